This design comes from an exercise in tuning for a short achievable clock period and few clock cycles on the open sky130 flow, not from production work.
Where RTL was checked, it was by simulation tests only, not by an equivalence proof against the original.
The runs stand in the order in which they began. Some may have run side by side, so a run need not build on the results above it, and the first need not be the original design.
The series may have gaps, and a smaller design here may also do less where the tests do not look.
For runs 2 to 4, 6 to 8 and 10, only the layout was checked, not whether the RTL still works.
Power figures rest on the tool's default switching activity, not on a simulated workload.

===== flow/design.v =====
`timescale 1ns / 1ps
module ARM(
    input CLK,
    input RESET,
    input [31:0] InstrF,
    input [31:0] ReadData,
    output reg MemWriteM,
    output [31:0] PCF,
    output reg [31:0] ALUResultM,
    output [31:0] WriteData
    );
    reg [31:0] InstrD;
	reg[31:0] RD1E;
	wire [31:0] ResultW;
	wire [31:0] PC_Prev;
    wire WE3 ;
    wire [31:0] WD3 ;
    wire [31:0] R15 ;
    wire [31:0] RD1D ;
    wire [31:0] RD2D ;
    wire [1:0] ImmSrc ;
    wire [23:0] InstrImm ;
    wire [31:0] ExtImmD ;
    wire [3:0] Rd ;
    wire [1:0] Op ;
    wire [5:0] Funct ;
    wire MemtoRegD ;
    wire ALUSrcD ;
    wire [1:0] RegSrcD ;
    wire PCSD ;
    wire RegWD ;
    wire NoWriteD ;
    wire MemWD ;
    wire [1:0] FlagWD ;
    wire [3:0] CondD ;
    wire C_Flag ;
    wire [1:0] ShD ;
    reg [1:0] ShE;
    wire [4:0] Shamt5D ;
    wire [31:0] ShIn ;
    wire [31:0] ShOut ;
    wire [3:0] ALUControlD ;
    wire [3:0] ALUFlags ;
    wire WE_PC ;    
    wire [31:0] PC_IN ;
    reg PCSE;
    reg RegWE;
    reg MemWE;
    reg [1:0] FlagWE;
    reg NoWriteE;
    reg [3:0] ALUControlE;
    reg MemtoRegE;
    reg ALUSrcE;
    reg [3:0] CondE;
    reg [31:0] RD2E;
    reg [3:0] WA3E;
    reg [31:0] ExtImmE;
    reg [4:0] Shamt5E;
    wire RegWriteE;
    wire MemWriteE;
    wire FlushE;
    wire [31:0] SrcAE;
    wire [31:0] SrcBE;
    wire [1:0] ForwardAE;
    wire [1:0] ForwardBE;
    wire [31:0] WriteDataE;
    wire [31:0] ALUResultE;    
    wire PCSrcE;
    reg PCSrcM;
    reg RegWriteM;
    reg MemtoRegM;
    reg [3:0] WA3M;
    reg [31:0] WriteDataM;
    wire ForwardM;
    reg PCSrcW;
    reg RegWriteW;
    reg MemtoRegW;
    reg [31:0] ReadDataW;
    reg [31:0] ALUResultW;
    reg [3:0] WA3W;
    wire StallF;
    wire FlushD;
    wire StallD;
    reg [31:0] PCD;
    reg [31:0] PCE;
    wire [31:0] PCPlus4F;
    reg [31:0] PCPlus4D;
    reg [31:0] PCPlus4E;
    wire WE_PrALUResult;
    wire WE_PrPCSrc;
    wire BranchAcceptD = 1'b0;
    wire [3:0] RA1D;
    wire [3:0] RA2D;
    reg [3:0] RA1E;
    reg [3:0] RA2E;
    reg [3:0] RA2M;
    wire FlushD_H;
    wire FlushE_H;
    always @ (posedge CLK) begin
        if (RESET || FlushD) begin
            InstrD <= 1'b0;
            PCD <= 1'b0;
            PCPlus4D <= 1'b0;
        end
        else if (!StallD) begin
            InstrD <= InstrF;
            PCD <= PCF;
            PCPlus4D <= PCPlus4F;
        end
    end 
    always @ (posedge CLK) begin
        if (RESET || FlushE) begin
            PCSE <= 1'b0;
            RegWE <= 1'b0;
            MemWE <= 1'b0;
            FlagWE <= 1'b0;
            NoWriteE <= 1'b0;
            ALUControlE <= 1'b0;
            MemtoRegE <= 1'b0;
            ALUSrcE <= 1'b0;
            CondE <= 1'b0;
            ShE <= 1'b0;
            RD1E <= 1'b0;
            RD2E <= 1'b0;
            WA3E <= 1'b0;
            ExtImmE <= 1'b0;
            RA1E <= 1'b0;
            RA2E <= 1'b0;
            Shamt5E <= 1'b0;
            PCE <= 1'b0;
            PCPlus4E <= 1'b0;
        end
        else begin    
            ShE <= ShD;
            PCSE <= PCSD;
            RegWE <= RegWD;
            MemWE <= MemWD;
            FlagWE <= FlagWD;
            NoWriteE <= NoWriteD;
            ALUControlE <= ALUControlD;
            MemtoRegE <= MemtoRegD;
            ALUSrcE <= ALUSrcD;
            CondE <= CondD;
            RD1E <= RD1D;
            RD2E <= RD2D;
            WA3E <= InstrD[15:12];
            ExtImmE <= ExtImmD;
            RA1E <= RA1D;
            RA2E <= RA2D;
            Shamt5E <= Shamt5D;
            PCE <= PCD;
            PCPlus4E <= PCPlus4D;
        end
    end
    assign SrcAE = 
        ForwardAE == 2'b00 ? RD1E:
        ForwardAE == 2'b01 ? ResultW:
        ForwardAE == 2'b10 ? ALUResultM:
        1'b0;
    assign ShIn = 
        ForwardBE == 2'b00 ? RD2E:
        ForwardBE == 2'b01 ? ResultW:
        ForwardBE == 2'b10 ? ALUResultM:
        1'b0;
    assign WriteDataE = ShIn;    
    assign SrcBE = 
        ALUSrcE == 1'b0 ? ShOut: 
        ExtImmE;
    assign InstrImm = InstrD[23:0];
    assign Shamt5D = InstrD[11:7]; 
    assign ShD = InstrD[6:5];
    always @ (posedge CLK) begin
        if (RESET) begin
            RegWriteM <= 1'b0;
            MemWriteM <= 1'b0;
            MemtoRegM <= 1'b0;
        end
        else begin
            RegWriteM <= RegWriteE;
            MemWriteM <= MemWriteE;
            MemtoRegM <= MemtoRegE;
        end
        ALUResultM <= ALUResultE;
        WriteDataM <= WriteDataE;
        WA3M <= WA3E;
        RA2M <= RA2E;
    end
    always @ (posedge CLK) begin
        if (RESET) begin
            RegWriteW <= 1'b0;
            MemtoRegW <= 1'b0;
        end
        else begin
            RegWriteW <= RegWriteM;
            MemtoRegW <= MemtoRegM;
        end
        ReadDataW <= ReadData;
        ALUResultW <= ALUResultM;
        WA3W <= WA3M;
    end
    assign ResultW = (MemtoRegW == 1'b1) ? ReadDataW : ALUResultW;
    assign WE_PC = !StallF ;  
    RegFile RegFile1( 
                    CLK,
                    WE3,
                    RA1D,
                    RA2D,
                    WA3W,
                    WD3,
                    R15,
                    RD1D,
                    RD2D     
                );
    Extend Extend1(
                    ImmSrc,
                    InstrImm,
                    ExtImmD
                );
    Decoder Decoder1(
                    Rd,
                    Op,
                    Funct,
                    PCSD,
                    RegWD,
                    MemWD,
                    MemtoRegD,
                    ALUSrcD,
                    ImmSrc,
                    RegSrcD,
                    NoWriteD,
                    ALUControlD,
                    FlagWD
                );
    CondLogic CondLogic1(
                    CLK,
                    PCSE,
                    RegWE,
                    NoWriteE,
                    MemWE,
                    FlagWE,
                    CondE,
                    ALUFlags,
                    C_Flag,
                    PCSrcE,
                    RegWriteE,
                    MemWriteE,
                    RESET
                );
    Shifter Shifter1(
                    ShE,
                    Shamt5E,
                    ShIn,
                    ShOut
                );
    ALU ALU1(
                    SrcAE,
                    SrcBE,
                    ALUControlE,
                    C_Flag,
                    ALUResultE,
                    ALUFlags
                );           
    hazard_logic hazard_logic1(
                    RA1E,
                    RA2E,
                    RA1D,
                    RA2D,
                    WA3E,
                    MemtoRegE,
                    RegWriteE,
                    RegWriteM,
                    RegWriteW,
                    WA3M,
                    WA3W,
                    RA2M,
                    MemWriteM,
                    MemtoRegW,
                    PCSrcE,
                    MemtoRegD,
                    FlushD_H,
                    StallF,
                    StallD,
                    FlushE_H,
                    ForwardAE,
                    ForwardBE,
                    ForwardM
    );
    assign PCPlus4F = PCF + 3'b100;
    ProgramCounter ProgramCounter1(
                    CLK,
                    RESET,
                    WE_PC,    
                    PC_IN,
                    PCF  
                );                      
    assign CondD = InstrD[31:28];
    assign Op = InstrD[27:26];
    assign Funct = InstrD[25:20];
    assign Rd = InstrD[15:12];
    assign RA1D = RegSrcD[0] == 1'b0 ? InstrD[19:16] : 4'b1111;
    assign RA2D = RegSrcD[1] == 1'b0 ? InstrD[3:0] : InstrD[15:12];
    assign WD3 = ResultW;
    assign WE3 = RegWriteW;
    assign R15 = (BranchAcceptD) ? PCPlus4D + 3'b100 : PCPlus4F;
    assign WriteData = 
        ForwardM == 1'b0 ? WriteDataM :
        ResultW;   
    assign FlushD = FlushD_H;
    assign FlushE = FlushE_H;
    assign PC_IN = (!PCSrcE == 1'b0) ? ALUResultE : PCPlus4F ;
    assign PC_Prev = PC_IN;
endmodule
`timescale 1ns / 1ps
module RegFile(
    input         CLK,
    input         WE3,
    input  [3:0]  A1,
    input  [3:0]  A2,
    input  [3:0]  A3,
    input  [31:0] WD3,
    input  [31:0] R15,
    output [31:0] RD1,
    output [31:0] RD2
    );
    reg [31:0] RegBank [0:14];
    always @(posedge CLK) begin
        if (WE3 && A3 != 4'b1111)
            RegBank[A3] <= WD3;
    end
    assign RD1 = (A1 == 4'b1111) ? R15 :
                 (WE3 && A1 == A3) ? WD3 : RegBank[A1];
    assign RD2 = (A2 == 4'b1111) ? R15 :
                 (WE3 && A2 == A3) ? WD3 : RegBank[A2];
endmodule
`timescale 1ns / 1ps
module Extend(
    input      [1:0]  ImmSrc,
    input      [23:0] InstrImm,
    output reg [31:0] ExtImm
    );
    always @(*) begin
        case (ImmSrc)
            2'b00:   ExtImm = {24'b0, InstrImm[7:0]};                        
            2'b01:   ExtImm = {20'b0, InstrImm[11:0]};                       
            2'b10:   ExtImm = {{6{InstrImm[23]}}, InstrImm[23:0], 2'b00};    
            default: ExtImm = 32'h00000000;
        endcase
    end
endmodule
`timescale 1ns / 1ps
module Decoder(
    input  [3:0] Rd,
    input  [1:0] Op,
    input  [5:0] Funct,
    output PCS,
    output RegW,
    output MemW,
    output MemtoReg,
    output ALUSrc,
    output [1:0] ImmSrc,
    output [1:0] RegSrc,
    output reg NoWrite,
    output reg [3:0] ALUControl,
    output reg [1:0] FlagW
    );
    wire [1:0] ALUOp;
    wire Branch;
    wire RegW_internal;
    assign Branch = (Op == 2'b10);
    assign MemtoReg = (Op == 2'b01);
    assign MemW = (Op == 2'b01 && Funct[0] == 1'b0);
    assign ALUSrc = (Op == 2'b00 && Funct[5] == 1'b0) ? 1'b0 : 1'b1;
    assign ImmSrc = (Op == 2'b00) ? 2'b00 :
                    (Op == 2'b01) ? 2'b01 : 2'b10;
    assign RegW_internal = ((Op == 2'b01 && Funct[0] == 1'b0) || (Op == 2'b10)) ? 1'b0 : 1'b1;
    assign RegW = RegW_internal;
    assign RegSrc[0] = (Op == 2'b10);
    assign RegSrc[1] = (Op == 2'b01 && Funct[0] == 1'b0);
    assign ALUOp = (Op == 2'b00) ? 2'b01 :
                   (Op == 2'b01 && Funct[3] == 1'b1) ? 2'b10 :
                   (Op == 2'b01 && Funct[3] == 1'b0) ? 2'b11 :
                   2'b00;
    assign PCS = ((Rd == 4'b1111 && RegW_internal) || Branch) ? 1'b1 : 1'b0;
    always @(*) begin
        NoWrite = 1'b0;
        ALUControl = 4'b0100;
        FlagW = 2'b00;
        if (ALUOp[1]) begin
            if (ALUOp[0]) ALUControl = 4'b0010;    
            else          ALUControl = 4'b0100;    
        end
        else if (ALUOp[0]) begin
            case (Funct[4:1])
                4'b0000: begin ALUControl = 4'b0000; FlagW = Funct[0] ? 2'b10 : 2'b00; end  
                4'b0001: begin ALUControl = 4'b0001; FlagW = Funct[0] ? 2'b10 : 2'b00; end  
                4'b0010: begin ALUControl = 4'b0010; FlagW = Funct[0] ? 2'b11 : 2'b00; end  
                4'b0011: begin ALUControl = 4'b0011; FlagW = Funct[0] ? 2'b11 : 2'b00; end  
                4'b0100: begin ALUControl = 4'b0100; FlagW = Funct[0] ? 2'b11 : 2'b00; end  
                4'b0101: begin ALUControl = 4'b0101; FlagW = Funct[0] ? 2'b11 : 2'b00; end  
                4'b0110: begin ALUControl = 4'b0110; FlagW = Funct[0] ? 2'b11 : 2'b00; end  
                4'b0111: begin ALUControl = 4'b0111; FlagW = Funct[0] ? 2'b11 : 2'b00; end  
                4'b1000: begin ALUControl = 4'b0000; FlagW = 2'b10; NoWrite = 1'b1; end     
                4'b1001: begin ALUControl = 4'b0001; FlagW = 2'b10; NoWrite = 1'b1; end     
                4'b1010: begin ALUControl = 4'b0010; FlagW = 2'b11; NoWrite = 1'b1; end     
                4'b1011: begin ALUControl = 4'b0100; FlagW = 2'b11; NoWrite = 1'b1; end     
                4'b1100: begin ALUControl = 4'b1100; FlagW = Funct[0] ? 2'b10 : 2'b00; end  
                4'b1101: begin ALUControl = 4'b1101; FlagW = 2'b10; end                     
                4'b1110: begin ALUControl = 4'b1110; FlagW = Funct[0] ? 2'b10 : 2'b00; end  
                default: begin ALUControl = 4'b1111; FlagW = Funct[0] ? 2'b10 : 2'b00; end  
            endcase
        end
    end
endmodule
`timescale 1ns / 1ps
module CondLogic(
    input        CLK,
    input        PCS,
    input        RegW,
    input        NoWrite,
    input        MemW,
    input  [1:0] FlagW,
    input  [3:0] Cond,
    input  [3:0] ALUFlags,
    output       C_Flag,
    output       PCSrc,
    output       RegWrite,
    output       MemWrite,
    input        RESET
    );
    reg CondEx;
    reg N, Z, C, V;
    wire [1:0] FlagWrite;
    always @(*) begin
        case (Cond)
            4'b0000: CondEx = Z;
            4'b0001: CondEx = ~Z;
            4'b0010: CondEx = C;
            4'b0011: CondEx = ~C;
            4'b0100: CondEx = N;
            4'b0101: CondEx = ~N;
            4'b0110: CondEx = V;
            4'b0111: CondEx = ~V;
            4'b1000: CondEx = ~Z & C;
            4'b1001: CondEx = Z | ~C;
            4'b1010: CondEx = ~(N ^ V);
            4'b1011: CondEx = N ^ V;
            4'b1100: CondEx = ~Z & ~(N ^ V);
            4'b1101: CondEx = Z | (N ^ V);
            4'b1110: CondEx = 1'b1;
            default: CondEx = 1'b0;    
        endcase
    end
    assign FlagWrite = FlagW & {2{CondEx}};
    assign PCSrc = PCS & CondEx;
    assign RegWrite = RegW & CondEx & ~NoWrite;
    assign MemWrite = MemW & CondEx;
    assign C_Flag = C;
    always @(posedge CLK) begin
        if (RESET) begin
            N <= 1'b0;
            Z <= 1'b0;
            C <= 1'b0;
            V <= 1'b0;
        end
        else begin
            if (FlagWrite[1]) begin
                N <= ALUFlags[3];
                Z <= ALUFlags[2];
            end
            if (FlagWrite[0]) begin
                C <= ALUFlags[1];
                V <= ALUFlags[0];
            end
        end
    end
endmodule
`timescale 1ns / 1ps
module Shifter(
    input      [1:0]  Sh,
    input      [4:0]  Shamt5,
    input      [31:0] ShIn,
    output reg [31:0] ShOut
    );
    always @(*) begin
        case (Sh)
            2'b00:   ShOut = ShIn << Shamt5;
            2'b01:   ShOut = ShIn >> Shamt5;
            2'b10:   ShOut = $signed(ShIn) >>> Shamt5;
            default: ShOut = (ShIn >> Shamt5) | (ShIn << (6'd32 - {1'b0, Shamt5}));
        endcase
    end
endmodule
`timescale 1ns / 1ps
module ALU(
    input  [31:0] Src_A,
    input  [31:0] Src_B,
    input  [3:0]  ALUControl,
    input         C_Flag,
    output [31:0] ALUResult,
    output [3:0]  ALUFlags
    );
    reg  [32:0] Src_A_comp;
    reg  [32:0] Src_B_comp;
    reg  [32:0] C_0;
    reg  [31:0] ALUResult_i;
    reg         V;
    wire [32:0] S_wider;
    wire N, Z, C;
    assign S_wider = Src_A_comp + Src_B_comp + C_0;
    always @(*) begin
        C_0 = 33'd0;
        Src_A_comp = {1'b0, Src_A};
        Src_B_comp = {1'b0, Src_B};
        ALUResult_i = Src_B;
        V = 1'b0;
        case (ALUControl)
            4'b0000: ALUResult_i = Src_A & Src_B;
            4'b0001: ALUResult_i = Src_A ^ Src_B;
            4'b0010: begin
                C_0[0] = 1'b1;
                Src_B_comp = {1'b0, ~Src_B};
                ALUResult_i = S_wider[31:0];
                V = (Src_A[31] ^ Src_B[31]) & ~(Src_B[31] ^ S_wider[31]);
            end
            4'b0011: begin
                C_0[0] = 1'b1;
                Src_A_comp = {1'b0, ~Src_A};
                ALUResult_i = S_wider[31:0];
            end
            4'b0100: begin
                ALUResult_i = S_wider[31:0];
                V = ~(Src_A[31] ^ Src_B[31]) & (Src_B[31] ^ S_wider[31]);
            end
            4'b0101: begin
                C_0[0] = 1'b1;
                ALUResult_i = S_wider[31:0];
                V = ~(Src_A[31] ^ Src_B[31]) & (Src_B[31] ^ S_wider[31]);
            end
            4'b0110: begin
                C_0 = C_Flag ? {33{1'b1}} : 33'd0;
                Src_B_comp = {1'b0, ~Src_B};
                ALUResult_i = S_wider[31:0];
                V = ~(Src_A[31] ^ Src_B[31]) & (Src_B[31] ^ S_wider[31]);
            end
            4'b0111: begin
                C_0 = C_Flag ? {33{1'b1}} : 33'd0;
                Src_A_comp = {1'b0, ~Src_A};
                ALUResult_i = S_wider[31:0];
                V = ~(Src_A[31] ^ Src_B[31]) & (Src_B[31] ^ S_wider[31]);
            end
            4'b1100: ALUResult_i = Src_A | Src_B;
            4'b1101: ALUResult_i = Src_B;
            4'b1110: ALUResult_i = Src_A & ~Src_B;
            4'b1111: ALUResult_i = ~Src_B;
            default: ALUResult_i = Src_B;    
        endcase
    end
    assign N = ALUResult_i[31];
    assign Z = (ALUResult_i == 32'h00000000);
    assign C = S_wider[32];
    assign ALUResult = ALUResult_i;
    assign ALUFlags = {N, Z, C, V};
endmodule
`timescale 1ns / 1ps
module hazard_logic(
    input  [3:0] RA1E,
    input  [3:0] RA2E,
    input  [3:0] RA1D,
    input  [3:0] RA2D,
    input  [3:0] WA3E,
    input        MemtoRegE,
    input        RegWriteE,
    input        RegWriteM,
    input        RegWriteW,
    input  [3:0] WA3M,
    input  [3:0] WA3W,
    input  [3:0] RA2M,
    input        MemWriteM,
    input        MemtoRegW,
    input        PCSrcE,
    input        MemtoRegD,
    output       FlushD,
    output       StallF,
    output       StallD,
    output       FlushE,
    output [1:0] ForwardAE,
    output [1:0] ForwardBE,
    output       ForwardM
    );
    wire Match_1E_M = (RA1E == WA3M);
    wire Match_2E_M = (RA2E == WA3M);
    wire Match_1E_W = (RA1E == WA3W);
    wire Match_2E_W = (RA2E == WA3W);
    wire Match_12_D_E;
    wire ldrstall;
    assign ForwardAE = (Match_1E_M && RegWriteM) ? 2'b10 :
                       (Match_1E_W && RegWriteW) ? 2'b01 : 2'b00;
    assign ForwardBE = (Match_2E_M && RegWriteM) ? 2'b10 :
                       (Match_2E_W && RegWriteW) ? 2'b01 : 2'b00;
    assign ForwardM = (RA2M == WA3W) && MemWriteM && MemtoRegW && RegWriteW;
    assign Match_12_D_E = (RA1D == WA3E) || ((RA2D == WA3E) && !MemtoRegD);
    assign ldrstall = Match_12_D_E && MemtoRegE && RegWriteE;
    assign StallF = ldrstall;
    assign StallD = ldrstall;
    assign FlushE = ldrstall || PCSrcE;
    assign FlushD = PCSrcE;
endmodule
`timescale 1ns / 1ps
module ProgramCounter(
    input             CLK,
    input             RESET,
    input             WE_PC,
    input      [31:0] PC_IN,
    output reg [31:0] PC
    );
    always @(posedge CLK) begin
        if (RESET)
            PC <= 32'h00000000;
        else if (WE_PC)
            PC <= PC_IN;
    end
endmodule

===== flow/run.sh =====
#!/bin/bash
# synth_recipe.tcl (not shown) runs the flow's synth.tcl, then flattens the netlist and writes it again
# the make line also repeats each setting of config.mk as NAME=value (left out here)
make -C /OpenROAD-flow-scripts/flow DESIGN_CONFIG=/design/flow/config.mk WORK_HOME=/design/flow/orfs CLKGATE_MAP_FILE= SYNTH_SCRIPT=/design/flow/synth_recipe.tcl finish

===== flow/config.mk =====
export PLATFORM = sky130hd
export DESIGN_NAME = ARM
export DESIGN_NICKNAME = ARM
export VERILOG_FILES = /design/flow/design.v
export SDC_FILE = /design/flow/constraint.sdc
export NUM_CORES = 4
export LEC_CHECK = 0
export CAP_MARGIN = 20
export CORE_MARGIN = 2
export CORE_UTILIZATION = 40
export SLEW_MARGIN = 20

===== flow/constraint.sdc =====
create_clock -name core_clock -period 9.0 [get_ports {CLK}]
set_input_delay 1.8000 -clock core_clock [delete_from_list [all_inputs] [get_ports {CLK}]]
set_output_delay 1.8000 -clock core_clock [all_outputs]
set_load 0.01 [all_outputs]

==> impl_metrics.toml, run 1 <==
[clock_tree]
clockRootBuffer = "clkbuf_16"
cts_tree = "built"
path_clk_slew_ns = 0.06
cts_buffer_depth = 3
clock-sinks = 818
clk_latency_ns = 0.71
cts_buffers = 89
htree_levels = 3

[logic_synthesis]
synth_area_leaders = "edfxtp_1 29%, dfxtp_1 14%, mux2i_1 5.5%, nand2_1 4.6%, mux4_2 4.4%"
yosysSeqAreaShare = 0.4254
synthArstFlopShare = 0
syn_area_per_cell_sq_um = 9.444
synthFlopType = "edfxtp_1"
syn-cell-area_sq_um = 49790
synth_top_cell_area_share = 0.2895
synth-seq-cells = 818
synth_edf_count = 480
synthCells = 5272
ys_types = 99
yosys_warnings = 8
yosys.area.top_type = "edfxtp_1"

[sta]
worst_pin_slew_ns = 1.231
hold_viol = 0
rsz0062_at_grt = "no"
max_freq_ghz = 0.1156
fin_tns_setup_ns = 0
slew_violations = 0
fin_skew_ns = 0.03433
finalCriticalPeriod_ns = 8.653
period_share = 0.9615
finalSetupViolCount = 0
slew_headroom = 0.1766

[global_routing]
grt_overflow = 0
grt_pass1_wl_um = 358900
grt_pass1_vias = 45133
antenna_found_initial = 26
grt_max_degree = 198
grt_use_total = 0.4000

[hold_path]
hp-class = "reg2reg"
min_path_cells = 0

[status]
status = "timing/DRC/antenna clean"

[worst_setup_path]
cp-end-kind = "flip-flop"
worstPathRequired_ns = 9.63
slowest_stage = "mux4_2"
reg2reg_depth = 30
cp-start-kind = "flip-flop"
rrSetupSlack_ns = 0.35
criticalPathCategory = "reg2reg"
arrival_ns = 9.29
crit_path_max_incr_delay_ns = 0.62
crit_fanout = 12
cp_common_cell = "a21oi_1"

[power_and_ir_drop]
powerDensity_nw_per_um2 = 207.6
vdd_ir_drop_max_mv = 0.1607
total_power_mw = 11.97
power_leakage_nw = 21.12

[placement]
dpl.hpwl_um = 186200
port_buffers = 162
dp_cells = 6965
place.gp.congestion = 1.157

[floorplan]
ios = 163
rows = 129
die-area_sq_um = 127300
core-area_sq_um = 123600
start_util = 0.4027
die_w_um = 356.8
die_h_um = 356.8

[finish]
drive_gt1_frac = 0.1331
final_common_cell = "nand2_1"
stdcell_count = 7152
syn_to_final_growth_pct = 15.83
nets = 5593
final_cell_mix = "611 x nand2_1, 480 x edfxtp_1, 432 x nor2_1"

[routing]
detail-route-antenna-nets = 0
first_pass_iters = 12
routedWlPerCell_um = 36.68
drt_iter0_markers = 7783
via_per_inst = 6.850
drt_wl_total_um = 262300
route.detailed.drc = 0
dr_total_vias = 48992

[flow_run]
maxCapViolCount = 0
path summary, 6_finish.rpt:
kind,startpoint,endpoint
hold / removal,WA3M[0],WA3W[0]
setup reg to reg,MemtoRegW,ProgramCounter1.PC[8]
setup / recovery,MemtoRegW,ProgramCounter1.PC[8]
hold reg to reg,WA3M[0],WA3W[0]
sequential cells by signal, indices dropped and copies added (netlist names), 2 cells and up:
name	count
InstrD	32
RegFile1.RegBank	480
CondE	4
ReadDataW	32
RD2E	32
ALUControlE	4
ALUResultW	32
FlagWE	2
ALUResultM	32
RA2M	4
RA2E	4
WriteDataM	32
Shamt5E	5
RA1E	4
ShE	2
ProgramCounter1.PC	32
RD1E	32
WA3W	4
WA3E	4
WA3M	4
ExtImmE	26
critical path: cells and delay by family (launching register included):
| family | cells | cell delay (ns) |
|---|---|---|
| AOI/OAI and AO/OA | 12 | 3.20 |
| buffers and inverters | 6 | 1.37 |
| and+or+nand+nor | 6 | 1.36 |
| muxes | 2 | 1.00 |
| adders and majority gates | 2 | 0.86 |
| DFF | 1 | 0.51 |
| xor gates and xnor gates | 2 | 0.22 |
cells by family (layout without fill, tap and decap cells):
logic type               after synthesis  in the layout  synth area share
XOR/XNOR                             155            155           0.02742
AND/OR/NAND/NOR                     1615           1617            0.1446
AO/OA/AOI/OAI                       1596           1596            0.2191
multiplexers                         407            407            0.1074
flip-flops                           818            818            0.4254
adder cells (fa/ha/maj)               98             98           0.02960
other                                  0             16                 0
buffers and inverters                583            808           0.04647
where the power goes:
| group | total [mW] | leakage [nW] | internal [mW] | switching (mW) |
|---|---|---|---|---|
| Sequential | 4.52 | 7.19 | 4.31 | 0.212 |
| Combinational | 3.84 | 12.6 | 1.22 | 2.62 |
| Clock | 3.61 | 1.36 | 2.00 | 1.61 |
cell type report:
class                      count  area [sq um]
multi-input combinational   3873         26680
sequential                   818         21200
antenna                       16         40.04
timing repair buffer         502          4323
clock buffer                 114          2382
inverter                     145         559.3
clock inverter                47         430.4
tap                         1637          2048
fill                       11721         65970
cell usage after synthesis, types with 12 or more instances:
library cell and count:
mux4_2 98, fa_1 33, o31a_1 24, xnor2_1 92, nor4_1 22, nand2b_1 28, nor2b_1 19, nand4_1 18
edfxtp_1 480, nor3_1 82, mux2i_1 273, inv_1 129, a21o_1 28, buf_1 51, dfxtp_1 338, o22ai_1 94
o211ai_1 111, and2_1 41, a2111oi_0 14, xor2_1 62, clkbuf_1 347, a221o_1 15, nor2_1 450, mux2_2 36
ha_1 65, a21oi_1 338, o221ai_1 128, nand3_1 187, and3_1 80, a311oi_1 41, a22oi_1 25, o2111ai_1 14
o21ai_0 324, a211oi_1 36, or3_1 17, o31ai_1 19, o21a_1 16, o311ai_0 60, or2_2 13, a221oi_1 94
buf_2 22, a31oi_1 67, nand2_1 612, a21boi_0 12
layer usage:
metal,part of all wire,up-vias,global-route usage
met1,0.37,24034,0.5059
met3,0.12,863,0.1172
met2,0.42,3719,0.5898
met4,0.087,22,0.2718
li1,-,20354,-
met5,0.0011,-,0
timing repair:
action,CTS,global route
buffers inserted,0,5
hold buffers,0,0
gates resized for setup,0,12
setup endpoints to repair,0,11
stage by stage:
step           worst slack, ns  hold WS (ns)    util  cell area [sq um]
5_1_grt                0.03002        0.3891  0.4661              57630
3_3_place_gp            0.2091        0.3760  0.4420              54650
6_report                0.3465        0.3794  0.4664              57670
3_5_place_dp            0.2496        0.3769  0.4422              54670
2_1_floorplan           0.7427        0.3632       -              49790
4_1_cts                 0.2342        0.3851  0.4649              57480
Testbench counts, summed over its fixed seeds: cycles 105,132.
==> run 2, diff against run 1 <==
==> flow/design.v (replaced) <==
`timescale 1ns / 1ps
module ARM(
    input CLK,
    input RESET,
    input [31:0] InstrF,
    input [31:0] ReadData,
    output reg MemWriteM,
    output [31:0] PCF,
    output reg [31:0] ALUResultM,
    output [31:0] WriteData
    );
    localparam NBTB = 8;
    reg  [31:2] pcF;
    reg         validD;
    reg  [31:0] InstrD;
    reg  [31:2] pcD;
    reg         btbHitD;
    reg         validE;
    reg  [3:0]  condE;
    reg         branchE, predE;
    reg         regWE, memWE, memtoRegE;
    reg  [1:0]  flagWE;
    reg  [3:0]  wa3E;
    reg  [31:0] srcAE, srcBE, stDataE;
    reg         fwdAE, fwdBE, fwdSE;
    reg         invAE, invBE, cinE, m1E;
    reg         selSumE, selAndE, selEorE, selOrrE, selBicE, selMovE, selMvnE;
    reg         vSubE, vAddE;
    reg  [31:2] tgtE, fallE;
    reg         regWriteM, memtoRegM;
    reg  [3:0]  wa3M;
    reg  [31:0] WriteDataM;
    reg  [1:0]  flagWM;
    reg         cM, vM;
    reg         flagN, flagZ, flagC, flagV;
    reg  [31:0] rf [0:14];
    reg         btbV   [0:NBTB-1];
    reg  [31:2] btbTag [0:NBTB-1];
    reg  [31:2] btbTgt [0:NBTB-1];
    reg  [2:0]  btbPtr;
    assign PCF = {pcF, 2'b00};
    assign WriteData = WriteDataM;
    wire [31:0] wdM = memtoRegM ? ReadData : ALUResultM;
    wire        zM  = (ALUResultM == 32'd0);
    wire fN = flagWM[1] ? ALUResultM[31] : flagN;
    wire fZ = flagWM[1] ? zM : flagZ;
    wire fC = flagWM[0] ? cM : flagC;
    wire fV = flagWM[0] ? vM : flagV;
    always @(posedge CLK) begin
        if (RESET) begin
            flagN <= 1'b0; flagZ <= 1'b0; flagC <= 1'b0; flagV <= 1'b0;
        end else begin
            flagN <= fN; flagZ <= fZ; flagC <= fC; flagV <= fV;
        end
        if (regWriteM && wa3M != 4'd15)
            rf[wa3M] <= wdM;
    end
    reg condEx;
    always @(*) begin
        case (condE)
            4'b0000: condEx = fZ;
            4'b0001: condEx = ~fZ;
            4'b0010: condEx = fC;
            4'b0011: condEx = ~fC;
            4'b0100: condEx = fN;
            4'b0101: condEx = ~fN;
            4'b0110: condEx = fV;
            4'b0111: condEx = ~fV;
            4'b1000: condEx = ~fZ & fC;
            4'b1001: condEx = fZ | ~fC;
            4'b1010: condEx = ~(fN ^ fV);
            4'b1011: condEx = fN ^ fV;
            4'b1100: condEx = ~fZ & ~(fN ^ fV);
            4'b1101: condEx = fZ | (fN ^ fV);
            4'b1110: condEx = 1'b1;
            default: condEx = 1'b0;
        endcase
    end
    wire fwdA = fwdAE & regWriteM;
    wire fwdB = fwdBE & regWriteM;
    wire [31:0] A = fwdA ? ALUResultM : srcAE;
    wire [31:0] B = fwdB ? ALUResultM : srcBE;
    wire [31:0] a1 = invAE ? ~A : A;
    wire [31:0] b1 = invBE ? ~B : B;
    wire        m1 = m1E & fC;      
    wire [32:0] X = m1 ? {1'b1, ~(a1 ^ b1)} : {1'b0, a1};
    wire [32:0] Y = m1 ? {a1 | b1, 1'b0}    : {1'b0, b1};
    wire [32:0] sum = X + Y + {32'd0, cinE};
    wire [31:0] resE = ({32{selSumE}} & sum[31:0])
                     | ({32{selAndE}} & (A & B))
                     | ({32{selEorE}} & (A ^ B))
                     | ({32{selOrrE}} & (A | B))
                     | ({32{selBicE}} & (A & ~B))
                     | ({32{selMovE}} & B)
                     | ({32{selMvnE}} & ~B);
    wire vE = (vSubE & (A[31] ^ B[31]) & ~(B[31] ^ sum[31]))
            | (vAddE & ~(A[31] ^ B[31]) & (B[31] ^ sum[31]));
    wire fwdS = fwdSE & regWriteM;
    wire [31:0] stE = fwdS ? wdM : stDataE;
    wire takenE = validE & branchE & condEx;
    wire redirE = validE & branchE & (condEx ^ predE);
    wire [31:2] redirPcE = predE ? fallE : tgtE;
    always @(posedge CLK) begin
        if (RESET) begin
            regWriteM <= 1'b0;
            MemWriteM <= 1'b0;
            flagWM    <= 2'b00;
        end else begin
            regWriteM <= validE & regWE & condEx;
            MemWriteM <= validE & memWE & condEx;
            flagWM    <= {2{validE & condEx}} & flagWE;
        end
        memtoRegM  <= memtoRegE;
        wa3M       <= wa3E;
        ALUResultM <= resE;
        WriteDataM <= stE;
        cM         <= sum[32];
        vM         <= vE;
    end
    wire [3:0] condD  = InstrD[31:28];
    wire [1:0] opD    = InstrD[27:26];
    wire       immD   = InstrD[25];
    wire [3:0] aluOpD = InstrD[24:21];
    wire       sD     = InstrD[20];
    wire       loadD  = InstrD[20];
    wire       upD    = InstrD[23];
    wire [3:0] rnD    = InstrD[19:16];
    wire [3:0] rdD    = InstrD[15:12];
    wire [3:0] rmD    = InstrD[3:0];
    wire [4:0] shamtD = InstrD[11:7];
    wire [1:0] shD    = InstrD[6:5];
    wire isDP    = (opD == 2'b00);
    wire isMem   = (opD == 2'b01);
    wire isBr    = (opD == 2'b10);
    wire isStore = isMem & ~loadD;
    wire isLoad  = isMem & loadD;
    wire isMovMvn = isDP & (aluOpD == 4'b1101 || aluOpD == 4'b1111);
    wire useA  = (isDP & ~isMovMvn) | isMem;
    wire useBr = isDP & ~immD;               
    wire [3:0] ra2D = isStore ? rdD : rmD;
    wire useB2 = useBr | isStore;
    wire regWD = isLoad | (isDP & ~(aluOpD[3:2] == 2'b10));   
    wire [31:2] pc8D = pcD + 30'd2;
    wire [31:0] rfA = rf[rnD];
    wire [31:0] rfB = rf[ra2D];
    wire byA = regWriteM & (wa3M == rnD);
    wire byB = regWriteM & (wa3M == ra2D);
    wire [31:0] rd1D = (rnD == 4'd15) ? {pc8D, 2'b00} : (byA ? wdM : rfA);
    wire [31:0] rd2D = byB ? wdM : rfB;
    reg [31:0] shOut;
    always @(*) begin
        case (shD)
            2'b00:   shOut = rd2D << shamtD;
            2'b01:   shOut = rd2D >> shamtD;
            2'b10:   shOut = $signed(rd2D) >>> shamtD;
            default: shOut = (rd2D >> shamtD) | (rd2D << (6'd32 - {1'b0, shamtD}));
        endcase
    end
    wire [31:0] opBD = isDP ? (immD ? {24'd0, InstrD[7:0]} : shOut) : {20'd0, InstrD[11:0]};
    wire eW = validE & regWE;
    wire depA  = eW & useA  & (wa3E == rnD);
    wire depB  = eW & useBr & (wa3E == rmD);
    wire depS  = eW & isStore & (wa3E == rdD);
    wire stallD = validD & ((memtoRegE & (depA | depB)) | (depB & (shamtD != 5'd0)));
    reg invA, invB, cin, m1D, selSum, selAnd, selEor, selOrr, selBic, selMov, selMvn, vSub, vAdd;
    reg [1:0] flagW;
    always @(*) begin
        invA = 0; invB = 0; cin = 0; m1D = 0; vSub = 0; vAdd = 0;
        selSum = 0; selAnd = 0; selEor = 0; selOrr = 0; selBic = 0; selMov = 0; selMvn = 0;
        flagW = 2'b00;
        if (isMem) begin
            selSum = 1;
            if (!upD) begin invB = 1; cin = 1; vSub = 1; end
        end else if (isDP) begin
            case (aluOpD)
                4'b0000: begin selAnd = 1; flagW = {sD, 1'b0}; end
                4'b0001: begin selEor = 1; flagW = {sD, 1'b0}; end
                4'b0010: begin selSum = 1; invB = 1; cin = 1; vSub = 1; flagW = {2{sD}}; end
                4'b0011: begin selSum = 1; invA = 1; cin = 1; flagW = {2{sD}}; end
                4'b0100: begin selSum = 1; vAdd = 1; flagW = {2{sD}}; end
                4'b0101: begin selSum = 1; cin = 1; vAdd = 1; flagW = {2{sD}}; end
                4'b0110: begin selSum = 1; invB = 1; m1D = 1; vAdd = 1; flagW = {2{sD}}; end
                4'b0111: begin selSum = 1; invA = 1; m1D = 1; vAdd = 1; flagW = {2{sD}}; end
                4'b1000: begin selAnd = 1; flagW = 2'b10; end
                4'b1001: begin selEor = 1; flagW = 2'b10; end
                4'b1010: begin selSum = 1; invB = 1; cin = 1; vSub = 1; flagW = 2'b11; end
                4'b1011: begin selSum = 1; vAdd = 1; flagW = 2'b11; end
                4'b1100: begin selOrr = 1; flagW = {sD, 1'b0}; end
                4'b1101: begin selMov = 1; flagW = 2'b10; end
                4'b1110: begin selBic = 1; flagW = {sD, 1'b0}; end
                default: begin selMvn = 1; flagW = {sD, 1'b0}; end
            endcase
        end
    end
    wire [31:2] tgtD  = pc8D + {{6{InstrD[23]}}, InstrD[23:0]};
    wire [31:2] fallD = pcD + 30'd1;
    wire predD  = isBr & ((condD == 4'b1110) | InstrD[23]);
    wire redirD = validD & predD & ~btbHitD;
    always @(posedge CLK) begin
        if (RESET || redirE || stallD || !validD) begin
            validE  <= 1'b0;
            regWE   <= 1'b0;
            memWE   <= 1'b0;
            branchE <= 1'b0;
            flagWE  <= 2'b00;
        end else begin
            validE  <= 1'b1;
            regWE   <= regWD;
            memWE   <= isStore;
            branchE <= isBr;
            flagWE  <= flagW;
        end
        condE     <= condD;
        predE     <= predD;
        memtoRegE <= isLoad;
        wa3E      <= rdD;
        srcAE     <= rd1D;
        srcBE     <= opBD;
        stDataE   <= rd2D;
        fwdAE     <= depA;
        fwdBE     <= depB;
        fwdSE     <= depS;
        invAE <= invA; invBE <= invB; cinE <= cin; m1E <= m1D;
        selSumE <= selSum; selAndE <= selAnd; selEorE <= selEor; selOrrE <= selOrr;
        selBicE <= selBic; selMovE <= selMov; selMvnE <= selMvn;
        vSubE <= vSub; vAddE <= vAdd;
        tgtE  <= tgtD;
        fallE <= fallD;
    end
    reg btbHitF;
    reg [31:2] btbTgtF;
    integer i;
    always @(*) begin
        btbHitF = 1'b0;
        btbTgtF = 30'd0;
        for (i = 0; i < NBTB; i = i + 1)
            if (btbV[i] && btbTag[i] == pcF) begin
                btbHitF = 1'b1;
                btbTgtF = btbTgtF | btbTgt[i];
            end
    end
    always @(posedge CLK) begin
        if (RESET)
            pcF <= 30'd0;
        else if (redirE)
            pcF <= redirPcE;
        else if (stallD)
            pcF <= pcF;
        else if (redirD)
            pcF <= tgtD;
        else if (btbHitF)
            pcF <= btbTgtF;
        else
            pcF <= pcF + 30'd1;
        if (RESET || redirE || redirD)
            validD <= 1'b0;
        else if (!stallD)
            validD <= 1'b1;
        if (!stallD) begin
            InstrD  <= InstrF;
            pcD     <= pcF;
            btbHitD <= btbHitF;
        end
    end
    always @(posedge CLK) begin
        if (RESET) begin
            for (i = 0; i < NBTB; i = i + 1) btbV[i] <= 1'b0;
            btbPtr <= 3'd0;
        end else if (redirD) begin
            btbV[btbPtr]   <= 1'b1;
            btbTag[btbPtr] <= pcD;
            btbTgt[btbPtr] <= tgtD;
            btbPtr <= btbPtr + 3'd1;
        end
    end
endmodule
--- a/flow/config.mk
+++ b/flow/config.mk
@@ -7,2 +7,3 @@
 export LEC_CHECK = 0
+export ABC_CLOCK_PERIOD_IN_PS = 3500
 export CAP_MARGIN = 20
@@ -10,2 +11,3 @@
 export CORE_UTILIZATION = 40
+export SETUP_SLACK_MARGIN = 5
 export SLEW_MARGIN = 20
==> impl_metrics.toml, run 2 <==
[status]
status = "timing/DRC/antenna clean"

[finish]
top_register = "rf"
syn_to_final_growth_pct = 28.22
drive_gt1_frac = 0.2805
reg_top3 = "rf x480, btbTag x240, btbTgt x240"
nets = 6672
largest_reg_flops = 480
fin_area_sq_um = 89430
final_cell_mix = "1023 x edfxtp_1, 536 x nand2_1, 414 x buf_4"
utilization = 0.5151
final_common_cell = "edfxtp_1"

[logic_synthesis]
yosys_warnings = 1
synthCells = 5828
yosysSeqAreaShare = 0.5303
synth_edf_count = 1023
synthTopCellsByCount = "1023 x edfxtp_1, 561 x nand2_1, 468 x mux2i_1, 313 x dfxtp_1, 295 x nor2_1"
synthFlopType = "edfxtp_1"
ys_types = 104
yosysMostFrequentCell = "edfxtp_1"
synth-seq-cells = 1336
syn_area_per_cell_sq_um = 11.97
synth_area_leaders = "edfxtp_1 44%, dfxtp_1 9.0%, mux2i_1 6.7%, mux4_2 5.2%, ha_1 3.5%"
synthArstFlopShare = 0
syn-cell-area_sq_um = 69750
yosys.area.top_type = "edfxtp_1"
synth_top_cell_area_share = 0.4404

[routing]
drt_wl_total_um = 290900
routedWlPerCell_um = 32.87
dr_total_vias = 56024
via_per_inst = 6.330
detail-route-antenna-nets = 0
first_pass_iters = 7
drt_iter0_markers = 6848
route.detailed.drc = 0

[floorplan]
core-area_sq_um = 173600
die_h_um = 421.6
ios = 163
start_util = 0.4017
die_w_um = 421.6
die-area_sq_um = 177700
rows = 153

[worst_setup_path]
cp-end-kind = "flip-flop"
cp-start-kind = "flip-flop"
criticalPathCategory = "reg2reg"
cp_common_cell = "buf_12"
worstPathRequired_ns = 9.73
crit_path_cell_trace = "buf_6, buf_6, or3b_4, buf_6, buf_12, a21oi_4, buf_12, buf_12, buf_12, buf_16, buf_4, nand2_1, nand3_2, a311oi_4, o31ai_4, mux2i_4, buf_12, mux4_2, a211oi_2, a21oi_4, a31oi_2"
crit_path_max_incr_delay_ns = 0.52
slowest_stage = "mux4_2"
crit_fanout = 5
arrival_ns = 5.43

[sta]
hold_viol = 0
slew_violations = 0
finalSetupViolCount = 0
worst_pin_slew_ns = 1.157
fin_tns_setup_ns = 0
slew_headroom = 0.2063
holdWs_ns = 0.3691
fin_skew_ns = 0.04852
period_share = 0.5219
finalCriticalPeriod_ns = 4.697
max_freq_ghz = 0.2129
rsz0062_at_grt = "yes"

[clock_tree]
cts_buffer_depth = 3
clk_latency_ns = 0.81
clockRootBuffer = "clkbuf_16"
htree_levels = 4
cts_buffers = 145
path_clk_slew_ns = 0.07
clock-sinks = 1336
postCtsHoldBufs = 0
cts_tree = "built"

[placement]
place.gp.congestion = 1.022
dpl.hpwl_um = 175900
post_dp_cell_area_sq_um = 74810
port_buffers = 160

[global_routing]
grt_use_total = 0.3129
grt_max_degree = 125
antenna_found_initial = 14
grt_pass1_vias = 53152
grt_overflow = 0
grt_pass1_wl_um = 401400

[flow_run]
maxCapViolCount = 0

[power_and_ir_drop]
vdd_ir_drop_max_mv = 0.2148
total_power_mw = 17.03
power_leakage_nw = 33.09
powerDensity_nw_per_um2 = 190.4

[hold_path]
hp-class = "reg2reg"
[run 2: cell types whose count changed in the layout (fill, tap and decap cells not counted), sizes merged, moves of 81 or more]
cell / previous run / this run
edfxtp: 480 / 1023
buf: 341 / 650
o21ai: 328 / 219
mux2i: 273 / 471
xnor2: 93 / 240
nor2: 450 / 303
o221ai: 130 / 22
xor2: 62 / 224
nand4: 18 / 99
a21oi: 338 / 216
ha: 65 / 194
clkbuf: 114 / 200
[run 2: final timing paths]
| check | startpoint | end | slack [ns] | cells past startpoint |
|---|---|---|---|---|
| worst max-delay path | InstrD[20] | srcBE[18] | 4.30 | 21 |
| worst min-delay path | InstrD[30] | condE[2] | 0.37 | 0 |
| worst max register to register | InstrD[20] | srcBE[18] | 4.30 | 21 |
| worst min register to register | InstrD[30] | condE[2] | 0.37 | 0 |
[run 2: cells by family after synthesis]
family | share of synthesized area
AOI/OAI and AO/OA | 0.1169
xor gates and xnor gates | 0.05827
adders and majority gates | 0.03566
buffers and inverters | 0.03281
DFF | 0.5303
muxes | 0.1343
other | 0.00005376
and+or+nand+nor | 0.09174
[run 2: worst max-delay path, delay by kind of cell, from the launching register on]
family          cells  cell delay [ns]
compound gates      6             1.36
buf+inv            10             1.39
flops               1             0.42
mux                 2             0.78
simple gates        3             0.63
[run 2: what timing repair did]
item / CTS / global route
gates cloned: 30 / 11
resized for setup: 721 / 373
pin swaps: 192 / 200
endpoints found under the setup margin: 395 / 205
buffers inserted: 301 / 141
[run 2: per-stage QoR]
stage,worst slack [ns],instances
detailed placement,2.739,8102
global placement,2.613,8101
CTS,4.311,8692
floorplan,4.535,5829
finish,4.303,8850
global route,4.229,8846
[run 2: report_power, final]
| group | switching [mW] | internal (mW) | total (mW) |
|---|---|---|---|
| Combinational | 2.27 | 1.54 | 3.81 |
| Sequential | 0.276 | 6.98 | 7.26 |
| Clock | 2.60 | 3.36 | 5.96 |
[run 2: cell type report]
class                      instances  area (sq um)
timing repair buffer             822          8701
clock buffer                     192          3909
multi-input combinational       3944         35510
sequential                      1336         37060
clock inverter                    67         694.4
inverter                         160         634.4
antenna                            4         10.01
fill                           14833         84200
tap                             2325          2909
[run 2: per-layer routing]
metal	wire length (um)	track usage
met3	29700	0.07492
met1	108500	0.3942
met4	21680	0.1980
met5	86	0
met2	130900	0.4838
==> run 3, diff against run 2 <==
==> flow/design.v (replaced) <==
`timescale 1ns / 1ps
module ARM(
    input CLK,
    input RESET,
    input [31:0] InstrF,
    input [31:0] ReadData,
    output reg MemWriteM,
    output [31:0] PCF,
    output reg [31:0] ALUResultM,
    output [31:0] WriteData
    );
    localparam NBTB = 8;
    localparam NBW  = 3;
    reg  [31:2] pcF;
    reg         validD;
    reg  [31:0] InstrD;
    reg  [31:2] pcD, pc4D, pc8D, tgtD;
    reg         seqD;
    reg         fbD, fbPredD;
    reg  [3:0]  fbCondD;
    reg  [31:2] fbAltD;
    reg  [NBW-1:0] fbIdxD;
    reg  [3:0]  raAD, raBD;
    reg         isDPD, isMemD, isBrD, isStoreD, isLoadD, useAD, useBrD, regWDD, pcAD;
    reg         validE;
    reg  [3:0]  condE;
    reg         branchE, predE;
    reg         regWE, memWE, memtoRegE;
    reg  [1:0]  flagWE;
    reg  [3:0]  wa3E;
    reg  [31:0] srcAE, srcBE, stDataE;
    reg         fwdAE, fwdBE, fwdSE;
    reg         invAE, invBE, cinE, m1E;
    reg         selSumE, selAndE, selEorE, selOrrE, selBicE, selMovE, selMvnE;
    reg         vSubE, vAddE;
    reg  [31:2] tgtE, fallE, pcE;
    reg         fbE, fbPredE;
    reg  [3:0]  fbCondE;
    reg  [31:2] fbAltE;
    reg  [NBW-1:0] fbIdxE;
    reg         regWriteM, memtoRegM;
    reg  [3:0]  wa3M;
    reg  [31:0] WriteDataM;
    reg  [1:0]  flagWM;
    reg         cM, vM;
    reg         fbM, fbPredM;
    reg  [3:0]  fbCondM;
    reg  [31:2] fbAltM;
    reg  [NBW-1:0] fbIdxM;
    reg         flagN, flagZ, flagC, flagV;
    reg  [31:0] rf [0:14];
    reg         btbV   [0:NBTB-1];
    reg  [31:2] btbTag [0:NBTB-1];
    reg  [31:2] btbTgt [0:NBTB-1];
    reg  [3:0]  btbCond[0:NBTB-1];
    reg  [1:0]  btbCtr [0:NBTB-1];
    reg  [NBW-1:0] btbPtr;
    assign PCF = {pcF, 2'b00};
    assign WriteData = WriteDataM;
    function condPass(input [3:0] c, input n, input z, input cf, input v);
        case (c)
            4'b0000: condPass = z;
            4'b0001: condPass = ~z;
            4'b0010: condPass = cf;
            4'b0011: condPass = ~cf;
            4'b0100: condPass = n;
            4'b0101: condPass = ~n;
            4'b0110: condPass = v;
            4'b0111: condPass = ~v;
            4'b1000: condPass = ~z & cf;
            4'b1001: condPass = z | ~cf;
            4'b1010: condPass = ~(n ^ v);
            4'b1011: condPass = n ^ v;
            4'b1100: condPass = ~z & ~(n ^ v);
            4'b1101: condPass = z | (n ^ v);
            4'b1110: condPass = 1'b1;
            default: condPass = 1'b0;
        endcase
    endfunction
    wire [31:0] wdM = memtoRegM ? ReadData : ALUResultM;
    wire        zM  = (ALUResultM == 32'd0);
    wire fN = flagWM[1] ? ALUResultM[31] : flagN;
    wire fZ = flagWM[1] ? zM : flagZ;
    wire fC = flagWM[0] ? cM : flagC;
    wire fV = flagWM[0] ? vM : flagV;
    always @(posedge CLK) begin
        if (RESET) begin
            flagN <= 1'b0; flagZ <= 1'b0; flagC <= 1'b0; flagV <= 1'b0;
        end else begin
            flagN <= fN; flagZ <= fZ; flagC <= fC; flagV <= fV;
        end
        if (regWriteM && wa3M != 4'd15)
            rf[wa3M] <= wdM;
    end
    wire fbPassM = condPass(fbCondM, fN, fZ, fC, fV);
    wire fbMissM = fbM & (fbPassM ^ fbPredM);
    wire condEx = condPass(condE, fN, fZ, fC, fV);
    wire killE  = fbMissM;
    wire [31:0] A = fwdAE ? ALUResultM : srcAE;
    wire [31:0] B = fwdBE ? ALUResultM : srcBE;
    wire [31:0] a1 = invAE ? ~A : A;
    wire [31:0] b1 = invBE ? ~B : B;
    wire        m1 = m1E & fC;
    wire [32:0] xm = {1'b1, ~(a1 ^ b1)};
    wire [32:0] ym = {a1 | b1, 1'b0};
    wire [32:0] pg = m1 ? (xm ^ ym) : {1'b0, a1 ^ b1};
    wire [32:0] gg = m1 ? (xm & ym) : {1'b0, a1 & b1};
    wire [33:0] kp [0:6];
    wire [33:0] kg [0:6];
    assign kp[0] = {pg, 1'b0};
    assign kg[0] = {gg, cinE & ~m1};
    genvar gl, gb;
    generate
        for (gl = 0; gl < 6; gl = gl + 1) begin : ks
            for (gb = 0; gb < 34; gb = gb + 1) begin : bit_
                if (gb >= (1 << gl)) begin : op
                    assign kg[gl+1][gb] = kg[gl][gb] | (kp[gl][gb] & kg[gl][gb - (1 << gl)]);
                    assign kp[gl+1][gb] = kp[gl][gb] & kp[gl][gb - (1 << gl)];
                end else begin : pass
                    assign kg[gl+1][gb] = kg[gl][gb];
                    assign kp[gl+1][gb] = kp[gl][gb];
                end
            end
        end
    endgenerate
    wire [32:0] sum = pg ^ kg[6][32:0];
    wire [31:0] resE = ({32{selSumE}} & sum[31:0])
                     | ({32{selAndE}} & (A & B))
                     | ({32{selEorE}} & (A ^ B))
                     | ({32{selOrrE}} & (A | B))
                     | ({32{selBicE}} & (A & ~B))
                     | ({32{selMovE}} & B)
                     | ({32{selMvnE}} & ~B);
    wire vE = (vSubE & (A[31] ^ B[31]) & ~(B[31] ^ sum[31]))
            | (vAddE & ~(A[31] ^ B[31]) & (B[31] ^ sum[31]));
    wire [31:0] stE = fwdSE ? wdM : stDataE;
    wire redirE = validE & branchE & (condEx ^ predE) & ~killE;
    wire [31:2] redirPcE = predE ? fallE : tgtE;
    always @(posedge CLK) begin
        if (RESET) begin
            regWriteM <= 1'b0;
            MemWriteM <= 1'b0;
            flagWM    <= 2'b00;
            fbM       <= 1'b0;
        end else begin
            regWriteM <= validE & ~killE & regWE & condEx;
            MemWriteM <= validE & ~killE & memWE & condEx;
            flagWM    <= {2{validE & ~killE & condEx}} & flagWE;
            fbM       <= validE & ~killE & fbE;
        end
        fbPredM    <= fbPredE;
        fbCondM    <= fbCondE;
        fbAltM     <= fbAltE;
        fbIdxM     <= fbIdxE;
        memtoRegM  <= memtoRegE;
        wa3M       <= wa3E;
        ALUResultM <= resE;
        WriteDataM <= stE;
        cM         <= sum[32];
        vM         <= vE;
    end
    wire [3:0] condD  = InstrD[31:28];
    wire       immD   = InstrD[25];
    wire [3:0] aluOpD = InstrD[24:21];
    wire       sD     = InstrD[20];
    wire       upD    = InstrD[23];
    wire [3:0] rdD    = InstrD[15:12];
    wire [4:0] shamtD = InstrD[11:7];
    wire [1:0] shD    = InstrD[6:5];
    wire [31:0] rfA = rf[raAD];
    wire [31:0] rfB = rf[raBD];
    wire byA = regWriteM & (wa3M == raAD);
    wire byB = regWriteM & (wa3M == raBD);
    wire byBL = byB & memtoRegM;
    wire [31:0] rd1D = pcAD ? {pc8D, 2'b00} : (byA ? wdM : rfA);
    wire [31:0] rd2D = byB ? wdM : rfB;
    wire [31:0] rd2S = (byB & ~memtoRegM) ? ALUResultM : rfB;
    reg [31:0] shOut;
    always @(*) begin
        case (shD)
            2'b00:   shOut = rd2S << shamtD;
            2'b01:   shOut = rd2S >> shamtD;
            2'b10:   shOut = $signed(rd2S) >>> shamtD;
            default: shOut = (rd2S >> shamtD) | (rd2S << (6'd32 - {1'b0, shamtD}));
        endcase
    end
    wire [31:0] opBD = isDPD ? (immD ? {24'd0, InstrD[7:0]} : (byBL ? ReadData : shOut))
                             : {20'd0, InstrD[11:0]};
    wire eW = validE & regWE;
    wire depA  = eW & useAD    & (wa3E == raAD);
    wire depB  = eW & useBrD   & (wa3E == raBD);
    wire depS  = eW & isStoreD & (wa3E == raBD);
    wire stallD = validD & ((memtoRegE & (depA | depB)) |
                            ((depB | (useBrD & byBL)) & (shamtD != 5'd0)));
    wire eWill = validE & ~killE & regWE & condEx;
    reg invA, invB, cin, m1D, selSum, selAnd, selEor, selOrr, selBic, selMov, selMvn, vSub, vAdd;
    reg [1:0] flagW;
    always @(*) begin
        invA = 0; invB = 0; cin = 0; m1D = 0; vSub = 0; vAdd = 0;
        selSum = 0; selAnd = 0; selEor = 0; selOrr = 0; selBic = 0; selMov = 0; selMvn = 0;
        flagW = 2'b00;
        if (isMemD) begin
            selSum = 1;
            if (!upD) begin invB = 1; cin = 1; vSub = 1; end
        end else if (isDPD) begin
            case (aluOpD)
                4'b0000: begin selAnd = 1; flagW = {sD, 1'b0}; end
                4'b0001: begin selEor = 1; flagW = {sD, 1'b0}; end
                4'b0010: begin selSum = 1; invB = 1; cin = 1; vSub = 1; flagW = {2{sD}}; end
                4'b0011: begin selSum = 1; invA = 1; cin = 1; flagW = {2{sD}}; end
                4'b0100: begin selSum = 1; vAdd = 1; flagW = {2{sD}}; end
                4'b0101: begin selSum = 1; cin = 1; vAdd = 1; flagW = {2{sD}}; end
                4'b0110: begin selSum = 1; invB = 1; m1D = 1; vAdd = 1; flagW = {2{sD}}; end
                4'b0111: begin selSum = 1; invA = 1; m1D = 1; vAdd = 1; flagW = {2{sD}}; end
                4'b1000: begin selAnd = 1; flagW = 2'b10; end
                4'b1001: begin selEor = 1; flagW = 2'b10; end
                4'b1010: begin selSum = 1; invB = 1; cin = 1; vSub = 1; flagW = 2'b11; end
                4'b1011: begin selSum = 1; vAdd = 1; flagW = 2'b11; end
                4'b1100: begin selOrr = 1; flagW = {sD, 1'b0}; end
                4'b1101: begin selMov = 1; flagW = 2'b10; end
                4'b1110: begin selBic = 1; flagW = {sD, 1'b0}; end
                default: begin selMvn = 1; flagW = {sD, 1'b0}; end
            endcase
        end
    end
    wire [31:2] fallD = pc4D;
    wire predD  = isBrD & ((condD == 4'b1110) | InstrD[23]);
    wire redirD = validD & predD;
    wire learnD = validD & isBrD & validE & ~branchE & ~fbE & seqD;
    always @(posedge CLK) begin
        if (RESET || killE || redirE || stallD || !validD) begin
            validE  <= 1'b0;
            regWE   <= 1'b0;
            memWE   <= 1'b0;
            branchE <= 1'b0;
            flagWE  <= 2'b00;
            fbE     <= 1'b0;
        end else begin
            validE  <= 1'b1;
            regWE   <= regWDD;
            memWE   <= isStoreD;
            branchE <= isBrD;
            flagWE  <= flagW;
            fbE     <= fbD;
        end
        fbPredE   <= fbPredD;
        fbCondE   <= fbCondD;
        fbAltE    <= fbAltD;
        fbIdxE    <= fbIdxD;
        condE     <= condD;
        predE     <= predD;
        memtoRegE <= isLoadD;
        wa3E      <= rdD;
        srcAE     <= rd1D;
        srcBE     <= opBD;
        stDataE   <= rd2D;
        fwdAE     <= depA & eWill;
        fwdBE     <= depB & eWill;
        fwdSE     <= depS & eWill;
        invAE <= invA; invBE <= invB; cinE <= cin; m1E <= m1D;
        selSumE <= selSum; selAndE <= selAnd; selEorE <= selEor; selOrrE <= selOrr;
        selBicE <= selBic; selMovE <= selMov; selMvnE <= selMvn;
        vSubE <= vSub; vAddE <= vAdd;
        tgtE  <= tgtD;
        fallE <= fallD;
        pcE   <= pcD;
    end
    reg btbHitF;
    reg [1:0] btbCtrF;
    reg [31:2] btbTgtF;
    reg [3:0] btbCondF;
    reg [NBW-1:0] btbIdxF;
    integer i;
    always @(*) begin
        btbHitF = 1'b0;
        btbCtrF = 2'd0;
        btbTgtF = 30'd0;
        btbCondF = 4'd0;
        btbIdxF = {NBW{1'b0}};
        for (i = 0; i < NBTB; i = i + 1)
            if (btbV[i] && btbTag[i] == pcF) begin
                btbHitF  = 1'b1;
                btbCtrF  = btbCtrF | btbCtr[i];
                btbTgtF  = btbTgtF | btbTgt[i];
                btbCondF = btbCondF | btbCond[i];
                btbIdxF  = btbIdxF | i[NBW-1:0];
            end
    end
    wire btbPredF = btbCtrF[1];
    wire [31:2] pcF1 = pcF + 30'd1;
    wire [31:2] pcF2 = pcF + 30'd2;
    wire [1:0] opF     = InstrF[27:26];
    wire       isDPF   = (opF == 2'b00);
    wire       isMemF  = (opF == 2'b01);
    wire       isStoreF = isMemF & ~InstrF[20];
    wire       isMovMvnF = isDPF & (InstrF[24:21] == 4'b1101 || InstrF[24:21] == 4'b1111);
    always @(posedge CLK) begin
        if (RESET)
            pcF <= 30'd0;
        else if (fbMissM)
            pcF <= fbAltM;
        else if (redirE)
            pcF <= redirPcE;
        else if (stallD)
            pcF <= pcF;
        else if (redirD)
            pcF <= tgtD;
        else if (btbHitF)
            pcF <= btbPredF ? btbTgtF : pcF2;
        else
            pcF <= pcF1;
        if (RESET || fbMissM || redirE || redirD)
            validD <= 1'b0;
        else if (!stallD)
            validD <= 1'b1;
        if (!stallD) begin
            InstrD  <= InstrF;
            pcD     <= pcF;
            pc4D    <= pcF1;
            pc8D    <= pcF2;
            tgtD    <= pcF2 + {{6{InstrF[23]}}, InstrF[23:0]};
            seqD    <= (pcF == pc4D);
            fbD     <= btbHitF;
            fbPredD <= btbPredF;
            fbCondD <= btbCondF;
            fbAltD  <= btbPredF ? pcF2 : btbTgtF;
            fbIdxD  <= btbIdxF;
            raAD     <= InstrF[19:16];
            raBD     <= isStoreF ? InstrF[15:12] : InstrF[3:0];
            pcAD     <= (InstrF[19:16] == 4'd15);
            isDPD    <= isDPF;
            isMemD   <= isMemF;
            isBrD    <= (opF == 2'b10);
            isStoreD <= isStoreF;
            isLoadD  <= isMemF & InstrF[20];
            useAD    <= (isDPF & ~isMovMvnF) | isMemF;
            useBrD   <= isDPF & ~InstrF[25];
            regWDD   <= (isMemF & InstrF[20]) | (isDPF & ~(InstrF[24:23] == 2'b10));
        end
    end
    always @(posedge CLK) begin
        if (RESET) begin
            for (i = 0; i < NBTB; i = i + 1) btbV[i] <= 1'b0;
            btbPtr <= {NBW{1'b0}};
        end else begin
            if (fbM) begin
                if (fbPassM && btbCtr[fbIdxM] != 2'b11)
                    btbCtr[fbIdxM] <= btbCtr[fbIdxM] + 2'd1;
                else if (!fbPassM && btbCtr[fbIdxM] != 2'b00)
                    btbCtr[fbIdxM] <= btbCtr[fbIdxM] - 2'd1;
            end
            if (learnD) begin
                btbV[btbPtr]    <= 1'b1;
                btbTag[btbPtr]  <= pcE;
                btbTgt[btbPtr]  <= tgtD;
                btbCond[btbPtr] <= condD;
                btbCtr[btbPtr]  <= predD ? 2'b11 : 2'b01;
                btbPtr <= btbPtr + 1'b1;
            end
        end
    end
endmodule
==> impl_metrics.toml, run 3 <==
[clock_tree]
clk_latency_ns = 0.87
path_clk_slew_ns = 0.06
cts_tree = "built"
clock-sinks = 1635
cts_buffers = 174
cts_buffer_depth = 3
clockRootBuffer = "clkbuf_16"
htree_levels = 4

[logic_synthesis]
synth-seq-cells = 1635
synthArstFlopShare = 0
synthCells = 6319
synth_edf_count = 1202
yosys_warnings = 1
yosysSeqAreaShare = 0.5576
synth_top_cell_area_share = 0.4496
synthFlopType = "edfxtp_1"
ys_types = 99
synth_area_leaders = "edfxtp_1 45%, dfxtp_1 11%, mux4_2 7.1%, mux2i_1 5.3%, xnor2_1 4.4%"
yosysMostFrequentCell = "edfxtp_1"
yosys.area.top_type = "edfxtp_1"
synthTopCellsByCount = "1202 x edfxtp_1, 433 x dfxtp_1, 428 x mux2i_1, 403 x xnor2_1, 385 x nand2_1"
syn_area_per_cell_sq_um = 12.70
syn-cell-area_sq_um = 80280

[power_and_ir_drop]
combPwrFrac = 0.168
power_switching_mw = 5.708
total_power_mw = 19.84
vdd_ir_drop_max_mv = 0.2002
powerDensity_nw_per_um2 = 204.1
clkPwrFrac = 0.382
swShare = 0.2877
power_leakage_nw = 34.82
p_seq_frac = 0.450
p_int_mw = 14.13

[worst_setup_path]
crit_fanout = 4
crit_family = "compound AO/OA/AOI/OAI gates"
cp_num_buf_inv = 4
criticalPathCategory = "reg2reg"
crit_path_cell_trace = "buf_12, buf_16, mux2i_4, xnor2_2, ha_1, inv_1, ha_4, a211o_1, a21oi_2, o211ai_1, o22ai_2, a211o_1, a2111o_1, a31oi_1, xor2_1, mux2i_1, buf_4, xnor2_2, mux2i_1"
crit_path_max_incr_delay_ns = 0.45
arrival_ns = 5.03
slowest_stage = "a2111o_1"
cp-start-kind = "flip-flop"
worstPathRequired_ns = 9.73
cp-end-kind = "flip-flop"

[finish]
reg_top3 = "rf x480, btbTag x240, btbTgt x240"
n_fill_cell = 17309
top_register = "rf"
syn_to_final_growth_pct = 21.10
final_cell_mix = "1202 x edfxtp_1, 372 x nand2_1, 363 x dfxtp_1"
largest_reg_flops = 480
fin_area_sq_um = 97220
drive_gt1_frac = 0.2220
final_common_cell = "edfxtp_1"
nets = 6951

[sta]
slew_violations = 0
holdWs_ns = 0.3166
fin_skew_ns = 0.08172
fin_tns_setup_ns = 0
slew_headroom = 0.1582
worst_pin_slew_ns = 1.254
max_freq_ghz = 0.2325
finalSetupViolCount = 0
finalCriticalPeriod_ns = 4.302
hold_viol = 0
fin_ws_ns = 4.698
period_share = 0.4780
rsz0062_at_grt = "yes"

[routing]
dr_total_vias = 58351
route.detailed.drc = 0
drt_iter0_markers = 8112
routedWlPerCell_um = 32.51
first_pass_iters = 7
drt_wl_total_um = 308100
via_per_inst = 6.158
detail-route-antenna-nets = 0

[flow_run]
maxCapViolCount = 0

[hold_path]
hp-class = "reg2reg"

[floorplan]
ios = 163
rows = 164
start_util = 0.4021
die_h_um = 452.0
die-area_sq_um = 204300
core-area_sq_um = 199700
die_w_um = 452.0

[global_routing]
antenna_found_initial = 21
grt_overflow = 0
grt_max_degree = 102
grt_pass1_wl_um = 424000
grt_use_total = 0.2910
grt_pass1_vias = 55092

[placement]
port_buffers = 160
place_ws_ns = 3.489
dpl.hpwl_um = 199700
place.gp.congestion = 1.002
post_dp_cell_area_sq_um = 85150

[status]
status = "timing/DRC/antenna clean"
run 3: layout make-up:
type                       count  area [sq um]  share of cell area
multi-input combinational   4005         35700              0.3672
sequential                  1635         44900              0.4618
tap                         2656          3323             0.03418
clock buffer                 227          4791             0.04928
inverter                     266          1050             0.01080
antenna                       10         25.02           0.0002574
timing repair buffer         572          6095             0.06269
timing repair inverter         4         35.03           0.0003604
clock inverter               101          1306             0.01344
run 3: worst paths after layout:
path / startpoint / endpoint / slack, ns / depth (start not counted)
worst max-delay path: fwdAE / vM / 4.70 / 19
worst min-delay path: fbAltE[22] / fbAltM[22] / 0.32 / 0
worst min register to register: fbAltE[22] / fbAltM[22] / 0.32 / 0
worst max register to register: fwdAE / vM / 4.70 / 19
run 3: cells by family after synthesis:
kind of cell | after synthesis | synth area share
fa+ha+maj | 228 | 0.03560
simple gates | 1389 | 0.08711
mux | 753 | 0.1366
xor+xnor | 481 | 0.05248
compound gates | 1151 | 0.09551
buf+inv | 681 | 0.03510
flops | 1635 | 0.5576
other cells | 1 | 0.00004671
run 3: routing by layer:
layer / global-route usage / part of all wire / vias to the layer above
met5: 0 / 0.00042 / -
met2: 0.4381 / 0.44 / 3357
met4: 0.1363 / 0.054 / 20
li1: - / - / 24708
met3: 0.06029 / 0.10 / 613
met1: 0.4023 / 0.40 / 29653
run 3: worst reg2reg max path, cell delays in order, from the launching register on:
cell      delay, ns
dfxtp_4        0.40
buf_12         0.12
buf_16         0.14
mux2i_4        0.30
xnor2_2        0.09
ha_1           0.31
inv_1          0.08
ha_4           0.29
a211o_1        0.16
a21oi_2        0.09
o211ai_1       0.26
o22ai_2        0.18
a211o_1        0.31
a2111o_1       0.45
a31oi_1        0.23
xor2_1         0.17
mux2i_1        0.09
buf_4          0.17
xnor2_2        0.14
mux2i_1        0.20
run 3: through the flow:
step | util | std cells
2_1_floorplan | - | 6320
3_3_place_gp | 0.4263 | 8892
3_5_place_dp | 0.4265 | 8893
4_1_cts | 0.4741 | 9347
5_1_grt | 0.4868 | 9469
6_report | 0.4869 | 9476
run 3: power by group through the flow:
stage                     logic [mW]  clock network (mW)  registers [mW]
final                           3.34                7.57            8.93
after global routing            3.51                7.93            8.93
after CTS                       3.03                7.64            8.91
after detailed placement        2.80                   0            9.04
after global placement          2.79                   0            9.04
after floorplan                 1.72                   0            8.79
run 3: what timing repair did:
action | in CTS | in global routing
hold endpoints to repair | 0 | 0
gates cloned | 17 | 8
pin swaps | 48 | 85
buffers inserted | 109 | 110
gates resized for setup | 443 | 280
setup endpoints to repair | 425 | 88
hold buffers | 0 | 0
==> run 4, diff against run 3 <==
--- a/flow/config.mk
+++ b/flow/config.mk
@@ -7,3 +7,3 @@
 export LEC_CHECK = 0
-export ABC_CLOCK_PERIOD_IN_PS = 3500
+export ABC_CLOCK_PERIOD_IN_PS = 2500
 export CAP_MARGIN = 20
==> impl_metrics.toml, run 4 <==
[worst_setup_path]
crit_end = "vM"
crit_fanout = 4
crit_path_start = "fwdAE"
cp_num_buf_inv = 4
reg2reg_from = "fwdAE"
worstPathRequired_ns = 9.73
reg2reg_depth = 19
crit_family = "compound AO/OA/AOI/OAI gates"
criticalPathCategory = "reg2reg"
cp.depth = 19
crit_path_max_incr_delay_ns = 0.45
cp-end-kind = "flip-flop"
arrival_ns = 5.03
crit_path_cell_trace = "buf_12, buf_16, mux2i_4, xnor2_2, ha_1, inv_1, ha_4, a211o_1, a21oi_2, o211ai_1, o22ai_2, a211o_1, a2111o_1, a31oi_1, xor2_1, mux2i_1, buf_4, xnor2_2, mux2i_1"
rrSetupSlack_ns = 4.70
cp-start-kind = "flip-flop"
r2r-end = "vM"
slowest_stage = "a2111o_1"

[power_and_ir_drop]
powerDensity_nw_per_um2 = 204.1
total_power_mw = 19.84
power_leakage_nw = 34.82
vdd_ir_drop_max_mv = 0.2002

[clock_tree]
clk_latency_ns = 0.87
clock-sinks = 1635
cts_buffer_depth = 3
cts_tree = "built"
cts_buffers = 174
path_clk_slew_ns = 0.06
clockRootBuffer = "clkbuf_16"
htree_levels = 4

[finish]
reg_top3 = "rf x480, btbTag x240, btbTgt x240"
final_common_cell = "edfxtp_1"
syn_to_final_growth_pct = 21.10
n_fill_cell = 17309
largest_reg_flops = 480
final_cell_mix = "1202 x edfxtp_1, 372 x nand2_1, 363 x dfxtp_1"
fin_area_sq_um = 97220
top_register = "rf"
drive_gt1_frac = 0.2220
nets = 6951

[routing]
routedWlPerCell_um = 32.51
drt_iter0_markers = 8112
route.detailed.drc = 0
first_pass_iters = 7
via_per_inst = 6.158
drt_wl_total_um = 308100
detail-route-antenna-nets = 0
dr_total_vias = 58351

[sta]
slew_headroom = 0.1582
holdWs_ns = 0.3166
hold_viol = 0
fin_skew_ns = 0.08172
worst_pin_slew_ns = 1.254
slew_violations = 0
finalSetupViolCount = 0
rsz0062_at_grt = "yes"
fin_tns_setup_ns = 0
max_freq_ghz = 0.2325
finalCriticalPeriod_ns = 4.302
fin_ws_ns = 4.698
period_share = 0.4780

[logic_synthesis]
synthTopCellsByCount = "1202 x edfxtp_1, 433 x dfxtp_1, 428 x mux2i_1, 403 x xnor2_1, 385 x nand2_1"
yosys_warnings = 1
yosys.area.top_type = "edfxtp_1"
syn_area_per_cell_sq_um = 12.70
ys_types = 99
yosysSeqAreaShare = 0.5576
syn-cell-area_sq_um = 80280
synth_top_cell_area_share = 0.4496
synth-seq-cells = 1635
yosysMostFrequentCell = "edfxtp_1"
synth_area_leaders = "edfxtp_1 45%, dfxtp_1 11%, mux4_2 7.1%, mux2i_1 5.3%, xnor2_1 4.4%"
synthCells = 6319
synth_edf_count = 1202
synthFlopType = "edfxtp_1"
synthArstFlopShare = 0

[placement]
place_ws_ns = 3.489
port_buffers = 160
dpl.hpwl_um = 199700
post_dp_cell_area_sq_um = 85150
place.gp.congestion = 1.002

[flow_run]
maxCapViolCount = 0

[floorplan]
die_h_um = 452.0
rows = 164
die-area_sq_um = 204300
start_util = 0.4021
ios = 163
die_w_um = 452.0
core-area_sq_um = 199700

[global_routing]
grt_max_degree = 102
grt_pass1_wl_um = 424000
grt_overflow = 0
antenna_found_initial = 21
grt_use_total = 0.2910
grt_pass1_vias = 55092

[status]
status = "timing/DRC/antenna clean"

[hold_path]
hp-class = "reg2reg"
==> run 4: worst min-delay path by stage <==
stage	from	endpoint	slack, ns	cells after the start
2_1_floorplan	fbAltE[10]	fbAltM[10]	0.31	0
3_5_place_dp	fbAltE[26]	fbAltM[26]	0.31	0
4_1_cts	fbAltE[26]	fbAltM[26]	0.32	0
3_3_place_gp	fbAltE[18]	fbAltM[18]	0.31	0
5_1_grt	fbCondE[1]	fbCondM[1]	0.33	0
6_report	fbAltE[22]	fbAltM[22]	0.32	0
==> run 4: layout make-up <==
type / count / area, sq um / share of cell area
multi-input cells: 4005 / 35700 / 0.3672
flip-flops and latches: 1635 / 44900 / 0.4618
repair inverters: 4 / 35.03 / 0.0003604
repair buffers: 572 / 6095 / 0.06269
clock buffers: 227 / 4791 / 0.04928
clock inverters: 101 / 1306 / 0.01344
well taps: 2656 / 3323 / 0.03418
diodes: 10 / 25.02 / 0.0002574
inverters: 266 / 1050 / 0.01080
==> run 4: metrics by stage <==
step / util / std cells
5_1_grt: 0.4868 / 9469
4_1_cts: 0.4741 / 9347
3_3_place_gp: 0.4263 / 8892
6_report: 0.4869 / 9476
2_1_floorplan: - / 6320
3_5_place_dp: 0.4265 / 8893
==> run 4: what timing repair did <==
item                                    in CTS  in global routing
buffers inserted                           109                110
endpoints found under the hold margin        0                  0
endpoints found under the setup margin     425                 88
pin swaps                                   48                 85
gates cloned                                17                  8
hold buffers                                 0                  0
resized for setup                          443                280
==> run 4: metal layers <==
| metal | vias to the layer above | track usage | share of wire |
|---|---|---|---|
| li1 | 24708 | - | - |
| met1 | 29653 | 0.4023 | 0.40 |
| met2 | 3357 | 0.4381 | 0.44 |
| met3 | 613 | 0.06029 | 0.10 |
| met4 | 20 | 0.1363 | 0.054 |
| met5 | - | 0 | 0.00042 |
==> run 4: kinds of logic after synthesis <==
group / Yosys count / share of synthesized area
compound gates: 1151 / 0.09551
xor+xnor: 481 / 0.05248
fa+ha+maj: 228 / 0.03560
buf+inv: 681 / 0.03510
flops: 1635 / 0.5576
mux: 753 / 0.1366
other cells: 1 / 0.00004671
simple gates: 1389 / 0.08711
==> run 4: power breakdown <==
group / internal (mW) / switching [mW] / total [mW]
logic: 1.31 / 2.02 / 3.34
clock network: 4.34 / 3.23 / 7.57
registers: 8.48 / 0.454 / 8.93
total: 14.1 / 5.71 / 19.8
==> run 4: worst reg2reg max path, stage by stage (launching register included) <==
cell	delay, ns
dfxtp_4	0.40
buf_12	0.12
buf_16	0.14
mux2i_4	0.30
xnor2_2	0.09
ha_1	0.31
inv_1	0.08
ha_4	0.29
a211o_1	0.16
a21oi_2	0.09
o211ai_1	0.26
o22ai_2	0.18
a211o_1	0.31
a2111o_1	0.45
a31oi_1	0.23
xor2_1	0.17
mux2i_1	0.09
buf_4	0.17
xnor2_2	0.14
mux2i_1	0.20
==> run 5, diff against run 4 <==
--- a/flow/design.v
+++ b/flow/design.v
@@ -16,4 +16,3 @@
     reg  [31:0] InstrD;
-    reg  [31:2] pcD, pc4D, pc8D, tgtD;
-    reg         seqD;
+    reg  [31:2] pcD, pc8D;
     reg         fbD, fbPredD;
@@ -98,30 +97,13 @@
     wire killE  = fbMissM;
-    wire [31:0] A = fwdAE ? ALUResultM : srcAE;
-    wire [31:0] B = fwdBE ? ALUResultM : srcBE;
+    wire fwdA = fwdAE & regWriteM;
+    wire fwdB = fwdBE & regWriteM;
+    wire [31:0] A = fwdA ? ALUResultM : srcAE;
+    wire [31:0] B = fwdB ? ALUResultM : srcBE;
     wire [31:0] a1 = invAE ? ~A : A;
     wire [31:0] b1 = invBE ? ~B : B;
-    wire        m1 = m1E & fC;
-    wire [32:0] xm = {1'b1, ~(a1 ^ b1)};
-    wire [32:0] ym = {a1 | b1, 1'b0};
-    wire [32:0] pg = m1 ? (xm ^ ym) : {1'b0, a1 ^ b1};
-    wire [32:0] gg = m1 ? (xm & ym) : {1'b0, a1 & b1};
-    wire [33:0] kp [0:6];
-    wire [33:0] kg [0:6];
-    assign kp[0] = {pg, 1'b0};
-    assign kg[0] = {gg, cinE & ~m1};
-    genvar gl, gb;
-    generate
-        for (gl = 0; gl < 6; gl = gl + 1) begin : ks
-            for (gb = 0; gb < 34; gb = gb + 1) begin : bit_
-                if (gb >= (1 << gl)) begin : op
-                    assign kg[gl+1][gb] = kg[gl][gb] | (kp[gl][gb] & kg[gl][gb - (1 << gl)]);
-                    assign kp[gl+1][gb] = kp[gl][gb] & kp[gl][gb - (1 << gl)];
-                end else begin : pass
-                    assign kg[gl+1][gb] = kg[gl][gb];
-                    assign kp[gl+1][gb] = kp[gl][gb];
-                end
-            end
-        end
-    endgenerate
-    wire [32:0] sum = pg ^ kg[6][32:0];
+    wire        m1 = m1E & fC;      
+    wire [32:0] X = m1 ? {1'b1, ~(a1 ^ b1)} : {1'b0, a1};
+    wire [32:0] Y = m1 ? {a1 | b1, 1'b0}    : {1'b0, b1};
+    wire [33:0] sum34 = {X, 1'b1} + {Y, cinE};
+    wire [32:0] sum = sum34[33:1];
     wire [31:0] resE = ({32{selSumE}} & sum[31:0])
@@ -135,3 +117,4 @@
             | (vAddE & ~(A[31] ^ B[31]) & (B[31] ^ sum[31]));
-    wire [31:0] stE = fwdSE ? wdM : stDataE;
+    wire fwdS = fwdSE & regWriteM;
+    wire [31:0] stE = fwdS ? wdM : stDataE;
     wire redirE = validE & branchE & (condEx ^ predE) & ~killE;
@@ -173,6 +156,4 @@
     wire byB = regWriteM & (wa3M == raBD);
-    wire byBL = byB & memtoRegM;
     wire [31:0] rd1D = pcAD ? {pc8D, 2'b00} : (byA ? wdM : rfA);
     wire [31:0] rd2D = byB ? wdM : rfB;
-    wire [31:0] rd2S = (byB & ~memtoRegM) ? ALUResultM : rfB;
     reg [31:0] shOut;
@@ -180,10 +161,9 @@
         case (shD)
-            2'b00:   shOut = rd2S << shamtD;
-            2'b01:   shOut = rd2S >> shamtD;
-            2'b10:   shOut = $signed(rd2S) >>> shamtD;
-            default: shOut = (rd2S >> shamtD) | (rd2S << (6'd32 - {1'b0, shamtD}));
+            2'b00:   shOut = rd2D << shamtD;
+            2'b01:   shOut = rd2D >> shamtD;
+            2'b10:   shOut = $signed(rd2D) >>> shamtD;
+            default: shOut = (rd2D >> shamtD) | (rd2D << (6'd32 - {1'b0, shamtD}));
         endcase
     end
-    wire [31:0] opBD = isDPD ? (immD ? {24'd0, InstrD[7:0]} : (byBL ? ReadData : shOut))
-                             : {20'd0, InstrD[11:0]};
+    wire [31:0] opBD = isDPD ? (immD ? {24'd0, InstrD[7:0]} : shOut) : {20'd0, InstrD[11:0]};
     wire eW = validE & regWE;
@@ -192,5 +172,3 @@
     wire depS  = eW & isStoreD & (wa3E == raBD);
-    wire stallD = validD & ((memtoRegE & (depA | depB)) |
-                            ((depB | (useBrD & byBL)) & (shamtD != 5'd0)));
-    wire eWill = validE & ~killE & regWE & condEx;
+    wire stallD = validD & ((memtoRegE & (depA | depB)) | (depB & (shamtD != 5'd0)));
     reg invA, invB, cin, m1D, selSum, selAnd, selEor, selOrr, selBic, selMov, selMvn, vSub, vAdd;
@@ -225,6 +203,7 @@
     end
-    wire [31:2] fallD = pc4D;
+    wire [31:2] tgtD  = pc8D + {{6{InstrD[23]}}, InstrD[23:0]};
+    wire [31:2] fallD = pcD + 30'd1;
     wire predD  = isBrD & ((condD == 4'b1110) | InstrD[23]);
     wire redirD = validD & predD;
-    wire learnD = validD & isBrD & validE & ~branchE & ~fbE & seqD;
+    wire learnD = validD & isBrD & validE & ~branchE & ~fbE & (fallE == pcD);
     always @(posedge CLK) begin
@@ -256,5 +235,5 @@
         stDataE   <= rd2D;
-        fwdAE     <= depA & eWill;
-        fwdBE     <= depB & eWill;
-        fwdSE     <= depS & eWill;
+        fwdAE     <= depA;
+        fwdBE     <= depB;
+        fwdSE     <= depS;
         invAE <= invA; invBE <= invB; cinE <= cin; m1E <= m1D;
@@ -318,6 +297,3 @@
             pcD     <= pcF;
-            pc4D    <= pcF1;
             pc8D    <= pcF2;
-            tgtD    <= pcF2 + {{6{InstrF[23]}}, InstrF[23:0]};
-            seqD    <= (pcF == pc4D);
             fbD     <= btbHitF;
--- a/flow/config.mk
+++ b/flow/config.mk
@@ -7,3 +7,3 @@
 export LEC_CHECK = 0
-export ABC_CLOCK_PERIOD_IN_PS = 2500
+export ABC_CLOCK_PERIOD_IN_PS = 3500
 export CAP_MARGIN = 20
==> impl_metrics.toml, run 5 <==
[routing]
via_per_inst = 6.244
dr_total_vias = 55695
first_pass_iters = 6
route.detailed.drc = 0
drt_wl_total_um = 292100
drt_iter0_markers = 7697
routedWlPerCell_um = 32.75
detail-route-antenna-nets = 0

[worst_setup_path]
cp-start-kind = "flip-flop"
cp_common_cell = "ha_1"
slowest_stage = "or4b_4"
crit_path_max_incr_delay_ns = 0.52
worstPathRequired_ns = 9.63
reg2reg_from = "regWriteM"
crit_fanout = 8
crit_path_cell_trace = "buf_12, nand2_8, mux2i_4, xor2_1, ha_1, mux2i_1, ha_1, and2_4, and4_1, a31oi_2, a21boi_1, or4b_4, a21oi_4, o31ai_4, o41ai_4, xnor2_1, nand2_1, nand4_1"
cp-end-kind = "flip-flop"
reg2reg_depth = 18
criticalPathCategory = "reg2reg"
rrSetupSlack_ns = 4.65
r2r-end = "ALUResultM[30]"
arrival_ns = 4.99

[logic_synthesis]
synth-seq-cells = 1574
synthTopCellsByCount = "1141 x edfxtp_1, 433 x dfxtp_1, 408 x mux2i_1, 406 x nand2_1, 289 x nor2_1"
synth_area_leaders = "edfxtp_1 45%, dfxtp_1 11%, mux4_2 7.5%, mux2i_1 5.3%, ha_1 3.2%"
yosysMostFrequentCell = "edfxtp_1"
synthFlopType = "edfxtp_1"
synthCells = 5926
ys_types = 103
syn-cell-area_sq_um = 76920
yosys_warnings = 1
synthArstFlopShare = 0
synth_top_cell_area_share = 0.4455
yosysSeqAreaShare = 0.5582
syn_area_per_cell_sq_um = 12.98
yosys.area.top_type = "edfxtp_1"
synth_edf_count = 1141

[global_routing]
grt_pass1_vias = 52612
grt_use_total = 0.2890
antenna_found_initial = 29
grt_pass1_wl_um = 404700
grt_overflow = 0
grt_max_degree = 101

[clock_tree]
clock-sinks = 1574
cts_buffer_depth = 3
cts_buffers = 166
postCtsHoldBufs = 0
clk_latency_ns = 0.86
clockRootBuffer = "clkbuf_16"
htree_levels = 4
cts_tree = "built"
path_clk_slew_ns = 0.06

[sta]
max_freq_ghz = 0.2298
finalCriticalPeriod_ns = 4.352
period_share = 0.4835
rsz0062_at_grt = "yes"
slew_headroom = 0.2076
finalSetupViolCount = 0
fin_skew_ns = 0.05737
fin_tns_setup_ns = 0
worst_pin_slew_ns = 1.182
slew_violations = 0
hold_viol = 0

[finish]
seq_area_sq_um = 42990
final_cell_mix = "1141 x edfxtp_1, 405 x dfxtp_1, 399 x nand2_1"
drive_gt1_frac = 0.2131
n_fill_cell = 16641
final_common_cell = "edfxtp_1"
reg_top3 = "rf x480, btbTag x240, btbTgt x240"
syn_to_final_growth_pct = 19.05
fin_area_sq_um = 91570
multi_input_area_sq_um = 34040
nets = 6521
largest_reg_flops = 480
top_register = "rf"

[floorplan]
ios = 163
rows = 160
die-area_sq_um = 195800
die_w_um = 442.5
start_util = 0.4036
core-area_sq_um = 190600
die_h_um = 442.5

[placement]
port_buffers = 160
post_dp_cell_area_sq_um = 81450
place.gp.congestion = 1.024
dpl.hpwl_um = 187800

[power_and_ir_drop]
power_switching_mw = 5.264
combPwrFrac = 0.167
p_int_mw = 13.28
powerDensity_nw_per_um2 = 202.5
clkPwrFrac = 0.381
swShare = 0.2839
vdd_ir_drop_max_mv = 0.1442
p_seq_frac = 0.452
power_leakage_nw = 33.74

[hold_path]
whs_endpoint = "fbAltE[26]"
min_path_cells = 0
hp-class = "reg2reg"
min-delay-start = "fbAltD[26]"

[flow_run]
maxCapViolCount = 0

[status]
status = "timing/DRC/antenna clean"
==> run 5: power groups by stage <==
stage / Combinational [mW] / Clock, mW / Sequential [mW]
2_1_floorplan: 1.57 / 0 / 8.40
3_3_place_gp: 2.65 / 0 / 8.49
3_5_place_dp: 2.66 / 0 / 8.50
4_1_cts: 2.91 / 7.12 / 8.36
5_1_grt: 3.22 / 7.41 / 8.38
6_report: 3.10 / 7.06 / 8.38
==> run 5: how the worst max path moves through the flow <==
stage / from / to / cells past startpoint
5_1_grt: regWriteM / vM / 19
3_5_place_dp: ReadData[3] / srcBE[1] / 11
3_3_place_gp: ReadData[3] / srcBE[1] / 11
2_1_floorplan: regWriteM / ALUResultM[21] / 19
4_1_cts: RESET / btbCtr[5][0] / 6
6_report: regWriteM / ALUResultM[30] / 18
==> run 5: layout make-up <==
type,instances,share of cell area
inverters,173,0.007597
repair buffers,520,0.05460
multi-input cells,3815,0.3717
well taps,2511,0.03431
flip-flops and latches,1574,0.4695
diodes,9,0.0002459
clock buffers,231,0.05050
clock inverters,79,0.01093
repair inverters,8,0.0005602
==> run 5: layer usage <==
layer	global-route usage	up-vias	wire (um)
li1	-	23267	-
met1	0.3934	28412	114900
met2	0.4362	3362	128900
met3	0.06138	644	31290
met4	0.1467	10	16920
met5	0	-	69
==> run 5: cell families (layout without fill, tap and decap cells) <==
family | count (synthesis) | count (layout) | share of synthesized area
multiplexers | 807 | 807 | 0.1515
other | 1 | 11 | 0.00004875
AO/OA/AOI/OAI | 1017 | 1017 | 0.09015
adder cells (fa/ha/maj) | 197 | 197 | 0.03224
flip-flops | 1574 | 1574 | 0.5582
AND/OR/NAND/NOR | 1305 | 1316 | 0.08203
buffers and inverters | 549 | 1011 | 0.03167
XOR/XNOR | 476 | 476 | 0.05420
==> run 5: through the flow <==
step / total power [mW] / std cells / setup WS (ns) / hold WS [ns] / utilization
3_3_place_gp: 11.15 / 8369 / 3.322 / 0.3103 / 0.4273
2_1_floorplan: 9.963 / 5927 / 5.006 / 0.3096 / -
5_1_grt: 19.02 / 8912 / 4.554 / 0.3284 / 0.4804
6_report: 18.54 / 8920 / 4.648 / 0.3228 / 0.4805
4_1_cts: 18.38 / 8840 / 4.738 / 0.3195 / 0.4737
3_5_place_dp: 11.16 / 8369 / 3.316 / 0.3121 / 0.4274
==> run 5: worst max-delay path: cells and delay by family, from the launching register on <==
family          cells  cell delay, ns
buf+inv             1            0.14
mux                 2            0.42
compound gates      5            0.96
simple gates        6            1.35
fa+ha+maj           2            0.55
xor+xnor            2            0.36
flops               1            0.37
==> run 5: repair_timing <==
action,4_1_cts,5_1_grt
hold endpoints to repair,0,0
buffers inserted,140,68
setup endpoints to repair,624,278
cloned,21,3
resized for setup,361,140
pin swaps,50,35
Testbench counts for the RTL of run 5, summed over its fixed seeds: cycles 79,922.
==> run 6, diff against run 5 <==
--- a/flow/design.v
+++ b/flow/design.v
@@ -13,6 +13,9 @@
     localparam NBW  = 3;
+    integer i, j;
     reg  [31:2] pcF;
+    reg  [NBTB-1:0] hitF;       
     reg         validD;
     reg  [31:0] InstrD;
-    reg  [31:2] pcD, pc8D;
+    reg  [31:2] pcD, pc4D, pc8D, tgtD;
+    reg         seqD;           
     reg         fbD, fbPredD;
@@ -23,2 +26,3 @@
     reg         isDPD, isMemD, isBrD, isStoreD, isLoadD, useAD, useBrD, regWDD, pcAD;
+    reg  [31:0] rfAD, rfBD;
     reg         validE;
@@ -29,7 +33,8 @@
     reg  [3:0]  wa3E;
-    reg  [31:0] srcAE, srcBE, stDataE;
-    reg         fwdAE, fwdBE, fwdSE;
-    reg         invAE, invBE, cinE, m1E;
-    reg         selSumE, selAndE, selEorE, selOrrE, selBicE, selMovE, selMvnE;
-    reg         vSubE, vAddE;
+    reg  [32:0] xE, yE;
+    reg         cinE;
+    reg  [31:0] logE;
+    reg         selSumE, vSubE, vAddE, vA31E, vB31E;
+    reg  [31:0] stDataE;
+    reg         fwdSE;
     reg  [31:2] tgtE, fallE, pcE;
@@ -50,3 +55,3 @@
     reg  [31:0] rf [0:14];
-    reg         btbV   [0:NBTB-1];
+    reg  [NBTB-1:0] btbV;
     reg  [31:2] btbTag [0:NBTB-1];
@@ -55,2 +60,3 @@
     reg  [1:0]  btbCtr [0:NBTB-1];
+    reg  [NBTB-1:0] btbTm [0:NBTB-1];    
     reg  [NBW-1:0] btbPtr;
@@ -78,2 +84,7 @@
     endfunction
+    function [NBTB-1:0] btbMatch(input [31:2] a);
+        integer k;
+        for (k = 0; k < NBTB; k = k + 1)
+            btbMatch[k] = btbV[k] & (btbTag[k] == a);
+    endfunction
     wire [31:0] wdM = memtoRegM ? ReadData : ALUResultM;
@@ -97,26 +108,29 @@
     wire killE  = fbMissM;
-    wire fwdA = fwdAE & regWriteM;
-    wire fwdB = fwdBE & regWriteM;
-    wire [31:0] A = fwdA ? ALUResultM : srcAE;
-    wire [31:0] B = fwdB ? ALUResultM : srcBE;
-    wire [31:0] a1 = invAE ? ~A : A;
-    wire [31:0] b1 = invBE ? ~B : B;
-    wire        m1 = m1E & fC;      
-    wire [32:0] X = m1 ? {1'b1, ~(a1 ^ b1)} : {1'b0, a1};
-    wire [32:0] Y = m1 ? {a1 | b1, 1'b0}    : {1'b0, b1};
-    wire [33:0] sum34 = {X, 1'b1} + {Y, cinE};
-    wire [32:0] sum = sum34[33:1];
-    wire [31:0] resE = ({32{selSumE}} & sum[31:0])
-                     | ({32{selAndE}} & (A & B))
-                     | ({32{selEorE}} & (A ^ B))
-                     | ({32{selOrrE}} & (A | B))
-                     | ({32{selBicE}} & (A & ~B))
-                     | ({32{selMovE}} & B)
-                     | ({32{selMvnE}} & ~B);
-    wire vE = (vSubE & (A[31] ^ B[31]) & ~(B[31] ^ sum[31]))
-            | (vAddE & ~(A[31] ^ B[31]) & (B[31] ^ sum[31]));
-    wire fwdS = fwdSE & regWriteM;
-    wire [31:0] stE = fwdS ? wdM : stDataE;
+    wire [32:0] pg = xE ^ yE;
+    wire [33:0] kp [0:6];
+    wire [33:0] kg [0:6];
+    assign kp[0] = {pg, 1'b0};
+    assign kg[0] = {xE & yE, cinE};
+    genvar gl, gb;
+    generate
+        for (gl = 0; gl < 6; gl = gl + 1) begin : ks
+            for (gb = 0; gb < 34; gb = gb + 1) begin : bit_
+                if (gb >= (1 << gl)) begin : op
+                    assign kg[gl+1][gb] = kg[gl][gb] | (kp[gl][gb] & kg[gl][gb - (1 << gl)]);
+                    assign kp[gl+1][gb] = kp[gl][gb] & kp[gl][gb - (1 << gl)];
+                end else begin : pass
+                    assign kg[gl+1][gb] = kg[gl][gb];
+                    assign kp[gl+1][gb] = kp[gl][gb];
+                end
+            end
+        end
+    endgenerate
+    wire [32:0] sum = pg ^ kg[6][32:0];
+    wire [31:0] resE = selSumE ? sum[31:0] : logE;
+    wire vE = (vSubE & (vA31E ^ vB31E) & ~(vB31E ^ sum[31]))
+            | (vAddE & ~(vA31E ^ vB31E) & (vB31E ^ sum[31]));
+    wire [31:0] stE = fwdSE ? wdM : stDataE;
     wire redirE = validE & branchE & (condEx ^ predE) & ~killE;
     wire [31:2] redirPcE = predE ? fallE : tgtE;
+    wire eWill = validE & regWE & condEx;
     always @(posedge CLK) begin
@@ -152,8 +166,8 @@
     wire [1:0] shD    = InstrD[6:5];
-    wire [31:0] rfA = rf[raAD];
-    wire [31:0] rfB = rf[raBD];
-    wire byA = regWriteM & (wa3M == raAD);
-    wire byB = regWriteM & (wa3M == raBD);
-    wire [31:0] rd1D = pcAD ? {pc8D, 2'b00} : (byA ? wdM : rfA);
-    wire [31:0] rd2D = byB ? wdM : rfB;
+    wire byA  = regWriteM & (wa3M == raAD);
+    wire byB  = regWriteM & (wa3M == raBD);
+    wire byBL = byB & memtoRegM;
+    wire [31:0] valA = pcAD ? {pc8D, 2'b00} : (byA ? wdM : rfAD);
+    wire [31:0] valB = byB ? wdM : rfBD;
+    wire [31:0] valBS = (byB & ~memtoRegM) ? ALUResultM : rfBD;
     reg [31:0] shOut;
@@ -161,19 +175,16 @@
         case (shD)
-            2'b00:   shOut = rd2D << shamtD;
-            2'b01:   shOut = rd2D >> shamtD;
-            2'b10:   shOut = $signed(rd2D) >>> shamtD;
-            default: shOut = (rd2D >> shamtD) | (rd2D << (6'd32 - {1'b0, shamtD}));
+            2'b00:   shOut = valBS << shamtD;
+            2'b01:   shOut = valBS >> shamtD;
+            2'b10:   shOut = $signed(valBS) >>> shamtD;
+            default: shOut = (valBS >> shamtD) | (valBS << (6'd32 - {1'b0, shamtD}));
         endcase
     end
-    wire [31:0] opBD = isDPD ? (immD ? {24'd0, InstrD[7:0]} : shOut) : {20'd0, InstrD[11:0]};
-    wire eW = validE & regWE;
-    wire depA  = eW & useAD    & (wa3E == raAD);
-    wire depB  = eW & useBrD   & (wa3E == raBD);
-    wire depS  = eW & isStoreD & (wa3E == raBD);
-    wire stallD = validD & ((memtoRegE & (depA | depB)) | (depB & (shamtD != 5'd0)));
-    reg invA, invB, cin, m1D, selSum, selAnd, selEor, selOrr, selBic, selMov, selMvn, vSub, vAdd;
+    wire [31:0] opB = isDPD ? (immD ? {24'd0, InstrD[7:0]} : (byBL ? ReadData : shOut))
+                            : {20'd0, InstrD[11:0]};
+    reg invA, invB, cin, m1D, selSum, vSub, vAdd;
+    reg [31:0] logic_;
     reg [1:0] flagW;
     always @(*) begin
-        invA = 0; invB = 0; cin = 0; m1D = 0; vSub = 0; vAdd = 0;
-        selSum = 0; selAnd = 0; selEor = 0; selOrr = 0; selBic = 0; selMov = 0; selMvn = 0;
+        invA = 0; invB = 0; cin = 0; m1D = 0; vSub = 0; vAdd = 0; selSum = 0;
+        logic_ = opB;
         flagW = 2'b00;
@@ -184,4 +195,4 @@
             case (aluOpD)
-                4'b0000: begin selAnd = 1; flagW = {sD, 1'b0}; end
-                4'b0001: begin selEor = 1; flagW = {sD, 1'b0}; end
+                4'b0000: begin logic_ = valA & opB; flagW = {sD, 1'b0}; end
+                4'b0001: begin logic_ = valA ^ opB; flagW = {sD, 1'b0}; end
                 4'b0010: begin selSum = 1; invB = 1; cin = 1; vSub = 1; flagW = {2{sD}}; end
@@ -192,10 +203,10 @@
                 4'b0111: begin selSum = 1; invA = 1; m1D = 1; vAdd = 1; flagW = {2{sD}}; end
-                4'b1000: begin selAnd = 1; flagW = 2'b10; end
-                4'b1001: begin selEor = 1; flagW = 2'b10; end
+                4'b1000: begin logic_ = valA & opB; flagW = 2'b10; end
+                4'b1001: begin logic_ = valA ^ opB; flagW = 2'b10; end
                 4'b1010: begin selSum = 1; invB = 1; cin = 1; vSub = 1; flagW = 2'b11; end
                 4'b1011: begin selSum = 1; vAdd = 1; flagW = 2'b11; end
-                4'b1100: begin selOrr = 1; flagW = {sD, 1'b0}; end
-                4'b1101: begin selMov = 1; flagW = 2'b10; end
-                4'b1110: begin selBic = 1; flagW = {sD, 1'b0}; end
-                default: begin selMvn = 1; flagW = {sD, 1'b0}; end
+                4'b1100: begin logic_ = valA | opB; flagW = {sD, 1'b0}; end
+                4'b1101: begin logic_ = opB; flagW = 2'b10; end
+                4'b1110: begin logic_ = valA & ~opB; flagW = {sD, 1'b0}; end
+                default: begin logic_ = ~opB; flagW = {sD, 1'b0}; end
             endcase
@@ -203,7 +214,15 @@
     end
-    wire [31:2] tgtD  = pc8D + {{6{InstrD[23]}}, InstrD[23:0]};
-    wire [31:2] fallD = pcD + 30'd1;
+    wire [31:0] a1 = invA ? ~valA : valA;
+    wire [31:0] b1 = invB ? ~opB : opB;
+    wire        m1 = m1D & fC;
+    wire [32:0] xD = m1 ? {1'b1, ~(a1 ^ b1)} : {1'b0, a1};
+    wire [32:0] yD = m1 ? {a1 | b1, 1'b0}    : {1'b0, b1};
+    wire depA = useAD  & (wa3E == raAD);
+    wire depB = useBrD & (wa3E == raBD);
+    wire stallD = validD & ((eWill & (depA | depB)) |
+                            (useBrD & byBL & (shamtD != 5'd0)) |
+                            (m1D & validE & flagWE[0]));
     wire predD  = isBrD & ((condD == 4'b1110) | InstrD[23]);
     wire redirD = validD & predD;
-    wire learnD = validD & isBrD & validE & ~branchE & ~fbE & (fallE == pcD);
+    wire learnD = validD & isBrD & validE & ~branchE & ~fbE & seqD;
     always @(posedge CLK) begin
@@ -232,17 +251,17 @@
         wa3E      <= rdD;
-        srcAE     <= rd1D;
-        srcBE     <= opBD;
-        stDataE   <= rd2D;
-        fwdAE     <= depA;
-        fwdBE     <= depB;
-        fwdSE     <= depS;
-        invAE <= invA; invBE <= invB; cinE <= cin; m1E <= m1D;
-        selSumE <= selSum; selAndE <= selAnd; selEorE <= selEor; selOrrE <= selOrr;
-        selBicE <= selBic; selMovE <= selMov; selMvnE <= selMvn;
-        vSubE <= vSub; vAddE <= vAdd;
-        tgtE  <= tgtD;
-        fallE <= fallD;
-        pcE   <= pcD;
+        xE        <= xD;
+        yE        <= yD;
+        cinE      <= cin;
+        logE      <= logic_;
+        selSumE   <= selSum;
+        vSubE     <= vSub;
+        vAddE     <= vAdd;
+        vA31E     <= valA[31];
+        vB31E     <= opB[31];
+        stDataE   <= valB;
+        fwdSE     <= eWill & isStoreD & (wa3E == raBD);
+        tgtE      <= tgtD;
+        fallE     <= pc4D;
+        pcE       <= pcD;
     end
-    reg btbHitF;
     reg [1:0] btbCtrF;
@@ -251,5 +270,4 @@
     reg [NBW-1:0] btbIdxF;
-    integer i;
+    reg [NBTB-1:0] tmHitF;     
     always @(*) begin
-        btbHitF = 1'b0;
         btbCtrF = 2'd0;
@@ -258,5 +276,5 @@
         btbIdxF = {NBW{1'b0}};
+        tmHitF = {NBTB{1'b0}};
         for (i = 0; i < NBTB; i = i + 1)
-            if (btbV[i] && btbTag[i] == pcF) begin
-                btbHitF  = 1'b1;
+            if (hitF[i]) begin
                 btbCtrF  = btbCtrF | btbCtr[i];
@@ -265,4 +283,6 @@
                 btbIdxF  = btbIdxF | i[NBW-1:0];
+                tmHitF   = tmHitF | btbTm[i];
             end
     end
+    wire btbHitF  = |hitF;
     wire btbPredF = btbCtrF[1];
@@ -270,22 +290,37 @@
     wire [31:2] pcF2 = pcF + 30'd2;
-    wire [1:0] opF     = InstrF[27:26];
-    wire       isDPF   = (opF == 2'b00);
-    wire       isMemF  = (opF == 2'b01);
-    wire       isStoreF = isMemF & ~InstrF[20];
+    reg [31:2] pcN;
+    reg [NBTB-1:0] hitN;
+    always @(*) begin
+        if (fbMissM) begin
+            pcN = fbAltM;    hitN = btbMatch(fbAltM);
+        end else if (redirE) begin
+            pcN = redirPcE;  hitN = predE ? btbMatch(fallE) : btbMatch(tgtE);
+        end else if (stallD) begin
+            pcN = pcF;       hitN = hitF;
+        end else if (redirD) begin
+            pcN = tgtD;      hitN = btbMatch(tgtD);
+        end else if (btbHitF) begin
+            pcN = btbPredF ? btbTgtF : pcF2;
+            hitN = btbPredF ? (tmHitF & btbV) : btbMatch(pcF2);
+        end else begin
+            pcN = pcF1;      hitN = btbMatch(pcF1);
+        end
+    end
+    wire [1:0] opF       = InstrF[27:26];
+    wire       isDPF     = (opF == 2'b00);
+    wire       isMemF    = (opF == 2'b01);
+    wire       isStoreF  = isMemF & ~InstrF[20];
     wire       isMovMvnF = isDPF & (InstrF[24:21] == 4'b1101 || InstrF[24:21] == 4'b1111);
+    wire [3:0] raAF = InstrF[19:16];
+    wire [3:0] raBF = isStoreF ? InstrF[15:12] : InstrF[3:0];
+    wire [31:0] rfAF = (regWriteM && wa3M == raAF) ? wdM : rf[raAF];
+    wire [31:0] rfBF = (regWriteM && wa3M == raBF) ? wdM : rf[raBF];
     always @(posedge CLK) begin
-        if (RESET)
-            pcF <= 30'd0;
-        else if (fbMissM)
-            pcF <= fbAltM;
-        else if (redirE)
-            pcF <= redirPcE;
-        else if (stallD)
-            pcF <= pcF;
-        else if (redirD)
-            pcF <= tgtD;
-        else if (btbHitF)
-            pcF <= btbPredF ? btbTgtF : pcF2;
-        else
-            pcF <= pcF1;
+        if (RESET) begin
+            pcF  <= 30'd0;
+            hitF <= {NBTB{1'b0}};
+        end else begin
+            pcF  <= pcN;
+            hitF <= hitN & ~({NBTB{learnD}} & (1 << btbPtr));
+        end
         if (RESET || fbMissM || redirE || redirD)
@@ -295,13 +330,16 @@
         if (!stallD) begin
-            InstrD  <= InstrF;
-            pcD     <= pcF;
-            pc8D    <= pcF2;
-            fbD     <= btbHitF;
-            fbPredD <= btbPredF;
-            fbCondD <= btbCondF;
-            fbAltD  <= btbPredF ? pcF2 : btbTgtF;
-            fbIdxD  <= btbIdxF;
-            raAD     <= InstrF[19:16];
-            raBD     <= isStoreF ? InstrF[15:12] : InstrF[3:0];
-            pcAD     <= (InstrF[19:16] == 4'd15);
+            InstrD   <= InstrF;
+            pcD      <= pcF;
+            pc4D     <= pcF1;
+            pc8D     <= pcF2;
+            tgtD     <= pcF2 + {{6{InstrF[23]}}, InstrF[23:0]};
+            seqD     <= (pcF == pc4D);
+            fbD      <= btbHitF;
+            fbPredD  <= btbPredF;
+            fbCondD  <= btbCondF;
+            fbAltD   <= btbPredF ? pcF2 : btbTgtF;
+            fbIdxD   <= btbIdxF;
+            raAD     <= raAF;
+            raBD     <= raBF;
+            pcAD     <= (raAF == 4'd15);
             isDPD    <= isDPF;
@@ -314,2 +352,7 @@
             regWDD   <= (isMemF & InstrF[20]) | (isDPF & ~(InstrF[24:23] == 2'b10));
+            rfAD     <= rfAF;
+            rfBD     <= rfBF;
+        end else begin
+            if (byA) rfAD <= wdM;
+            if (byB) rfBD <= wdM;
         end
@@ -318,3 +361,3 @@
         if (RESET) begin
-            for (i = 0; i < NBTB; i = i + 1) btbV[i] <= 1'b0;
+            btbV   <= {NBTB{1'b0}};
             btbPtr <= {NBW{1'b0}};
@@ -333,2 +376,10 @@
                 btbCtr[btbPtr]  <= predD ? 2'b11 : 2'b01;
+                for (i = 0; i < NBTB; i = i + 1) begin
+                    if (i == btbPtr) begin
+                        btbTm[i][i] <= (tgtD == pcE);
+                    end else begin
+                        btbTm[btbPtr][i] <= (tgtD == btbTag[i]);
+                        btbTm[i][btbPtr] <= (btbTgt[i] == pcE);
+                    end
+                end
                 btbPtr <= btbPtr + 1'b1;
==> impl_metrics.toml, run 6 <==
[worst_setup_path]
crit_path_cell_trace = "clkdlybuf4s50_1, mux2i_1, buf_4, nand2_1, o21ai_0, o21ai_0, inv_1, ha_1, nand2_1, o211ai_1, buf_4, o211ai_1, o21ai_1"
slowest_stage = "o21ai_0"
cp-start-kind = "input port"
criticalPathCategory = "in2reg"
crit_fanout = 5
crit_path_max_incr_delay_ns = 0.94
cp-end-kind = "flip-flop"
arrival_ns = 5.60
worstPathRequired_ns = 9.74

[logic_synthesis]
synthArstFlopShare = 0
synth-seq-cells = 1788
synthTopCellsByCount = "1266 x edfxtp_1, 1026 x xnor2_1, 906 x nand2_1, 646 x xor2_1, 631 x clkbuf_1"
synthFlopType = "edfxtp_1"
syn_area_per_cell_sq_um = 10.61
yosysSeqAreaShare = 0.4754
ys_types = 116
syn-cell-area_sq_um = 102000
synthCells = 9606
yosys.area.top_type = "edfxtp_1"
yosys_warnings = 1
synth_edf_count = 1266
synth_top_cell_area_share = 0.3729
synth_area_leaders = "edfxtp_1 37%, dfxtp_1 10%, xnor2_1 8.8%, xor2_1 5.5%, mux4_2 4.6%"
yosysMostFrequentCell = "edfxtp_1"

[finish]
multi_input_area_sq_um = 54180
nets = 10176
final_cell_mix = "1266 x edfxtp_1, 988 x xnor2_1, 883 x nand2_1"
seq_area_sq_um = 48620
largest_reg_flops = 480
final_common_cell = "edfxtp_1"
reg_top3 = "rf x480, btbTag x240, btbTgt x240"
syn_to_final_growth_pct = 22.98
n_fill_cell = 22621
drive_gt1_frac = 0.2219
utilization = 0.4942
top_register = "rf"

[power_and_ir_drop]
clkPwrFrac = 0.359
p_int_mw = 15.95
p_seq_frac = 0.408
powerDensity_nw_per_um2 = 189.5
vdd_ir_drop_max_mv = 0.2315
power_leakage_nw = 44.39
combPwrFrac = 0.233
swShare = 0.3286
power_switching_mw = 7.809

[floorplan]
start_util = 0.4019
core-area_sq_um = 253700
die_w_um = 508.9
die_h_um = 508.9
die-area_sq_um = 258900
rows = 185
ios = 163

[clock_tree]
clockRootBuffer = "clkbuf_16"
cts_buffers = 195
path_clk_slew_ns = 0.06
clock-sinks = 1788
cts_tree = "built"
postCtsHoldBufs = 0
htree_levels = 4
clk_latency_ns = 0.94
cts_buffer_depth = 3

[sta]
fin_tns_setup_ns = 0
finalSetupViolCount = 0
slew_headroom = 0.1192
worst_pin_slew_ns = 1.307
max_freq_ghz = 0.2059
fin_skew_ns = 0.1050
finalCriticalPeriod_ns = 4.857
slew_violations = 0
period_share = 0.5397
hold_viol = 0
rsz0062_at_grt = "yes"

[routing]
drt_wl_total_um = 565300
dr_total_vias = 92316
detail-route-antenna-nets = 0
drt_iter0_markers = 17316
first_pass_iters = 8
via_per_inst = 6.816
route.detailed.drc = 0
routedWlPerCell_um = 41.74

[global_routing]
grt_pass1_vias = 84180
grt_pass1_wl_um = 742100
antenna_found_initial = 59
grt_use_total = 0.4189
grt_overflow = 0
grt_max_degree = 103

[status]
status = "timing/DRC/antenna clean"

[placement]
place.gp.congestion = 1.111
dpl.hpwl_um = 363300
port_buffers = 160

[hold_path]
hp-class = "reg2reg"

[flow_run]
maxCapViolCount = 0
==> run 6: changes by cell type in the layout (fill, tap and decap cells not counted), moves of 125 or more <==
cell	change
buf_4	+369
xor2_1	+399
nand4_1	+207
edfxtp_1	+125
xnor2_1	+765
nor4_1	+136
nand2_1	+484
a21oi_1	+176
nor2_1	+167
==> run 6: cell families (layout without fill, tap and decap cells) <==
| kind of cell | after synthesis | after routing | share of synthesized area |
|---|---|---|---|
| AO/OA/AOI/OAI | 1789 | 1789 | 0.1161 |
| XOR/XNOR | 1704 | 1704 | 0.1502 |
| adder cells (fa/ha/maj) | 139 | 139 | 0.01720 |
| buffers and inverters | 1082 | 1607 | 0.04166 |
| flip-flops | 1788 | 1788 | 0.4754 |
| multiplexers | 517 | 518 | 0.07716 |
| other | 1 | 39 | 0.00003678 |
| AND/OR/NAND/NOR | 2586 | 2594 | 0.1223 |
==> run 6: power groups by stage <==
| stage | clock [mW] | combinational (mW) | sequential (mW) |
|---|---|---|---|
| 3_5_place_dp | 0 | 4.47 | 9.80 |
| 3_3_place_gp | 0 | 4.45 | 9.80 |
| 2_1_floorplan | 0 | 2.38 | 9.62 |
| 6_report | 8.54 | 5.53 | 9.70 |
| 5_1_grt | 8.86 | 5.53 | 9.68 |
| 4_1_cts | 8.54 | 4.94 | 9.64 |
==> run 6: cell type report <==
class / instances / area share
multi-input cells: 6746 / 0.4321
repair buffers: 1043 / 0.08423
diodes: 37 / 0.0007384
well taps: 3366 / 0.03359
repair inverters: 4 / 0.0002195
inverters: 193 / 0.006855
flip-flops and latches: 1788 / 0.3877
clock inverters: 110 / 0.01037
clock buffers: 257 / 0.04419
==> run 6: per-stage QoR <==
stage | std cells | hold slack (ns) | setup WS (ns) | area (sq um) | power [mW]
floorplan | 9607 | 0.3096 | 3.188 | 102400 | 12.00
global placement | 12641 | 0.3111 | 2.414 | 108300 | 14.25
detailed placement | 12642 | 0.3120 | 2.443 | 108300 | 14.27
CTS | 13311 | 0.2724 | 4.363 | 121900 | 23.13
global route | 13515 | 0.2616 | 4.070 | 125300 | 24.08
finish | 13544 | 0.2648 | 4.143 | 125400 | 23.76
==> run 6: final timing paths <==
| check | startpoint | endpoint | slack (ns) | cells after the start |
|---|---|---|---|---|
| min reg2reg | fbAltE[25] | fbAltM[25] | 0.26 | 0 |
| max reg2reg | raBD[1] | logE[9] | 4.20 | 19 |
| min | fbAltE[25] | fbAltM[25] | 0.26 | 0 |
| max | ReadData[17] | logE[17] | 4.14 | 13 |
==> run 6: what timing repair did <==
| item | CTS | global route |
|---|---|---|
| setup buffers | 272 | 176 |
| resized for setup | 842 | 344 |
| endpoints found under the hold margin | 0 | 0 |
| setup endpoints to repair | 604 | 636 |
| pin swaps | 124 | 167 |
| cloned | 30 | 17 |
==> run 6: metal layers <==
layer,vias up,GRT usage,share of wire
li1,35956,-,-
met1,45918,0.5440,0.37
met2,8391,0.5577,0.39
met3,1996,0.1966,0.16
met4,55,0.2548,0.078
met5,-,0.006296,0.0017
==> run 6: critical path: cells and delay by family <==
family	cells	cell delay, ns
buffers and inverters	4	1.35
muxes	1	0.18
AOI/OAI and AO/OA	5	1.78
and+or+nand+nor	2	0.13
adders and majority gates	1	0.33
==> run 7, diff against run 6 <==
--- a/flow/design.v
+++ b/flow/design.v
@@ -24,2 +24,4 @@
     reg  [NBW-1:0] fbIdxD;
+    reg         fbBackD, fbLpD;
+    reg  [4:0]  fbSnapD;
     reg  [3:0]  raAD, raBD;
@@ -35,3 +37,3 @@
     reg         cinE;
-    reg  [31:0] logE;
+    reg         selAndE, selEorE, selOrrE, selBicE, selMovE, selMvnE;
     reg         selSumE, vSubE, vAddE, vA31E, vB31E;
@@ -44,2 +46,4 @@
     reg  [NBW-1:0] fbIdxE;
+    reg         fbBackE, fbLpE;
+    reg  [4:0]  fbSnapE;
     reg         regWriteM, memtoRegM;
@@ -53,2 +57,4 @@
     reg  [NBW-1:0] fbIdxM;
+    reg         fbBackM, fbLpM;
+    reg  [4:0]  fbSnapM;
     reg         flagN, flagZ, flagC, flagV;
@@ -62,2 +68,5 @@
     reg  [NBW-1:0] btbPtr;
+    reg  [NBTB-1:0] btbBack, lpValid;
+    reg  [4:0]  lpCnt  [0:NBTB-1];
+    reg  [4:0]  lpTrip [0:NBTB-1];
     assign PCF = {pcF, 2'b00};
@@ -128,3 +137,9 @@
     wire [32:0] sum = pg ^ kg[6][32:0];
-    wire [31:0] resE = selSumE ? sum[31:0] : logE;
+    wire [31:0] resE = ({32{selSumE}} & sum[31:0])
+                     | ({32{selAndE}} & (xE[31:0] & yE[31:0]))
+                     | ({32{selEorE}} & pg[31:0])
+                     | ({32{selOrrE}} & (xE[31:0] | yE[31:0]))
+                     | ({32{selBicE}} & (xE[31:0] & ~yE[31:0]))
+                     | ({32{selMovE}} & yE[31:0])
+                     | ({32{selMvnE}} & ~yE[31:0]);
     wire vE = (vSubE & (vA31E ^ vB31E) & ~(vB31E ^ sum[31]))
@@ -151,2 +166,5 @@
         fbIdxM     <= fbIdxE;
+        fbBackM    <= fbBackE;
+        fbSnapM    <= fbSnapE;
+        fbLpM      <= fbLpE;
         memtoRegM  <= memtoRegE;
@@ -184,3 +202,3 @@
     reg invA, invB, cin, m1D, selSum, vSub, vAdd;
-    reg [31:0] logic_;
+    reg selAnd, selEor, selOrr, selBic, selMov, selMvn;
     reg [1:0] flagW;
@@ -188,3 +206,3 @@
         invA = 0; invB = 0; cin = 0; m1D = 0; vSub = 0; vAdd = 0; selSum = 0;
-        logic_ = opB;
+        selAnd = 0; selEor = 0; selOrr = 0; selBic = 0; selMov = 0; selMvn = 0;
         flagW = 2'b00;
@@ -195,4 +213,4 @@
             case (aluOpD)
-                4'b0000: begin logic_ = valA & opB; flagW = {sD, 1'b0}; end
-                4'b0001: begin logic_ = valA ^ opB; flagW = {sD, 1'b0}; end
+                4'b0000: begin selAnd = 1; flagW = {sD, 1'b0}; end
+                4'b0001: begin selEor = 1; flagW = {sD, 1'b0}; end
                 4'b0010: begin selSum = 1; invB = 1; cin = 1; vSub = 1; flagW = {2{sD}}; end
@@ -203,10 +221,10 @@
                 4'b0111: begin selSum = 1; invA = 1; m1D = 1; vAdd = 1; flagW = {2{sD}}; end
-                4'b1000: begin logic_ = valA & opB; flagW = 2'b10; end
-                4'b1001: begin logic_ = valA ^ opB; flagW = 2'b10; end
+                4'b1000: begin selAnd = 1; flagW = 2'b10; end
+                4'b1001: begin selEor = 1; flagW = 2'b10; end
                 4'b1010: begin selSum = 1; invB = 1; cin = 1; vSub = 1; flagW = 2'b11; end
                 4'b1011: begin selSum = 1; vAdd = 1; flagW = 2'b11; end
-                4'b1100: begin logic_ = valA | opB; flagW = {sD, 1'b0}; end
-                4'b1101: begin logic_ = opB; flagW = 2'b10; end
-                4'b1110: begin logic_ = valA & ~opB; flagW = {sD, 1'b0}; end
-                default: begin logic_ = ~opB; flagW = {sD, 1'b0}; end
+                4'b1100: begin selOrr = 1; flagW = {sD, 1'b0}; end
+                4'b1101: begin selMov = 1; flagW = 2'b10; end
+                4'b1110: begin selBic = 1; flagW = {sD, 1'b0}; end
+                default: begin selMvn = 1; flagW = {sD, 1'b0}; end
             endcase
@@ -247,2 +265,5 @@
         fbIdxE    <= fbIdxD;
+        fbBackE   <= fbBackD;
+        fbSnapE   <= fbSnapD;
+        fbLpE     <= fbLpD;
         condE     <= condD;
@@ -254,4 +275,9 @@
         cinE      <= cin;
-        logE      <= logic_;
         selSumE   <= selSum;
+        selAndE   <= selAnd;
+        selEorE   <= selEor;
+        selOrrE   <= selOrr;
+        selBicE   <= selBic;
+        selMovE   <= selMov;
+        selMvnE   <= selMvn;
         vSubE     <= vSub;
@@ -271,3 +297,8 @@
     reg [NBTB-1:0] tmHitF;     
+    reg btbBackF, lpExitF;
+    reg [4:0] lpCntF;
     always @(*) begin
+        btbBackF = 1'b0;
+        lpExitF = 1'b0;
+        lpCntF = 5'd0;
         btbCtrF = 2'd0;
@@ -284,2 +315,5 @@
                 tmHitF   = tmHitF | btbTm[i];
+                btbBackF = btbBackF | btbBack[i];
+                lpExitF  = lpExitF | (lpValid[i] & (lpCnt[i] == lpTrip[i]));
+                lpCntF   = lpCntF | lpCnt[i];
             end
@@ -287,3 +321,4 @@
     wire btbHitF  = |hitF;
-    wire btbPredF = btbCtrF[1];
+    wire lpUseF   = btbBackF & lpExitF;
+    wire btbPredF = btbCtrF[1] & ~lpUseF;
     wire [31:2] pcF1 = pcF + 30'd1;
@@ -341,2 +376,5 @@
             fbIdxD   <= btbIdxF;
+            fbBackD  <= btbBackF;
+            fbSnapD  <= lpCntF;
+            fbLpD    <= lpUseF;
             raAD     <= raAF;
@@ -370,3 +408,22 @@
             end
+            if (btbHitF && btbBackF && !stallD && !redirD && !redirE && !fbMissM)
+                lpCnt[btbIdxF] <= btbPredF ? (lpCntF + {4'd0, lpCntF != 5'd31}) : 5'd0;
+            if (validD && fbD && fbBackD && (redirE || fbMissM))
+                lpCnt[fbIdxD] <= fbSnapD;
+            if (validE && fbE && fbBackE && fbMissM)
+                lpCnt[fbIdxE] <= fbSnapE;
+            if (fbM && fbBackM) begin
+                if (!fbPassM) begin
+                    lpTrip[fbIdxM]  <= fbSnapM;
+                    lpValid[fbIdxM] <= (fbSnapM != 5'd31);
+                end else if (fbLpM) begin
+                    lpValid[fbIdxM] <= 1'b0;
+                end
+                if (fbMissM)
+                    lpCnt[fbIdxM] <= fbPassM ? fbSnapM + 5'd1 : 5'd0;
+            end
             if (learnD) begin
+                btbBack[btbPtr] <= InstrD[23];
+                lpValid[btbPtr] <= 1'b0;
+                lpCnt[btbPtr]   <= 5'd0;
                 btbV[btbPtr]    <= 1'b1;
==> impl_metrics.toml, run 7 <==
[worst_setup_path]
reg2reg_depth = 14
crit_path_start = "raBD[2]"
crit_end = "xE[21]"
worstPathRequired_ns = 9.78
cp-end-kind = "flip-flop"
cp-start-kind = "flip-flop"
criticalPathCategory = "reg2reg"
r2r-end = "xE[21]"
crit_fanout = 6
reg2reg_from = "raBD[2]"
arrival_ns = 5.04
rrSetupSlack_ns = 4.74

[routing]
met2_length_um = 217600
drt_wl_total_um = 556400
routedWlPerCell_um = 39.99
route.detailed.drc = 0
drt_iter0_markers = 18188
via_per_inst = 6.745
route.top_layer_used = "met5"
met3WireLength_um = 89090
first_pass_iters = 10
detail-route-antenna-nets = 0
dr_total_vias = 93845
wl_met1_um = 203100

[finish]
reg_top3 = "rf x480, btbTag x240, btbTgt x240"
syn_to_final_growth_pct = 18.83
nets = 10415
top_register = "rf"
final_common_cell = "edfxtp_1"
final_cell_mix = "1369 x edfxtp_1, 982 x nand2_1, 932 x xnor2_1"
largest_reg_flops = 480
drive_gt1_frac = 0.1803

[floorplan]
rows = 189
die_w_um = 520.2
die-area_sq_um = 270700
ios = 163
start_util = 0.4021
die_h_um = 520.2
core-area_sq_um = 265100

[sta]
slew_violations = 0
finalSetupViolCount = 0
holdWs_ns = 0.2615
worst_pin_slew_ns = 1.312
period_share = 0.4730
slew_headroom = 0.1176
finalCriticalPeriod_ns = 4.257
fin_skew_ns = 0.1130
rsz0062_at_grt = "yes"
max_freq_ghz = 0.2349
fin_tns_setup_ns = 0
hold_viol = 0

[logic_synthesis]
synth_edf_count = 1369
ys_types = 110
yosys.area.top_type = "edfxtp_1"
syn-cell-area_sq_um = 106600
synthArstFlopShare = 0
synth_top_cell_area_share = 0.3856
synthTopCellsByCount = "1369 x edfxtp_1, 1008 x nand2_1, 958 x xnor2_1, 761 x xor2_1, 630 x clkbuf_1"
synth_area_leaders = "edfxtp_1 39%, dfxtp_1 9.6%, xnor2_1 7.9%, xor2_1 6.3%, mux4_2 4.6%"
yosysMostFrequentCell = "edfxtp_1"
yosysSeqAreaShare = 0.4814
synthFlopType = "edfxtp_1"
synth-seq-cells = 1879
synthCells = 9965
syn_area_per_cell_sq_um = 10.70
yosys_warnings = 1

[placement]
port_buffers = 160
place.gp.congestion = 1.146
dpl.hpwl_um = 371800

[status]
status = "timing/DRC/antenna clean"

[power_and_ir_drop]
combPwrFrac = 0.209
p_seq_frac = 0.422
power_switching_mw = 7.610
powerDensity_nw_per_um2 = 189.2
p_int_mw = 16.35
vdd_ir_drop_max_mv = 0.2580
clkPwrFrac = 0.369
swShare = 0.3176
power_leakage_nw = 44.90

[hold_path]
hp-class = "reg2reg"

[clock_tree]
cts_buffers = 203
cts_buffer_depth = 3
clk_latency_ns = 0.95
clockRootBuffer = "clkbuf_16"
clock-sinks = 1879
htree_levels = 4
cts_tree = "built"
path_clk_slew_ns = 0.06

[global_routing]
antenna_found_initial = 64
grt_max_degree = 87
grt_overflow = 0
grt_pass1_wl_um = 732700
grt_use_total = 0.3923
grt_pass1_vias = 86061

[flow_run]
maxCapViolCount = 0
[run 7: changes by cell type after synthesis, sizes merged, moves of 33 or more]
| cell | delta |
|---|---|
| nor3 | -33 |
| inv | +45 |
| mux2i | +43 |
| ha | +40 |
| nand2 | +104 |
| a21oi | -64 |
| edfxtp | +103 |
| o211ai | -36 |
| nand4 | +40 |
| xnor2 | -69 |
| xor2 | +122 |
[run 7: timing repair]
action,CTS,global route
hold buffers,0,0
setup buffers,152,146
pin swaps,62,88
setup endpoints to repair,993,524
cloned,15,15
resized for setup,481,291
[run 7: area by class of cell]
class,count,area (sq um)
flip-flops and latches,1879,51500
clock inverters,114,1385
diodes,30,75.07
repair inverters,7,58.81
well taps,3533,4420
repair buffers,873,8275
fillers,23790,138400
inverters,239,1075
clock buffers,271,5690
multi-input cells,6967,54190
[run 7: through the flow]
stage	utilization	worst slack [ns]	cell area (sq um)	total power, mW	instances
after floorplan	-	3.149	107200	12.37	9966
after global placement	0.4266	2.633	113100	14.46	13166
after detailed placement	0.4267	2.670	113100	14.49	13166
after CTS	0.4666	4.920	123700	23.42	13718
after global routing	0.4777	4.698	126600	24.34	13894
final	0.4778	4.743	126700	23.96	13913
[run 7: worst min path at each step]
stage | cells after the start | to | start | slack [ns]
after floorplan | 0 | fbAltM[10] | fbAltE[10] | 0.31
after global placement | 0 | fbLpM | fbLpE | 0.31
after detailed placement | 0 | fbAltM[10] | fbAltE[10] | 0.31
after CTS | 0 | fbAltM[29] | fbAltE[29] | 0.27
after global routing | 0 | fbAltM[29] | fbAltE[29] | 0.29
final | 0 | fbAltM[29] | fbAltE[29] | 0.26
[run 7: cells by family after synthesis]
| kind of cell | Yosys count | share of synthesized area |
|---|---|---|
| flops | 1879 | 0.4814 |
| buf+inv | 1124 | 0.04096 |
| compound gates | 1779 | 0.1113 |
| fa+ha+maj | 179 | 0.02115 |
| xor+xnor | 1740 | 0.1448 |
| simple gates | 2709 | 0.1215 |
| other cells | 1 | 0.00003518 |
| mux | 554 | 0.07885 |
[run 7: power by group through the flow]
stage	registers [mW]	logic [mW]	clock network [mW]
final	10.1	5.00	8.84
after global routing	10.1	5.03	9.20
after CTS	10.1	4.44	8.88
after detailed placement	10.3	4.21	0
after global placement	10.3	4.19	0
after floorplan	10.1	2.27	0
[run 7: critical path, cell delays in order (launching register included)]
cell and delay [ns]:
edfxtp_1 0.43, xnor2_2 0.24, and3b_4 0.28, buf_12 0.16, nand2_8 0.12, mux2i_4 0.25
buf_4 0.16, mux4_2 0.48, mux2i_1 0.35, mux2_2 0.24, a21oi_1 0.06, a31oi_1 0.39
xor2_1 0.52, ha_1 0.33, mux2i_1 0.13
[run 7: layer usage]
| metal | global-route usage | vias to the layer above |
|---|---|---|
| met5 | 0.01422 | - |
| met4 | 0.2556 | 32 |
| met3 | 0.1669 | 2187 |
| met2 | 0.5333 | 8514 |
| met1 | 0.5043 | 46282 |
| li1 | - | 36830 |
==> run 8, diff against run 7 <==
--- a/flow/design.v
+++ b/flow/design.v
@@ -29,2 +29,3 @@
     reg  [31:0] rfAD, rfBD;
+    reg         byAD, byBD;     
     reg         validE;
@@ -52,3 +53,3 @@
     reg  [1:0]  flagWM;
-    reg         cM, vM;
+    reg         cM, vM, zM;
     reg         fbM, fbPredM;
@@ -63,2 +64,4 @@
     reg  [31:2] btbTag [0:NBTB-1];
+    reg  [31:2] btbTag1[0:NBTB-1];     
+    reg  [31:2] btbTag2[0:NBTB-1];     
     reg  [31:2] btbTgt [0:NBTB-1];
@@ -98,4 +101,10 @@
     endfunction
+    reg [NBTB-1:0] match1F, match2F;
+    always @(*) begin
+        for (j = 0; j < NBTB; j = j + 1) begin
+            match1F[j] = btbV[j] & (btbTag1[j] == pcF);
+            match2F[j] = btbV[j] & (btbTag2[j] == pcF);
+        end
+    end
     wire [31:0] wdM = memtoRegM ? ReadData : ALUResultM;
-    wire        zM  = (ALUResultM == 32'd0);
     wire fN = flagWM[1] ? ALUResultM[31] : flagN;
@@ -137,2 +146,4 @@
     wire [32:0] sum = pg ^ kg[6][32:0];
+    wire [31:0] tz = xE[31:0] | yE[31:0];
+    wire zSum = &(pg[31:0] ~^ {tz[30:0], cinE});
     wire [31:0] resE = ({32{selSumE}} & sum[31:0])
@@ -144,2 +155,9 @@
                      | ({32{selMvnE}} & ~yE[31:0]);
+    wire [31:0] logRes = ({32{selAndE}} & (xE[31:0] & yE[31:0]))
+                       | ({32{selEorE}} & pg[31:0])
+                       | ({32{selOrrE}} & (xE[31:0] | yE[31:0]))
+                       | ({32{selBicE}} & (xE[31:0] & ~yE[31:0]))
+                       | ({32{selMovE}} & yE[31:0])
+                       | ({32{selMvnE}} & ~yE[31:0]);
+    wire zE = selSumE ? zSum : ~|logRes;
     wire vE = (vSubE & (vA31E ^ vB31E) & ~(vB31E ^ sum[31]))
@@ -174,2 +192,3 @@
         cM         <= sum[32];
+        zM         <= zE;
         vM         <= vE;
@@ -184,4 +203,4 @@
     wire [1:0] shD    = InstrD[6:5];
-    wire byA  = regWriteM & (wa3M == raAD);
-    wire byB  = regWriteM & (wa3M == raBD);
+    wire byA  = byAD;
+    wire byB  = byBD;
     wire byBL = byB & memtoRegM;
@@ -338,5 +357,5 @@
             pcN = btbPredF ? btbTgtF : pcF2;
-            hitN = btbPredF ? (tmHitF & btbV) : btbMatch(pcF2);
+            hitN = btbPredF ? (tmHitF & btbV) : match2F;
         end else begin
-            pcN = pcF1;      hitN = btbMatch(pcF1);
+            pcN = pcF1;      hitN = match1F;
         end
@@ -352,2 +371,12 @@
     wire [31:0] rfBF = (regWriteM && wa3M == raBF) ? wdM : rf[raBF];
+    wire eWillK = validE & ~killE & regWE & condEx;
+    always @(posedge CLK) begin
+        if (RESET) begin
+            byAD <= 1'b0;
+            byBD <= 1'b0;
+        end else begin
+            byAD <= eWillK & (wa3E == (stallD ? raAD : raAF));
+            byBD <= eWillK & (wa3E == (stallD ? raBD : raBF));
+        end
+    end
     always @(posedge CLK) begin
@@ -430,2 +459,4 @@
                 btbTag[btbPtr]  <= pcE;
+                btbTag1[btbPtr] <= pcE - 30'd1;
+                btbTag2[btbPtr] <= pcE - 30'd2;
                 btbTgt[btbPtr]  <= tgtD;
==> impl_metrics.toml, run 8 <==
[worst_setup_path]
criticalPathCategory = "reg2reg"
arrival_ns = 5.16
crit_fanout = 14
worstPathRequired_ns = 9.86
cp-end-kind = "flip-flop"
cp-start-kind = "flip-flop"

[sta]
fin_skew_ns = 0.09001
slew_headroom = 0.1760
worst_pin_slew_ns = 1.231
fin_tns_setup_ns = 0
hold_viol = 0
max_freq_ghz = 0.2325
period_share = 0.4779
finalCriticalPeriod_ns = 4.301
finalSetupViolCount = 0
slew_violations = 0
rsz0062_at_grt = "yes"
holdWs_ns = 0.2900

[clock_tree]
cts_buffer_depth = 4
cts_buffers = 268
clock-sinks = 2354
path_clk_slew_ns = 0.07
postCtsHoldBufs = 0
cts_tree = "built"
clockRootBuffer = "clkbuf_16"
htree_levels = 5
clk_latency_ns = 0.94

[placement]
place.gp.congestion = 1.019
post_dp_cell_area_sq_um = 128000
dpl.hpwl_um = 349800
port_buffers = 160
dp_cells = 14141

[finish]
multi_input_area_sq_um = 53940
seq_area_sq_um = 65610
top_register = "rf"
drive_gt1_frac = 0.1481
final_cell_mix = "1833 x edfxtp_1, 991 x xnor2_1, 846 x nand2_1"
stdcell_count = 14793
largest_reg_flops = 480
fin_area_sq_um = 141000
final_common_cell = "edfxtp_1"
syn_to_final_growth_pct = 16.72
nets = 10845
n_fill_cell = 26887

[logic_synthesis]
synthTopCellsByCount = "1833 x edfxtp_1, 1022 x xnor2_1, 862 x nand2_1, 817 x xor2_1, 649 x nor2_1"
synth_fa_ha_area_frac = 0.01887
synthFlopType = "edfxtp_1"
synth_top_cell_area_share = 0.4555
syn-cell-area_sq_um = 120800
yosys.area.top_type = "edfxtp_1"
synth_simple_gate_area_frac = 0.1080
yosys_warnings = 1
synth_compound_area_frac = 0.09320
synth-seq-cells = 2354
ys_types = 99
synth_xor_area_frac = 0.1337
synth_area_leaders = "edfxtp_1 46%, dfxtp_1 8.6%, xnor2_1 7.4%, xor2_1 5.9%, mux4_2 3.6%"
yosysMostFrequentCell = "edfxtp_1"
synthCells = 10396
synth_top_family_by_area = "XOR/XNOR gates"
synthArstFlopShare = 0
yosysSeqAreaShare = 0.5418
syn_area_per_cell_sq_um = 11.62
synth_edf_count = 1833
muxShareOfSynthArea = 0.07479

[power_and_ir_drop]
power_leakage_nw = 50.31
powerDensity_nw_per_um2 = 212.1
total_power_mw = 29.91
vdd_ir_drop_max_mv = 0.1655

[routing]
route.detailed.drc = 0
routedWlPerCell_um = 37.05
drt_wl_total_um = 548100
dr_total_vias = 95865
detail-route-antenna-nets = 0
drt_iter0_markers = 16303
via_per_inst = 6.480
first_pass_iters = 9

[floorplan]
rows = 201
ios = 163
core-area_sq_um = 300300
die_w_um = 553.6
die_h_um = 553.6
die-area_sq_um = 306500
start_util = 0.4024

[hold_path]
hp-class = "reg2reg"

[global_routing]
antenna_found_initial = 53
grt_max_degree = 125
grt_pass1_wl_um = 736100
grt_use_total = 0.3422
grt_overflow = 0
grt_pass1_vias = 89512

[status]
status = "timing/DRC/antenna clean"

[flow_run]
maxCapViolCount = 0
run 8: changes by cell type in the layout (fill, tap and decap cells not counted), moves of 41 or more:
cell,previous run,this run
nor2_1,471,618
mux2i_1,256,322
a21o_1,47,88
nor4_1,165,206
buf_4,581,376
xor2_1,746,806
edfxtp_1,1369,1833
a21oi_1,327,460
xnor2_1,932,991
o21ai_0,332,240
nand2_1,982,846
clkbuf_16,219,292
run 8: cells by family (layout without fill, tap and decap cells):
logic type,after synthesis,in the layout
fa+ha+maj,181,181
simple gates,2738,2739
mux,648,652
buf+inv,914,1325
compound gates,1719,1719
flops,2354,2354
xor+xnor,1841,1841
other cells,1,24
run 8: area by class of cell:
type	instances	area share
Antenna cell	22	0.0003903
Clock buffer	363	0.05337
Inverter	189	0.005740
Clock inverter	122	0.01043
Timing Repair Buffer	650	0.04726
Sequential cell	2354	0.4652
Tap cell	3958	0.03511
Multi-Input combinational cell	7134	0.3825
Timing Repair inverter	1	0.00006210
run 8: what timing repair did:
item | 4_1_cts | 5_1_grt
resized for setup | 367 | 193
gates cloned | 14 | 14
endpoints found under the setup margin | 1037 | 693
pin swaps | 27 | 28
setup buffers | 79 | 37
run 8: critical path, cell delays in order (launching register included):
cell and delay (ns):
dfxtp_4 0.48, buf_4 0.23, buf_4 0.38, xor2_1 0.12, nor4_1 0.55, nand4_1 0.49, o41ai_2 0.95, a311oi_2 0.22
o21ai_2 0.54, a31o_2 0.25
run 8: path summary, 6_finish.rpt:
kind	from	to	slack (ns)	depth (start not counted)
hold / removal	fbAltE[6]	fbAltM[6]	0.29	0
setup reg to reg	pcF[5]	hitF[3]	4.70	9
setup / recovery	pcF[5]	hitF[3]	4.70	9
hold reg to reg	fbAltE[6]	fbAltM[6]	0.29	0
run 8: power breakdown:
part	internal [mW]	switching [mW]	total [mW]
logic	1.77	3.94	5.71
clock network	6.63	4.74	11.4
registers	12.4	0.472	12.8
total	20.8	9.15	29.9
run 8: metrics by stage:
| stage | util | setup slack [ns] |
|---|---|---|
| 5_1_grt | 0.4696 | 4.823 |
| 4_1_cts | 0.4645 | 4.939 |
| 3_3_place_gp | 0.4258 | 2.837 |
| 6_report | 0.4697 | 4.699 |
| 2_1_floorplan | - | 4.364 |
| 3_5_place_dp | 0.4261 | 2.925 |
run 8: per-layer routing:
layer | global-route usage | up-vias | wire length [um] | part of all wire
met5 | 0.002032 | - | 290 | 0.00053
met2 | 0.4941 | 7462 | 227700 | 0.42
met3 | 0.09378 | 1759 | 70940 | 0.13
met4 | 0.2044 | 12 | 40630 | 0.074
met1 | 0.4572 | 47906 | 208500 | 0.38
li1 | - | 38726 | - | -
==> run 9, diff against run 8 <==
--- a/flow/design.v
+++ b/flow/design.v
@@ -20,2 +20,3 @@
     reg         seqD;           
+    reg         redirFD;        
     reg         fbD, fbPredD;
@@ -36,3 +37,4 @@
     reg  [3:0]  wa3E;
-    reg  [32:0] xE, yE;
+    reg  [32:0] xE, yE, xmE, ymE;
+    reg         m1E;
     reg         cinE;
@@ -145,5 +147,29 @@
     endgenerate
-    wire [32:0] sum = pg ^ kg[6][32:0];
+    wire [32:0] sumN = pg ^ kg[6][32:0];
     wire [31:0] tz = xE[31:0] | yE[31:0];
-    wire zSum = &(pg[31:0] ~^ {tz[30:0], cinE});
+    wire zSumN = &(pg[31:0] ~^ {tz[30:0], cinE});
+    wire [32:0] pgm = xmE ^ ymE;
+    wire [32:0] mp [0:6];
+    wire [32:0] mg [0:6];
+    assign mp[0] = pgm;
+    assign mg[0] = xmE & ymE;
+    generate
+        for (gl = 0; gl < 6; gl = gl + 1) begin : ksm
+            for (gb = 0; gb < 33; gb = gb + 1) begin : bit_
+                if (gb >= (1 << gl)) begin : op
+                    assign mg[gl+1][gb] = mg[gl][gb] | (mp[gl][gb] & mg[gl][gb - (1 << gl)]);
+                    assign mp[gl+1][gb] = mp[gl][gb] & mp[gl][gb - (1 << gl)];
+                end else begin : pass
+                    assign mg[gl+1][gb] = mg[gl][gb];
+                    assign mp[gl+1][gb] = mp[gl][gb];
+                end
+            end
+        end
+    endgenerate
+    wire [32:0] sumM = pgm ^ {mg[6][31:0], 1'b0};
+    wire [31:0] tzm = xmE[31:0] | ymE[31:0];
+    wire zSumM = &(pgm[31:0] ~^ {tzm[30:0], 1'b0});
+    wire        m1   = m1E & fC;
+    wire [32:0] sum  = m1 ? sumM : sumN;
+    wire        zSum = m1 ? zSumM : zSumN;
     wire [31:0] resE = ({32{selSumE}} & sum[31:0])
@@ -253,5 +279,6 @@
     wire [31:0] b1 = invB ? ~opB : opB;
-    wire        m1 = m1D & fC;
-    wire [32:0] xD = m1 ? {1'b1, ~(a1 ^ b1)} : {1'b0, a1};
-    wire [32:0] yD = m1 ? {a1 | b1, 1'b0}    : {1'b0, b1};
+    wire [32:0] xD  = {1'b0, a1};
+    wire [32:0] yD  = {1'b0, b1};
+    wire [32:0] xmD = {1'b1, ~(a1 ^ b1)};
+    wire [32:0] ymD = {a1 | b1, 1'b0};
     wire depA = useAD  & (wa3E == raAD);
@@ -259,6 +286,5 @@
     wire stallD = validD & ((eWill & (depA | depB)) |
-                            (useBrD & byBL & (shamtD != 5'd0)) |
-                            (m1D & validE & flagWE[0]));
+                            (useBrD & byBL & (shamtD != 5'd0)));
     wire predD  = isBrD & ((condD == 4'b1110) | InstrD[23]);
-    wire redirD = validD & predD;
+    wire redirD = validD & predD & ~redirFD;
     wire learnD = validD & isBrD & validE & ~branchE & ~fbE & seqD;
@@ -293,2 +319,5 @@
         yE        <= yD;
+        xmE       <= xmD;
+        ymE       <= ymD;
+        m1E       <= m1D;
         cinE      <= cin;
@@ -358,2 +387,4 @@
             hitN = btbPredF ? (tmHitF & btbV) : match2F;
+        end else if (predF) begin
+            pcN = tgtF;      hitN = {NBTB{1'b0}};
         end else begin
@@ -371,2 +402,4 @@
     wire [31:0] rfBF = (regWriteM && wa3M == raBF) ? wdM : rf[raBF];
+    wire [31:2] tgtF = pcF2 + {{6{InstrF[23]}}, InstrF[23:0]};
+    wire        predF = (opF == 2'b10) & ((InstrF[31:28] == 4'b1110) | InstrF[23]);
     wire eWillK = validE & ~killE & regWE & condEx;
@@ -398,3 +431,4 @@
             pc8D     <= pcF2;
-            tgtD     <= pcF2 + {{6{InstrF[23]}}, InstrF[23:0]};
+            tgtD     <= tgtF;
+            redirFD  <= predF & ~btbHitF;
             seqD     <= (pcF == pc4D);
==> flow/flow/run.sh (new file) <==
#!/bin/bash
set -euo pipefail
bash standard.sh SETUP_SLACK_MARGIN=5.8 finish > flow_make.log 2>&1
==> flow/standard.sh (new file) <==
#!/bin/bash
# synth_recipe.tcl (not shown) runs the flow's synth.tcl, then flattens the netlist and writes it again
# the make line also repeats each setting of config.mk as NAME=value (left out here)
make -C /OpenROAD-flow-scripts/flow DESIGN_CONFIG=/design/flow/config.mk WORK_HOME=/design/flow/orfs CLKGATE_MAP_FILE= SYNTH_SCRIPT=/design/flow/synth_recipe.tcl "${@:-finish}"
--- a/flow/config.mk
+++ b/flow/config.mk
@@ -7,3 +7,3 @@
 export LEC_CHECK = 0
-export ABC_CLOCK_PERIOD_IN_PS = 3500
+export ABC_CLOCK_PERIOD_IN_PS = 3000
 export CAP_MARGIN = 20
@@ -11,3 +11,2 @@
 export CORE_UTILIZATION = 40
-export SETUP_SLACK_MARGIN = 5
 export SLEW_MARGIN = 20
removed: flow/run.sh
==> impl_metrics.toml, run 9 <==
[floorplan]
die_w_um = 561.2
rows = 204
start_util = 0.4021
ios = 163
core-area_sq_um = 308800
die_h_um = 561.2
die-area_sq_um = 314900

[finish]
multi_input_area_sq_um = 61360
drive_gt1_frac = 0.2814
final_cell_mix = "1834 x edfxtp_1, 1023 x xnor2_1, 794 x buf_4"
nets = 11799
final_common_cell = "edfxtp_1"
syn_to_final_growth_pct = 28.83
largest_reg_flops = 480
n_fill_cell = 26200
stdcell_count = 15870
seq_area_sq_um = 67080
top_register = "rf"

[clock_tree]
path_clk_slew_ns = 0.06
cts_tree = "built"
cts_buffer_depth = 4
htree_levels = 5
clockRootBuffer = "clkbuf_16"
clock-sinks = 2418
clk_latency_ns = 0.93
postCtsHoldBufs = 0
cts_buffers = 278

[routing]
route.detailed.drc = 0
detail-route-antenna-nets = 0
first_pass_iters = 10
dr_total_vias = 103336
routedWlPerCell_um = 38.42
via_per_inst = 6.511
drt_iter0_markers = 19006
drt_wl_total_um = 609700

[logic_synthesis]
syn_area_per_cell_sq_um = 11.85
synthArstFlopShare = 0
yosysSeqAreaShare = 0.5376
synth_area_leaders = "edfxtp_1 44%, dfxtp_1 9.4%, xnor2_1 7.5%, xor2_1 6.0%, mux4_2 4.7%"
yosys.area.top_type = "edfxtp_1"
syn-cell-area_sq_um = 124200
ys_types = 110
yosys_warnings = 1
synth_top_cell_area_share = 0.4435
synth_edf_count = 1834
synth-seq-cells = 2418
synthTopCellsByCount = "1834 x edfxtp_1, 1063 x xnor2_1, 857 x xor2_1, 664 x nor2_1, 616 x nand2_1"
synthCells = 10483
yosysMostFrequentCell = "edfxtp_1"
synthFlopType = "edfxtp_1"

[global_routing]
grt_use_total = 0.3676
grt_pass1_vias = 95953
grt_max_degree = 124
antenna_found_initial = 71
grt_overflow = 0
grt_pass1_wl_um = 805000

[placement]
port_buffers = 160
dpl.hpwl_um = 367500
dp_cells = 14452
place.gp.congestion = 1.031

[sta]
max_freq_ghz = 0.2562
finalSetupViolCount = 0
slew_headroom = 0.1310
fin_tns_setup_ns = 0
worst_pin_slew_ns = 1.302
hold_viol = 0
period_share = 0.4336
slew_violations = 0
fin_skew_ns = 0.08370
rsz0062_at_grt = "yes"
finalCriticalPeriod_ns = 3.903

[worst_setup_path]
cp-start-kind = "flip-flop"
crit_fanout = 5
arrival_ns = 4.70
criticalPathCategory = "reg2reg"
cp-end-kind = "flip-flop"
worstPathRequired_ns = 9.80

[power_and_ir_drop]
powerDensity_nw_per_um2 = 214.4
total_power_mw = 34.31
vdd_ir_drop_max_mv = 0.1829
power_leakage_nw = 57.81

[flow_run]
maxCapViolCount = 0

[status]
status = "timing/DRC/antenna clean"

[hold_path]
hp-class = "reg2reg"
run 9: repair_timing:
item                                     CTS  global route
endpoints found under the setup margin  2078          1464
resized for setup                       1969           589
pin swaps                                304           304
cloned                                    73            33
setup buffers                            564           208
run 9: critical path, stage by stage (launching register included):
cell,delay [ns]
dfxtp_2,0.34
buf_12,0.11
and3_4,0.26
and3_4,0.24
buf_4,0.12
and2_4,0.19
buf_4,0.15
xor2_4,0.25
ha_4,0.25
buf_4,0.15
and2_1,0.20
and3_1,0.25
a221oi_4,0.34
o21ai_2,0.11
xor2_2,0.43
o21ai_1,0.16
a311oi_1,0.22
run 9: cells by family after synthesis:
kind of cell	synth area share
DFF	0.5376
buffers and inverters	0.03272
other	0.00003020
muxes	0.07935
AOI/OAI and AO/OA	0.09052
and+or+nand+nor	0.09933
adders and majority gates	0.02466
xor gates and xnor gates	0.1358
run 9: routing by layer:
layer / GRT usage / up-vias / wire [um]
met2: 0.5143 / 8989 / 244700
met4: 0.2111 / 28 / 46500
li1: - / 40737 / -
met5: 0.004217 / - / 391
met1: 0.4885 / 51424 / 224300
met3: 0.1326 / 2158 / 93820
run 9: stage by stage:
| stage | setup slack [ns] | util | hold slack, ns | instance area [sq um] |
|---|---|---|---|---|
| 5_1_grt | 5.075 | 0.5178 | 0.2888 | 159900 |
| 3_3_place_gp | 2.459 | 0.4292 | 0.3108 | 132600 |
| 4_1_cts | 5.289 | 0.5017 | 0.2816 | 154900 |
| 6_report | 5.097 | 0.5180 | 0.2719 | 160000 |
| 3_5_place_dp | 2.450 | 0.4294 | 0.3120 | 132600 |
| 2_1_floorplan | 4.394 | - | 0.3096 | 125800 |
run 9: power by group:
part	internal (mW)	switching, mW	total [mW]
combinational	3.32	6.09	9.42
sequential	12.9	0.473	13.3
clock	6.63	4.93	11.6
total	22.8	11.5	34.3
run 9: worst paths after layout:
kind / startpoint / end / slack [ns] / depth (start not counted)
worst max-delay path: pcF[5] / pcF[27] / 5.10 / 16
worst min register to register: fbAltE[29] / fbAltM[29] / 0.27 / 0
worst max register to register: pcF[5] / pcF[27] / 5.10 / 16
worst min-delay path: fbAltE[29] / fbAltM[29] / 0.27 / 0
run 9: area by class of cell:
cell class	instances	area share
flip-flops and latches	2418	0.4193
multi-input cells	7052	0.3835
repair buffers	1386	0.09760
clock buffers	389	0.04803
well taps	4120	0.03222
inverters	343	0.009080
clock inverters	119	0.008829
repair inverters	11	0.0009776
diodes	32	0.0005005
Testbench counts for the RTL of run 9, summed over its fixed seeds: cycles 79,060.
==> run 10, diff against run 9 <==
--- a/flow/design.v
+++ b/flow/design.v
@@ -20,3 +20,2 @@
     reg         seqD;           
-    reg         redirFD;        
     reg         fbD, fbPredD;
@@ -288,3 +287,3 @@
     wire predD  = isBrD & ((condD == 4'b1110) | InstrD[23]);
-    wire redirD = validD & predD & ~redirFD;
+    wire redirD = validD & predD;
     wire learnD = validD & isBrD & validE & ~branchE & ~fbE & seqD;
@@ -387,4 +386,2 @@
             hitN = btbPredF ? (tmHitF & btbV) : match2F;
-        end else if (predF) begin
-            pcN = tgtF;      hitN = {NBTB{1'b0}};
         end else begin
@@ -403,3 +400,2 @@
     wire [31:2] tgtF = pcF2 + {{6{InstrF[23]}}, InstrF[23:0]};
-    wire        predF = (opF == 2'b10) & ((InstrF[31:28] == 4'b1110) | InstrF[23]);
     wire eWillK = validE & ~killE & regWE & condEx;
@@ -432,3 +428,2 @@
             tgtD     <= tgtF;
-            redirFD  <= predF & ~btbHitF;
             seqD     <= (pcF == pc4D);
==> flow/flow/run.sh (replaced) <==
#!/bin/bash
set -euo pipefail
bash standard.sh SETUP_SLACK_MARGIN=6.4 finish > flow_make.log 2>&1
--- a/flow/config.mk
+++ b/flow/config.mk
@@ -7,6 +7,6 @@
 export LEC_CHECK = 0
-export ABC_CLOCK_PERIOD_IN_PS = 3000
+export ABC_CLOCK_PERIOD_IN_PS = 2500
 export CAP_MARGIN = 20
 export CORE_MARGIN = 2
-export CORE_UTILIZATION = 40
+export CORE_UTILIZATION = 60
 export SLEW_MARGIN = 20
==> impl_metrics.toml, run 10 <==
[logic_synthesis]
yosysMostFrequentCell = "edfxtp_1"
synth_area_leaders = "edfxtp_1 44%, dfxtp_1 9.4%, xnor2_1 7.3%, xor2_1 6.3%, nand2_1 2.9%"
synth_edf_count = 1833
synthTopCellsByCount = "1833 x edfxtp_1, 1033 x xnor2_1, 967 x nand2_1, 888 x xor2_1, 628 x nor2_1"
synthArstFlopShare = 0
syn-cell-area_sq_um = 123900
ys_types = 100
synthFlopType = "edfxtp_1"
synthCells = 10894
yosys.area.top_type = "edfxtp_1"
yosys_warnings = 1
yosysSeqAreaShare = 0.5386
synth_top_cell_area_share = 0.4442
syn_area_per_cell_sq_um = 11.37
synth-seq-cells = 2417

[clock_tree]
cts_buffer_depth = 4
clock-sinks = 2417
cts_buffers = 274
htree_levels = 5
postCtsHoldBufs = 0
clockRootBuffer = "clkbuf_16"

[placement]
port_buffers = 160
dp_cells = 13358
place.gp.congestion = 1.049
dpl.hpwl_um = 334500

[global_routing]
grt_use_total = 0.7443
grt_overflow = 52
grt_max_degree = 91
antenna_found_initial = 142

[status]
status = "aborted with a tool error"
stop_error = "[ERROR GRT-0232] Routing congestion too high. Check the congestion heatmap in the GUI."
stop_stage = "global routing (5_1_grt)"

[floorplan]
rows = 166
die_h_um = 458.4
ios = 163
die_w_um = 458.4
start_util = 0.6044

[sta]
worst_endpoint_kind = "register input"
grt-worst-endpoint = "tgtD[30]$_DFFE_PN_/D"
## run 10: cell types whose count changed after synthesis, moves of 28 or more
cell / change
nand2_1: +351
mux4_2: -112
clkbuf_1: +74
nand3_1: +73
a21oi_1: +59
a211oi_1: -56
a311oi_1: +39
mux2i_1: +39
nor2_1: -36
xor2_1: +31
xnor2_1: -30
o21ai_0: -28
## run 10: repair_timing
action,4_1_cts
setup endpoints to repair,2608
pin swaps,548
setup buffers,852
resized for setup,2866
cloned,190
## run 10: per-layer routing
metal	track usage	GRT overflow
met4	0.6791	20
met5	0.4310	1
met2	0.8771	16
met3	0.6251	14
met1	0.7617	1
## run 10: cell families after synthesis
group	Yosys count	synth area share
DFF	2417	0.5386
adders and majority gates	243	0.02472
muxes	547	0.06073
other	1	0.00003026
AOI/OAI and AO/OA	1795	0.09474
buffers and inverters	1077	0.03359
xor gates and xnor gates	1923	0.1361
and+or+nand+nor	2891	0.1115
## run 10: worst max-delay path by stage
stage               cells after the start             end        from
global placement                       13        rfBD[12]  InstrF[26]
floorplan                              10     btbTm[5][3]       RESET
CTS                                    14  btbTag1[2][29]      pcE[3]
detailed placement                     12         rfBD[6]  InstrF[20]
## run 10: power groups by stage
stage / clock network (mW) / logic (mW) / registers [mW]
2_1_floorplan: 0 / 3.14 / 13.2
3_3_place_gp: 0 / 5.51 / 13.4
3_5_place_dp: 0 / 5.57 / 13.4
4_1_cts: 11.0 / 7.46 / 13.1
## run 10: through the flow
stage / total power, mW / cell area, sq um / worst slack (ns)
after floorplan: 16.32 / 124500 / 4.244
after detailed placement: 18.96 / 129400 / 2.867
after global placement: 18.90 / 129400 / 2.867
after CTS: 31.64 / 160400 / 5.277
==> run 11, diff against run 10 <==
--- a/flow/design.v
+++ b/flow/design.v
@@ -20,2 +20,3 @@
     reg         seqD;           
+    reg         redirFD;        
     reg         fbD, fbPredD;
@@ -287,3 +288,3 @@
     wire predD  = isBrD & ((condD == 4'b1110) | InstrD[23]);
-    wire redirD = validD & predD;
+    wire redirD = validD & predD & ~redirFD;
     wire learnD = validD & isBrD & validE & ~branchE & ~fbE & seqD;
@@ -386,2 +387,4 @@
             hitN = btbPredF ? (tmHitF & btbV) : match2F;
+        end else if (predF) begin
+            pcN = tgtF;      hitN = {NBTB{1'b0}};
         end else begin
@@ -400,2 +403,3 @@
     wire [31:2] tgtF = pcF2 + {{6{InstrF[23]}}, InstrF[23:0]};
+    wire        predF = (opF == 2'b10) & ((InstrF[31:28] == 4'b1110) | InstrF[23]);
     wire eWillK = validE & ~killE & regWE & condEx;
@@ -428,2 +432,3 @@
             tgtD     <= tgtF;
+            redirFD  <= predF & ~btbHitF;
             seqD     <= (pcF == pc4D);
==> flow/flow/run.sh (replaced) <==
#!/bin/bash
set -euo pipefail
bash standard.sh SETUP_SLACK_MARGIN=5.8 finish > flow_make.log 2>&1
--- a/flow/config.mk
+++ b/flow/config.mk
@@ -7,6 +7,6 @@
 export LEC_CHECK = 0
-export ABC_CLOCK_PERIOD_IN_PS = 2500
+export ABC_CLOCK_PERIOD_IN_PS = 3000
 export CAP_MARGIN = 20
 export CORE_MARGIN = 2
-export CORE_UTILIZATION = 60
+export CORE_UTILIZATION = 55
 export SLEW_MARGIN = 20
==> impl_metrics.toml, run 11 <==
[sta]
hold_viol = 0
slew_violations = 0
fin_tns_setup_ns = 0
max_freq_ghz = 0.2647
rsz0062_at_grt = "yes"
period_share = 0.4198
fin_skew_ns = 0.09942
finalSetupViolCount = 0
slew_headroom = 0.1671
fin_ws_ns = 5.222
worst_pin_slew_ns = 1.245
finalCriticalPeriod_ns = 3.778

[finish]
syn_to_final_growth_pct = 26.58
final_common_cell = "edfxtp_1"
top_register = "rf"
multi_input_area_sq_um = 60450
largest_reg_flops = 480
nets = 11769
seq_area_sq_um = 67100
final_cell_mix = "1834 x edfxtp_1, 1016 x xnor2_1, 816 x xor2_1"
n_fill_cell = 15482
drive_gt1_frac = 0.2753

[logic_synthesis]
syn_area_per_cell_sq_um = 11.85
synth-seq-cells = 2418
synthFlopType = "edfxtp_1"
yosysSeqAreaShare = 0.5376
synthArstFlopShare = 0
ys_types = 110
synth_edf_count = 1834
yosys.area.top_type = "edfxtp_1"
synthCells = 10483
synthTopCellsByCount = "1834 x edfxtp_1, 1063 x xnor2_1, 857 x xor2_1, 664 x nor2_1, 616 x nand2_1"
syn-cell-area_sq_um = 124200
yosysMostFrequentCell = "edfxtp_1"
synth_area_leaders = "edfxtp_1 44%, dfxtp_1 9.4%, xnor2_1 7.5%, xor2_1 6.0%, mux4_2 4.7%"
yosys_warnings = 1
synth_top_cell_area_share = 0.4435

[clock_tree]
clockRootBuffer = "clkbuf_16"
postCtsHoldBufs = 0
clock-sinks = 2418
cts_buffers = 278
htree_levels = 5
clk_latency_ns = 0.99
path_clk_slew_ns = 0.07
cts_buffer_depth = 4
cts_tree = "built"

[hold_path]
hp-class = "reg2reg"
min_path_cells = 0
min-delay-start = "fbAltE[20]"

[worst_setup_path]
crit_path_max_incr_delay_ns = 0.37
arrival_ns = 4.64
crit_fanout = 6
worstPathRequired_ns = 9.87
slowest_stage = "dfxtp_4"
reg2reg_depth = 16
cp-start-kind = "flip-flop"
cp-end-kind = "flip-flop"
reg2reg_from = "pcF[13]"
criticalPathCategory = "reg2reg"
crit_path_cell_trace = "buf_12, buf_4, nand3_1, nor3_4, buf_6, nand3_1, xnor2_1, buf_4, ha_2, and3_1, and3_1, a221oi_2, o21ai_1, xor2_1, o21ai_1, a311oi_1"
crit_path_start = "pcF[13]"

[routing]
first_pass_iters = 15
dr_total_vias = 105639
drt_wl_total_um = 593400
via_per_inst = 7.195
drt_iter0_markers = 20633
detail-route-antenna-nets = 0
routedWlPerCell_um = 40.41
route.detailed.drc = 0

[floorplan]
die-area_sq_um = 229600
core-area_sq_um = 224700
die_w_um = 479.2
ios = 163
rows = 174
die_h_um = 479.2
start_util = 0.5527

[global_routing]
antenna_found_initial = 64
grt_pass1_wl_um = 781800
grt_pass1_vias = 96702
grt_use_total = 0.4924
grt_max_degree = 124
grt_overflow = 0

[placement]
port_buffers = 160
place.gp.congestion = 1.045
dpl.hpwl_um = 347700
place_ws_ns = 2.387

[power_and_ir_drop]
powerDensity_nw_per_um2 = 216.1
vdd_ir_drop_max_mv = 0.2390
power_leakage_nw = 57.47

[status]
status = "timing/DRC/antenna clean"

[flow_run]
maxCapViolCount = 0
==> run 11: cell types whose count changed after synthesis, sizes merged, moves of 31 or more <==
cell    previous run  this run
a211oi            56       113
a21oi            540       482
a311oi           106        67
buf              188       220
clkbuf           543       469
mux2i            331       298
mux4             149       271
nand2            968       616
nand3            276       203
nor2             631       668
o21ai            239       277
xor2             888       857
==> run 11: critical path, delay by kind of cell (launching register included) <==
| kind | cells | cell delay (ns) |
|---|---|---|
| AO/OA/AOI/OAI | 4 | 0.83 |
| buffers and inverters | 4 | 0.61 |
| flip-flops | 1 | 0.37 |
| AND/OR/NAND/NOR | 5 | 1.02 |
| adder cells (fa/ha/maj) | 1 | 0.34 |
| XOR/XNOR | 2 | 0.49 |
==> run 11: worst paths after layout <==
path	endpoint	slack, ns
worst max-delay path	pcF[27]	5.22
worst min-delay path	fbAltM[20]	0.29
worst max register to register	pcF[27]	5.22
worst min register to register	fbAltM[20]	0.29
==> run 11: timing repair <==
| item | 4_1_cts | 5_1_grt |
|---|---|---|
| gates resized for setup | 1694 | 668 |
| cloned | 86 | 22 |
| setup buffers | 503 | 258 |
| endpoints found under the setup margin | 1973 | 1302 |
| hold endpoints to repair | 0 | 0 |
| pin swaps | 233 | 309 |
==> run 11: metal layers <==
| layer | vias up | global-route usage | part of all wire |
|---|---|---|---|
| met2 | 10249 | 0.6674 | 0.39 |
| li1 | 40633 | - | - |
| met4 | 59 | 0.3029 | 0.085 |
| met1 | 51813 | 0.6359 | 0.35 |
| met5 | - | 0.009528 | 0.0022 |
| met3 | 2885 | 0.2285 | 0.17 |
==> run 11: area by class of cell <==
cell class | count | share of cell area
Tap cell | 2992 | 0.02381
Timing Repair Buffer | 1360 | 0.09751
Sequential cell | 2418 | 0.4268
Antenna cell | 40 | 0.0006368
Clock inverter | 116 | 0.008437
Multi-Input combinational cell | 7052 | 0.3845
Clock buffer | 355 | 0.04845
Timing Repair inverter | 7 | 0.0005492
Inverter | 343 | 0.009217
==> run 11: power breakdown <==
group	internal (mW)	total [mW]	switching [mW]
clock network	6.74	11.5	4.74
registers	12.9	13.3	0.468
logic	3.24	9.17	5.93
total	22.8	34.0	11.1
==> run 11: cell families after synthesis <==
group,count (synthesis),share of synthesized area
and+or+nand+nor,2521,0.09933
adders and majority gates,243,0.02466
DFF,2418,0.5376
buffers and inverters,1032,0.03272
muxes,623,0.07935
other,1,0.00003020
xor gates and xnor gates,1922,0.1358
AOI/OAI and AO/OA,1723,0.09052
==> run 11: metrics by stage <==
| stage | cell area, sq um | util | total power [mW] | hold WS (ns) | std cells |
|---|---|---|---|---|---|
| after CTS | 151700 | 0.6751 | 32.74 | 0.2953 | 14363 |
| after global placement | 130900 | 0.5826 | 20.31 | 0.3101 | 13301 |
| after global routing | 157100 | 0.6993 | 34.31 | 0.3007 | 14649 |
| after floorplan | 125800 | - | 17.14 | 0.3096 | 10484 |
| final | 157200 | 0.6997 | 33.97 | 0.2925 | 14683 |
| after detailed placement | 131000 | 0.5830 | 20.38 | 0.3121 | 13303 |
Testbench counts for the RTL of run 11, summed over its fixed seeds: cycles 79,060.
==> run 12, diff against run 11 <==
--- a/flow/design.v
+++ b/flow/design.v
@@ -20,3 +20,2 @@
     reg         seqD;           
-    reg         redirFD;        
     reg         fbD, fbPredD;
@@ -38,3 +37,3 @@
     reg  [32:0] xE, yE, xmE, ymE;
-    reg         m1E;
+    reg         m1E, invAE, invBE;
     reg         cinE;
@@ -128,3 +127,5 @@
     wire killE  = fbMissM;
-    wire [32:0] pg = xE ^ yE;
+    wire [32:0] xa = {1'b0, xE[31:0] ^ {32{invAE}}};
+    wire [32:0] yb = {1'b0, yE[31:0] ^ {32{invBE}}};
+    wire [32:0] pg = xa ^ yb;
     wire [33:0] kp [0:6];
@@ -132,3 +133,3 @@
     assign kp[0] = {pg, 1'b0};
-    assign kg[0] = {xE & yE, cinE};
+    assign kg[0] = {xa & yb, cinE};
     genvar gl, gb;
@@ -148,3 +149,3 @@
     wire [32:0] sumN = pg ^ kg[6][32:0];
-    wire [31:0] tz = xE[31:0] | yE[31:0];
+    wire [31:0] tz = xa[31:0] | yb[31:0];
     wire zSumN = &(pg[31:0] ~^ {tz[30:0], cinE});
@@ -182,3 +183,3 @@
     wire [31:0] logRes = ({32{selAndE}} & (xE[31:0] & yE[31:0]))
-                       | ({32{selEorE}} & pg[31:0])
+                       | ({32{selEorE}} & (xE[31:0] ^ yE[31:0]))
                        | ({32{selOrrE}} & (xE[31:0] | yE[31:0]))
@@ -277,8 +278,6 @@
     end
-    wire [31:0] a1 = invA ? ~valA : valA;
-    wire [31:0] b1 = invB ? ~opB : opB;
-    wire [32:0] xD  = {1'b0, a1};
-    wire [32:0] yD  = {1'b0, b1};
-    wire [32:0] xmD = {1'b1, ~(a1 ^ b1)};
-    wire [32:0] ymD = {a1 | b1, 1'b0};
+    wire [32:0] xD  = {1'b0, valA};
+    wire [32:0] yD  = {1'b0, opB};
+    wire [32:0] xmD = {1'b1, valA ^ opB};
+    wire [32:0] ymD = {invB ? (valA | ~opB) : (~valA | opB), 1'b0};
     wire depA = useAD  & (wa3E == raAD);
@@ -288,3 +287,3 @@
     wire predD  = isBrD & ((condD == 4'b1110) | InstrD[23]);
-    wire redirD = validD & predD & ~redirFD;
+    wire redirD = validD & predD;
     wire learnD = validD & isBrD & validE & ~branchE & ~fbE & seqD;
@@ -322,2 +321,4 @@
         m1E       <= m1D;
+        invAE     <= invA;
+        invBE     <= invB;
         cinE      <= cin;
@@ -387,4 +388,2 @@
             hitN = btbPredF ? (tmHitF & btbV) : match2F;
-        end else if (predF) begin
-            pcN = tgtF;      hitN = {NBTB{1'b0}};
         end else begin
@@ -403,3 +402,2 @@
     wire [31:2] tgtF = pcF2 + {{6{InstrF[23]}}, InstrF[23:0]};
-    wire        predF = (opF == 2'b10) & ((InstrF[31:28] == 4'b1110) | InstrF[23]);
     wire eWillK = validE & ~killE & regWE & condEx;
@@ -432,3 +430,2 @@
             tgtD     <= tgtF;
-            redirFD  <= predF & ~btbHitF;
             seqD     <= (pcF == pc4D);
==> impl_metrics.toml, run 12 <==
[clock_tree]
path_clk_slew_ns = 0.07
clock-sinks = 2417
clk_latency_ns = 1.00
cts_buffers = 277
cts_buffer_depth = 4
postCtsHoldBufs = 0
htree_levels = 5
clockRootBuffer = "clkbuf_16"
cts_tree = "built"

[routing]
drt_wl_total_um = 593100
drt_iter0_markers = 20673
dr_total_vias = 106850
via_per_inst = 7.102
detail-route-antenna-nets = 0
route.detailed.drc = 0
first_pass_iters = 11
routedWlPerCell_um = 39.42

[sta]
period_share = 0.4274
rsz0062_at_grt = "yes"
fin_skew_ns = 0.09572
worst_pin_slew_ns = 1.314
finalSetupViolCount = 0
finalCriticalPeriod_ns = 3.847
fin_tns_setup_ns = 0
max_freq_ghz = 0.2599
holdWs_ns = 0.3055
hold_viol = 0
slew_headroom = 0.1160
slew_violations = 0

[hold_path]
hp-class = "reg2reg"

[logic_synthesis]
synth_area_leaders = "edfxtp_1 44%, dfxtp_1 9.3%, xnor2_1 6.9%, xor2_1 6.2%, mux4_2 3.9%"
yosysMostFrequentCell = "edfxtp_1"
ys_types = 98
synthCells = 10933
syn-cell-area_sq_um = 125700
synthFlopType = "edfxtp_1"
yosysSeqAreaShare = 0.5309
syn_area_per_cell_sq_um = 11.50
yosys_warnings = 1
synth_top_cell_area_share = 0.4379
synthArstFlopShare = 0
synthTopCellsByCount = "1833 x edfxtp_1, 988 x xnor2_1, 917 x nand2_1, 897 x xor2_1, 592 x nor2_1"
synth-seq-cells = 2417
synth_edf_count = 1833
yosys.area.top_type = "edfxtp_1"

[global_routing]
grt_use_total = 0.4875
grt_overflow = 0
antenna_found_initial = 65
grt_pass1_wl_um = 782200
grt_pass1_vias = 98001
grt_max_degree = 124

[power_and_ir_drop]
powerDensity_nw_per_um2 = 199.8
vdd_ir_drop_max_mv = 0.2241
power_leakage_nw = 58.91

[flow_run]
maxCapViolCount = 0

[finish]
drive_gt1_frac = 0.2620
final_cell_mix = "1833 x edfxtp_1, 944 x xnor2_1, 882 x nand2_1"
multi_input_area_sq_um = 62650
seq_area_sq_um = 67070
nets = 12208
top_register = "rf"
final_common_cell = "edfxtp_1"
syn_to_final_growth_pct = 26.83
n_fill_cell = 15740
largest_reg_flops = 480

[worst_setup_path]
slowest_stage = "dfxtp_4"
crit_fanout = 7
crit_path_max_incr_delay_ns = 0.36
worstPathRequired_ns = 9.68
crit_path_cell_trace = "buf_12, ha_4, and3_4, nand3_4, buf_12, nor3_4, xnor2_1, inv_2, ha_4, nand4_1, nor4_2, a31oi_2, o21ai_4, o41ai_4, o21ai_2, o21ai_2, nor2b_2, xnor2_1"
arrival_ns = 4.53
criticalPathCategory = "reg2reg"
cp-end-kind = "flip-flop"
cp-start-kind = "flip-flop"

[placement]
place.gp.congestion = 1.045
port_buffers = 160
dpl.hpwl_um = 341200

[status]
status = "timing/DRC/antenna clean"

[floorplan]
core-area_sq_um = 227300
die_h_um = 482.1
rows = 175
die_w_um = 482.1
die-area_sq_um = 232400
ios = 163
start_util = 0.5531
==> run 12: timing repair <==
action / 4_1_cts / 5_1_grt
resized for setup: 1943 / 769
gates cloned: 95 / 22
pin swaps: 346 / 368
setup endpoints to repair: 2148 / 1478
buffers inserted: 519 / 185
==> run 12: worst max-delay path: cells and delay by family, from the launching register on <==
family	cells	cell delay (ns)
AOI/OAI and AO/OA	5	0.69
adders and majority gates	2	0.52
buffers and inverters	3	0.47
xor gates and xnor gates	2	0.27
and+or+nand+nor	6	1.21
DFF	1	0.36
==> run 12: cells by family (layout without fill, tap and decap cells) <==
kind of cell / Yosys count / after routing / synth area share
simple gates: 2728 / 2734 / 0.1038
flops: 2417 / 2417 / 0.5309
compound gates: 1841 / 1841 / 0.09682
fa+ha+maj: 338 / 338 / 0.03382
buf+inv: 1150 / 2208 / 0.03485
other cells: 1 / 37 / 0.00002983
mux: 571 / 575 / 0.06809
xor+xnor: 1887 / 1887 / 0.1317
==> run 12: path summary, 6_finish.rpt <==
path	from	endpoint	slack [ns]	cells past startpoint
setup reg to reg	pcF[3]	tgtD[29]	5.15	18
setup / recovery	pcF[3]	tgtD[29]	5.15	18
hold / removal	pcD[15]	pcE[15]	0.31	0
hold reg to reg	pcD[15]	pcE[15]	0.31	0
==> run 12: report_power, final <==
| group | switching [mW] | internal (mW) | total (mW) | leakage, nW |
|---|---|---|---|---|
| clock network | 4.70 | 6.58 | 11.3 | 4.33 |
| registers | 0.443 | 12.7 | 13.1 | 22.1 |
| logic | 4.79 | 2.66 | 7.45 | 32.5 |
| total | 9.93 | 21.9 | 31.8 | 58.9 |
==> run 12: final cells by class <==
type                    instances  share of cell area
diodes                         35           0.0005493
inverters                     410             0.01064
clock buffers                 356             0.04779
well taps                    3009             0.02361
multi-input cells            7377              0.3929
flip-flops and latches       2417              0.4207
clock inverters               121            0.007605
repair buffers               1315             0.09559
repair inverters                6           0.0006043
==> run 12: per-layer routing <==
layer / part of all wire / track usage
met5: 0.0014 / 0.006944
met2: 0.40 / 0.6618
met1: 0.35 / 0.6249
met4: 0.087 / 0.3232
met3: 0.17 / 0.2175
==> run 12: through the flow <==
stage	instance area [sq um]	cells	setup slack, ns	power (mW)	util
after CTS	153600	14804	5.299	30.79	0.6760
after floorplan	126000	10934	4.152	16.07	-
after detailed placement	131600	13713	2.744	18.71	0.5790
final	159400	15046	5.153	31.85	0.7015
after global placement	131500	13711	2.762	18.65	0.5785
after global routing	159400	15020	5.105	32.28	0.7012
Testbench counts for the RTL of run 12, summed over its fixed seeds: cycles 79,596.

==> separate check: timing with driven ports <==
No port has a modelled driver above. Below, the same layouts with a new extraction and two added sets of constraints.
Step 1 assumes that a clkbuf_16 drives the clock port and a buf_2 every other input.
Step 2 moves the port delays by t, midway between the first and last clock arrival at a register: inputs arrive t later, outputs are due t later. That takes back most of the time a late clock gives input paths.
Three values: ideal, step 1, step 2; two values: the first two.
| run | t (ns) | setup WS [ns] | hold WS [ns] | worst setup path at the end | clock arrival spread, ns |
|---|---|---|---|---|---|
| run 1 | 0.778 | 0.347 / 0.347 / 0.347 | 0.379 / 0.379 / 0.379 | register to register | 0.043 / 0.043 |
| run 2 | 0.877 | 4.303 / 4.303 / 3.849 | 0.369 / 0.369 / 0.369 | input to register | 0.049 / 0.049 |
| run 3 | 0.918 | 4.698 / 4.698 / 4.080 | 0.317 / 0.317 / 0.317 | input to register | 0.082 / 0.082 |
| run 4 | 0.918 | 4.698 / 4.698 / 4.080 | 0.317 / 0.317 / 0.317 | input to register | 0.082 / 0.082 |
| run 5 | 0.913 | 4.648 / 4.648 / 4.084 | 0.323 / 0.323 / 0.323 | input to register | 0.058 / 0.058 |
| run 6 | 0.997 | 4.143 / 4.201 / 3.205 | 0.265 / 0.265 / 0.265 | input to register | 0.105 / 0.106 |
| run 7 | 0.992 | 4.743 / 4.743 / 3.851 | 0.262 / 0.262 / 0.262 | input to register | 0.113 / 0.113 |
| run 8 | 1.002 | 4.699 / 4.699 / 3.879 | 0.290 / 0.290 / 0.290 | input to register | 0.090 / 0.090 |
| run 9 | 0.996 | 5.097 / 5.097 / 4.261 | 0.272 / 0.272 / 0.272 | input to register | 0.084 / 0.085 |
| run 11 | 1.051 | 5.222 / 5.158 / 4.276 | 0.292 / 0.292 / 0.292 | input to register | 0.104 / 0.104 |
| run 12 | 1.052 | 5.153 / 5.153 / 4.148 | 0.306 / 0.306 / 0.306 | input to register | 0.107 / 0.107 |
After both steps setup and hold are still met in every run listed. For run 12, which loses most, drivers alone change the setup slack by 0.000 ns; drivers and shift together by -1.005 ns.
